This design comes from an exercise in tuning for small area on the open sky130 flow, not from production work. At most, simulation tests tie the RTL to the original design; equivalence was not proved. The runs stand in the order in which they began. Some may have run side by side, so a run need not build on the results above it, and the first need not be the original design. Some runs may be left out. An edit can pass the tests and still lose a function that they never use. Only the layout flow was run in runs 4 and 5; the RTL was not checked for function there.

==> config.mk <==
export PLATFORM = sky130hd
export DESIGN_NAME = top_module
export DESIGN_NICKNAME = top_module
export VERILOG_FILES = /design/flow/design.v
export SDC_FILE = /design/flow/constraint.sdc
export NUM_CORES = 4
export LEC_CHECK = 0
export ABC_AREA = 1
export CAP_MARGIN = 20
export CORE_MARGIN = 2
export CORE_UTILIZATION = 45
export SLEW_MARGIN = 20
==> constraint.sdc <==
create_clock -name core_clock -period 400.0 [get_ports {clk_100MHz}]
set_input_delay 80.0000 -clock core_clock [delete_from_list [all_inputs] [get_ports {clk_100MHz}]]
set_output_delay 80.0000 -clock core_clock [all_outputs]
set_load 0.01 [all_outputs]
==> design.v <==
module hx711_data_module(   
    input  wire clk_100MHz,      
    input  wire rst,             
    input  wire DOUT,            
    output reg PD_SCK,              
    output wire signed [23:0] RAW_VAL,  
    output wire DATA_VALID       
);
    parameter CLKS_PER_HALF_CYCLE = 5;
    typedef enum logic [1:0] {
        IDLE         = 2'b00,  
        READING_BITS = 2'b01,  
        NEXT_CONV    = 2'b10,  
        CLEANUP      = 2'b11   
    } state_t;
    state_t state;         
    reg [4:0]  bit_index;  
    reg [23:0] read_val;   
    reg [3:0]  counter;    
    always_ff @(posedge clk_100MHz) begin  
        if (rst) begin  
            state     <= IDLE;
            bit_index <= 5'b00000;
            counter   <= 4'b0;
            read_val  <= 24'b0;
            PD_SCK    <= 1'b0;
        end else
        case(state)
            IDLE: begin
                bit_index <= 0;
                counter   <= 0;
                PD_SCK <= 1'b0;  
                if (DOUT == 1'b0) begin  
                    state <= READING_BITS;  
                end
                else begin  
                    state <= IDLE;  
                end
            end
            READING_BITS: begin
                counter <= counter + 4'd1;
                if (PD_SCK == 1'b0) begin
                    if (counter >= CLKS_PER_HALF_CYCLE) begin
                        counter <= 0;      
                        PD_SCK <= 1'b1;    
                    end
                end
                else begin
                    if (counter == 1) begin
                        read_val <= {read_val[22:0], DOUT};   
                    end
                    if (counter >= CLKS_PER_HALF_CYCLE) begin 
                        counter <= 0;
                        PD_SCK <= 1'b0;    
                        bit_index <= bit_index + 5'd1;  
                        if (bit_index == 23) begin
                            state <= NEXT_CONV;   
                        end
                    end
                end
            end
            NEXT_CONV: begin
                counter <= counter + 4'd1;
                if (PD_SCK == 1'b0) begin
                    if (counter >= CLKS_PER_HALF_CYCLE) begin
                        counter <= 0;  
                        PD_SCK <= 1'b1;     
                    end
                end
                else begin
                    if (counter >= CLKS_PER_HALF_CYCLE) begin
                        counter <= 0;
                        PD_SCK <= 1'b0;     
                        state <= CLEANUP;  
                    end
                end
            end
            CLEANUP: begin
                PD_SCK <= 1'b0;  
                counter   <= 0;
                bit_index <= 0;
                state <= IDLE;  
            end
            default: state <= IDLE;  
        endcase
    end
    assign RAW_VAL    = read_val;  
    assign DATA_VALID = (state == CLEANUP);  
endmodule
module get_tare_and_calibration(  
    input  wire        clk_100MHz,      
    input  wire        rst,             
    input  wire        tare_button,     
    input  wire        calib_button,    
    input  wire        DATA_VALID,      
    input  wire signed [23:0] RAW_VAL,  
    output reg  signed [23:0] TARE,           
    output reg  signed [23:0] CALIBRATE_VAL   
);
    reg [2:0] counter;
    reg       slow_clk;
    always @(posedge clk_100MHz) begin
        if (rst) begin
            counter  <= 0;
            slow_clk <= 0;
        end else if (counter >= 3'd7) begin  
            counter  <= 0;   
            slow_clk <= ~slow_clk;    
        end else begin 
            counter <= counter + 3'd1;  
        end
    end
    wire slow_en = (counter >= 3'd7) & ~slow_clk;  
    reg t_dff0, t_dff1, t_dff2;
    always @(posedge clk_100MHz) begin
        if (rst) begin
            t_dff0 <= 0;
            t_dff1 <= 0;
            t_dff2 <= 0;
        end else if (slow_en) begin
            t_dff0 <= tare_button;
            t_dff1 <= t_dff0;
            t_dff2 <= t_dff1;
        end
    end
    wire tare_pulse_slow = t_dff1 & ~t_dff2;  
    reg c_dff0, c_dff1, c_dff2;
    always @(posedge clk_100MHz) begin
        if (rst) begin
            c_dff0 <= 0;
            c_dff1 <= 0;
            c_dff2 <= 0;
        end else if (slow_en) begin
            c_dff0 <= calib_button;
            c_dff1 <= c_dff0;
            c_dff2 <= c_dff1;
        end
    end
    wire calib_pulse_slow = c_dff1 & ~c_dff2;  
    reg t_sync0, t_sync1;  
    reg c_sync0, c_sync1;  
    always @(posedge clk_100MHz) begin  
        if (rst) begin
            t_sync0 <= 0;
            t_sync1 <= 0;
            c_sync0 <= 0;
            c_sync1 <= 0;
        end else begin
            t_sync0 <= tare_pulse_slow;  
            t_sync1 <= t_sync0;  
            c_sync0 <= calib_pulse_slow;  
            c_sync1 <= c_sync0;  
        end
    end
    wire tare_pulse  = t_sync0 & ~t_sync1;  
    wire calib_pulse = c_sync0 & ~c_sync1;  
    reg signed [23:0] last_raw_val;
    always @(posedge clk_100MHz) begin  
        if (rst) begin
            last_raw_val <= 24'sd0;
        end else if (DATA_VALID) begin
            last_raw_val <= RAW_VAL;  
        end
    end
    always @(posedge clk_100MHz) begin
        if (rst) begin
            TARE          <= 24'sd0;  
            CALIBRATE_VAL <= 24'sd100000;  
        end else begin
            if (tare_pulse) begin  
                TARE <= last_raw_val;  
            end
            if (calib_pulse) begin  
                if ((last_raw_val - TARE) != 24'sd0)  
                    CALIBRATE_VAL <= last_raw_val - TARE;  
            end
        end
    end
endmodule
module output_calibrated_weight(input clk, 
                                input rst,
                                input signed [23:0] TARE,
                                input signed [23:0] CALIBRATE_VAL,
                                input signed [23:0] RAW_VAL,
                                output [24:0] CALIBRATED_OUTPUT,
                                output [2:0] DP_LOC
    );
    reg signed [38:0] big_calibrated_output, big_tare, big_calibrate, big_raw;
    parameter signed [38:0]calibration_mass = 5;
    always@(posedge clk) begin
        if (rst) begin
            big_tare <= 0;
            big_calibrate <= 39'sd100000;  
            big_raw <= 0;
            big_calibrated_output <= 0;
        end else begin
            big_tare <= TARE;  
            big_calibrate <= CALIBRATE_VAL;  
            big_raw <= RAW_VAL;  
            big_calibrated_output <= ((big_raw-big_tare)*(calibration_mass*10000))/(big_calibrate);
        end
    end
    assign CALIBRATED_OUTPUT = big_calibrated_output[24]?{1'b1, ~big_calibrated_output[23:0]}:big_calibrated_output[24:0];
    assign DP_LOC = 4;  
endmodule
module signed_bcd_driver(
                        input CLK,
                        input RST,
                        input [24:0] SIGNED_INT_DISPLAY,
                        output reg [7:0]segment,
                        output reg [7:0]anode
    );
    parameter TICKS_PER_DIGIT = 3;
    localparam [2:0] DECIMAL_LOCATION = 3;
    reg [1:0] TICK_COUNT;  
    reg NEGATIVE;  
    reg [2:0] selected_digit;  
    reg [3:0] active_segment;  
    reg [27:0]bcd;  
    integer i, j;  
    always @(posedge CLK) begin  
        if (RST) begin
            TICK_COUNT <= 0;
            selected_digit <= 0;  
            active_segment <= 0;  
            anode <= 8'b11111111;  
        end
        else if(TICK_COUNT < TICKS_PER_DIGIT) begin  
            TICK_COUNT <= TICK_COUNT + 2'd1;
        end
        else begin
            TICK_COUNT <= 0;  
            selected_digit <= (selected_digit > 7) ? 3'd0 : selected_digit + 3'd1;  
            case(selected_digit)  
                3'b000: begin
                    active_segment <= bcd[3:0];
                    anode <= 8'b11111110;
                end
                3'b001: begin
                    active_segment <= bcd[7:4];
                    anode <= 8'b11111101;
                end
                3'b010: begin
                    active_segment <= bcd[11:8];
                    anode <= 8'b11111011;
                end
                3'b011: begin
                    active_segment <= bcd[15:12];
                    anode <= 8'b11110111;
                end
                3'b100: begin
                    active_segment <= bcd[19:16];
                    anode <= 8'b11101111;
                end
                3'b101: begin
                    active_segment <= bcd[23:20];
                    anode <= 8'b11011111;
                end
                3'b110: begin
                    active_segment <= bcd[27:24];
                    anode <= 8'b10111111;
                end
                3'b111: begin
                    active_segment <= NEGATIVE?4'b1010:4'b1011;
                    anode <= 8'b01111111;
                end
            endcase
        end
    end
    always @(posedge CLK) begin
        if (RST) begin
            segment <= 8'b11111111;  
        end else begin
        case(active_segment)
            4'b0000: segment <= 8'b00000011;  
            4'b0001: segment <= 8'b10011111;  
            4'b0010: segment <= 8'b00100101;  
            4'b0011: segment <= 8'b00001101;  
            4'b0100: segment <= 8'b10011001;  
            4'b0101: segment <= 8'b01001001;  
            4'b0110: segment <= 8'b01000001;  
            4'b0111: segment <= 8'b00011111;  
            4'b1000: segment <= 8'b00000001;  
            4'b1001: segment <= 8'b00001001;  
            4'b1010: segment <= 8'b11111101;  
            default: segment <= 8'b11111111;  
       endcase 
        if ((selected_digit == DECIMAL_LOCATION) && (selected_digit != 3'b000)) begin
                if (DECIMAL_LOCATION != 3'b000)
                    segment[0] <= 1'b0;  
                else
                    segment[0] <= 1'b1;  
        end
        end
end
    always @* begin
        NEGATIVE = SIGNED_INT_DISPLAY[24];
        bcd=0;		 	
        for (i=0;i<24;i=i+1) begin					                 
           for (j=0; (j<7) && (i >= 3*j+3+j/3); j=j+1)
               if (bcd[4*j +: 4] >= 4'd5) bcd[4*j +: 4] = bcd[4*j +: 4] + 4'd3;
           bcd = {bcd[26:0],SIGNED_INT_DISPLAY[23-i]};	 
        end
    end 
endmodule
module UARTtx(
    input wire clk_100MHz,      
    input wire rst,             
    input wire signed [24:0] WEIGHTED,   
    output reg tx  
);
    reg baud_tick;  
    typedef enum logic [1:0] {
	   IDLE_BIT	    = 2'b00,  
	   START_BIT    = 2'b01,  
	   DATA_BIT	    = 2'b10,  
	   STOP_BIT	    = 2'b11   
       } bit_state_t;
       bit_state_t state_bit;  
    typedef enum logic [3:0] {
        IDLE_BYTE    = 4'b0000,  
        SEND0        = 4'b0001,  
        WAIT0_DONE   = 4'b0010,  
	    SEND1	     = 4'b0011,  
	    WAIT1_DONE   = 4'b0100,  
	    SEND2        = 4'b0101,  
	    WAIT2_DONE   = 4'b0110,  
	    SEND3        = 4'b0111,  
	    WAIT3_DONE   = 4'b1000   
	    } byte_state_t;
	    byte_state_t state_byte;  
    parameter int DIV = 8;  
    reg [3:0] cnt;	 
    reg [2:0] bit_index;  
    reg [24:0] latched_weight;  
    wire [7:0] byte0 = latched_weight[7:0];  
    wire [7:0] byte1 = latched_weight[15:8];  
    wire [7:0] byte2 = latched_weight[23:16];  
    wire [7:0] byte3 = {7'b0, latched_weight[24]};  
    reg [7:0] load_byte;  
    always_ff @(posedge clk_100MHz) begin  
      if (rst) begin  
        tx <= 1'b1;
        baud_tick <= 1'b0;
        state_bit <= IDLE_BIT;
        state_byte <= IDLE_BYTE;
        cnt <= 4'b0;
        bit_index <= 3'b0;
        latched_weight <= 25'b0;
        load_byte <= 8'b0;
      end else begin
        if (cnt == DIV-1) begin 
            cnt <= 0;  
            baud_tick <= 1;  
        end
        else begin
	        cnt <= cnt + 4'd1;  
	        baud_tick <= 0;  
        end
	    if (baud_tick) begin  
	        case (state_bit)  
	            IDLE_BIT: begin  
	                tx <= 1;  
		        end		
		        START_BIT: begin  
                    tx <= 0;  
		            state_bit <= DATA_BIT;  
		            bit_index <= 0;  
		        end
		        DATA_BIT: begin  
		            tx <= load_byte[bit_index];  
		            if (bit_index == 7)  
			            state_bit <= STOP_BIT;  
		            else
			            bit_index <= bit_index + 3'd1;  
		        end
		        STOP_BIT: begin  
		            tx <= 1;  
		            state_bit <= IDLE_BIT;  
		        end
	        endcase
	        case (state_byte)
		        IDLE_BYTE: begin  
		            if (state_bit == IDLE_BIT)   
			            state_byte <= SEND0;  
		            else
			            state_byte <= IDLE_BYTE;  
			            latched_weight <= WEIGHTED;  
		        end       
		        SEND0: begin  
		            if (state_bit == IDLE_BIT) begin  
		                load_byte <= byte0;  
		                state_bit <= START_BIT;  
		                state_byte <= WAIT0_DONE;  
		            end
		        end
		        WAIT0_DONE: begin  
                    if (state_bit == IDLE_BIT)  
			            state_byte <= SEND1;  
		        end
		        SEND1: begin  
		            if (state_bit == IDLE_BIT) begin  
		                load_byte <= byte1;  
		                state_bit <= START_BIT;  
		                state_byte <= WAIT1_DONE;  
		            end
		        end
		        WAIT1_DONE: begin  
		            if (state_bit == IDLE_BIT)  
			            state_byte <= SEND2;  
		        end
		        SEND2: begin  
		            if (state_bit == IDLE_BIT) begin  
		                load_byte <= byte2;  
		                state_bit <= START_BIT;  
		                state_byte <= WAIT2_DONE;  
		            end
		        end
		        WAIT2_DONE: begin  
		            if (state_bit == IDLE_BIT)  
			            state_byte <= SEND3;  
		            end
	            SEND3: begin  
		            if (state_bit == IDLE_BIT) begin  
		                load_byte <= byte3;  
		                state_bit <= START_BIT;  
		                state_byte <= WAIT3_DONE;  
		            end
		        end
		        WAIT3_DONE: begin  
		            if (state_bit == IDLE_BIT)  
			            state_byte <= IDLE_BYTE;  
		        end
		    endcase
        end
      end
    end
endmodule
module top_module(
    input wire clk_100MHz,
    input wire rst,
    input wire DOUT,
    input wire tare_button,       
    input wire calib_button,      
    output wire PD_SCK,
    output wire [7:0] SEG,
    output wire [7:0] AN,
    output wire TX
);
    wire signed [23:0] RAW_VAL;
    wire DATA_VALID; 
    wire signed [24:0] CALIBRATED_OUTPUT;
    wire [2:0] DP_LOC;
    wire signed [23:0] TARE;
    wire signed [23:0] CALIBRATE_VAL;
    hx711_data_module HX711(
        clk_100MHz, 
        rst,
        DOUT, 
        PD_SCK, 
        RAW_VAL, 
        DATA_VALID
    );
    output_calibrated_weight CALC_WEIGHT(
        clk_100MHz, 
        rst,
        TARE, 
        CALIBRATE_VAL, 
        RAW_VAL, 
        CALIBRATED_OUTPUT, 
        DP_LOC
    );
    signed_bcd_driver DISPLAY(
        clk_100MHz, 
        rst,
        CALIBRATED_OUTPUT, 
        SEG, 
        AN
    );
    get_tare_and_calibration GET_TARE_CAL(
        clk_100MHz, 
        rst,
        tare_button, 
        calib_button, 
        DATA_VALID, 
        RAW_VAL, 
        TARE,
        CALIBRATE_VAL
    );
    UARTtx UART(
        clk_100MHz, 
        rst,
        CALIBRATED_OUTPUT, 
        TX
    );
endmodule
==> run.sh <==
#!/bin/bash
# synth_recipe.tcl (not shown) runs the flow's synth.tcl, then flattens the netlist and writes it again
# the make line also repeats each setting of config.mk as NAME=value (left out here)
make -C /OpenROAD-flow-scripts/flow DESIGN_CONFIG=/design/flow/config.mk WORK_HOME=/design/flow/orfs CLKGATE_MAP_FILE= SYNTH_SCRIPT=/design/flow/synth_recipe.tcl finish
==> parameters.txt, run 1 <==
Parameter                              Value

Critical path
  Setup Crit Path Kind    reg -> reg
  Worst endpoint required time    400.46 ns
  Top Family by Delay on Critical Path    compound AO/OA/AOI/OAI gates
  Slowest stage delay, CP    0.93 ns
  CP Capture Type    flip-flop
  Critical path endpoint    CALC_WEIGHT.big_calibrated_output[24]$_SDFF_PP0_
  Maximum net fanout on the critical path    53
  RR Endpoint    CALC_WEIGHT.big_calibrated_output[24]$_SDFF_PP0_
  Count of buffer and inverter cells on the critical path    195
  Cell type of the slowest stage on the worst timing path    sky130_fd_sc_hd__inv_1
  Reg2reg start    CALC_WEIGHT.big_tare[2]$_SDFF_PP0_
  Cell occurring most often along the worst timing path    sky130_fd_sc_hd__inv_1
  Cell depth of the worst setup path    938
  Register-to-register path setup slack    272.29 ns
  Crit path arrival time    about 130 ns
  Path depth of the worst reg2reg path    ~750
  Element type at the critical path start    flip-flop
  Beginning of the critical path    CALC_WEIGHT.big_tare[2]$_SDFF_PP0_

Logic synthesis
  Top FF cell, synth    sky130_fd_sc_hd__dfxtp_1
  Number of warnings issued by yosys    5
  Synth Area per Inst    5.93 µm²
  FFs w/ async S/R, synth    0%
  Portion of the post-synthesis area used by sequential elements    7.99%
  Number of distinct library cells after synthesis    88
  Gate count of the mapped netlist    12300
  Flip-flop and latch count after synthesis    slightly below 300
  Count of flip-flops with a built-in enable after synthesis    0
  Area of the mapped netlist    approximately 73000 µm²

Finish
  Largest registers    CALC_WEIGHT.big_calibrated_output: 25 flops, UART.latched_weight: 25 flops
  Number of cells in the finished layout apart from fillers    14600
  Share of post-route cells with drive strength above 1    5.17%
  Synthesis-to-layout area growth    5.96%
  Net count reported at finish    13600

Die
  Initial standard-cell utilization of the core    45.4%
  Total Die Area    about 170000 µm²
  I/O pin total    23
  Width of the die    407 µm
  Row count    147
  Height of the die    between 400 and 500 µm
  Floorplan Core Area    161000 µm²

Global route
  Layer with the highest usage after global routing    met2
  Met3 GRT Util    2.76%
  Antenna violations before repair    6
  Met2 capacity usage during global routing    43.7%
  Via count of the first global-routing pass    between 70000 and 80000
  Overflow left after global routing    0
  Largest net degree at the start of global routing    88
  Global routing usage on met1    37.3%
  GRT Resource Usage Total    26.7%
  Wire length of the first global-routing pass    369000 µm

Drt
  Aggregate routed wire length    229000 µm
  Routed via count divided by cell count    5.27
  Number of nets with antenna violations after routing    0
  DR iter-0 viols    5918
  Average routed wire per standard cell    around 16 µm
  Number of remaining DRC errors    0
  Drt first pass iters    6
  Total via count in the routed design    76800

Status
  Outcome    finished clean

Min path
  Hold path startpoint    GET_TARE_CAL.c_dff2$_SDFFE_PP0P_
  Count of cells along the worst hold path    1
  Endpoint of the worst hold-timing path    GET_TARE_CAL.c_sync0$_SDFF_PP0_
  Worst Hold Class    reg -> reg

Clock network
  Post-CTS setup buffer count    0
  Clock latency (worst-skew pair)    ~0.6 ns
  Hold Buf Count CTS    0
  Quantity of gates resized following cts    0
  Clock-pin slew of the registers on the worst-case setup and hold paths    roughly 0.06 ns
  Max Root-Sink Buffers    3
  TritonCTS sink count    292
  Clock H-tree levels    2
  TritonCTS Buffers    37
  Clock tree from TritonCTS    yes
  Clock root buffer    sky130_fd_sc_hd__clkbuf_16

Placement
  Placer Congestion    0.962
  Cell Count Post-Placement    14500
  I/O Buffers    22
  DPL Wire Length    ~180000 µm

STA
  Final hold violation count    0
  Worst clock skew on the final layout    0.0233 ns
  Clock period minus final worst setup slack    roughly 130 ns
  Fmax    roughly 0.008 GHz
  Setup TNS    0 ns
  Worst hold slack after final layout    ~0.41 ns
  Worst Tran Pin Value    1.15 ns
  Relative max-transition margin    22.1%
  Tcrit/Tclk final    approximately a third
  Setup repair after global routing missed its margin    no
  Number of slew-limit violations in the final report    0
  Setup-failing EPs final    0

Flow run
  Max Cap Violations    0
## final cells by class
type	instances	area, µm²
fillers	17100	83600
multi-input cells	9833	59000
inverters	2139	8030
flip-flops and latches	292	5850
well taps	2160	2700
clock buffers	49	1020
repair buffers	88	726
clock inverters	18	228
diodes	1	2.50
## per-stage QoR
step                      utilization (%)  instance area (µm²)  setup WS (ns)
after global routing                 48.1                77500         256.72
after CTS                            48.1                77500         273.77
final                                48.1                77500         272.29
after global placement               47.3                76300         278.01
after detailed placement             47.3                76300         274.11
after floorplan                         -                73600         299.18
## cells in the mapped netlist (12+ instances only)
cell type | number | share of area [%]
sky130_fd_sc_hd__nor4_1 | 42 | 0.36
sky130_fd_sc_hd__nand4_1 | 123 | 1.1
sky130_fd_sc_hd__a211oi_1 | 55 | 0.56
sky130_fd_sc_hd__xnor2_1 | 276 | 3.3
sky130_fd_sc_hd__a21oi_1 | 1003 | 6.9
sky130_fd_sc_hd__nor3_1 | 114 | 0.78
sky130_fd_sc_hd__nor2_2 | 15 | 0.13
sky130_fd_sc_hd__nand3_2 | 53 | 0.72
sky130_fd_sc_hd__nand2_1 | 3292 | 17
sky130_fd_sc_hd__o21bai_1 | 73 | 0.75
sky130_fd_sc_hd__dfxtp_1 | 292 | 8.0
sky130_fd_sc_hd__a31oi_1 | 48 | 0.41
sky130_fd_sc_hd__ha_1 | 1141 | 20
sky130_fd_sc_hd__and2_1 | 21 | 0.18
sky130_fd_sc_hd__inv_1 | 2040 | 10
sky130_fd_sc_hd__nand3b_1 | 45 | 0.46
sky130_fd_sc_hd__o21ai_2 | 39 | 0.47
sky130_fd_sc_hd__xor2_1 | 424 | 5.1
sky130_fd_sc_hd__o21ai_1 | 91 | 0.62
sky130_fd_sc_hd__nor2_1 | 916 | 4.7
sky130_fd_sc_hd__inv_2 | 88 | 0.45
sky130_fd_sc_hd__o21ai_0 | 622 | 4.3
sky130_fd_sc_hd__or2_2 | 129 | 1.1
sky130_fd_sc_hd__fa_1 | 76 | 2.1
sky130_fd_sc_hd__o311ai_0 | 12 | 0.14
sky130_fd_sc_hd__o21a_1 | 30 | 0.31
sky130_fd_sc_hd__nand2_2 | 105 | 0.90
sky130_fd_sc_hd__buf_1 | 21 | 0.11
sky130_fd_sc_hd__clkbuf_1 | 110 | 0.56
sky130_fd_sc_hd__nand3_1 | 656 | 4.5
sky130_fd_sc_hd__o221ai_1 | 14 | 0.17
sky130_fd_sc_hd__o211ai_1 | 42 | 0.43
sky130_fd_sc_hd__o31ai_1 | 40 | 0.41
sky130_fd_sc_hd__a21o_1 | 48 | 0.49
sky130_fd_sc_hd__buf_2 | 59 | 0.40
## kinds of logic (layout without fill, tap and decap cells)
family | count (synthesis) | in the layout | synth area share, %
AND/OR/NAND/NOR | 5572 | 5572 | 32.6
buffers and inverters | 2337 | 2294 | 12.1
AO/OA/AOI/OAI | 2206 | 2206 | 17.0
adder cells (fa/ha/maj) | 1217 | 1217 | 21.6
XOR/XNOR | 707 | 707 | 8.56
flip-flops | 292 | 292 | 7.99
multiplexers | 11 | 11 | 0.150
other | 1 | 121 | 0.00512
## per-layer routing
layer,vias to the layer above,wire length [µm]
met4,8,6140
met5,-,55
li1,39900,-
met3,316,13500
met1,34700,110000
met2,1875,99200
## placed cells by master, fill, tap and decap left out, types with 12 or more instances in the layout
cell                              netlist  layout
sky130_fd_sc_hd__a211oi_1              55      55
sky130_fd_sc_hd__a21o_1                48      48
sky130_fd_sc_hd__a21oi_1             1003    1003
sky130_fd_sc_hd__a31oi_1               48      42
sky130_fd_sc_hd__and2_1                21      21
sky130_fd_sc_hd__buf_4                  5      66
sky130_fd_sc_hd__clkbuf_16              0      37
sky130_fd_sc_hd__clkdlybuf4s50_1        0      21
sky130_fd_sc_hd__conb_1                 1     120
sky130_fd_sc_hd__dfxtp_1              292     291
sky130_fd_sc_hd__fa_1                  76      76
sky130_fd_sc_hd__ha_1                1141    1141
sky130_fd_sc_hd__inv_1               2040    2025
sky130_fd_sc_hd__inv_2                 88     101
sky130_fd_sc_hd__nand2_1             3292    3291
sky130_fd_sc_hd__nand2_2              105     106
sky130_fd_sc_hd__nand3_1              656     656
sky130_fd_sc_hd__nand3_2               53      53
sky130_fd_sc_hd__nand3b_1              45      45
sky130_fd_sc_hd__nand4_1              123     123
sky130_fd_sc_hd__nor2_1               916     915
sky130_fd_sc_hd__nor2_2                15      15
sky130_fd_sc_hd__nor3_1               114     114
sky130_fd_sc_hd__nor4_1                42      42
sky130_fd_sc_hd__o211ai_1              42      42
sky130_fd_sc_hd__o21a_1                30      30
sky130_fd_sc_hd__o21ai_0              622     619
sky130_fd_sc_hd__o21ai_1               91      93
sky130_fd_sc_hd__o21ai_2               39      40
sky130_fd_sc_hd__o21bai_1              73      73
sky130_fd_sc_hd__o221ai_1              14      14
sky130_fd_sc_hd__o311ai_0              12      12
sky130_fd_sc_hd__o31ai_1               40      40
sky130_fd_sc_hd__or2_2                129     129
sky130_fd_sc_hd__xnor2_1              276     275
sky130_fd_sc_hd__xor2_1               424     423
Power of run 1 is not shown: the default activity estimate is doubtful for this run.
==> run 2: changes to the inputs <==
==> design.v (replaced) <==
module hx711_data_module(
    input  wire clk_100MHz,
    input  wire rst,
    input  wire [1:0] phase,
    input  wire DOUT,
    output reg  PD_SCK,
    output wire signed [23:0] RAW_VAL,
    output wire DATA_VALID,
    output reg  RAW_PEND           
);
    parameter CLKS_PER_HALF_CYCLE = 5;
    localparam [1:0] IDLE = 2'b00, READING_BITS = 2'b01, NEXT_CONV = 2'b10, CLEANUP = 2'b11;
    reg [1:0]  state;
    reg [4:0]  bit_index;
    reg [2:0]  counter;
    reg [23:0] read_val;
    reg        pend_bit;
    wire half_done = (counter >= CLKS_PER_HALF_CYCLE);
    wire shift_now = (state == READING_BITS) & PD_SCK & (counter == 3'd1);
    wire apply     = (phase == 2'd0);
    always @(posedge clk_100MHz) begin
        if (rst) begin
            read_val <= 24'b0;
            RAW_PEND <= 1'b0;
        end else if (apply) begin
            RAW_PEND <= 1'b0;
            if (shift_now | RAW_PEND)
                read_val <= {read_val[22:0], shift_now ? DOUT : pend_bit};
        end else if (shift_now) begin
            RAW_PEND <= 1'b1;
        end
        if (shift_now) pend_bit <= DOUT;
    end
    always @(posedge clk_100MHz) begin
        if (rst) begin
            state     <= IDLE;
            bit_index <= 5'd0;
            counter   <= 3'd0;
            PD_SCK    <= 1'b0;
        end else
        case (state)
            IDLE: begin
                bit_index <= 5'd0;
                counter   <= 3'd0;
                PD_SCK    <= 1'b0;
                if (!DOUT) state <= READING_BITS;
            end
            READING_BITS, NEXT_CONV: begin
                counter <= counter + 3'd1;
                if (half_done) begin
                    counter <= 3'd0;
                    PD_SCK  <= ~PD_SCK;
                    if (PD_SCK) begin
                        if (state == NEXT_CONV) state <= CLEANUP;
                        else begin
                            bit_index <= bit_index + 5'd1;
                            if (bit_index == 5'd23) state <= NEXT_CONV;
                        end
                    end
                end
            end
            CLEANUP: begin
                PD_SCK    <= 1'b0;
                counter   <= 3'd0;
                bit_index <= 5'd0;
                state     <= IDLE;
            end
        endcase
    end
    assign RAW_VAL    = read_val;
    assign DATA_VALID = (state == CLEANUP);
endmodule
module get_tare_and_calibration(
    input  wire        clk_100MHz,
    input  wire        rst,
    input  wire [3:0]  T,
    input  wire        tare_button,
    input  wire        calib_button,
    input  wire        DATA_VALID,
    input  wire signed [23:0] RAW_VAL,
    output reg  signed [23:0] TARE,
    output reg  signed [23:0] CALIBRATE_VAL
);
    wire slow_en = (T == 4'd7);
    wire upd     = (T == 4'd12);
    reg t_dff0, t_dff1, t_dff2;
    reg c_dff0, c_dff1, c_dff2;
    always @(posedge clk_100MHz) begin
        if (rst) begin
            {t_dff0, t_dff1, t_dff2} <= 3'b0;
            {c_dff0, c_dff1, c_dff2} <= 3'b0;
        end else if (slow_en) begin
            {t_dff0, t_dff1, t_dff2} <= {tare_button, t_dff0, t_dff1};
            {c_dff0, c_dff1, c_dff2} <= {calib_button, c_dff0, c_dff1};
        end
    end
    wire tare_pulse  = upd & t_dff1 & ~t_dff2;
    wire calib_pulse = upd & c_dff1 & ~c_dff2;
    reg [2:0] dv_d;
    reg signed [23:0] last_raw_val;
    always @(posedge clk_100MHz) begin
        if (rst) begin
            dv_d         <= 3'b0;
            last_raw_val <= 24'sd0;
        end else begin
            dv_d <= {dv_d[1:0], DATA_VALID};
            if (dv_d[2]) last_raw_val <= RAW_VAL;
        end
    end
    reg [23:0] new_cal;
    reg c;
    integer i;
    always @* begin
        c = 1'b1;
        for (i = 0; i < 24; i = i + 1) begin
            new_cal[i] = last_raw_val[i] ^ ~TARE[i] ^ c;
            c = (last_raw_val[i] & ~TARE[i]) | (c & (last_raw_val[i] ^ ~TARE[i]));
        end
    end
    always @(posedge clk_100MHz) begin
        if (rst) begin
            TARE          <= 24'sd0;
            CALIBRATE_VAL <= 24'sd100000;
        end else begin
            if (tare_pulse) TARE <= last_raw_val;
            if (calib_pulse && new_cal != 24'd0) CALIBRATE_VAL <= new_cal;
        end
    end
endmodule
module output_calibrated_weight(
    input  wire clk,
    input  wire clr,                  
    input  wire [1:0] phase,
    input  wire signed [23:0] TARE,
    input  wire signed [23:0] CALIBRATE_VAL,
    input  wire signed [23:0] RAW_VAL,
    output reg  [24:0] CALIBRATED_OUTPUT
);
    function automatic [34:0] add35(input [34:0] a, input [34:0] b, input cin);
        reg c; integer i;
        begin
            c = cin;
            for (i = 0; i < 35; i = i + 1) begin
                add35[i] = a[i] ^ b[i] ^ c;
                c = (a[i] & b[i]) | (c & (a[i] ^ b[i]));
            end
        end
    endfunction
    function automatic [24:0] add25(input [24:0] a, input [24:0] b, input cin);
        reg c; integer i;
        begin
            c = cin;
            for (i = 0; i < 25; i = i + 1) begin
                add25[i] = a[i] ^ b[i] ^ c;
                c = (a[i] & b[i]) | (c & (a[i] ^ b[i]));
            end
        end
    endfunction
    wire [34:0] d  = add35({{11{RAW_VAL[23]}}, RAW_VAL}, ~{{11{TARE[23]}}, TARE}, 1'b1);
    wire [34:0] d3 = add35(d, {d[33:0], 1'b0}, 1'b0);
    wire [34:0] d5 = add35(d, {d[32:0], 2'b0}, 1'b0);
    wire [34:0] e  = add35({d3[24:0], 10'b0}, {d3[30:0], 4'b0}, 1'b0);
    wire [34:0] Np = add35(e, d5, 1'b0);
    wire        sN = Np[34];
    reg [34:0] absN;
    reg        ci;
    integer i;
    always @* begin
        ci = sN;
        for (i = 0; i < 35; i = i + 1) begin
            absN[i] = Np[i] ^ sN ^ ci;
            ci = ci & (Np[i] ^ sN);
        end
    end
    wire [39:0] X = {1'b0, absN, 4'b0};
    wire [9:0] xin = (phase == 2'd1) ? X[39:30] :
                     (phase == 2'd2) ? X[29:20] :
                     (phase == 2'd3) ? X[19:10] : X[9:0];
    wire        sD   = CALIBRATE_VAL[23];
    wire [24:0] Dext = {sD, CALIBRATE_VAL};
    reg  [24:0] rem_q;    
    reg  [13:0] q_hi;     
    reg [24:0] r;
    reg [9:0]  qb;
    reg        sub;
    integer k;
    always @* begin
        r = (phase == 2'd1) ? 25'd0 : rem_q;
        for (k = 9; k >= 0; k = k - 1) begin
            sub   = ~(r[24] ^ sD);
            qb[k] = sub;
            r = add25({r[23:0], xin[k]}, Dext ^ {25{sub}}, sub);
        end
    end
    wire        rneg = r[24];
    wire        inc  = rneg & (sD ^ sN);
    wire [23:0] y    = {q_hi, qb} ^ {24{sN}};
    reg  [23:0] yi;
    reg         cy;
    integer m;
    always @* begin
        cy = inc;
        for (m = 0; m < 24; m = m + 1) begin
            yi[m] = y[m] ^ cy;
            cy = cy & y[m];
        end
    end
    wire [24:0] Q = {yi, ~rneg};
    wire [24:0] W = {Q[24], Q[23:0] ^ {24{Q[24]}}};
    always @(posedge clk) begin
        rem_q <= r;
        q_hi  <= {q_hi[3:0], qb};
        if (clr) CALIBRATED_OUTPUT <= 25'd0;
        else if (phase == 2'd0) CALIBRATED_OUTPUT <= W;
    end
endmodule
module signed_bcd_driver(
    input  wire       CLK,
    input  wire       RST,
    input  wire       RST_D,
    input  wire [4:0] T,
    input  wire [24:0] SIGNED_INT_DISPLAY,
    output reg  [7:0] segment,
    output reg  [7:0] anode
);
    reg started4;   
    reg started5;   
    always @(posedge CLK) begin
        if (RST | RST_D) begin
            started4 <= 1'b0;
            started5 <= 1'b0;
        end else begin
            if (T[1:0] == 2'd3) started4 <= 1'b1;
            if (T[1:0] == 2'd0) started5 <= 1'b1;
        end
    end
    wire [27:0] st [0:24];
    assign st[0] = 28'd0;
    genvar gi, gj;
    generate for (gi = 0; gi < 24; gi = gi + 1) begin : g_step
        wire [27:0] adj;
        for (gj = 0; gj < 7; gj = gj + 1) begin : g_dig
            if (gi >= 3*gj+3+gj/3) begin : g_add
                bcd_add3 u_add3(.a(st[gi][4*gj +: 4]), .o(adj[4*gj +: 4]));
            end else begin : g_keep
                assign adj[4*gj +: 4] = st[gi][4*gj +: 4];
            end
        end
        assign st[gi+1] = {adj[26:0], SIGNED_INT_DISPLAY[23-gi]};
    end endgenerate
    wire [27:0] bcd = st[24];
    wire [4:0]  tm5   = T - 5'd5;
    wire [2:0]  sel   = tm5[4:2];
    wire [31:0] codes = {3'b101, ~SIGNED_INT_DISPLAY[24], bcd};
    wire [3:0]  dig   = started5 ? codes[4*sel +: 4] : 4'd0;
    always @* begin
        case (dig)
            4'b0000: segment = 8'b00000011;
            4'b0001: segment = 8'b10011111;
            4'b0010: segment = 8'b00100101;
            4'b0011: segment = 8'b00001101;
            4'b0100: segment = 8'b10011001;
            4'b0101: segment = 8'b01001001;
            4'b0110: segment = 8'b01000001;
            4'b0111: segment = 8'b00011111;
            4'b1000: segment = 8'b00000001;
            4'b1001: segment = 8'b00001001;
            4'b1010: segment = 8'b11111101;
            default: segment = 8'b11111111;
        endcase
        if (T >= 5'd13 && T <= 5'd16) segment[0] = 1'b0;
        if (RST_D) segment = 8'b11111111;
        anode = started4 ? ~(8'd1 << (T[4:2] - 3'd1)) : 8'b11111111;
    end
endmodule
module bcd_add3(input wire [3:0] a, output wire [3:0] o);
    wire g = a[3] | (a[2] & (a[1] | a[0]));
    assign o[3] = g;
    assign o[2] = (a[2] & ~a[1] & ~a[0]) | (a[3] & a[0]);
    assign o[1] = a[1] ^ (g & ~a[0]);
    assign o[0] = a[0] ^ g;
endmodule
module UARTtx(
    input  wire clk_100MHz,
    input  wire rst,
    input  wire rst_d,
    input  wire [2:0] T,
    input  wire raw_pend,
    input  wire [24:0] WEIGHTED,
    output reg  tx
);
    reg [5:0]  fc;      
    reg [24:0] sr;      
    reg        fix;
    wire tick = (T == 3'd0) & ~rst_d;
    wire [3:0] pos = (fc >= 6'd37) ? fc - 6'd36 : (fc >= 6'd25) ? fc - 6'd24 :
                     (fc >= 6'd13) ? fc - 6'd12 : fc[3:0];    
    wire start_bit = (fc != 6'd0) & (pos == 4'd2);
    wire data_bit  = (fc != 6'd0) & (pos >= 4'd3) & (pos <= 4'd10);
    always @(posedge clk_100MHz) begin
        if (rst) begin
            tx  <= 1'b1;
            fc  <= 6'd0;
            fix <= 1'b0;
        end else begin
            if (T == 3'd6) fix <= raw_pend;
            if (tick) begin
                fc <= (fc == 6'd48) ? 6'd0 : fc + 6'd1;
                tx <= start_bit ? 1'b0 : data_bit ? sr[0] : 1'b1;
            end
        end
        if (fc == 6'd1 && (T == 3'd1 || (T == 3'd5 && fix)))
            sr <= WEIGHTED;
        else if (tick && data_bit)
            sr <= {1'b0, sr[24:1]};
    end
endmodule
module top_module(
    input wire clk_100MHz,
    input wire rst,
    input wire DOUT,
    input wire tare_button,
    input wire calib_button,
    output wire PD_SCK,
    output wire [7:0] SEG,
    output wire [7:0] AN,
    output wire TX
);
    reg [4:0] T;      
    reg       rst_d;  
    always @(posedge clk_100MHz) begin
        rst_d <= rst;
        if (rst) T <= 5'd0;
        else     T <= T + 5'd1;
    end
    wire signed [23:0] RAW_VAL;
    wire        DATA_VALID;
    wire        RAW_PEND;
    wire signed [23:0] TARE;
    wire signed [23:0] CALIBRATE_VAL;
    wire [24:0] CALIBRATED_OUTPUT;
    hx711_data_module HX711(
        .clk_100MHz(clk_100MHz), .rst(rst), .phase(T[1:0]), .DOUT(DOUT),
        .PD_SCK(PD_SCK), .RAW_VAL(RAW_VAL), .DATA_VALID(DATA_VALID), .RAW_PEND(RAW_PEND)
    );
    get_tare_and_calibration GET_TARE_CAL(
        .clk_100MHz(clk_100MHz), .rst(rst), .T(T[3:0]),
        .tare_button(tare_button), .calib_button(calib_button),
        .DATA_VALID(DATA_VALID), .RAW_VAL(RAW_VAL),
        .TARE(TARE), .CALIBRATE_VAL(CALIBRATE_VAL)
    );
    output_calibrated_weight CALC_WEIGHT(
        .clk(clk_100MHz), .clr(rst | rst_d), .phase(T[1:0]),
        .TARE(TARE), .CALIBRATE_VAL(CALIBRATE_VAL), .RAW_VAL(RAW_VAL),
        .CALIBRATED_OUTPUT(CALIBRATED_OUTPUT)
    );
    signed_bcd_driver DISPLAY(
        .CLK(clk_100MHz), .RST(rst), .RST_D(rst_d), .T(T),
        .SIGNED_INT_DISPLAY(CALIBRATED_OUTPUT), .segment(SEG), .anode(AN)
    );
    UARTtx UART(
        .clk_100MHz(clk_100MHz), .rst(rst), .rst_d(rst_d), .T(T[2:0]),
        .raw_pend(RAW_PEND), .WEIGHTED(CALIBRATED_OUTPUT), .tx(TX)
    );
endmodule
==> run 2 against run 1 <==
Clock-buffer cell count decreased by 11; cell count down 74%; sequential cell count fell by 69; die area is 63% lower; final area fell by 63%; via count fell by 75%; register-to-register slack got worse by 0.43 ns; non-clock buffer count is 46 lower; largest cell class unchanged; highest routed layer is now met4.
==> parameters.txt, run 2 <==
Parameter                              Value

Drt
  DR iter-0 viols    912 (-85%)
  Aggregate routed wire length    57600 µm (-75%)
  Routed via count divided by cell count    4.98 (-5.6%)
  Number of remaining DRC errors    0 (unchanged)
  Average routed wire per standard cell    15.1 µm (-3.7%)
  Number of nets with antenna violations after routing    0 (unchanged)
  Drt first pass iters    5 (-1)
  Total via count in the routed design    18900 (-75%)

Logic synthesis
  Proportion of netlist area held by the largest area contributor    29.5% (+9.9 points)
  Top FF cell, synth    sky130_fd_sc_hd__dfxtp_1
  Number of distinct library cells after synthesis    53 (-40%)
  List of most frequent post-synthesis cells    507 x sky130_fd_sc_hd__inv_1, 463 x sky130_fd_sc_hd__nand2_1, 389 x sky130_fd_sc_hd__fa_1
  Portion of the post-synthesis area used by sequential elements    17.8% (+9.8 points)
  Library cell with the highest instance count after synthesis    sky130_fd_sc_hd__inv_1
  Gate count of the mapped netlist    3032 (-75%)
  Number of warnings issued by yosys    6 (+1)
  FFs w/ async S/R, synth    0% (unchanged)
  Count of flip-flops with a built-in enable after synthesis    25 (+25)
  Library cell with the largest summed area after synthesis    sky130_fd_sc_hd__fa_1
  Flip-flop and latch count after synthesis    223 (-24%)
  Area of the mapped netlist    26400 µm² (-64%)
  Leading post-synthesis cells by cell area    sky130_fd_sc_hd__fa_1 29%, sky130_fd_sc_hd__dfxtp_1 15%, sky130_fd_sc_hd__xor2_1 9.7%
  Synth Area per Inst    8.72 µm² (+47%)

Finish
  Number of cells in the finished layout apart from fillers    3807 (-74%)
  Fill cell total of the finished layout    5472 (-68%)
  Ant. Diodes    0 (-1)
  Net count reported at finish    3582 (-74%)
  Share of post-route cells with drive strength above 1    5.33% (+0.16 points)
  Commonest cells after routing, fill and taps aside    506 x sky130_fd_sc_hd__inv_1, 462 x sky130_fd_sc_hd__nand2_1, 389 x sky130_fd_sc_hd__fa_1, 288 x sky130_fd_sc_hd__xor2_1, 198 x sky130_fd_sc_hd__dfxtp_1
  Largest registers    CALC_WEIGHT.CALIBRATED_OUTPUT: 25 flops, CALC_WEIGHT.rem_q: 25 flops, UART.sr: 25 flops
  Leading cell type in the layout, fill and taps excluded    sky130_fd_sc_hd__inv_1
  Synthesis-to-layout area growth    7.67%
  Finished layout cell area    28500 µm² (-63%)

Critical path
  Cell occurring most often along the worst timing path    sky130_fd_sc_hd__fa_1
  Slowest stage delay, CP    0.70 ns (-0.23 ns)
  CP Capture Type    flip-flop
  Cell type of the slowest stage on the worst timing path    sky130_fd_sc_hd__nand2_1
  Setup Crit Path Kind    reg -> reg
  Element type at the critical path start    flip-flop
  Crit path arrival time    128.59 ns (+0.42 ns)
  Maximum net fanout on the critical path    52 (-1.9%)
  Worst endpoint required time    400.44 ns (-0.02 ns)

Global route
  Antenna violations before repair    0 (-6)
  GRT Resource Usage Total    19.8% (-7.0 points)
  Via count of the first global-routing pass    20000 (-72%)
  Overflow left after global routing    0 (unchanged)
  Wire length of the first global-routing pass    97500 µm (-74%)
  Largest net degree at the start of global routing    103 (+17%)

STA
  Final hold violation count    0 (unchanged)
  Tcrit/Tclk final    32.0% (+0.11 points)
  Setup-failing EPs final    0 (unchanged)
  Worst clock skew on the final layout    0.0220 ns (-0.00133 ns)
  Setup TNS    0 ns (unchanged)
  Fmax    0.00780 GHz (-0.34%)
  Setup repair after global routing missed its margin    no
  Clock period minus final worst setup slack    128.14 ns (+0.433 ns)
  Relative max-transition margin    29.7% (+7.6 points)
  Worst hold slack after final layout    0.364 ns (-0.0463 ns)
  Number of slew-limit violations in the final report    0 (unchanged)
  Worst Tran Pin Value    1.05 ns (-0.102 ns)

Clock network
  Post-CTS setup buffer count    0 (unchanged)
  Quantity of gates resized following cts    0 (unchanged)
  TritonCTS sink count    223 (-24%)
  Max Root-Sink Buffers    3 (unchanged)
  Hold Buf Count CTS    0 (unchanged)
  TritonCTS Buffers    28 (-24%)
  Clock latency (worst-skew pair)    0.57 ns (-0.04 ns)
  Clock-pin slew of the registers on the worst-case setup and hold paths    0.06 ns (about the same)
  Clock root buffer    sky130_fd_sc_hd__clkbuf_16
  Clock tree from TritonCTS    yes
  Clock H-tree levels    1 (-1)

Status
  Outcome    finished clean

Placement
  Placer Congestion    0.892 (-7.2%)
  DPL Wire Length    47500 µm (-74%)
  Area after detailed placement    27500 µm² (-64%)
  I/O Buffers    22 (unchanged)
  Cell Count Post-Placement    3755 (-74%)

Min path
  Worst Hold Class    reg -> reg

Flow run
  Max Cap Violations    0 (unchanged)

Die
  Total Die Area    60700 µm² (-63%)
  Height of the die    246 µm (-40%)
  Floorplan Core Area    57900 µm² (-64%)
  Row count    88 (-40%)
  Initial standard-cell utilization of the core    45.7% (+0.23 points)
  I/O pin total    23 (unchanged)
  Width of the die    246 µm (-40%)
[run 2: cell type report]
class                           count  area [µm²]  share of cell area [%]
Multi-Input combinational cell   2200       19500                    68.3
Clock buffer                       38         820                    2.88
Timing Repair Buffer               42         370                    1.30
Inverter                          525        1970                    6.93
Tap cell                          765         957                    3.36
Sequential cell                   223        4710                    16.6
Clock inverter                     14         178                   0.624
[run 2: kinds of logic (layout without fill, tap and decap cells)]
kind of cell	count (synthesis)	after routing	synth area share [%]
AO/OA/AOI/OAI	386	386	7.63
XOR/XNOR	411	411	14.1
adder cells (fa/ha/maj)	557	557	37.4
AND/OR/NAND/NOR	846	846	14.2
buffers and inverters	609	619	8.80
flip-flops	223	223	17.8
[run 2: worst paths after layout]
check | slack (ns) | endpoint | cells after the start | start
max | 271.86 | CALC_WEIGHT.CALIBRATED_OUTPUT[19]$_SDFFE_PP0P_ | 432 | HX711.read_val[0]$_SDFFE_PP0P_
min | 0.36 | CALC_WEIGHT.q_hi[10]$_DFF_P_ | 0 | CALC_WEIGHT.q_hi[0]$_DFF_P_
max reg2reg | 271.86 | CALC_WEIGHT.CALIBRATED_OUTPUT[19]$_SDFFE_PP0P_ | 432 | HX711.read_val[0]$_SDFFE_PP0P_
min reg2reg | 0.36 | CALC_WEIGHT.q_hi[10]$_DFF_P_ | 0 | CALC_WEIGHT.q_hi[0]$_DFF_P_
[run 2: routing by layer]
layer | share of wire [%] | track usage, % | vias up
met5 | 0 | 0 | -
met4 | 2.2 | 4.41 | 0
met3 | 3.4 | 2.08 | 69
met2 | 48 | 34.8 | 261
met1 | 46 | 26.1 | 9229
li1 | - | - | 9383
[run 2: critical path: cells and delay by family, from the launching register on]
kind | cells | cell delay [ns]
xor+xnor | 26 | 6.00
flops | 1 | 0.30
compound gates | 3 | 0.57
buf+inv | 58 | 5.89
fa+ha+maj | 314 | 109.93
simple gates | 31 | 5.10
[run 2: per-stage QoR]
step / setup slack (ns) / utilization (%)
finish: 271.86 / 49.2
global route: 266.87 / 49.2
CTS: 272.16 / 49.2
detailed placement: 272.48 / 47.4
global placement: 273.95 / 47.4
floorplan: 279.75 / -
Power of run 2 is not shown: default switching activity piles up to over one toggle a cycle in this logic, so the estimate is an artifact.
==> run 3: changes to the inputs <==
--- a/config.mk
+++ b/config.mk
@@ -9,4 +9,6 @@
 export CAP_MARGIN = 20
 export CORE_MARGIN = 2
 export CORE_UTILIZATION = 45
+export CTS_BUF_LIST = sky130_fd_sc_hd__clkbuf_4
+export CTS_CLUSTER_SIZE = 30
 export SLEW_MARGIN = 20
==> run 3 against run 2 <==
Still clean; critical path depth stayed put; non-clock buffer count stayed put; synthesized area stayed put; worst hold slack better by 0.020 ns; global-route usage is 0.35 points higher; via count is 1.7% higher; final area is 0.46% lower; worst setup slack better by 0.049 ns; core utilization is 0.23 points lower; sequential share of layout area is 0.077 points higher; synthesized cell count stayed put; clock skew is 0.035 ns higher.
==> parameters.txt, run 3 <==
Parameter                              Value

Logic synthesis
  Synth Area per Inst    8.72 µm² (unchanged)
  Top FF cell, synth    sky130_fd_sc_hd__dfxtp_1
  Number of distinct library cells after synthesis    53 (unchanged)
  Flip-flop and latch count after synthesis    223 (unchanged)
  Xor/xnor share of the synthesized area    14.1% (unchanged)
  Library cell with the largest summed area after synthesis    sky130_fd_sc_hd__fa_1
  Area of the mapped netlist    26400 µm² (unchanged)
  FFs w/ async S/R, synth    0% (unchanged)
  Leading post-synthesis cells by cell area    sky130_fd_sc_hd__fa_1 29%, sky130_fd_sc_hd__dfxtp_1 15%, sky130_fd_sc_hd__xor2_1 9.7%
  Simple-gate share of the synthesized area    14.2% (unchanged)
  Arithmetic-cell share of the synthesized area counting full adders, half adders and majority gates    37.4% (unchanged)
  Combinational family with the most area after synthesis    adder cells
  Proportion of netlist area held by the largest area contributor    29.5% (unchanged)
  Number of warnings issued by yosys    6 (unchanged)
  Portion of the post-synthesis area used by sequential elements    17.8% (unchanged)
  Area fraction in compound gates after synthesis    7.63% (unchanged)
  Count of flip-flops with a built-in enable after synthesis    25 (unchanged)
  Multiplexer share of the synthesized area    0% (unchanged)
  List of most frequent post-synthesis cells    507 x sky130_fd_sc_hd__inv_1, 463 x sky130_fd_sc_hd__nand2_1, 389 x sky130_fd_sc_hd__fa_1
  Library cell with the highest instance count after synthesis    sky130_fd_sc_hd__inv_1
  Gate count of the mapped netlist    3032 (unchanged)

Min path
  Hold path startpoint    CALC_WEIGHT.q_hi[0]$_DFF_P_
  Endpoint of the worst hold-timing path    CALC_WEIGHT.q_hi[10]$_DFF_P_
  Worst Hold Class    reg -> reg
  Count of cells along the worst hold path    0 (unchanged)

Finish
  Net count reported at finish    3623 (+1.1%)
  Fill cell total of the finished layout    5541 (+1.3%)
  Largest registers    CALC_WEIGHT.CALIBRATED_OUTPUT: 25 flops, CALC_WEIGHT.rem_q: 25 flops, UART.sr: 25 flops
  Commonest cells after routing, fill and taps aside    506 x sky130_fd_sc_hd__inv_1, 462 x sky130_fd_sc_hd__nand2_1, 389 x sky130_fd_sc_hd__fa_1, 288 x sky130_fd_sc_hd__xor2_1, 198 x sky130_fd_sc_hd__dfxtp_1
  Share of post-route cells with drive strength above 1    7.27% (+1.9 points)
  Synthesis-to-layout area growth    7.17%
  Leading cell type in the layout, fill and taps excluded    sky130_fd_sc_hd__inv_1
  Final Util    48.9% (-0.23 points)

Critical path
  Cell occurring most often along the worst timing path    sky130_fd_sc_hd__fa_1
  Register-to-register path setup slack    271.91 ns (+0.05 ns)
  Element type at the critical path start    flip-flop
  Setup Crit Path Kind    reg -> reg
  Reg2reg start    HX711.read_val[0]$_SDFFE_PP0P_
  Beginning of the critical path    HX711.read_val[0]$_SDFFE_PP0P_
  Maximum net fanout on the critical path    52 (unchanged)
  Worst endpoint required time    400.63 ns (+0.19 ns)
  RR Endpoint    CALC_WEIGHT.CALIBRATED_OUTPUT[19]$_SDFFE_PP0P_
  Crit path arrival time    128.73 ns (+0.14 ns)
  CP Capture Type    flip-flop
  Cell type of the slowest stage on the worst timing path    sky130_fd_sc_hd__nand2_1
  Path depth of the worst reg2reg path    432 (unchanged)
  Slowest stage delay, CP    0.72 ns (+0.02 ns)

Flow run
  Max Cap Violations    0 (unchanged)

Clock network
  TritonCTS sink count    223 (unchanged)
  Max Root-Sink Buffers    3 (unchanged)
  Clock latency (worst-skew pair)    0.80 ns (+0.23 ns)
  Clock-pin slew of the registers on the worst-case setup and hold paths    0.06 ns (about the same)
  Quantity of gates resized following cts    0 (unchanged)
  Clock H-tree levels    3 (+2)
  Hold Buf Count CTS    0 (unchanged)
  TritonCTS Buffers    69 (+150%)
  Clock tree from TritonCTS    yes
  Clock root buffer    sky130_fd_sc_hd__clkbuf_4
  Post-CTS setup buffer count    0 (unchanged)

Global route
  Antenna violations before repair    2 (+2)
  GRT Resource Usage Total    20.1% (+0.35 points)
  Largest net degree at the start of global routing    103 (unchanged)
  Via count of the first global-routing pass    20300 (+1.7%)
  Wire length of the first global-routing pass    98100 µm (+0.59%)
  Overflow left after global routing    0 (unchanged)

STA
  Setup repair after global routing missed its margin    no
  Tcrit/Tclk final    32.0% (about the same)
  Worst Tran Pin Value    1.04 ns (-0.0134 ns)
  Worst clock skew on the final layout    0.0571 ns (+0.0352 ns)
  Clock period minus final worst setup slack    128.09 ns (-0.0490 ns)
  Final hold violation count    0 (unchanged)
  Fmax    0.00781 GHz (about the same)
  Relative max-transition margin    30.6% (+0.90 points)
  Setup-failing EPs final    0 (unchanged)
  Number of slew-limit violations in the final report    0 (unchanged)
  Setup TNS    0 ns (unchanged)

Drt
  DR iter-0 viols    910 (-0.22%)
  Aggregate routed wire length    57900 µm (+0.55%)
  Total via count in the routed design    19300 (+1.7%)
  Number of remaining DRC errors    0 (unchanged)
  Routed via count divided by cell count    4.97 (-0.12%)
  Number of nets with antenna violations after routing    0 (unchanged)
  Drt first pass iters    6 (+1)
  Average routed wire per standard cell    14.9 µm (-1.2%)

Die
  Width of the die    246 µm (unchanged)
  Height of the die    246 µm (unchanged)
  Row count    88 (unchanged)
  Total Die Area    60700 µm² (unchanged)
  Floorplan Core Area    57900 µm² (unchanged)
  Initial standard-cell utilization of the core    45.7% (unchanged)
  I/O pin total    23 (unchanged)

Placement
  I/O Buffers    22 (unchanged)
  Placer Congestion    0.892 (unchanged)
  DPL Wire Length    47500 µm (unchanged)

Status
  Outcome    finished clean
==> run 3: per-stage QoR <==
stage | area [µm²] | std cells | setup WS, ns | hold slack (ns)
after floorplan | 26400 | 3032 | 279.75 | 0.350
after global placement | 27500 | 3755 | 273.95 | 0.359
after detailed placement | 27500 | 3755 | 272.48 | 0.359
after CTS | 28300 | 3873 | 272.18 | 0.386
after global routing | 28300 | 3876 | 266.90 | 0.377
final | 28300 | 3876 | 271.91 | 0.385
==> run 3: final cells by class <==
class	count	area (µm²)	area share [%]
antenna	3	7.51	0.0265
clock buffer	101	758	2.68
clock inverter	17	100	0.353
inverter	525	1970	6.96
multi-input combinational	2200	19500	68.7
sequential	223	4710	16.6
tap	765	957	3.38
timing repair buffer	42	370	1.31
==> run 3: how the worst max path moves through the flow <==
stage          depth (start not counted)                                              to
3_3_place_gp                         428   CALC_WEIGHT.CALIBRATED_OUTPUT[2]$_SDFFE_PP0P_
4_1_cts                              428  CALC_WEIGHT.CALIBRATED_OUTPUT[19]$_SDFFE_PP0P_
2_1_floorplan                        437  CALC_WEIGHT.CALIBRATED_OUTPUT[10]$_SDFFE_PP0P_
3_5_place_dp                         428  CALC_WEIGHT.CALIBRATED_OUTPUT[19]$_SDFFE_PP0P_
6_report                             432  CALC_WEIGHT.CALIBRATED_OUTPUT[19]$_SDFFE_PP0P_
5_1_grt                              433  CALC_WEIGHT.CALIBRATED_OUTPUT[17]$_SDFFE_PP0P_
==> run 3: layer usage <==
| metal | track usage (%) | part of all wire, % | vias to the layer above |
|---|---|---|---|
| met1 | 25.8 | 45 | 9352 |
| met2 | 34.6 | 48 | 316 |
| met4 | 6.38 | 2.5 | 0 |
| met3 | 3.30 | 3.8 | 87 |
| met5 | 0 | 0 | - |
| li1 | - | - | 9507 |
==> run 3: logic make-up after synthesis <==
kind of cell,count (synthesis)
AOI/OAI and AO/OA,386
adders and majority gates,557
DFF,223
xor gates and xnor gates,411
buffers and inverters,609
and+or+nand+nor,846
==> run 3: critical path, delay by kind of cell (launching register included) <==
kind | cells | cell delay [ns]
flops | 1 | 0.30
compound gates | 3 | 0.58
xor+xnor | 26 | 5.97
fa+ha+maj | 314 | 109.90
simple gates | 31 | 5.11
buf+inv | 58 | 5.89
Power of run 3 is left out for the same reason.
==> run 4: changes to the inputs <==
--- a/design.v
+++ b/design.v
@@ -73,6 +73,7 @@
 module get_tare_and_calibration(
     input  wire        clk_100MHz,
     input  wire        rst,
+    input  wire        rst_d,           
     input  wire [3:0]  T,
     input  wire        tare_button,
     input  wire        calib_button,
@@ -99,13 +100,9 @@
     reg [2:0] dv_d;
     reg signed [23:0] last_raw_val;
     always @(posedge clk_100MHz) begin
-        if (rst) begin
-            dv_d         <= 3'b0;
-            last_raw_val <= 24'sd0;
-        end else begin
-            dv_d <= {dv_d[1:0], DATA_VALID};
-            if (dv_d[2]) last_raw_val <= RAW_VAL;
-        end
+        if (rst) dv_d <= 3'b0;
+        else     dv_d <= {dv_d[1:0], DATA_VALID};
+        if (dv_d[2] | rst_d) last_raw_val <= RAW_VAL;
     end
     reg [23:0] new_cal;
     reg c;
@@ -129,7 +126,6 @@
 endmodule
 module output_calibrated_weight(
     input  wire clk,
-    input  wire clr,                  
     input  wire [1:0] phase,
     input  wire signed [23:0] TARE,
     input  wire signed [23:0] CALIBRATE_VAL,
@@ -157,10 +153,10 @@
         end
     endfunction
     wire [34:0] d  = add35({{11{RAW_VAL[23]}}, RAW_VAL}, ~{{11{TARE[23]}}, TARE}, 1'b1);
-    wire [34:0] d3 = add35(d, {d[33:0], 1'b0}, 1'b0);
-    wire [34:0] d5 = add35(d, {d[32:0], 2'b0}, 1'b0);
-    wire [34:0] e  = add35({d3[24:0], 10'b0}, {d3[30:0], 4'b0}, 1'b0);
-    wire [34:0] Np = add35(e, d5, 1'b0);
+    wire [34:0] d3 = add35({{10{d[24]}}, d[24:0]}, {{9{d[24]}}, d[24:0], 1'b0}, 1'b0);
+    wire [34:0] d5 = add35({{10{d[24]}}, d[24:0]}, {{8{d[24]}}, d[24:0], 2'b0}, 1'b0);
+    wire [34:0] e  = add35({d3[24:0], 10'b0}, {{4{d3[26]}}, d3[26:0], 4'b0}, 1'b0);
+    wire [34:0] Np = add35(e, {{7{d5[27]}}, d5[27:0]}, 1'b0);
     wire        sN = Np[34];
     reg [34:0] absN;
     reg        ci;
@@ -210,8 +206,7 @@
     always @(posedge clk) begin
         rem_q <= r;
         q_hi  <= {q_hi[3:0], qb};
-        if (clr) CALIBRATED_OUTPUT <= 25'd0;
-        else if (phase == 2'd0) CALIBRATED_OUTPUT <= W;
+        if (phase == 2'd0) CALIBRATED_OUTPUT <= W;
     end
 endmodule
 module signed_bcd_driver(
@@ -234,25 +229,162 @@
             if (T[1:0] == 2'd0) started5 <= 1'b1;
         end
     end
-    wire [27:0] st [0:24];
-    assign st[0] = 28'd0;
+    wire [25:0] st [0:24];
+    assign st[0] = 26'd0;
     genvar gi, gj;
     generate for (gi = 0; gi < 24; gi = gi + 1) begin : g_step
-        wire [27:0] adj;
-        for (gj = 0; gj < 7; gj = gj + 1) begin : g_dig
-            if (gi >= 3*gj+3+gj/3) begin : g_add
-                bcd_add3 u_add3(.a(st[gi][4*gj +: 4]), .o(adj[4*gj +: 4]));
+        wire [25:0] adj;
+        for (gj = 0; gj < 3; gj = gj + 1) begin : g_dig
+            if (gi >= (gj == 0 ? 6 : gj == 1 ? 13 : 19)) begin : g_add
+                b100_fix u_fix(.a(st[gi][7*gj +: 7]), .o(adj[7*gj +: 7]));
             end else begin : g_keep
-                assign adj[4*gj +: 4] = st[gi][4*gj +: 4];
+                assign adj[7*gj +: 7] = st[gi][7*gj +: 7];
             end
         end
-        assign st[gi+1] = {adj[26:0], SIGNED_INT_DISPLAY[23-gi]};
+        assign adj[25:21] = st[gi][25:21];
+        assign st[gi+1] = {adj[24:0], SIGNED_INT_DISPLAY[23-gi]};
     end endgenerate
-    wire [27:0] bcd = st[24];
-    wire [4:0]  tm5   = T - 5'd5;
-    wire [2:0]  sel   = tm5[4:2];
-    wire [31:0] codes = {3'b101, ~SIGNED_INT_DISPLAY[24], bcd};
-    wire [3:0]  dig   = started5 ? codes[4*sel +: 4] : 4'd0;
+    wire [4:0] tm5 = T - 5'd5;
+    wire [2:0] sel = tm5[4:2];
+    wire [6:0] b100 = (sel[2:1] == 2'd0) ? st[24][6:0] :
+                      (sel[2:1] == 2'd1) ? st[24][13:7] :
+                      (sel[2:1] == 2'd2) ? st[24][20:14] : {2'b0, st[24][25:21]};
+    reg [7:0] tu;        
+    always @* begin
+        case (b100)
+            7'd0: tu = 8'h00;
+            7'd1: tu = 8'h01;
+            7'd2: tu = 8'h02;
+            7'd3: tu = 8'h03;
+            7'd4: tu = 8'h04;
+            7'd5: tu = 8'h05;
+            7'd6: tu = 8'h06;
+            7'd7: tu = 8'h07;
+            7'd8: tu = 8'h08;
+            7'd9: tu = 8'h09;
+            7'd10: tu = 8'h10;
+            7'd11: tu = 8'h11;
+            7'd12: tu = 8'h12;
+            7'd13: tu = 8'h13;
+            7'd14: tu = 8'h14;
+            7'd15: tu = 8'h15;
+            7'd16: tu = 8'h16;
+            7'd17: tu = 8'h17;
+            7'd18: tu = 8'h18;
+            7'd19: tu = 8'h19;
+            7'd20: tu = 8'h20;
+            7'd21: tu = 8'h21;
+            7'd22: tu = 8'h22;
+            7'd23: tu = 8'h23;
+            7'd24: tu = 8'h24;
+            7'd25: tu = 8'h25;
+            7'd26: tu = 8'h26;
+            7'd27: tu = 8'h27;
+            7'd28: tu = 8'h28;
+            7'd29: tu = 8'h29;
+            7'd30: tu = 8'h30;
+            7'd31: tu = 8'h31;
+            7'd32: tu = 8'h32;
+            7'd33: tu = 8'h33;
+            7'd34: tu = 8'h34;
+            7'd35: tu = 8'h35;
+            7'd36: tu = 8'h36;
+            7'd37: tu = 8'h37;
+            7'd38: tu = 8'h38;
+            7'd39: tu = 8'h39;
+            7'd40: tu = 8'h40;
+            7'd41: tu = 8'h41;
+            7'd42: tu = 8'h42;
+            7'd43: tu = 8'h43;
+            7'd44: tu = 8'h44;
+            7'd45: tu = 8'h45;
+            7'd46: tu = 8'h46;
+            7'd47: tu = 8'h47;
+            7'd48: tu = 8'h48;
+            7'd49: tu = 8'h49;
+            7'd50: tu = 8'h50;
+            7'd51: tu = 8'h51;
+            7'd52: tu = 8'h52;
+            7'd53: tu = 8'h53;
+            7'd54: tu = 8'h54;
+            7'd55: tu = 8'h55;
+            7'd56: tu = 8'h56;
+            7'd57: tu = 8'h57;
+            7'd58: tu = 8'h58;
+            7'd59: tu = 8'h59;
+            7'd60: tu = 8'h60;
+            7'd61: tu = 8'h61;
+            7'd62: tu = 8'h62;
+            7'd63: tu = 8'h63;
+            7'd64: tu = 8'h64;
+            7'd65: tu = 8'h65;
+            7'd66: tu = 8'h66;
+            7'd67: tu = 8'h67;
+            7'd68: tu = 8'h68;
+            7'd69: tu = 8'h69;
+            7'd70: tu = 8'h70;
+            7'd71: tu = 8'h71;
+            7'd72: tu = 8'h72;
+            7'd73: tu = 8'h73;
+            7'd74: tu = 8'h74;
+            7'd75: tu = 8'h75;
+            7'd76: tu = 8'h76;
+            7'd77: tu = 8'h77;
+            7'd78: tu = 8'h78;
+            7'd79: tu = 8'h79;
+            7'd80: tu = 8'h80;
+            7'd81: tu = 8'h81;
+            7'd82: tu = 8'h82;
+            7'd83: tu = 8'h83;
+            7'd84: tu = 8'h84;
+            7'd85: tu = 8'h85;
+            7'd86: tu = 8'h86;
+            7'd87: tu = 8'h87;
+            7'd88: tu = 8'h88;
+            7'd89: tu = 8'h89;
+            7'd90: tu = 8'h90;
+            7'd91: tu = 8'h91;
+            7'd92: tu = 8'h92;
+            7'd93: tu = 8'h93;
+            7'd94: tu = 8'h94;
+            7'd95: tu = 8'h95;
+            7'd96: tu = 8'h96;
+            7'd97: tu = 8'h97;
+            7'd98: tu = 8'h98;
+            7'd99: tu = 8'h99;
+            7'd100: tu = 8'h00;
+            7'd101: tu = 8'h00;
+            7'd102: tu = 8'h00;
+            7'd103: tu = 8'h00;
+            7'd104: tu = 8'h00;
+            7'd105: tu = 8'h00;
+            7'd106: tu = 8'h00;
+            7'd107: tu = 8'h00;
+            7'd108: tu = 8'h00;
+            7'd109: tu = 8'h00;
+            7'd110: tu = 8'h00;
+            7'd111: tu = 8'h00;
+            7'd112: tu = 8'h00;
+            7'd113: tu = 8'h00;
+            7'd114: tu = 8'h00;
+            7'd115: tu = 8'h00;
+            7'd116: tu = 8'h00;
+            7'd117: tu = 8'h00;
+            7'd118: tu = 8'h00;
+            7'd119: tu = 8'h00;
+            7'd120: tu = 8'h00;
+            7'd121: tu = 8'h00;
+            7'd122: tu = 8'h00;
+            7'd123: tu = 8'h00;
+            7'd124: tu = 8'h00;
+            7'd125: tu = 8'h00;
+            7'd126: tu = 8'h00;
+            7'd127: tu = 8'h00;
+        endcase
+    end
+    wire [3:0] dig = ~started5 ? 4'd0 :
+                     (sel == 3'd7) ? {3'b101, ~SIGNED_INT_DISPLAY[24]} :
+                     sel[0] ? tu[7:4] : tu[3:0];
     always @* begin
         case (dig)
             4'b0000: segment = 8'b00000011;
@@ -273,12 +405,14 @@
         anode = started4 ? ~(8'd1 << (T[4:2] - 3'd1)) : 8'b11111111;
     end
 endmodule
-module bcd_add3(input wire [3:0] a, output wire [3:0] o);
-    wire g = a[3] | (a[2] & (a[1] | a[0]));
-    assign o[3] = g;
-    assign o[2] = (a[2] & ~a[1] & ~a[0]) | (a[3] & a[0]);
-    assign o[1] = a[1] ^ (g & ~a[0]);
-    assign o[0] = a[0] ^ g;
+module b100_fix(input wire [6:0] a, output wire [6:0] o);
+    wire g  = a[6] | (a[5] & a[4] & (a[3] | a[2] | a[1]));
+    wire c2 = a[1] & g;
+    wire c3 = (a[2] & g) | (c2 & (a[2] | g));
+    wire c4 = (a[3] & g) | (c3 & (a[3] | g));
+    wire c5 = a[4] & c4;
+    wire c6 = a[5] & c5;
+    assign o = {a[6] ^ c6, a[5] ^ c5, a[4] ^ c4, a[3] ^ g ^ c3, a[2] ^ g ^ c2, a[1] ^ g, a[0]};
 endmodule
 module UARTtx(
     input  wire clk_100MHz,
@@ -289,27 +423,33 @@
     input  wire [24:0] WEIGHTED,
     output reg  tx
 );
-    reg [5:0]  fc;      
+    reg        fs;      
+    reg [3:0]  pc;      
+    reg [1:0]  bc;      
     reg [24:0] sr;      
     reg        fix;
-    wire tick = (T == 3'd0) & ~rst_d;
-    wire [3:0] pos = (fc >= 6'd37) ? fc - 6'd36 : (fc >= 6'd25) ? fc - 6'd24 :
-                     (fc >= 6'd13) ? fc - 6'd12 : fc[3:0];    
-    wire start_bit = (fc != 6'd0) & (pos == 4'd2);
-    wire data_bit  = (fc != 6'd0) & (pos >= 4'd3) & (pos <= 4'd10);
+    wire tick      = (T == 3'd0) & ~rst_d;
+    wire start_bit = ~fs & (pc == 4'd2);
+    wire data_bit  = ~fs & (pc >= 4'd3) & (pc <= 4'd10);
+    wire byte_end  = (pc == 4'd12);
     always @(posedge clk_100MHz) begin
         if (rst) begin
             tx  <= 1'b1;
-            fc  <= 6'd0;
+            fs  <= 1'b1;
             fix <= 1'b0;
         end else begin
             if (T == 3'd6) fix <= raw_pend;
             if (tick) begin
-                fc <= (fc == 6'd48) ? 6'd0 : fc + 6'd1;
                 tx <= start_bit ? 1'b0 : data_bit ? sr[0] : 1'b1;
+                if (fs | byte_end) fs <= ~fs & (bc == 2'd3);
             end
         end
-        if (fc == 6'd1 && (T == 3'd1 || (T == 3'd5 && fix)))
+        if (tick) begin
+            pc <= (fs | byte_end) ? 4'd1 : pc + 4'd1;
+            if (fs) bc <= 2'd0;
+            else if (byte_end) bc <= bc + 2'd1;
+        end
+        if (~fs && pc == 4'd1 && bc == 2'd0 && (T == 3'd1 || (T == 3'd5 && fix)))
             sr <= WEIGHTED;
         else if (tick && data_bit)
             sr <= {1'b0, sr[24:1]};
@@ -344,13 +484,13 @@
         .PD_SCK(PD_SCK), .RAW_VAL(RAW_VAL), .DATA_VALID(DATA_VALID), .RAW_PEND(RAW_PEND)
     );
     get_tare_and_calibration GET_TARE_CAL(
-        .clk_100MHz(clk_100MHz), .rst(rst), .T(T[3:0]),
+        .clk_100MHz(clk_100MHz), .rst(rst), .rst_d(rst_d), .T(T[3:0]),
         .tare_button(tare_button), .calib_button(calib_button),
         .DATA_VALID(DATA_VALID), .RAW_VAL(RAW_VAL),
         .TARE(TARE), .CALIBRATE_VAL(CALIBRATE_VAL)
     );
     output_calibrated_weight CALC_WEIGHT(
-        .clk(clk_100MHz), .clr(rst | rst_d), .phase(T[1:0]),
+        .clk(clk_100MHz), .phase(T[1:0]),
         .TARE(TARE), .CALIBRATE_VAL(CALIBRATE_VAL), .RAW_VAL(RAW_VAL),
         .CALIBRATED_OUTPUT(CALIBRATED_OUTPUT)
     );
--- a/config.mk
+++ b/config.mk
@@ -9,6 +9,7 @@
 export CAP_MARGIN = 20
 export CORE_MARGIN = 2
 export CORE_UTILIZATION = 45
-export CTS_BUF_LIST = sky130_fd_sc_hd__clkbuf_4
-export CTS_CLUSTER_SIZE = 30
+export CTS_BUF_LIST = sky130_fd_sc_hd__clkbuf_8
+export CTS_CLUSTER_DIAMETER = 60
+export CTS_CLUSTER_SIZE = 16
 export SLEW_MARGIN = 20
==> run 4 against run 3 <==
Critical path depth fell by 4; still clean on timing, DRC and antenna; worst setup slack gained 1.7 ns; highest routed layer is now met5; synthesized cell count fell by 14%; non-clock buffer count unchanged; critical endpoint is now CALC_WEIGHT.CALIBRATED_OUTPUT[0]$_DFFE_PP_; clock skew decreased by 0.022 ns; wire length shrank 1.5%; first-iteration DRC count down 15%; register-to-register slack improved by 1.7 ns.
==> parameters.txt, run 4 <==
Parameter                              Value

Logic synthesis
  Area of the mapped netlist    26000 µm² (-1.6%)
  Number of distinct library cells after synthesis    56 (+5.7%)
  Portion of the post-synthesis area used by sequential elements    20.3% (+2.5 points)
  Gate count of the mapped netlist    2617 (-14%)
  Leading post-synthesis cells by cell area    sky130_fd_sc_hd__fa_1 34%, sky130_fd_sc_hd__dfxtp_1 11%, sky130_fd_sc_hd__xor2_1 11%
  Top FF cell, synth    sky130_fd_sc_hd__dfxtp_1
  List of most frequent post-synthesis cells    437 x sky130_fd_sc_hd__fa_1, 433 x sky130_fd_sc_hd__inv_1, 314 x sky130_fd_sc_hd__xor2_1
  Count of flip-flops with a built-in enable after synthesis    80 (+220%)
  Number of warnings issued by yosys    6 (unchanged)
  Library cell with the largest summed area after synthesis    sky130_fd_sc_hd__fa_1
  Flip-flop and latch count after synthesis    224 (+0.45%)
  Synth Area per Inst    9.94 µm² (+14%)
  Library cell with the highest instance count after synthesis    sky130_fd_sc_hd__fa_1
  FFs w/ async S/R, synth    0% (unchanged)
  Proportion of netlist area held by the largest area contributor    33.6% (+4.2 points)

STA
  Setup repair after global routing missed its margin    no
  Clock period minus final worst setup slack    126.35 ns (-1.75 ns)
  Worst clock skew on the final layout    0.0355 ns (-0.0217 ns)
  Fmax    0.00791 GHz (+1.4%)
  Final hold violation count    0 (unchanged)
  Setup TNS    0 ns (unchanged)
  Setup-failing EPs final    0 (unchanged)
  Worst Tran Pin Value    0.834 ns (-0.206 ns)
  Tcrit/Tclk final    31.6% (-0.44 points)
  Number of slew-limit violations in the final report    0 (unchanged)
  Relative max-transition margin    44.4% (+14 points)

Clock network
  Clock tree from TritonCTS    yes
  TritonCTS sink count    224 (+0.45%)
  Clock latency (worst-skew pair)    0.66 ns (-0.14 ns)
  Clock-pin slew of the registers on the worst-case setup and hold paths    0.10 ns (+0.04 ns)
  TritonCTS Buffers    27 (-61%)
  Post-CTS setup buffer count    0 (unchanged)
  Hold Buf Count CTS    0 (unchanged)
  Clock H-tree levels    1 (-2)
  Clock root buffer    sky130_fd_sc_hd__clkbuf_8
  Max Root-Sink Buffers    3 (unchanged)
  Quantity of gates resized following cts    0 (unchanged)

Finish
  Net count reported at finish    3228 (-11%)
  Share of post-route cells with drive strength above 1    5.86% (-1.4 points)
  Commonest cells after routing, fill and taps aside    438 x sky130_fd_sc_hd__inv_1, 437 x sky130_fd_sc_hd__fa_1, 312 x sky130_fd_sc_hd__xor2_1, 267 x sky130_fd_sc_hd__nand2_1, 196 x sky130_fd_sc_hd__ha_1
  Ant. Diodes    0 (-3)
  Largest registers    CALC_WEIGHT.CALIBRATED_OUTPUT: 25 flops, CALC_WEIGHT.rem_q: 25 flops, UART.sr: 25 flops
  Leading cell type in the layout, fill and taps excluded    sky130_fd_sc_hd__inv_1
  Synthesis-to-layout area growth    6.06%

Critical path
  Slowest stage delay, CP    0.62 ns (-0.10 ns)
  Cell occurring most often along the worst timing path    sky130_fd_sc_hd__fa_1
  Setup Crit Path Kind    reg -> reg
  Worst endpoint required time    400.39 ns (-0.24 ns)
  CP Capture Type    flip-flop
  Element type at the critical path start    flip-flop
  Cell type of the slowest stage on the worst timing path    sky130_fd_sc_hd__fa_1
  Maximum net fanout on the critical path    26 (-50%)
  Crit path arrival time    126.74 ns (-1.99 ns)

Global route
  Antenna violations before repair    1 (-1)
  Via count of the first global-routing pass    18500 (-9.0%)
  Largest net degree at the start of global routing    72 (-30%)
  GRT Resource Usage Total    19.9% (-0.18 points)
  Wire length of the first global-routing pass    95300 µm (-2.8%)
  Overflow left after global routing    0 (unchanged)

Die
  Initial standard-cell utilization of the core    45.3% (-0.31 points)
  Height of the die    244 µm (-0.80%)
  Floorplan Core Area    57400 µm² (-0.95%)
  Row count    88 (unchanged)
  Total Die Area    59700 µm² (-1.6%)
  Width of the die    244 µm (-0.80%)
  I/O pin total    23 (unchanged)

Drt
  Number of remaining DRC errors    0 (unchanged)
  Routed metal-1 wirelength    25100 µm (-4.5%)
  Number of nets with antenna violations after routing    0 (unchanged)
  Total via count in the routed design    17100 (-11%)
  Met3 Wirelength    2250 µm (+1.7%)
  Drt first pass iters    5 (-1)
  Met2 wirelength from detailed routing    28000 µm (+0.14%)
  Routed via count divided by cell count    5.05 (+1.7%)
  Aggregate routed wire length    57000 µm (-1.5%)
  Uppermost layer routed    met5
  DR iter-0 viols    772 (-15%)
  Average routed wire per standard cell    16.9 µm (+13%)

Placement
  Placer Congestion    0.903 (+1.2%)
  DPL Wire Length    46400 µm (-2.2%)
  I/O Buffers    22 (unchanged)

Status
  Outcome    finished clean

Flow run
  Max Cap Violations    0 (unchanged)

Min path
  Worst Hold Class    reg -> reg
run 4: kinds of logic after synthesis:
group / after synthesis / share of synthesized area, %
xor gates and xnor gates: 339 / 11.5
AOI/OAI and AO/OA: 280 / 5.94
buffers and inverters: 565 / 8.58
and+or+nand+nor: 556 / 9.76
adders and majority gates: 633 / 43.1
DFF: 224 / 20.3
muxes: 20 / 0.866
run 4: worst max-delay path, delay by kind of cell (launching register included):
family / cells / cell delay (ns)
flops: 1 / 0.35
compound gates: 7 / 1.19
xor+xnor: 18 / 4.28
buf+inv: 59 / 6.32
simple gates: 30 / 5.00
fa+ha+maj: 314 / 108.69
run 4: through the flow:
step                      std cells  area [µm²]  setup slack, ns  hold WS (ns)  utilization (%)
after floorplan                2617       26000           282.34         0.349                -
after global placement         3326       26900           275.35         0.358             47.0
after detailed placement       3326       26900           274.11         0.357             47.0
after CTS                      3376       27600           273.99         0.370             48.1
after global routing           3376       27600           268.59         0.366             48.1
final                          3376       27600           273.65         0.368             48.1
run 4: path summary, 6_finish.rpt:
check	startpoint	to	slack [ns]	cells past startpoint
setup / recovery	HX711.read_val[0]$_SDFFE_PP0P_	CALC_WEIGHT.CALIBRATED_OUTPUT[0]$_DFFE_PP_	273.65	428
hold / removal	CALC_WEIGHT.q_hi[0]$_DFF_P_	CALC_WEIGHT.q_hi[10]$_DFF_P_	0.37	0
setup reg to reg	HX711.read_val[0]$_SDFFE_PP0P_	CALC_WEIGHT.CALIBRATED_OUTPUT[0]$_DFFE_PP_	273.65	428
hold reg to reg	CALC_WEIGHT.q_hi[0]$_DFF_P_	CALC_WEIGHT.q_hi[10]$_DFF_P_	0.37	0
run 4: layout make-up:
class / count / area [µm²]
fill: 5336 / 29800
multi-input combinational: 1828 / 18600
sequential: 224 / 5290
inverter: 467 / 1760
tap: 765 / 957
clock buffer: 27 / 372
timing repair buffer: 42 / 370
clock inverter: 23 / 282
run 4: routing by layer:
layer / vias up / track usage, %
met4: 2 / 5.74
met1: 8593 / 26.1
met2: 289 / 34.7
li1: 8095 / -
met3: 82 / 2.34
met5: - / 0
Power of run 4 is left out for the same reason.
==> run 5: changes to the inputs <==
--- a/config.mk
+++ b/config.mk
@@ -9,7 +9,7 @@
 export CAP_MARGIN = 20
 export CORE_MARGIN = 2
 export CORE_UTILIZATION = 45
-export CTS_BUF_LIST = sky130_fd_sc_hd__clkbuf_8
+export CTS_BUF_LIST = sky130_fd_sc_hd__clkbuf_16
 export CTS_CLUSTER_DIAMETER = 60
-export CTS_CLUSTER_SIZE = 16
+export CTS_CLUSTER_SIZE = 25
 export SLEW_MARGIN = 20
==> run 5 against run 4 <==
Register-to-register slack improved by 0.06 ns; critical path depth did not move; die area did not move; sequential share of layout area fell by 0.23 points; maximum frequency barely moved; clock-buffer cell count rose by 1; wire length fell by 0.14%; sequential cell count did not move; cell count barely moved; clock skew fell by 0.0083 ns.
==> parameters.txt, run 5 <==
Parameter                              Value

Status
  Outcome    finished clean

Critical path
  Path depth of the worst reg2reg path    428 (unchanged)
  Worst endpoint required time    400.31 ns (-0.08 ns)
  Count of buffer and inverter cells on the critical path    59 (unchanged)
  RR Endpoint    CALC_WEIGHT.CALIBRATED_OUTPUT[0]$_DFFE_PP_
  Cell type of the slowest stage on the worst timing path    sky130_fd_sc_hd__fa_1
  Maximum net fanout on the critical path    26 (unchanged)
  Crit path arrival time    126.60 ns (-0.14 ns)
  Top Family by Delay on Critical Path    adder cells
  CP Capture Type    flip-flop
  Element type at the critical path start    flip-flop
  Slowest stage delay, CP    0.62 ns (about the same)
  Setup Crit Path Kind    reg -> reg
  Cell depth of the worst setup path    428 (unchanged)
  Cell occurring most often along the worst timing path    sky130_fd_sc_hd__fa_1
  Register-to-register path setup slack    273.71 ns (+0.06 ns)
  Reg2reg start    HX711.read_val[0]$_SDFFE_PP0P_

Finish
  Finished layout cell area    27900 µm² (+1.2%)
  Ant. Diodes    0 (unchanged)
  Share of post-route cells with drive strength above 1    5.94% (+0.081 points)
  Net count reported at finish    3227 (-0.031%)
  Synthesis-to-layout area growth    7.34%
  Leading cell type in the layout, fill and taps excluded    sky130_fd_sc_hd__fa_1
  Largest registers    CALC_WEIGHT.CALIBRATED_OUTPUT: 25 flops, CALC_WEIGHT.rem_q: 25 flops, UART.sr: 25 flops
  Commonest cells after routing, fill and taps aside    437 x sky130_fd_sc_hd__fa_1, 434 x sky130_fd_sc_hd__inv_1, 312 x sky130_fd_sc_hd__xor2_1, 267 x sky130_fd_sc_hd__nand2_1, 196 x sky130_fd_sc_hd__ha_1
  Final Util    48.7% (+0.58 points)

Logic synthesis
  List of most frequent post-synthesis cells    437 x sky130_fd_sc_hd__fa_1, 433 x sky130_fd_sc_hd__inv_1, 314 x sky130_fd_sc_hd__xor2_1
  Library cell with the highest instance count after synthesis    sky130_fd_sc_hd__fa_1
  Count of flip-flops with a built-in enable after synthesis    80 (unchanged)
  Leading post-synthesis cells by cell area    sky130_fd_sc_hd__fa_1 34%, sky130_fd_sc_hd__dfxtp_1 11%, sky130_fd_sc_hd__xor2_1 11%
  Area of the mapped netlist    26000 µm² (unchanged)
  Synth Area per Inst    9.94 µm² (unchanged)
  Number of distinct library cells after synthesis    56 (unchanged)
  Gate count of the mapped netlist    2617 (unchanged)
  Flip-flop and latch count after synthesis    224 (unchanged)
  Top FF cell, synth    sky130_fd_sc_hd__dfxtp_1
  FFs w/ async S/R, synth    0% (unchanged)
  Proportion of netlist area held by the largest area contributor    33.6% (unchanged)
  Library cell with the largest summed area after synthesis    sky130_fd_sc_hd__fa_1
  Portion of the post-synthesis area used by sequential elements    20.3% (unchanged)
  Number of warnings issued by yosys    6 (unchanged)

Placement
  Placer Congestion    0.903 (unchanged)
  Area after detailed placement    26900 µm² (unchanged)
  DPL Wire Length    46400 µm (unchanged)
  I/O Buffers    22 (unchanged)

Global route
  Via count of the first global-routing pass    18400 (-0.45%)
  Largest net degree at the start of global routing    72 (unchanged)
  GRT Resource Usage Total    19.9% (about the same)
  Overflow left after global routing    0 (unchanged)
  Wire length of the first global-routing pass    95200 µm (about the same)
  Antenna violations before repair    0 (-1)

STA
  Final hold violation count    0 (unchanged)
  Relative max-transition margin    45.8% (+1.5 points)
  Worst clock skew on the final layout    0.0271 ns (-0.00832 ns)
  Worst Tran Pin Value    0.812 ns (-0.0219 ns)
  Setup repair after global routing missed its margin    no
  Fmax    0.00792 GHz (about the same)
  Tcrit/Tclk final    31.6% (about the same)
  Worst hold slack after final layout    0.367 ns (-0.00116 ns)
  Clock period minus final worst setup slack    126.29 ns (-0.0600 ns)
  Number of slew-limit violations in the final report    0 (unchanged)
  Setup TNS    0 ns (unchanged)
  Setup-failing EPs final    0 (unchanged)

Die
  I/O pin total    23 (unchanged)
  Total Die Area    59700 µm² (unchanged)
  Height of the die    244 µm (unchanged)
  Initial standard-cell utilization of the core    45.3% (unchanged)
  Width of the die    244 µm (unchanged)
  Floorplan Core Area    57400 µm² (unchanged)
  Row count    88 (unchanged)

Drt
  DR iter-0 viols    751 (-2.7%)
  Total via count in the routed design    17000 (-0.16%)
  Aggregate routed wire length    57000 µm (-0.14%)
  Drt first pass iters    7 (+2)
  Number of remaining DRC errors    0 (unchanged)
  Number of nets with antenna violations after routing    0 (unchanged)
  Average routed wire per standard cell    16.9 µm (about the same)
  Routed via count divided by cell count    5.05 (about the same)

Clock network
  Max Root-Sink Buffers    3 (unchanged)
  Post-CTS setup buffer count    0 (unchanged)
  Clock latency (worst-skew pair)    0.58 ns (-0.08 ns)
  TritonCTS sink count    224 (unchanged)
  Clock tree from TritonCTS    yes
  Quantity of gates resized following cts    0 (unchanged)
  Clock root buffer    sky130_fd_sc_hd__clkbuf_16
  TritonCTS Buffers    26 (-3.7%)
  Clock-pin slew of the registers on the worst-case setup and hold paths    0.09 ns (about the same)
  Hold Buf Count CTS    0 (unchanged)
  Clock H-tree levels    1 (unchanged)

Min path
  Hold path startpoint    CALC_WEIGHT.q_hi[0]$_DFF_P_
  Endpoint of the worst hold-timing path    CALC_WEIGHT.q_hi[10]$_DFF_P_
  Worst Hold Class    reg -> reg
  Count of cells along the worst hold path    0 (unchanged)

Flow run
  Max Cap Violations    0 (unchanged)
run 5: cell counts after synthesis:
No cell type changed its count.
run 5: metal layers:
| metal | part of all wire (%) | track usage, % | wire length, µm |
|---|---|---|---|
| met5 | 0 | 0 | 0 |
| met1 | 44 | 26.1 | 25100 |
| met2 | 49 | 35.0 | 28200 |
| met4 | 2.6 | 5.22 | 1470 |
| met3 | 3.9 | 2.16 | 2240 |
run 5: cells by family after synthesis:
logic type | after synthesis | share of synthesized area [%]
AOI/OAI and AO/OA | 280 | 5.94
xor gates and xnor gates | 339 | 11.5
adders and majority gates | 633 | 43.1
buffers and inverters | 565 | 8.58
DFF | 224 | 20.3
muxes | 20 | 0.866
and+or+nand+nor | 556 | 9.76
run 5: how the worst max path moves through the flow:
stage,slack (ns),endpoint,start
after floorplan,282.34,CALC_WEIGHT.CALIBRATED_OUTPUT[10]$_DFFE_PP_,HX711.read_val[0]$_SDFFE_PP0P_
after global placement,275.35,CALC_WEIGHT.CALIBRATED_OUTPUT[0]$_DFFE_PP_,HX711.read_val[0]$_SDFFE_PP0P_
after detailed placement,274.11,CALC_WEIGHT.CALIBRATED_OUTPUT[0]$_DFFE_PP_,HX711.read_val[0]$_SDFFE_PP0P_
after CTS,274.01,CALC_WEIGHT.CALIBRATED_OUTPUT[0]$_DFFE_PP_,HX711.read_val[0]$_SDFFE_PP0P_
after global routing,268.64,CALC_WEIGHT.CALIBRATED_OUTPUT[0]$_DFFE_PP_,HX711.read_val[0]$_SDFFE_PP0P_
final,273.71,CALC_WEIGHT.CALIBRATED_OUTPUT[0]$_DFFE_PP_,HX711.read_val[0]$_SDFFE_PP0P_
run 5: per-stage QoR:
stage,setup slack [ns],instances
final,273.71,3374
after floorplan,282.34,2617
after global placement,275.35,3326
after global routing,268.64,3374
after detailed placement,274.11,3326
after CTS,274.01,3374
run 5: layout make-up:
cell class                 count  area (µm²)
fill                        5302       29400
multi-input combinational   1828       18600
sequential                   224        5290
inverter                     467        1760
tap                          765         957
clock buffer                  28         701
timing repair buffer          42         370
clock inverter                20         284
Power of run 5 is left out for the same reason.
==> run 6: changes to the inputs <==
--- a/design.v
+++ b/design.v
@@ -130,7 +130,7 @@
     input  wire signed [23:0] TARE,
     input  wire signed [23:0] CALIBRATE_VAL,
     input  wire signed [23:0] RAW_VAL,
-    output reg  [24:0] CALIBRATED_OUTPUT
+    output wire [24:0] CALIBRATED_OUTPUT
 );
     function automatic [34:0] add35(input [34:0] a, input [34:0] b, input cin);
         reg c; integer i;
@@ -202,11 +202,10 @@
         end
     end
     wire [24:0] Q = {yi, ~rneg};
-    wire [24:0] W = {Q[24], Q[23:0] ^ {24{Q[24]}}};
+    assign CALIBRATED_OUTPUT = {Q[24], Q[23:0] ^ {24{Q[24]}}};
     always @(posedge clk) begin
         rem_q <= r;
         q_hi  <= {q_hi[3:0], qb};
-        if (phase == 2'd0) CALIBRATED_OUTPUT <= W;
     end
 endmodule
 module signed_bcd_driver(
@@ -219,15 +218,9 @@
     output reg  [7:0] anode
 );
     reg started4;   
-    reg started5;   
     always @(posedge CLK) begin
-        if (RST | RST_D) begin
-            started4 <= 1'b0;
-            started5 <= 1'b0;
-        end else begin
-            if (T[1:0] == 2'd3) started4 <= 1'b1;
-            if (T[1:0] == 2'd0) started5 <= 1'b1;
-        end
+        if (RST | RST_D)        started4 <= 1'b0;
+        else if (T[1:0] == 2'd3) started4 <= 1'b1;
     end
     wire [25:0] st [0:24];
     assign st[0] = 26'd0;
@@ -244,8 +237,7 @@
         assign adj[25:21] = st[gi][25:21];
         assign st[gi+1] = {adj[24:0], SIGNED_INT_DISPLAY[23-gi]};
     end endgenerate
-    wire [4:0] tm5 = T - 5'd5;
-    wire [2:0] sel = tm5[4:2];
+    wire [2:0] sel = T[4:2] - 3'd1;
     wire [6:0] b100 = (sel[2:1] == 2'd0) ? st[24][6:0] :
                       (sel[2:1] == 2'd1) ? st[24][13:7] :
                       (sel[2:1] == 2'd2) ? st[24][20:14] : {2'b0, st[24][25:21]};
@@ -382,9 +374,13 @@
             7'd127: tu = 8'h00;
         endcase
     end
-    wire [3:0] dig = ~started5 ? 4'd0 :
-                     (sel == 3'd7) ? {3'b101, ~SIGNED_INT_DISPLAY[24]} :
-                     sel[0] ? tu[7:4] : tu[3:0];
+    wire [3:0] code = (sel == 3'd7) ? {3'b101, ~SIGNED_INT_DISPLAY[24]} :
+                      sel[0] ? tu[7:4] : tu[3:0];
+    reg  [3:0] dig;      
+    always @(posedge CLK) begin
+        if (RST | RST_D)         dig <= 4'd0;
+        else if (T[1:0] == 2'd0) dig <= code;
+    end
     always @* begin
         case (dig)
             4'b0000: segment = 8'b00000011;
@@ -402,7 +398,7 @@
         endcase
         if (T >= 5'd13 && T <= 5'd16) segment[0] = 1'b0;
         if (RST_D) segment = 8'b11111111;
-        anode = started4 ? ~(8'd1 << (T[4:2] - 3'd1)) : 8'b11111111;
+        anode = started4 ? ~(8'd1 << sel) : 8'b11111111;
     end
 endmodule
 module b100_fix(input wire [6:0] a, output wire [6:0] o);
@@ -449,7 +445,7 @@
             if (fs) bc <= 2'd0;
             else if (byte_end) bc <= bc + 2'd1;
         end
-        if (~fs && pc == 4'd1 && bc == 2'd0 && (T == 3'd1 || (T == 3'd5 && fix)))
+        if ((tick && fs) || (~fs && pc == 4'd1 && bc == 2'd0 && T == 3'd4 && fix))
             sr <= WEIGHTED;
         else if (tick && data_bit)
             sr <= {1'b0, sr[24:1]};
--- a/config.mk
+++ b/config.mk
@@ -9,7 +9,7 @@
 export CAP_MARGIN = 20
 export CORE_MARGIN = 2
 export CORE_UTILIZATION = 45
-export CTS_BUF_LIST = sky130_fd_sc_hd__clkbuf_16
+export CTS_BUF_LIST = sky130_fd_sc_hd__clkbuf_8
 export CTS_CLUSTER_DIAMETER = 60
-export CTS_CLUSTER_SIZE = 25
+export CTS_CLUSTER_SIZE = 16
 export SLEW_MARGIN = 20
==> run 6 against run 5 <==
Wire length decreased by 4.5%; register-to-register slack lost 33 ns; synthesized cell count fell by 0.76%; non-clock buffer count shrank 4; final area decreased by 3.4%; via count is 2.7% lower; cell count shrank 0.92%; highest routed layer unchanged.
==> parameters.txt, run 6 <==
Parameter                              Value

Flow run
  Max Cap Violations    0 (unchanged)

Logic synthesis
  Synth Area per Inst    9.80 µm² (-1.4%)
  Xor/xnor share of the synthesized area    12.7% (+1.3 points)
  Portion of the post-synthesis area used by sequential elements    18.6% (-1.7 points)
  Number of distinct library cells after synthesis    53 (-5.4%)
  Area of the mapped netlist    25400 µm² (-2.2%)
  Proportion of netlist area held by the largest area contributor    34.2% (+0.58 points)
  Multiplexer share of the synthesized area    0% (-0.87 points)
  Combinational family with the most area after synthesis    adder cells
  Leading post-synthesis cells by cell area    sky130_fd_sc_hd__fa_1 34%, sky130_fd_sc_hd__dfxtp_1 12%, sky130_fd_sc_hd__xor2_1 11%
  List of most frequent post-synthesis cells    492 x sky130_fd_sc_hd__inv_1, 435 x sky130_fd_sc_hd__fa_1, 324 x sky130_fd_sc_hd__xor2_1
  Flip-flop and latch count after synthesis    209 (-6.7%)
  Library cell with the highest instance count after synthesis    sky130_fd_sc_hd__inv_1
  Top FF cell, synth    sky130_fd_sc_hd__dfxtp_1
  Arithmetic-cell share of the synthesized area counting full adders, half adders and majority gates    44.2% (+1.2 points)
  FFs w/ async S/R, synth    0% (unchanged)
  Number of warnings issued by yosys    6 (unchanged)
  Library cell with the largest summed area after synthesis    sky130_fd_sc_hd__fa_1
  Gate count of the mapped netlist    2597 (-0.76%)
  Area fraction in compound gates after synthesis    7.04% (+1.1 points)
  Simple-gate share of the synthesized area    8.06% (-1.7 points)
  Count of flip-flops with a built-in enable after synthesis    55 (-31%)

Critical path
  Crit path arrival time    159.80 ns (+33.20 ns)
  Top Family by Delay on Critical Path    adder cells
  CP Capture Type    flip-flop
  Setup Crit Path Kind    reg -> reg
  Register-to-register path setup slack    240.73 ns (-32.98 ns)
  Cell type of the slowest stage on the worst timing path    sky130_fd_sc_hd__buf_4
  Cell depth of the worst setup path    594 (+39%)
  Worst endpoint required time    400.54 ns (+0.23 ns)
  Slowest stage delay, CP    0.65 ns (+0.03 ns)
  Element type at the critical path start    flip-flop
  Count of buffer and inverter cells on the critical path    103 (+75%)
  Path depth of the worst reg2reg path    594 (+39%)
  Cell occurring most often along the worst timing path    sky130_fd_sc_hd__fa_1
  Reg2reg start    HX711.read_val[0]$_SDFFE_PP0P_
  Beginning of the critical path    HX711.read_val[0]$_SDFFE_PP0P_
  Maximum net fanout on the critical path    52 (+100%)

STA
  Number of slew-limit violations in the final report    0 (unchanged)
  Fmax    0.00628 GHz (-21%)
  Final hold violation count    0 (unchanged)
  Clock period minus final worst setup slack    159.27 ns (+32.98 ns)
  Worst clock skew on the final layout    0.0393 ns (+0.0121 ns)
  Tcrit/Tclk final    39.8% (+8.2 points)
  Setup TNS    0 ns (unchanged)
  Relative max-transition margin    38.1% (-7.7 points)
  Worst Tran Pin Value    0.922 ns (+0.111 ns)
  Setup repair after global routing missed its margin    no
  Setup-failing EPs final    0 (unchanged)

Finish
  Area occupied by multi-input gates    18400 µm² (-0.90%)
  Leading cell type in the layout, fill and taps excluded    sky130_fd_sc_hd__inv_1
  Largest registers    CALC_WEIGHT.rem_q: 25 flops, UART.sr: 25 flops
  Share of post-route cells with drive strength above 1    4.99% (-0.95 points)
  Synthesis-to-layout area growth    5.95%
  Commonest cells after routing, fill and taps aside    493 x sky130_fd_sc_hd__inv_1, 435 x sky130_fd_sc_hd__fa_1, 323 x sky130_fd_sc_hd__xor2_1, 215 x sky130_fd_sc_hd__nand2_1, 204 x sky130_fd_sc_hd__ha_1
  Fill cell total of the finished layout    5300 (-0.038%)
  Ant. Diodes    0 (unchanged)
  Sequential cell area    4730 µm² (-10%)
  Net count reported at finish    3212 (-0.46%)

Die
  Height of the die    242 µm (-1.1%)
  I/O pin total    23 (unchanged)
  Floorplan Core Area    56200 µm² (-2.1%)
  Initial standard-cell utilization of the core    45.3% (about the same)
  Total Die Area    58500 µm² (-2.1%)
  Width of the die    242 µm (-1.1%)
  Row count    87 (-1.1%)

Clock network
  TritonCTS sink count    209 (-6.7%)
  Clock latency (worst-skew pair)    0.62 ns (+0.04 ns)
  Clock-pin slew of the registers on the worst-case setup and hold paths    0.09 ns (about the same)
  Quantity of gates resized following cts    0 (unchanged)
  TritonCTS Buffers    25 (-3.8%)
  Clock tree from TritonCTS    yes
  Post-CTS setup buffer count    0 (unchanged)
  Max Root-Sink Buffers    3 (unchanged)
  Clock H-tree levels    1 (unchanged)
  Hold Buf Count CTS    0 (unchanged)
  Clock root buffer    sky130_fd_sc_hd__clkbuf_8

Global route
  Overflow left after global routing    0 (unchanged)
  Largest net degree at the start of global routing    60 (-17%)
  Antenna violations before repair    0 (unchanged)
  GRT Resource Usage Total    19.3% (-0.61 points)
  Wire length of the first global-routing pass    91500 µm (-3.9%)
  Via count of the first global-routing pass    17900 (-2.7%)

Drt
  Number of nets with antenna violations after routing    0 (unchanged)
  Total via count in the routed design    16600 (-2.7%)
  Number of remaining DRC errors    0 (unchanged)
  Routed via count divided by cell count    4.96 (-1.8%)
  DR iter-0 viols    788 (+4.9%)
  Aggregate routed wire length    54400 µm (-4.5%)
  Drt first pass iters    6 (-1)
  Average routed wire per standard cell    16.3 µm (-3.6%)

Min path
  Count of cells along the worst hold path    0 (unchanged)
  Hold path startpoint    CALC_WEIGHT.q_hi[3]$_DFF_P_
  Endpoint of the worst hold-timing path    CALC_WEIGHT.q_hi[13]$_DFF_P_
  Worst Hold Class    reg -> reg

Status
  Outcome    finished clean

Placement
  I/O Buffers    22 (unchanged)
  DPL Wire Length    44800 µm (-3.6%)
  Placer Congestion    0.861 (-4.6%)
-- run 6: changes by cell type after synthesis, moves of 11 or more --
cell	before	now
sky130_fd_sc_hd__mux2_2	20	0
sky130_fd_sc_hd__edfxtp_1	80	55
sky130_fd_sc_hd__nand2_1	268	215
sky130_fd_sc_hd__a31oi_1	9	21
sky130_fd_sc_hd__xnor2_1	23	34
sky130_fd_sc_hd__nand3_1	106	60
sky130_fd_sc_hd__inv_1	433	492
sky130_fd_sc_hd__buf_2	37	14
sky130_fd_sc_hd__buf_1	12	23
sky130_fd_sc_hd__nor3_1	35	24
-- run 6: cell type report --
class                   count  share of cell area [%]
clock buffers              27                    1.38
repair buffers             38                    1.26
flip-flops and latches    209                    17.6
multi-input cells        1771                    68.2
well taps                 756                    3.51
inverters                 523                    7.28
clock inverters            19                   0.789
-- run 6: logic make-up (layout without fill, tap and decap cells) --
group,after synthesis,after routing
flip-flops,209,209
AND/OR/NAND/NOR,446,446
XOR/XNOR,363,363
AO/OA/AOI/OAI,323,323
adder cells (fa/ha/maj),639,639
buffers and inverters,617,607
-- run 6: worst max-delay path by stage --
stage,depth (start not counted),end,start
floorplan,598,flip-flop,HX711.read_val[0]$_SDFFE_PP0P_
global placement,592,flip-flop,HX711.read_val[0]$_SDFFE_PP0P_
-- run 6: metal layers --
metal / global-route usage (%) / vias up / wire length, µm
met5: 0 / - / 0
met3: 2.64 / 65 / 2230
li1: - / 7939 / -
met4: 4.07 / 0 / 1220
met2: 33.2 / 249 / 26400
met1: 26.0 / 8321 / 24500
-- run 6: stage by stage --
stage / setup WS [ns] / hold WS, ns / instances / area, µm² / util (%)
3_5_place_dp: 241.22 / 0.363 / 3297 / 26400 / 47.0
6_report: 240.73 / 0.374 / 3343 / 27000 / 48.0
3_3_place_gp: 243.49 / 0.362 / 3297 / 26400 / 47.0
5_1_grt: 232.91 / 0.380 / 3343 / 27000 / 48.0
4_1_cts: 240.86 / 0.377 / 3343 / 27000 / 48.0
2_1_floorplan: 252.29 / 0.349 / 2597 / 25400 / -
Power of run 6 is not shown: the default activity estimate is doubtful for this run.
==> run 7: changes to the inputs <==
--- a/design.v
+++ b/design.v
@@ -219,163 +219,44 @@
 );
     reg started4;   
     always @(posedge CLK) begin
-        if (RST | RST_D)        started4 <= 1'b0;
+        if (RST | RST_D)         started4 <= 1'b0;
         else if (T[1:0] == 2'd3) started4 <= 1'b1;
     end
-    wire [25:0] st [0:24];
-    assign st[0] = 26'd0;
+    wire [24:0] st [0:24];
+    assign st[0] = 25'd0;
     genvar gi, gj;
     generate for (gi = 0; gi < 24; gi = gi + 1) begin : g_step
-        wire [25:0] adj;
-        for (gj = 0; gj < 3; gj = gj + 1) begin : g_dig
-            if (gi >= (gj == 0 ? 6 : gj == 1 ? 13 : 19)) begin : g_add
-                b100_fix u_fix(.a(st[gi][7*gj +: 7]), .o(adj[7*gj +: 7]));
+        wire [24:0] adj;
+        for (gj = 0; gj < 2; gj = gj + 1) begin : g_dig
+            if (gi >= (gj == 0 ? 9 : 19)) begin : g_add
+                b1000_fix u_fix(.a(st[gi][10*gj +: 10]), .o(adj[10*gj +: 10]));
             end else begin : g_keep
-                assign adj[7*gj +: 7] = st[gi][7*gj +: 7];
+                assign adj[10*gj +: 10] = st[gi][10*gj +: 10];
             end
         end
-        assign adj[25:21] = st[gi][25:21];
-        assign st[gi+1] = {adj[24:0], SIGNED_INT_DISPLAY[23-gi]};
+        assign adj[24:20] = st[gi][24:20];
+        assign st[gi+1] = {adj[23:0], SIGNED_INT_DISPLAY[23-gi]};
     end endgenerate
     wire [2:0] sel = T[4:2] - 3'd1;
-    wire [6:0] b100 = (sel[2:1] == 2'd0) ? st[24][6:0] :
-                      (sel[2:1] == 2'd1) ? st[24][13:7] :
-                      (sel[2:1] == 2'd2) ? st[24][20:14] : {2'b0, st[24][25:21]};
-    reg [7:0] tu;        
-    always @* begin
-        case (b100)
-            7'd0: tu = 8'h00;
-            7'd1: tu = 8'h01;
-            7'd2: tu = 8'h02;
-            7'd3: tu = 8'h03;
-            7'd4: tu = 8'h04;
-            7'd5: tu = 8'h05;
-            7'd6: tu = 8'h06;
-            7'd7: tu = 8'h07;
-            7'd8: tu = 8'h08;
-            7'd9: tu = 8'h09;
-            7'd10: tu = 8'h10;
-            7'd11: tu = 8'h11;
-            7'd12: tu = 8'h12;
-            7'd13: tu = 8'h13;
-            7'd14: tu = 8'h14;
-            7'd15: tu = 8'h15;
-            7'd16: tu = 8'h16;
-            7'd17: tu = 8'h17;
-            7'd18: tu = 8'h18;
-            7'd19: tu = 8'h19;
-            7'd20: tu = 8'h20;
-            7'd21: tu = 8'h21;
-            7'd22: tu = 8'h22;
-            7'd23: tu = 8'h23;
-            7'd24: tu = 8'h24;
-            7'd25: tu = 8'h25;
-            7'd26: tu = 8'h26;
-            7'd27: tu = 8'h27;
-            7'd28: tu = 8'h28;
-            7'd29: tu = 8'h29;
-            7'd30: tu = 8'h30;
-            7'd31: tu = 8'h31;
-            7'd32: tu = 8'h32;
-            7'd33: tu = 8'h33;
-            7'd34: tu = 8'h34;
-            7'd35: tu = 8'h35;
-            7'd36: tu = 8'h36;
-            7'd37: tu = 8'h37;
-            7'd38: tu = 8'h38;
-            7'd39: tu = 8'h39;
-            7'd40: tu = 8'h40;
-            7'd41: tu = 8'h41;
-            7'd42: tu = 8'h42;
-            7'd43: tu = 8'h43;
-            7'd44: tu = 8'h44;
-            7'd45: tu = 8'h45;
-            7'd46: tu = 8'h46;
-            7'd47: tu = 8'h47;
-            7'd48: tu = 8'h48;
-            7'd49: tu = 8'h49;
-            7'd50: tu = 8'h50;
-            7'd51: tu = 8'h51;
-            7'd52: tu = 8'h52;
-            7'd53: tu = 8'h53;
-            7'd54: tu = 8'h54;
-            7'd55: tu = 8'h55;
-            7'd56: tu = 8'h56;
-            7'd57: tu = 8'h57;
-            7'd58: tu = 8'h58;
-            7'd59: tu = 8'h59;
-            7'd60: tu = 8'h60;
-            7'd61: tu = 8'h61;
-            7'd62: tu = 8'h62;
-            7'd63: tu = 8'h63;
-            7'd64: tu = 8'h64;
-            7'd65: tu = 8'h65;
-            7'd66: tu = 8'h66;
-            7'd67: tu = 8'h67;
-            7'd68: tu = 8'h68;
-            7'd69: tu = 8'h69;
-            7'd70: tu = 8'h70;
-            7'd71: tu = 8'h71;
-            7'd72: tu = 8'h72;
-            7'd73: tu = 8'h73;
-            7'd74: tu = 8'h74;
-            7'd75: tu = 8'h75;
-            7'd76: tu = 8'h76;
-            7'd77: tu = 8'h77;
-            7'd78: tu = 8'h78;
-            7'd79: tu = 8'h79;
-            7'd80: tu = 8'h80;
-            7'd81: tu = 8'h81;
-            7'd82: tu = 8'h82;
-            7'd83: tu = 8'h83;
-            7'd84: tu = 8'h84;
-            7'd85: tu = 8'h85;
-            7'd86: tu = 8'h86;
-            7'd87: tu = 8'h87;
-            7'd88: tu = 8'h88;
-            7'd89: tu = 8'h89;
-            7'd90: tu = 8'h90;
-            7'd91: tu = 8'h91;
-            7'd92: tu = 8'h92;
-            7'd93: tu = 8'h93;
-            7'd94: tu = 8'h94;
-            7'd95: tu = 8'h95;
-            7'd96: tu = 8'h96;
-            7'd97: tu = 8'h97;
-            7'd98: tu = 8'h98;
-            7'd99: tu = 8'h99;
-            7'd100: tu = 8'h00;
-            7'd101: tu = 8'h00;
-            7'd102: tu = 8'h00;
-            7'd103: tu = 8'h00;
-            7'd104: tu = 8'h00;
-            7'd105: tu = 8'h00;
-            7'd106: tu = 8'h00;
-            7'd107: tu = 8'h00;
-            7'd108: tu = 8'h00;
-            7'd109: tu = 8'h00;
-            7'd110: tu = 8'h00;
-            7'd111: tu = 8'h00;
-            7'd112: tu = 8'h00;
-            7'd113: tu = 8'h00;
-            7'd114: tu = 8'h00;
-            7'd115: tu = 8'h00;
-            7'd116: tu = 8'h00;
-            7'd117: tu = 8'h00;
-            7'd118: tu = 8'h00;
-            7'd119: tu = 8'h00;
-            7'd120: tu = 8'h00;
-            7'd121: tu = 8'h00;
-            7'd122: tu = 8'h00;
-            7'd123: tu = 8'h00;
-            7'd124: tu = 8'h00;
-            7'd125: tu = 8'h00;
-            7'd126: tu = 8'h00;
-            7'd127: tu = 8'h00;
-        endcase
-    end
+    wire [9:0] b  = (sel <= 3'd2) ? st[24][9:0] :
+                    (sel <= 3'd5) ? st[24][19:10] : {5'd0, st[24][24:20]};
+    wire [1:0] p  = (sel == 3'd0 || sel == 3'd3 || sel == 3'd6) ? 2'd0 :
+                    (sel == 3'd1 || sel == 3'd4) ? 2'd1 : 2'd2;
+    wire [11:0] s2 [0:10];
+    assign s2[0] = 12'd0;
+    generate for (gi = 0; gi < 10; gi = gi + 1) begin : g_s2
+        wire [11:0] adj;
+        for (gj = 0; gj < 3; gj = gj + 1) begin : g_d2
+            if (gi >= 3*gj+3+gj/3) begin : g_add
+                bcd_add3 u_add3(.a(s2[gi][4*gj +: 4]), .o(adj[4*gj +: 4]));
+            end else begin : g_keep
+                assign adj[4*gj +: 4] = s2[gi][4*gj +: 4];
+            end
+        end
+        assign s2[gi+1] = {adj[10:0], b[9-gi]};
+    end endgenerate
     wire [3:0] code = (sel == 3'd7) ? {3'b101, ~SIGNED_INT_DISPLAY[24]} :
-                      sel[0] ? tu[7:4] : tu[3:0];
+                      (p == 2'd0) ? s2[10][3:0] : (p == 2'd1) ? s2[10][7:4] : s2[10][11:8];
     reg  [3:0] dig;      
     always @(posedge CLK) begin
         if (RST | RST_D)         dig <= 4'd0;
@@ -401,14 +282,23 @@
         anode = started4 ? ~(8'd1 << sel) : 8'b11111111;
     end
 endmodule
-module b100_fix(input wire [6:0] a, output wire [6:0] o);
-    wire g  = a[6] | (a[5] & a[4] & (a[3] | a[2] | a[1]));
-    wire c2 = a[1] & g;
-    wire c3 = (a[2] & g) | (c2 & (a[2] | g));
+module b1000_fix(input wire [9:0] a, output wire [9:0] o);
+    wire g  = a[9] | (a[8] & a[7] & a[6] & a[5] & a[4] & (a[3] | a[2]));
+    wire c3 = a[2] & g;
     wire c4 = (a[3] & g) | (c3 & (a[3] | g));
     wire c5 = a[4] & c4;
     wire c6 = a[5] & c5;
-    assign o = {a[6] ^ c6, a[5] ^ c5, a[4] ^ c4, a[3] ^ g ^ c3, a[2] ^ g ^ c2, a[1] ^ g, a[0]};
+    wire c7 = a[6] & c6;
+    wire c8 = a[7] & c7;
+    assign o = {g, a[8] ^ c8, a[7] ^ c7, a[6] ^ c6, a[5] ^ c5, a[4] ^ c4,
+                a[3] ^ g ^ c3, a[2] ^ g, a[1:0]};
+endmodule
+module bcd_add3(input wire [3:0] a, output wire [3:0] o);
+    wire g = a[3] | (a[2] & (a[1] | a[0]));
+    assign o[3] = g;
+    assign o[2] = (a[2] & ~a[1] & ~a[0]) | (a[3] & a[0]);
+    assign o[1] = a[1] ^ (g & ~a[0]);
+    assign o[0] = a[0] ^ g;
 endmodule
 module UARTtx(
     input  wire clk_100MHz,
==> run 7 against run 6 <==
Sequential share of layout area grew 0.88 points; sequential cell count unchanged; clock skew down 0.0056 ns.
==> parameters.txt, run 7 <==
Parameter                              Value

Status
  Outcome    finished clean

Critical path
  Maximum net fanout on the critical path    32 (-38%)
  Worst endpoint required time    400.58 ns (+0.04 ns)
  Cell depth of the worst setup path    629 (+5.9%)
  Element type at the critical path start    flip-flop
  Slowest stage delay, CP    0.68 ns (+0.03 ns)
  Path depth of the worst reg2reg path    629 (+5.9%)
  Top Family by Delay on Critical Path    adder cells
  Cell occurring most often along the worst timing path    sky130_fd_sc_hd__fa_1
  Reg2reg start    HX711.read_val[0]$_SDFFE_PP0P_
  Crit path arrival time    159.25 ns (-0.55 ns)
  Setup Crit Path Kind    reg -> reg
  CP Capture Type    flip-flop
  Count of buffer and inverter cells on the critical path    72 (-30%)
  Register-to-register path setup slack    241.33 ns (+0.60 ns)
  Cell type of the slowest stage on the worst timing path    sky130_fd_sc_hd__nand2_2
  Beginning of the critical path    HX711.read_val[0]$_SDFFE_PP0P_

Clock network
  Clock tree from TritonCTS    yes
  Post-CTS setup buffer count    0 (unchanged)
  Hold Buf Count CTS    0 (unchanged)
  TritonCTS Buffers    28 (+12%)
  Clock root buffer    sky130_fd_sc_hd__clkbuf_8
  Clock H-tree levels    1 (unchanged)
  Clock latency (worst-skew pair)    0.64 ns (+0.02 ns)
  Max Root-Sink Buffers    3 (unchanged)
  Quantity of gates resized following cts    0 (unchanged)
  TritonCTS sink count    209 (unchanged)
  Clock-pin slew of the registers on the worst-case setup and hold paths    0.10 ns (about the same)

Placement
  Dpl ws    241.48 ns (+0.255 ns)
  Placer Congestion    0.855 (-0.73%)
  DPL Wire Length    41800 µm (-6.7%)
  I/O Buffers    22 (unchanged)

Logic synthesis
  Number of warnings issued by yosys    6 (unchanged)
  Portion of the post-synthesis area used by sequential elements    19.6% (+1.0 points)
  List of most frequent post-synthesis cells    411 x sky130_fd_sc_hd__inv_1, 390 x sky130_fd_sc_hd__fa_1, 303 x sky130_fd_sc_hd__xor2_1
  Proportion of netlist area held by the largest area contributor    32.3% (-1.9 points)
  FFs w/ async S/R, synth    0% (unchanged)
  Library cell with the largest summed area after synthesis    sky130_fd_sc_hd__fa_1
  Area of the mapped netlist    24100 µm² (-5.1%)
  Number of distinct library cells after synthesis    49 (-7.5%)
  Gate count of the mapped netlist    2489 (-4.2%)
  Synth Area per Inst    9.70 µm² (-1.0%)
  Count of flip-flops with a built-in enable after synthesis    55 (unchanged)
  Leading post-synthesis cells by cell area    sky130_fd_sc_hd__fa_1 32%, sky130_fd_sc_hd__dfxtp_1 13%, sky130_fd_sc_hd__xor2_1 11%
  Library cell with the highest instance count after synthesis    sky130_fd_sc_hd__inv_1
  Flip-flop and latch count after synthesis    209 (unchanged)
  Top FF cell, synth    sky130_fd_sc_hd__dfxtp_1

Min path
  Endpoint of the worst hold-timing path    CALC_WEIGHT.q_hi[11]$_DFF_P_
  Worst Hold Class    reg -> reg
  Count of cells along the worst hold path    0 (unchanged)
  Hold path startpoint    CALC_WEIGHT.q_hi[1]$_DFF_P_

Finish
  Share of post-route cells with drive strength above 1    5.76% (+0.77 points)
  Commonest cells after routing, fill and taps aside    413 x sky130_fd_sc_hd__inv_1, 390 x sky130_fd_sc_hd__fa_1, 302 x sky130_fd_sc_hd__xor2_1, 262 x sky130_fd_sc_hd__nand2_1, 205 x sky130_fd_sc_hd__ha_1
  Final Util    48.7% (+0.66 points)
  Leading cell type in the layout, fill and taps excluded    sky130_fd_sc_hd__inv_1
  Synthesis-to-layout area growth    6.33%
  Fill cell total of the finished layout    4960 (-6.4%)
  Largest registers    CALC_WEIGHT.rem_q: 25 flops, UART.sr: 25 flops
  Net count reported at finish    3080 (-4.1%)
  Ant. Diodes    0 (unchanged)

Global route
  Antenna violations before repair    0 (unchanged)
  Overflow left after global routing    0 (unchanged)
  Via count of the first global-routing pass    17100 (-4.2%)
  Wire length of the first global-routing pass    87200 µm (-4.7%)
  GRT Resource Usage Total    19.3% (-0.037 points)
  Largest net degree at the start of global routing    69 (+15%)

STA
  Setup TNS    0 ns (unchanged)
  Number of slew-limit violations in the final report    0 (unchanged)
  Final worst setup slack    241.33 ns (+0.601 ns)
  Clock period minus final worst setup slack    158.67 ns (-0.601 ns)
  Setup-failing EPs final    0 (unchanged)
  Setup repair after global routing missed its margin    no
  Tcrit/Tclk final    39.7% (-0.15 points)
  Worst clock skew on the final layout    0.0337 ns (-0.00558 ns)
  Worst hold slack after final layout    0.368 ns (-0.00562 ns)
  Fmax    0.00630 GHz (+0.38%)
  Worst Tran Pin Value    1.03 ns (+0.106 ns)
  Final hold violation count    0 (unchanged)
  Relative max-transition margin    31.2% (-6.9 points)

Die
  Height of the die    236 µm (-2.5%)
  I/O pin total    23 (unchanged)
  Initial standard-cell utilization of the core    45.8% (+0.46 points)
  Total Die Area    55500 µm² (-5.0%)
  Floorplan Core Area    52800 µm² (-6.1%)
  Width of the die    236 µm (-2.5%)
  Row count    84 (-3.4%)

Drt
  Aggregate routed wire length    51300 µm (-5.7%)
  DR iter-0 viols    765 (-2.9%)
  Drt first pass iters    7 (+1)
  Number of nets with antenna violations after routing    0 (unchanged)
  Number of remaining DRC errors    0 (unchanged)
  Total via count in the routed design    15900 (-3.8%)
  Average routed wire per standard cell    16.1 µm (-1.2%)
  Routed via count divided by cell count    5.00 (+0.83%)

Flow run
  Max Cap Violations    0 (unchanged)
run 7: cell types whose count changed after synthesis, sizes merged, moves of 10 or more:
cell    before  now
clkinv      21    4
nand2      234  299
nand3       70   98
xnor2       36   46
fa         435  390
inv        502  425
a31oi       21    9
nor2        74  107
o21bai      12    0
buf         44   30
xor2       327  303
run 7: kinds of logic (layout without fill, tap and decap cells):
group / Yosys count / count (layout) / share of synthesized area, %
flip-flops: 209 / 209 / 19.6
adder cells (fa/ha/maj): 595 / 595 / 43.0
XOR/XNOR: 349 / 349 / 12.7
AO/OA/AOI/OAI: 268 / 268 / 5.88
AND/OR/NAND/NOR: 567 / 567 / 10.8
buffers and inverters: 501 / 513 / 8.04
run 7: area by class of cell:
| class | count | area (µm²) | area share (%) |
|---|---|---|---|
| Tap cell | 688 | 861 | 3.35 |
| Sequential cell | 209 | 4730 | 18.4 |
| Clock buffer | 28 | 385 | 1.50 |
| Timing Repair Buffer | 33 | 303 | 1.18 |
| Multi-Input combinational cell | 1779 | 17500 | 68.2 |
| Inverter | 429 | 1610 | 6.27 |
| Clock inverter | 23 | 279 | 1.09 |
run 7: routing by layer:
| metal | wire [µm] | track usage (%) | up-vias |
|---|---|---|---|
| met4 | 692 | 3.42 | 0 |
| met3 | 1380 | 1.92 | 52 |
| met5 | 0 | 0 | - |
| met2 | 25100 | 33.4 | 174 |
| met1 | 24100 | 26.4 | 7990 |
| li1 | - | - | 7726 |
run 7: per-stage QoR:
step,instances,instance area [µm²]
floorplan,2489,24100
global placement,3138,25000
detailed placement,3138,25000
CTS,3189,25700
global route,3189,25700
finish,3189,25700
Power of run 7 is not shown: the default activity estimate is doubtful for this run.
==> run 8: changes to the inputs <==
--- a/config.mk
+++ b/config.mk
@@ -8,8 +8,9 @@
 export ABC_AREA = 1
 export CAP_MARGIN = 20
 export CORE_MARGIN = 2
-export CORE_UTILIZATION = 45
+export CORE_UTILIZATION = 70
 export CTS_BUF_LIST = sky130_fd_sc_hd__clkbuf_8
 export CTS_CLUSTER_DIAMETER = 60
 export CTS_CLUSTER_SIZE = 16
+export PLACE_DENSITY = 0.8
 export SLEW_MARGIN = 20
==> run 8 against run 7 <==
Still clean on timing, DRC and antenna; clock skew grew 0.0090 ns; final area shrank 1.5%; maximum frequency shrank 0.19%; critical path type unchanged; largest cell class unchanged.
==> parameters.txt, run 8 <==
Parameter                              Value

Status
  Outcome    finished clean

Drt
  Number of nets with antenna violations after routing    0 (unchanged)
  Total via count in the routed design    16300 (+2.5%)
  Average routed wire per standard cell    16.8 µm (+4.4%)
  Aggregate routed wire length    49600 µm (-3.3%)
  Routed via count divided by cell count    5.53 (+11%)
  Drt first pass iters    5 (-2)
  DR iter-0 viols    956 (+25%)
  Number of remaining DRC errors    0 (unchanged)

Logic synthesis
  List of most frequent post-synthesis cells    411 x sky130_fd_sc_hd__inv_1, 390 x sky130_fd_sc_hd__fa_1, 303 x sky130_fd_sc_hd__xor2_1
  Count of flip-flops with a built-in enable after synthesis    55 (unchanged)
  Gate count of the mapped netlist    2489 (unchanged)
  Flip-flop and latch count after synthesis    209 (unchanged)
  Top FF cell, synth    sky130_fd_sc_hd__dfxtp_1
  Leading post-synthesis cells by cell area    sky130_fd_sc_hd__fa_1 32%, sky130_fd_sc_hd__dfxtp_1 13%, sky130_fd_sc_hd__xor2_1 11%
  Number of warnings issued by yosys    6 (unchanged)
  Number of distinct library cells after synthesis    49 (unchanged)
  FFs w/ async S/R, synth    0% (unchanged)
  Proportion of netlist area held by the largest area contributor    32.3% (unchanged)
  Portion of the post-synthesis area used by sequential elements    19.6% (unchanged)
  Library cell with the highest instance count after synthesis    sky130_fd_sc_hd__inv_1
  Area of the mapped netlist    24100 µm² (unchanged)
  Library cell with the largest summed area after synthesis    sky130_fd_sc_hd__fa_1
  Synth Area per Inst    9.70 µm² (unchanged)

Clock network
  Clock root buffer    sky130_fd_sc_hd__clkbuf_8
  TritonCTS Buffers    25 (-11%)
  Hold Buf Count CTS    0 (unchanged)
  Post-CTS setup buffer count    0 (unchanged)
  Max Root-Sink Buffers    3 (unchanged)
  Clock tree from TritonCTS    yes
  Clock latency (worst-skew pair)    0.64 ns (about the same)
  TritonCTS sink count    209 (unchanged)
  Clock-pin slew of the registers on the worst-case setup and hold paths    0.11 ns (about the same)
  Quantity of gates resized following cts    0 (unchanged)
  Clock H-tree levels    1 (unchanged)

Critical path
  Beginning of the critical path    HX711.read_val[0]$_SDFFE_PP0P_
  Crit path arrival time    159.56 ns (+0.31 ns)
  Setup Crit Path Kind    reg -> reg
  Cell depth of the worst setup path    623 (-0.95%)
  Worst endpoint required time    400.58 ns (about the same)
  Cell occurring most often along the worst timing path    sky130_fd_sc_hd__fa_1
  Top Family by Delay on Critical Path    adder cells
  Slowest stage delay, CP    0.62 ns (-0.06 ns)
  Path depth of the worst reg2reg path    623 (-0.95%)
  Reg2reg start    HX711.read_val[0]$_SDFFE_PP0P_
  Maximum net fanout on the critical path    34 (+6.3%)
  CP Capture Type    flip-flop
  Cell type of the slowest stage on the worst timing path    sky130_fd_sc_hd__fa_1
  Element type at the critical path start    flip-flop
  Count of buffer and inverter cells on the critical path    68 (-5.6%)
  Register-to-register path setup slack    241.02 ns (-0.31 ns)

Global route
  Largest net degree at the start of global routing    77 (+12%)
  Overflow left after global routing    0 (unchanged)
  Wire length of the first global-routing pass    85700 µm (-1.7%)
  GRT Resource Usage Total    29.8% (+11 points)
  Antenna violations before repair    0 (unchanged)
  Via count of the first global-routing pass    17900 (+4.5%)

STA
  Clock period minus final worst setup slack    158.98 ns (+0.309 ns)
  Tcrit/Tclk final    39.7% (+0.077 points)
  Final hold violation count    0 (unchanged)
  Setup TNS    0 ns (unchanged)
  Setup-failing EPs final    0 (unchanged)
  Number of slew-limit violations in the final report    0 (unchanged)
  Setup repair after global routing missed its margin    no
  Fmax    0.00629 GHz (-0.19%)
  Relative max-transition margin    32.9% (+1.7 points)
  Worst clock skew on the final layout    0.0427 ns (+0.00899 ns)
  Worst Tran Pin Value    1.00 ns (-0.0252 ns)

Flow run
  Max Cap Violations    0 (unchanged)

Placement
  Placer Congestion    0.906 (+5.9%)
  DPL Wire Length    40300 µm (-3.5%)
  I/O Buffers    22 (unchanged)
  Area after detailed placement    24700 µm² (-1.1%)

Die
  Width of the die    190 µm (-19%)
  Row count    68 (-19%)
  I/O pin total    23 (unchanged)
  Height of the die    190 µm (-19%)
  Initial standard-cell utilization of the core    70.4% (+25 points)
  Floorplan Core Area    34300 µm² (-35%)
  Total Die Area    36000 µm² (-35%)

Min path
  Endpoint of the worst hold-timing path    CALC_WEIGHT.q_hi[13]$_DFF_P_
  Count of cells along the worst hold path    0 (unchanged)
  Hold path startpoint    CALC_WEIGHT.q_hi[3]$_DFF_P_
  Worst Hold Class    reg -> reg

Finish
  Leading cell type in the layout, fill and taps excluded    sky130_fd_sc_hd__inv_1
  Area occupied by multi-input gates    17500 µm² (about the same)
  Net count reported at finish    3080 (unchanged)
  Fill cell total of the finished layout    2402 (-52%)
  Sequential cell area    4730 µm² (unchanged)
  Finished layout cell area    25300 µm² (-1.5%)
  Synthesis-to-layout area growth    4.78%
  Final Util    73.8% (+25 points)
  Largest registers    CALC_WEIGHT.rem_q: 25 flops, UART.sr: 25 flops
  Ant. Diodes    0 (unchanged)
  Commonest cells after routing, fill and taps aside    415 x sky130_fd_sc_hd__inv_1, 390 x sky130_fd_sc_hd__fa_1, 302 x sky130_fd_sc_hd__xor2_1, 262 x sky130_fd_sc_hd__nand2_1, 205 x sky130_fd_sc_hd__ha_1
  Share of post-route cells with drive strength above 1    5.60% (-0.16 points)
run 8: metal layers:
metal | vias up | GRT usage [%] | share of wire [%]
met4 | 0 | 6.80 | 2.2
met3 | 83 | 3.86 | 4.4
li1 | 7711 | - | -
met5 | - | 0 | 0
met1 | 8207 | 38.8 | 42
met2 | 339 | 53.4 | 51
run 8: area by class of cell:
type	instances	share of cell area [%]
multi-input cells	1779	69.1
flip-flops and latches	209	18.7
inverters	429	6.36
well taps	455	2.25
clock buffers	25	1.36
repair buffers	36	1.29
clock inverters	21	0.890
run 8: logic make-up (layout without fill, tap and decap cells):
family          count (synthesis)  in the layout  share of synthesized area [%]
buf+inv                       501            511                           8.04
compound gates                268            268                           5.88
fa+ha+maj                     595            595                           43.0
flops                         209            209                           19.6
simple gates                  567            567                           10.8
xor+xnor                      349            349                           12.7
run 8: through the flow:
stage	hold slack (ns)	worst slack, ns	std cells
after floorplan	0.349	253.89	2489
after global placement	0.366	244.97	2908
after detailed placement	0.369	242.21	2908
after CTS	0.376	241.86	2954
after global routing	0.386	233.61	2954
final	0.366	241.02	2954
Power of run 8 is not shown: the default activity estimate is doubtful for this run.
==> run 9: changes to the inputs <==
--- a/config.mk
+++ b/config.mk
@@ -8,9 +8,8 @@
 export ABC_AREA = 1
 export CAP_MARGIN = 20
 export CORE_MARGIN = 2
-export CORE_UTILIZATION = 70
-export CTS_BUF_LIST = sky130_fd_sc_hd__clkbuf_8
-export CTS_CLUSTER_DIAMETER = 60
-export CTS_CLUSTER_SIZE = 16
-export PLACE_DENSITY = 0.8
+export CORE_UTILIZATION = 45
+export CTS_BUF_LIST = sky130_fd_sc_hd__clkbuf_16
+export CTS_CLUSTER_DIAMETER = 100
+export CTS_CLUSTER_SIZE = 30
 export SLEW_MARGIN = 20
==> run 9 against run 8 <==
Sequential share of layout area shrank 0.20 points; worst hold slack gained 0.0061 ns; synthesized cell count unchanged; final area grew 1.1%; clock-buffer cell count decreased by 10; synthesized area unchanged; global-route usage fell by 11 points; first-iteration DRC count shrank 29%; via count shrank 2.6%; critical path depth rose by 6; critical path type unchanged; highest routed layer unchanged.
==> parameters.txt, run 9 <==
Parameter                              Value

Status
  Outcome    finished clean

Critical path
  Setup Crit Path Kind    reg -> reg
  Reg2reg start    HX711.read_val[0]$_SDFFE_PP0P_
  Beginning of the critical path    HX711.read_val[0]$_SDFFE_PP0P_
  Cell type of the slowest stage on the worst timing path    sky130_fd_sc_hd__nand2_2
  Slowest stage delay, CP    0.68 ns (+0.06 ns)
  Path depth of the worst reg2reg path    629 (+0.96%)
  CP Capture Type    flip-flop
  Register-to-register path setup slack    241.09 ns (+0.07 ns)
  Cell occurring most often along the worst timing path    sky130_fd_sc_hd__fa_1
  Top Family by Delay on Critical Path    adder cells
  Worst endpoint required time    400.49 ns (-0.09 ns)
  Element type at the critical path start    flip-flop
  Count of buffer and inverter cells on the critical path    72 (+5.9%)
  Crit path arrival time    159.39 ns (-0.17 ns)
  Maximum net fanout on the critical path    32 (-5.9%)
  Cell depth of the worst setup path    629 (+0.96%)

Drt
  Drt first pass iters    5 (unchanged)
  Met2 wirelength from detailed routing    25200 µm (-0.44%)
  Routed via count divided by cell count    5.03 (-9.0%)
  Total via count in the routed design    15900 (-2.6%)
  Aggregate routed wire length    51300 µm (+3.5%)
  Met3 Wirelength    1340 µm (-38%)
  Number of remaining DRC errors    0 (unchanged)
  DR iter-0 viols    683 (-29%)
  Average routed wire per standard cell    16.2 µm (-3.4%)
  Number of nets with antenna violations after routing    0 (unchanged)
  Uppermost layer routed    met4
  Routed metal-1 wirelength    24100 µm (+15%)

Die
  Row count    84 (+24%)
  Height of the die    236 µm (+24%)
  Width of the die    236 µm (+24%)
  Total Die Area    55500 µm² (+54%)
  Initial standard-cell utilization of the core    45.8% (-25 points)
  I/O pin total    23 (unchanged)
  Floorplan Core Area    52800 µm² (+54%)

Logic synthesis
  Xor/xnor share of the synthesized area    12.7% (unchanged)
  Number of warnings issued by yosys    6 (unchanged)
  Gate count of the mapped netlist    2489 (unchanged)
  Multiplexer share of the synthesized area    0% (unchanged)
  FFs w/ async S/R, synth    0% (unchanged)
  Count of flip-flops with a built-in enable after synthesis    55 (unchanged)
  Synth Area per Inst    9.70 µm² (unchanged)
  Flip-flop and latch count after synthesis    209 (unchanged)
  Arithmetic-cell share of the synthesized area counting full adders, half adders and majority gates    43.0% (unchanged)
  Area fraction in compound gates after synthesis    5.88% (unchanged)
  Simple-gate share of the synthesized area    10.8% (unchanged)
  Top FF cell, synth    sky130_fd_sc_hd__dfxtp_1
  Proportion of netlist area held by the largest area contributor    32.3% (unchanged)
  Library cell with the highest instance count after synthesis    sky130_fd_sc_hd__inv_1
  List of most frequent post-synthesis cells    411 x sky130_fd_sc_hd__inv_1, 390 x sky130_fd_sc_hd__fa_1, 303 x sky130_fd_sc_hd__xor2_1
  Portion of the post-synthesis area used by sequential elements    19.6% (unchanged)
  Library cell with the largest summed area after synthesis    sky130_fd_sc_hd__fa_1
  Leading post-synthesis cells by cell area    sky130_fd_sc_hd__fa_1 32%, sky130_fd_sc_hd__dfxtp_1 13%, sky130_fd_sc_hd__xor2_1 11%
  Combinational family with the most area after synthesis    adder cells
  Number of distinct library cells after synthesis    49 (unchanged)
  Area of the mapped netlist    24100 µm² (unchanged)

Clock network
  Clock root buffer    sky130_fd_sc_hd__clkbuf_16
  Hold Buf Count CTS    0 (unchanged)
  Post-CTS setup buffer count    0 (unchanged)
  TritonCTS Buffers    15 (-40%)
  Clock-pin slew of the registers on the worst-case setup and hold paths    0.11 ns (about the same)
  Clock tree from TritonCTS    yes
  Max Root-Sink Buffers    3 (unchanged)
  Quantity of gates resized following cts    0 (unchanged)
  Clock H-tree levels    1 (unchanged)
  Clock latency (worst-skew pair)    0.54 ns (-0.10 ns)
  TritonCTS sink count    209 (unchanged)

Placement
  Placer Congestion    0.855 (-5.6%)
  I/O Buffers    22 (unchanged)
  DPL Wire Length    41800 µm (+3.7%)

Global route
  Antenna violations before repair    0 (unchanged)
  GRT Resource Usage Total    19.2% (-11 points)
  Wire length of the first global-routing pass    86900 µm (+1.4%)
  Via count of the first global-routing pass    17000 (-5.0%)
  Overflow left after global routing    0 (unchanged)
  Largest net degree at the start of global routing    69 (-10%)

STA
  Setup TNS    0 ns (unchanged)
  Worst clock skew on the final layout    0.0416 ns (-0.00112 ns)
  Clock period minus final worst setup slack    158.91 ns (-0.0710 ns)
  Final hold violation count    0 (unchanged)
  Setup-failing EPs final    0 (unchanged)
  Tcrit/Tclk final    39.7% (about the same)
  Relative max-transition margin    30.7% (-2.3 points)
  Fmax    0.00629 GHz (about the same)
  Number of slew-limit violations in the final report    0 (unchanged)
  Setup repair after global routing missed its margin    no
  Worst Tran Pin Value    1.04 ns (+0.0339 ns)

Finish
  Ant. Diodes    0 (unchanged)
  Commonest cells after routing, fill and taps aside    411 x sky130_fd_sc_hd__inv_1, 390 x sky130_fd_sc_hd__fa_1, 302 x sky130_fd_sc_hd__xor2_1, 262 x sky130_fd_sc_hd__nand2_1, 205 x sky130_fd_sc_hd__ha_1
  Largest registers    CALC_WEIGHT.rem_q: 25 flops, UART.sr: 25 flops
  Leading cell type in the layout, fill and taps excluded    sky130_fd_sc_hd__inv_1
  Net count reported at finish    3067 (-0.42%)
  Share of post-route cells with drive strength above 1    4.93% (-0.67 points)
  Synthesis-to-layout area growth    5.89%

Min path
  Hold path startpoint    CALC_WEIGHT.q_hi[1]$_DFF_P_
  Count of cells along the worst hold path    0 (unchanged)
  Endpoint of the worst hold-timing path    CALC_WEIGHT.q_hi[11]$_DFF_P_
  Worst Hold Class    reg -> reg

Flow run
  Max Cap Violations    0 (unchanged)
==> run 9: cell counts after synthesis <==
No cell type changed its count.
==> run 9: metal layers <==
layer	GRT usage (%)	vias to the layer above
met5	0	-
met4	2.99	0
met3	1.95	47
met2	33.5	175
met1	26.4	8006
li1	-	7691
==> run 9: area by class of cell <==
type,instances,area [µm²]
Sequential cell,209,4730
Tap cell,688,861
Fill cell,4958,27200
Clock inverter,11,181
Inverter,429,1610
Clock buffer,15,375
Multi-Input combinational cell,1779,17500
Timing Repair Buffer,33,303
==> run 9: metrics by stage <==
stage | utilization, % | instance area, µm² | cells | hold WS (ns) | worst slack (ns)
floorplan | - | 24100 | 2489 | 0.349 | 253.89
global placement | 47.4 | 25000 | 3138 | 0.361 | 243.32
detailed placement | 47.4 | 25000 | 3138 | 0.359 | 241.48
CTS | 48.5 | 25600 | 3164 | 0.375 | 241.15
global route | 48.5 | 25600 | 3164 | 0.381 | 233.31
finish | 48.5 | 25600 | 3164 | 0.372 | 241.09
==> run 9: kinds of logic (layout without fill, tap and decap cells) <==
kind of cell    count (synthesis)  after routing
compound gates                268            268
fa+ha+maj                     595            595
flops                         209            209
buf+inv                       501            488
simple gates                  567            567
xor+xnor                      349            349
Power of run 9 is not shown: the default activity estimate is doubtful for this run.
==> run 10: changes to the inputs <==
==> flow/run.sh (new file) <==
#!/bin/bash
# Layout flow: the standard synthesis, unchanged; then the combinational
# cells of its netlist are mapped again by ABC with an area-oriented mapper
# (flip-flops, full and half adders and tie cells are kept as they are, with
# their names); then the standard flow from floorplan to finish.
set -euo pipefail
R=$PWD/orfs/results/$FLOW_PLATFORM/top_module/base
L=$PWD/orfs/logs/$FLOW_PLATFORM/top_module/base
LIB=$FLOW_HOME/platforms/$FLOW_PLATFORM/lib/sky130_fd_sc_hd__tt_025C_1v80.lib
YOSYS=$FLOW_HOME/../tools/install/yosys/bin/yosys
[ -x "$YOSYS" ] || YOSYS=yosys

# 1. standard synthesis (writes 1_2_yosys.v)
bash standard.sh "$R/1_2_yosys.v" > std_synth.log 2>&1
cp "$R/1_2_yosys.v" "$R/1_2_yosys_std.v"

# 2. re-map the combinational logic
KEEP=$(grep -o 'sky130_fd_sc_hd__[a-z0-9_]*' "$R/1_2_yosys_std.v" | sort -u |
       grep -E '__(df|edf|sdf|dl|fa_|ha_|conb)' | tr '\n' ' ')
DU=$(grep -o -- '-dont_use [A-Za-z0-9_]*' "$L/1_2_yosys.log" | sort -u | tr '\n' ' ')
sed -e "s#@LIB@#$LIB#g" -e "s#@KEEP@#$KEEP#g" -e "s#@DU@#$DU#g" \
    -e "s#@IN@#$R/1_2_yosys_std.v#g" -e "s#@OUT@#$R/1_2_yosys.v#g" \
    -e "s#@ABC@#$PWD/flow/area.abc#g" flow/remap.ys > remap_run.ys
"$YOSYS" -l remap.log remap_run.ys > /dev/null 2>&1
sed -e "s#@LIB@#$LIB#g" -e "s#@OUT@#$R/1_2_yosys.v#g" flow/stat.ys > stat_run.ys
"$YOSYS" -l remap_stat.log stat_run.ys > /dev/null 2>&1

# 3. standard flow on the re-mapped netlist
bash standard.sh > std_finish.log 2>&1
==> flow/area.abc (new file) <==
strash
dch -f
amap
topo
==> flow/remap.ys (new file) <==
# cells as their functions, except the ones kept as they are
read_liberty -ignore_miss_func @LIB@
read_verilog @IN@
hierarchy -top top_module
setattr -mod -set keep_hierarchy 1 @KEEP@
flatten top_module
opt_clean top_module
abc -script @ABC@ -liberty @LIB@ @DU@ top_module
opt_clean -purge top_module
hilomap -singleton -hicell sky130_fd_sc_hd__conb_1 HI -locell sky130_fd_sc_hd__conb_1 LO top_module
insbuf -buf sky130_fd_sc_hd__buf_4 A X top_module
opt_clean -purge top_module
select top_module
write_verilog -noattr -nohex -nodec -selected @OUT@
==> flow/stat.ys (new file) <==
read_liberty -lib @LIB@
read_verilog @OUT@
hierarchy -top top_module
check -assert
stat -liberty @LIB@
==> standard.sh (new file) <==
#!/bin/bash
# synth_recipe.tcl (not shown) runs the flow's synth.tcl, then flattens the netlist and writes it again
# the make line also repeats each setting of config.mk as NAME=value (left out here)
make -C /OpenROAD-flow-scripts/flow DESIGN_CONFIG=/design/flow/config.mk WORK_HOME=/design/flow/orfs CLKGATE_MAP_FILE= SYNTH_SCRIPT=/design/flow/synth_recipe.tcl "${@:-finish}"
removed: run.sh
==> run 10 against run 9 <==
Sequential share of layout area rose by 1.1 points; synthesized area shrank 7.4%; global-route usage rose by 3.0 points; critical path type unchanged.
==> parameters.txt, run 10 <==
Parameter                              Value

Critical path
  Top Family by Delay on Critical Path    adder cells
  Beginning of the critical path    HX711.read_val[0]$_SDFFE_PP0P_
  Cell occurring most often along the worst timing path    sky130_fd_sc_hd__fa_1
  Reg2reg start    HX711.read_val[0]$_SDFFE_PP0P_
  Maximum net fanout on the critical path    85 (+170%)
  Setup Crit Path Kind    reg -> reg
  Worst endpoint required time    400.36 ns (-0.13 ns)
  Cell type of the slowest stage on the worst timing path    sky130_fd_sc_hd__o31ai_1
  Count of buffer and inverter cells on the critical path    80 (+11%)
  Path depth of the worst reg2reg path    596 (-5.2%)
  Register-to-register path setup slack    235.88 ns (-5.22 ns)
  Crit path arrival time    164.49 ns (+5.10 ns)
  Slowest stage delay, CP    0.66 ns (-0.02 ns)
  CP Capture Type    flip-flop
  Element type at the critical path start    flip-flop
  Cell depth of the worst setup path    596 (-5.2%)

Finish
  Synthesis-to-layout area growth    7.88%
  Ant. Diodes    0 (unchanged)
  Largest registers    CALC_WEIGHT.rem_q: 25 flops, UART.sr: 25 flops
  Share of post-route cells with drive strength above 1    2.94% (-2.0 points)
  Leading cell type in the layout, fill and taps excluded    sky130_fd_sc_hd__clkinv_1
  Net count reported at finish    2868 (-6.5%)
  Commonest cells after routing, fill and taps aside    401 x sky130_fd_sc_hd__clkinv_1, 390 x sky130_fd_sc_hd__fa_1, 256 x sky130_fd_sc_hd__o22ai_1, 205 x sky130_fd_sc_hd__ha_1, 190 x sky130_fd_sc_hd__nor2_1
  Fill cell total of the finished layout    4475 (-9.7%)
  Final Util    49.3% (+0.82 points)

Logic synthesis
  Area of the mapped netlist    22400 µm² (-7.4%)
  Synth Area per Inst    10.1 µm² (+3.9%)
  Gate count of the mapped netlist    2218 (-11%)
  Number of warnings issued by yosys    6 (unchanged)

Drt
  Average routed wire per standard cell    18.6 µm (+15%)
  Number of remaining DRC errors    0 (unchanged)
  Number of nets with antenna violations after routing    0 (unchanged)
  DR iter-0 viols    1088 (+59%)
  Routed via count divided by cell count    5.70 (+13%)
  Aggregate routed wire length    54700 µm (+6.6%)
  Total via count in the routed design    16800 (+5.3%)
  Drt first pass iters    5 (unchanged)

Min path
  Worst Hold Class    reg -> reg
  Count of cells along the worst hold path    0 (unchanged)
  Endpoint of the worst hold-timing path    CALC_WEIGHT.q_hi[12]$_DFF_P_
  Hold path startpoint    CALC_WEIGHT.q_hi[2]$_DFF_P_

STA
  Setup repair after global routing missed its margin    no
  Worst Tran Pin Value    1.00 ns (-0.0320 ns)
  Setup TNS    0 ns (unchanged)
  Worst clock skew on the final layout    0.0253 ns (-0.0162 ns)
  Final hold violation count    0 (unchanged)
  Tcrit/Tclk final    41.0% (+1.3 points)
  Number of slew-limit violations in the final report    0 (unchanged)
  Relative max-transition margin    33.0% (+2.4 points)
  Setup-failing EPs final    0 (unchanged)
  Clock period minus final worst setup slack    164.12 ns (+5.22 ns)
  Fmax    0.00609 GHz (-3.2%)

Clock network
  TritonCTS sink count    209 (unchanged)
  Quantity of gates resized following cts    0 (unchanged)
  Post-CTS setup buffer count    0 (unchanged)
  Clock root buffer    sky130_fd_sc_hd__clkbuf_16
  Clock tree from TritonCTS    yes
  Hold Buf Count CTS    0 (unchanged)
  Clock-pin slew of the registers on the worst-case setup and hold paths    0.11 ns (about the same)
  TritonCTS Buffers    14 (-1)
  Max Root-Sink Buffers    3 (unchanged)
  Clock H-tree levels    1 (unchanged)
  Clock latency (worst-skew pair)    0.52 ns (-0.02 ns)

Die
  Total Die Area    51500 µm² (-7.3%)
  Initial standard-cell utilization of the core    45.7% (-0.080 points)
  Height of the die    227 µm (-3.7%)
  Floorplan Core Area    49000 µm² (-7.2%)
  Width of the die    227 µm (-3.7%)
  I/O pin total    23 (unchanged)
  Row count    81 (-3.6%)

Global route
  Wire length of the first global-routing pass    90700 µm (+4.4%)
  Overflow left after global routing    0 (unchanged)
  GRT Resource Usage Total    22.2% (+3.0 points)
  Antenna violations before repair    0 (unchanged)
  Via count of the first global-routing pass    17700 (+4.0%)
  Largest net degree at the start of global routing    86 (+25%)

Placement
  I/O Buffers    22 (unchanged)
  Placer Congestion    0.852 (-0.30%)
  DPL Wire Length    43000 µm (+3.0%)

Status
  Outcome    finished clean

Flow run
  Max Cap Violations    0 (unchanged)
==> run 10: cell types whose count changed in the layout (fill, tap and decap cells not counted), moves of 21 or more <==
cell,before,now
sky130_fd_sc_hd__xnor2_1,44,0
sky130_fd_sc_hd__o22ai_1,0,256
sky130_fd_sc_hd__inv_1,411,0
sky130_fd_sc_hd__nand2_2,30,0
sky130_fd_sc_hd__clkinv_1,4,401
sky130_fd_sc_hd__o21ai_0,129,74
sky130_fd_sc_hd__a22oi_1,1,37
sky130_fd_sc_hd__nand2_1,262,79
sky130_fd_sc_hd__a21oi_1,105,126
sky130_fd_sc_hd__nand3_1,88,18
sky130_fd_sc_hd__a221oi_1,0,40
sky130_fd_sc_hd__o221ai_1,0,25
sky130_fd_sc_hd__nor2_1,106,190
sky130_fd_sc_hd__xor2_1,302,0
==> run 10: layout make-up <==
| type | instances | area (µm²) | share of cell area [%] |
|---|---|---|---|
| clock buffer | 15 | 375 | 1.56 |
| clock inverter | 9 | 161 | 0.669 |
| inverter | 400 | 1500 | 6.22 |
| multi-input combinational | 1592 | 16100 | 66.7 |
| sequential | 209 | 4730 | 19.6 |
| tap | 664 | 831 | 3.44 |
| timing repair buffer | 51 | 433 | 1.79 |
==> run 10: metrics by stage <==
| step | instances | worst slack [ns] | hold WS [ns] | cell area (µm²) |
|---|---|---|---|---|
| floorplan | 2218 | 241.26 | 0.352 | 22400 |
| global placement | 2916 | 238.88 | 0.362 | 23600 |
| detailed placement | 2916 | 236.37 | 0.365 | 23600 |
| global route | 2940 | 227.49 | 0.389 | 24100 |
| CTS | 2940 | 236.20 | 0.382 | 24100 |
| finish | 2940 | 235.88 | 0.380 | 24100 |
==> run 10: worst min path at each step <==
stage | from | end | depth (start not counted)
2_1_floorplan | CALC_WEIGHT.q_hi[0]$_DFF_P_ | CALC_WEIGHT.q_hi[10]$_DFF_P_ | 0
3_3_place_gp | CALC_WEIGHT.q_hi[2]$_DFF_P_ | CALC_WEIGHT.q_hi[12]$_DFF_P_ | 0
==> run 10: metal layers <==
| layer | share of wire, % | GRT usage [%] | vias to the layer above |
|---|---|---|---|
| li1 | - | - | 7928 |
| met1 | 44 | 29.8 | 8362 |
| met2 | 49 | 38.7 | 398 |
| met3 | 5.3 | 2.70 | 77 |
| met4 | 2.1 | 5.10 | 0 |
| met5 | 0 | 0 | - |
Power of run 10 is not shown: the default activity estimate is doubtful for this run.
==> run 11: changes to the inputs <==
--- a/flow/run.sh
+++ b/flow/run.sh
@@ -1,7 +1,7 @@
 #!/bin/bash
 # Layout flow: the standard synthesis, unchanged; then the combinational
 # cells of its netlist are mapped again by ABC with an area-oriented mapper
-# (flip-flops, full and half adders and tie cells are kept as they are, with
+# (flip-flops, full adders and tie cells are kept as they are, with
 # their names); then the standard flow from floorplan to finish.
 set -euo pipefail
 R=$PWD/orfs/results/$FLOW_PLATFORM/top_module/base
@@ -16,7 +16,7 @@
 
 # 2. re-map the combinational logic
 KEEP=$(grep -o 'sky130_fd_sc_hd__[a-z0-9_]*' "$R/1_2_yosys_std.v" | sort -u |
-       grep -E '__(df|edf|sdf|dl|fa_|ha_|conb)' | tr '\n' ' ')
+       grep -E '__(df|edf|sdf|dl|fa_|conb)' | tr '\n' ' ')
 DU=$(grep -o -- '-dont_use [A-Za-z0-9_]*' "$L/1_2_yosys.log" | sort -u | tr '\n' ' ')
 sed -e "s#@LIB@#$LIB#g" -e "s#@KEEP@#$KEEP#g" -e "s#@DU@#$DU#g" \
     -e "s#@IN@#$R/1_2_yosys_std.v#g" -e "s#@OUT@#$R/1_2_yosys.v#g" \
==> run 11 against run 10 <==
Clock skew increased by 0.015 ns; global-route usage increased by 1.2 points; synthesized area decreased by 3.6%; still clean on timing, DRC and antenna.
==> parameters.txt, run 11 <==
Parameter                              Value

Clock network
  TritonCTS sink count    209 (unchanged)
  Clock root buffer    sky130_fd_sc_hd__clkbuf_16
  Max Root-Sink Buffers    3 (unchanged)
  Post-CTS setup buffer count    0 (unchanged)
  Clock-pin slew of the registers on the worst-case setup and hold paths    0.11 ns (about the same)
  Clock latency (worst-skew pair)    0.56 ns (+0.04 ns)
  TritonCTS Buffers    16 (+2)
  Hold Buf Count CTS    0 (unchanged)
  Quantity of gates resized following cts    0 (unchanged)
  Clock tree from TritonCTS    yes
  Clock H-tree levels    1 (unchanged)

STA
  Final hold violation count    0 (unchanged)
  Relative max-transition margin    32.5% (-0.52 points)
  Number of slew-limit violations in the final report    0 (unchanged)
  Setup-failing EPs final    0 (unchanged)
  Worst Tran Pin Value    1.00 ns (+0.00000647 ns)
  Tcrit/Tclk final    40.2% (-0.83 points)
  Fmax    0.00622 GHz (+2.1%)
  Setup repair after global routing missed its margin    no
  Setup TNS    0 ns (unchanged)
  Worst hold slack after final layout    0.375 ns (-0.00514 ns)
  Worst clock skew on the final layout    0.0399 ns (+0.0145 ns)
  Clock period minus final worst setup slack    160.79 ns (-3.33 ns)

Critical path
  Element type at the critical path start    flip-flop
  Cell occurring most often along the worst timing path    sky130_fd_sc_hd__fa_1
  Top Family by Delay on Critical Path    adder cells
  CP Capture Type    flip-flop
  Path depth of the worst reg2reg path    604 (+1.3%)
  Worst endpoint required time    400.48 ns (+0.12 ns)
  Beginning of the critical path    HX711.read_val[0]$_SDFFE_PP0P_
  Count of buffer and inverter cells on the critical path    116 (+45%)
  Cell type of the slowest stage on the worst timing path    sky130_fd_sc_hd__o41ai_1
  Cell depth of the worst setup path    604 (+1.3%)
  Maximum net fanout on the critical path    28 (-67%)
  Reg2reg start    HX711.read_val[0]$_SDFFE_PP0P_
  Slowest stage delay, CP    0.86 ns (+0.20 ns)
  Register-to-register path setup slack    239.21 ns (+3.33 ns)
  Setup Crit Path Kind    reg -> reg
  Crit path arrival time    161.27 ns (-3.22 ns)

Drt
  Total via count in the routed design    17900 (+6.7%)
  DR iter-0 viols    1279 (+18%)
  Drt first pass iters    7 (+2)
  Number of nets with antenna violations after routing    0 (unchanged)
  Aggregate routed wire length    57100 µm (+4.4%)
  Average routed wire per standard cell    18.4 µm (-1.1%)
  Number of remaining DRC errors    0 (unchanged)
  Routed via count divided by cell count    5.76 (+1.0%)

Min path
  Endpoint of the worst hold-timing path    CALC_WEIGHT.q_hi[12]$_DFF_P_
  Worst Hold Class    reg -> reg
  Hold path startpoint    CALC_WEIGHT.q_hi[2]$_DFF_P_
  Count of cells along the worst hold path    0 (unchanged)

Global route
  Overflow left after global routing    0 (unchanged)
  Wire length of the first global-routing pass    93900 µm (+3.5%)
  Global routing usage on met1    32.6% (+2.7 points)
  Met2 capacity usage during global routing    40.5% (+1.8 points)
  GRT Resource Usage Total    23.4% (+1.2 points)
  Layer with the highest usage after global routing    met2
  Met3 GRT Util    2.34% (-0.35 points)
  Antenna violations before repair    0 (unchanged)
  Via count of the first global-routing pass    17900 (+1.0%)
  Largest net degree at the start of global routing    74 (-14%)

Die
  Total Die Area    49700 µm² (-3.6%)
  Initial standard-cell utilization of the core    45.3% (-0.36 points)
  Row count    80 (-1.2%)
  Height of the die    223 µm (-1.8%)
  Width of the die    223 µm (-1.8%)
  I/O pin total    23 (unchanged)
  Floorplan Core Area    47500 µm² (-2.9%)

Finish
  Largest registers    CALC_WEIGHT.rem_q: 25 flops, UART.sr: 25 flops
  Finished layout cell area    23300 µm² (-3.4%)
  Synthesis-to-layout area growth    8.19%
  Number of cells in the finished layout apart from fillers    3104 (+5.6%)
  Share of post-route cells with drive strength above 1    2.89% (-0.051 points)
  Net count reported at finish    2874 (+0.21%)
  Commonest cells after routing, fill and taps aside    425 x sky130_fd_sc_hd__clkinv_1, 390 x sky130_fd_sc_hd__fa_1, 284 x sky130_fd_sc_hd__nor2_1, 254 x sky130_fd_sc_hd__o22ai_1, 185 x sky130_fd_sc_hd__nand2_1
  Ant. Diodes    0 (unchanged)
  Leading cell type in the layout, fill and taps excluded    sky130_fd_sc_hd__clkinv_1

Status
  Outcome    finished clean

Placement
  I/O Buffers    22 (unchanged)
  Cell Count Post-Placement    3076 (+5.5%)
  Placer Congestion    0.905 (+6.2%)
  Area after detailed placement    22700 µm² (-3.6%)
  DPL Wire Length    44500 µm (+3.5%)

Flow run
  Max Cap Violations    0 (unchanged)

Logic synthesis
  Gate count of the mapped netlist    2424 (+9.3%)
  Number of warnings issued by yosys    6 (unchanged)
  Area of the mapped netlist    21600 µm² (-3.6%)
  Synth Area per Inst    8.89 µm² (-12%)
-- run 11: changes by cell type in the layout (fill, tap and decap cells not counted), moves of 6 or more --
| cell | delta |
|---|---|
| sky130_fd_sc_hd__o21ai_0 | +94 |
| sky130_fd_sc_hd__o22a_1 | -16 |
| sky130_fd_sc_hd__ha_1 | -205 |
| sky130_fd_sc_hd__nor2_1 | +94 |
| sky130_fd_sc_hd__nand2_1 | +106 |
| sky130_fd_sc_hd__a31oi_1 | +13 |
| sky130_fd_sc_hd__nor4_1 | +6 |
| sky130_fd_sc_hd__a21oi_1 | +53 |
| sky130_fd_sc_hd__o221ai_1 | -8 |
| sky130_fd_sc_hd__nor3_1 | +25 |
| sky130_fd_sc_hd__or2_0 | +8 |
| sky130_fd_sc_hd__o2111ai_1 | -6 |
| sky130_fd_sc_hd__and2_0 | +8 |
| sky130_fd_sc_hd__clkinv_1 | +24 |
-- run 11: stage by stage --
step | util [%] | setup WS (ns)
floorplan | - | 248.67
global placement | 47.8 | 242.53
detailed placement | 47.8 | 240.70
CTS | 49.0 | 240.22
global route | 49.0 | 228.63
finish | 49.0 | 239.21
-- run 11: layout make-up --
type / count / area, µm²
Clock inverter: 12 / 184
Timing Repair Buffer: 52 / 440
Inverter: 426 / 1600
Tap cell: 615 / 769
Fill cell: 4505 / 24200
Multi-Input combinational cell: 1774 / 15200
Sequential cell: 209 / 4730
Clock buffer: 16 / 400
-- run 11: metal layers --
layer | up-vias | routed length (µm)
li1 | 8569 | -
met1 | 8765 | 25500
met2 | 458 | 27900
met3 | 92 | 2590
met4 | 0 | 1120
met5 | - | 0
Power of run 11 is not shown: the default activity estimate is doubtful for this run.
==> run 12: changes to the inputs <==
--- a/design.v
+++ b/design.v
@@ -34,8 +34,6 @@
     always @(posedge clk_100MHz) begin
         if (rst) begin
             state     <= IDLE;
-            bit_index <= 5'd0;
-            counter   <= 3'd0;
             PD_SCK    <= 1'b0;
         end else
         case (state)
@@ -100,8 +98,7 @@
     reg [2:0] dv_d;
     reg signed [23:0] last_raw_val;
     always @(posedge clk_100MHz) begin
-        if (rst) dv_d <= 3'b0;
-        else     dv_d <= {dv_d[1:0], DATA_VALID};
+        dv_d <= {dv_d[1:0], DATA_VALID};
         if (dv_d[2] | rst_d) last_raw_val <= RAW_VAL;
     end
     reg [23:0] new_cal;
@@ -319,12 +316,11 @@
     wire data_bit  = ~fs & (pc >= 4'd3) & (pc <= 4'd10);
     wire byte_end  = (pc == 4'd12);
     always @(posedge clk_100MHz) begin
+        if (T == 3'd6) fix <= raw_pend;    
         if (rst) begin
             tx  <= 1'b1;
             fs  <= 1'b1;
-            fix <= 1'b0;
         end else begin
-            if (T == 3'd6) fix <= raw_pend;
             if (tick) begin
                 tx <= start_bit ? 1'b0 : data_bit ? sr[0] : 1'b1;
                 if (fs | byte_end) fs <= ~fs & (bc == 2'd3);
==> run 12 against run 11 <==
Still clean; core utilization decreased by 0.073 points; synthesized area decreased by 0.23%; synthesized cell count decreased by 1.9%; highest routed layer unchanged.
==> parameters.txt, run 12 <==
Parameter                              Value

STA
  Setup TNS    0 ns (unchanged)
  Fmax    0.00624 GHz (+0.33%)
  Worst Tran Pin Value    1.06 ns (+0.0520 ns)
  Number of slew-limit violations in the final report    0 (unchanged)
  Tcrit/Tclk final    40.1% (-0.13 points)
  Setup repair after global routing missed its margin    no
  Setup-failing EPs final    0 (unchanged)
  Worst clock skew on the final layout    0.0393 ns (-0.000588 ns)
  Final hold violation count    0 (unchanged)
  Relative max-transition margin    29.5% (-3.0 points)
  Worst hold slack after final layout    0.338 ns (-0.0364 ns)
  Clock period minus final worst setup slack    160.26 ns (-0.529 ns)

Logic synthesis
  Gate count of the mapped netlist    2379 (-1.9%)
  Area of the mapped netlist    21500 µm² (-0.23%)
  Synth Area per Inst    9.04 µm² (+1.7%)
  Number of warnings issued by yosys    6 (unchanged)

Global route
  Overflow left after global routing    0 (unchanged)
  GRT Resource Usage Total    23.8% (+0.33 points)
  Via count of the first global-routing pass    18000 (+0.55%)
  Antenna violations before repair    3 (+3)
  Wire length of the first global-routing pass    94600 µm (+0.72%)
  Largest net degree at the start of global routing    76 (+2.7%)

Finish
  Leading cell type in the layout, fill and taps excluded    sky130_fd_sc_hd__fa_1
  Final Util    49.0% (-0.073 points)
  Number of cells in the finished layout apart from fillers    3063 (-1.3%)
  Fill cell total of the finished layout    4577 (+1.6%)
  Ant. Diodes    0 (unchanged)
  Net count reported at finish    2835 (-1.4%)
  Commonest cells after routing, fill and taps aside    390 x sky130_fd_sc_hd__fa_1, 380 x sky130_fd_sc_hd__clkinv_1, 307 x sky130_fd_sc_hd__nor2_1, 232 x sky130_fd_sc_hd__o22ai_1, 198 x sky130_fd_sc_hd__nand2_1
  Share of post-route cells with drive strength above 1    2.86% (-0.033 points)
  Synthesis-to-layout area growth    8.05%
  Largest registers    CALC_WEIGHT.rem_q: 25 flops, UART.sr: 25 flops

Clock network
  Hold Buf Count CTS    0 (unchanged)
  Clock latency (worst-skew pair)    0.52 ns (-0.04 ns)
  Quantity of gates resized following cts    0 (unchanged)
  Clock-pin slew of the registers on the worst-case setup and hold paths    0.11 ns (about the same)
  TritonCTS Buffers    14 (-2)
  Clock root buffer    sky130_fd_sc_hd__clkbuf_16
  Post-CTS setup buffer count    0 (unchanged)
  Clock tree from TritonCTS    yes
  Max Root-Sink Buffers    3 (unchanged)
  Clock H-tree levels    1 (unchanged)
  TritonCTS sink count    209 (unchanged)

Min path
  Count of cells along the worst hold path    0 (unchanged)
  Endpoint of the worst hold-timing path    GET_TARE_CAL.dv_d[2]$_DFF_P_
  Worst Hold Class    reg -> reg
  Hold path startpoint    GET_TARE_CAL.dv_d[1]$_DFF_P_

Critical path
  Cell depth of the worst setup path    596 (-1.3%)
  Worst endpoint required time    400.39 ns (-0.09 ns)
  Crit path arrival time    160.66 ns (-0.61 ns)
  Register-to-register path setup slack    239.74 ns (+0.53 ns)
  Beginning of the critical path    HX711.read_val[0]$_SDFFE_PP0P_
  Cell type of the slowest stage on the worst timing path    sky130_fd_sc_hd__o41ai_1
  Top Family by Delay on Critical Path    adder cells
  Maximum net fanout on the critical path    25 (-11%)
  CP Capture Type    flip-flop
  Setup Crit Path Kind    reg -> reg
  Path depth of the worst reg2reg path    596 (-1.3%)
  Cell occurring most often along the worst timing path    sky130_fd_sc_hd__fa_1
  Reg2reg start    HX711.read_val[0]$_SDFFE_PP0P_
  Element type at the critical path start    flip-flop
  Count of buffer and inverter cells on the critical path    96 (-17%)
  Slowest stage delay, CP    0.73 ns (-0.13 ns)

Drt
  Drt first pass iters    5 (-2)
  Number of nets with antenna violations after routing    0 (unchanged)
  Total via count in the routed design    17500 (-2.3%)
  DR iter-0 viols    1203 (-5.9%)
  Number of remaining DRC errors    0 (unchanged)
  Average routed wire per standard cell    18.7 µm (+1.5%)
  Aggregate routed wire length    57200 µm (+0.13%)
  Routed via count divided by cell count    5.70 (-1.0%)

Placement
  Cell Count Post-Placement    3039 (-1.2%)
  DPL Wire Length    44300 µm (-0.64%)
  Placer Congestion    0.872 (-3.6%)
  I/O Buffers    22 (unchanged)

Status
  Outcome    finished clean

Die
  Width of the die    223 µm (-0.11%)
  I/O pin total    23 (unchanged)
  Height of the die    223 µm (-0.11%)
  Total Die Area    49600 µm² (-0.22%)
  Row count    80 (unchanged)
  Initial standard-cell utilization of the core    45.3% (about the same)
  Floorplan Core Area    47400 µm² (-0.21%)

Flow run
  Max Cap Violations    0 (unchanged)
## run 12: worst max-delay path by stage
| stage | cells after the start | slack [ns] | endpoint |
|---|---|---|---|
| 2_1_floorplan | 583 | 248.38 | flip-flop |
| 3_3_place_gp | 596 | 243.19 | flip-flop |
## run 12: routing by layer
layer | track usage [%] | vias up | share of wire, %
li1 | - | 8436 | -
met1 | 31.8 | 8501 | 43
met2 | 40.9 | 444 | 49
met3 | 3.95 | 83 | 5.8
met4 | 4.63 | 0 | 2.1
met5 | 0 | - | 0
## run 12: final cells by class
class | count | area [µm²] | area share (%)
sequential | 209 | 4820 | 20.8
inverter | 381 | 1430 | 6.16
multi-input combinational | 1781 | 15300 | 65.8
tap | 615 | 769 | 3.31
clock buffer | 15 | 375 | 1.62
clock inverter | 9 | 110 | 0.474
timing repair buffer | 53 | 448 | 1.93
## run 12: stage by stage
stage / cell area, µm² / setup slack (ns)
global placement: 22700 / 243.19
finish: 23200 / 239.74
detailed placement: 22700 / 240.93
CTS: 23200 / 240.63
global route: 23200 / 229.61
floorplan: 21500 / 248.38
Power of run 12 is not shown: the default activity estimate is doubtful for this run.
==> run 13: changes to the inputs <==
--- a/config.mk
+++ b/config.mk
@@ -12,4 +12,5 @@
 export CTS_BUF_LIST = sky130_fd_sc_hd__clkbuf_16
 export CTS_CLUSTER_DIAMETER = 100
 export CTS_CLUSTER_SIZE = 30
+export GPL_TIMING_DRIVEN = 0
 export SLEW_MARGIN = 20
==> run 13 against run 12 <==
Synthesized area unchanged; cell count barely moved; via count up 1.1%; wire length decreased by 3.4%; maximum frequency decreased by 1.6%; clock skew decreased by 0.0090 ns; sequential cell count unchanged; global-route usage decreased by 0.73 points; largest cell class unchanged; highest routed layer unchanged.
==> parameters.txt, run 13 <==
Parameter                              Value

Status
  Outcome    finished clean

STA
  Setup-failing EPs final    0 (unchanged)
  Worst Tran Pin Value    1.07 ns (+0.0107 ns)
  Number of slew-limit violations in the final report    0 (unchanged)
  Setup TNS    0 ns (unchanged)
  Worst clock skew on the final layout    0.0303 ns (-0.00898 ns)
  Clock period minus final worst setup slack    162.83 ns (+2.57 ns)
  Tcrit/Tclk final    40.7% (+0.64 points)
  Fmax    0.00614 GHz (-1.6%)
  Worst hold slack after final layout    0.335 ns (-0.00288 ns)
  Setup repair after global routing missed its margin    no
  Relative max-transition margin    28.1% (-1.5 points)
  Final hold violation count    0 (unchanged)

Critical path
  Maximum net fanout on the critical path    24 (-4.0%)
  Element type at the critical path start    flip-flop
  Cell type of the slowest stage on the worst timing path    sky130_fd_sc_hd__o41ai_1
  Path depth of the worst reg2reg path    594 (-0.34%)
  Register-to-register path setup slack    237.17 ns (-2.57 ns)
  CP Capture Type    flip-flop
  Worst endpoint required time    400.45 ns (+0.06 ns)
  Count of buffer and inverter cells on the critical path    93 (-3.1%)
  Cell occurring most often along the worst timing path    sky130_fd_sc_hd__fa_1
  Cell depth of the worst setup path    594 (-0.34%)
  Reg2reg start    HX711.read_val[0]$_SDFFE_PP0P_
  Beginning of the critical path    HX711.read_val[0]$_SDFFE_PP0P_
  Crit path arrival time    163.28 ns (+2.62 ns)
  Slowest stage delay, CP    0.74 ns (about the same)
  Setup Crit Path Kind    reg -> reg
  Top Family by Delay on Critical Path    adder cells

Die
  I/O pin total    23 (unchanged)
  Initial standard-cell utilization of the core    45.3% (unchanged)
  Width of the die    223 µm (unchanged)
  Total Die Area    49600 µm² (unchanged)
  Floorplan Core Area    47400 µm² (unchanged)
  Row count    80 (unchanged)
  Height of the die    223 µm (unchanged)

Logic synthesis
  Number of warnings issued by yosys    6 (unchanged)
  Synth Area per Inst    9.04 µm² (unchanged)
  Area of the mapped netlist    21500 µm² (unchanged)
  Gate count of the mapped netlist    2379 (unchanged)

Clock network
  Max Root-Sink Buffers    3 (unchanged)
  Clock root buffer    sky130_fd_sc_hd__clkbuf_16
  Clock tree from TritonCTS    yes
  Clock latency (worst-skew pair)    0.53 ns (about the same)
  Post-CTS setup buffer count    0 (unchanged)
  Clock-pin slew of the registers on the worst-case setup and hold paths    0.11 ns (about the same)
  TritonCTS sink count    209 (unchanged)
  Quantity of gates resized following cts    0 (unchanged)
  Hold Buf Count CTS    0 (unchanged)
  TritonCTS Buffers    15 (+1)
  Clock H-tree levels    1 (unchanged)

Global route
  Via count of the first global-routing pass    18300 (+2.0%)
  GRT Resource Usage Total    23.0% (-0.73 points)
  Overflow left after global routing    0 (unchanged)
  Antenna violations before repair    0 (-3)
  Largest net degree at the start of global routing    57 (-25%)
  Wire length of the first global-routing pass    92600 µm (-2.1%)

Drt
  Average routed wire per standard cell    18.0 µm (-3.4%)
  Drt first pass iters    7 (+2)
  Number of nets with antenna violations after routing    0 (unchanged)
  Routed via count divided by cell count    5.76 (+1.1%)
  Total via count in the routed design    17700 (+1.1%)
  DR iter-0 viols    1111 (-7.6%)
  Aggregate routed wire length    55200 µm (-3.4%)
  Number of remaining DRC errors    0 (unchanged)

Placement
  I/O Buffers    22 (unchanged)
  Placer Congestion    0.857 (-1.7%)
  DPL Wire Length    43400 µm (-1.8%)
  Cell Count Post-Placement    3037 (-0.066%)

Flow run
  Max Cap Violations    0 (unchanged)

Finish
  Share of post-route cells with drive strength above 1    3.02% (+0.16 points)
  Area occupied by multi-input gates    15400 µm² (+0.57%)
  Ant. Diodes    0 (unchanged)
  Commonest cells after routing, fill and taps aside    390 x sky130_fd_sc_hd__fa_1, 379 x sky130_fd_sc_hd__clkinv_1, 305 x sky130_fd_sc_hd__nor2_1, 232 x sky130_fd_sc_hd__o22ai_1, 198 x sky130_fd_sc_hd__nand2_1
  Synthesis-to-layout area growth    9.72%
  Sequential cell area    4820 µm² (unchanged)
  Fill cell total of the finished layout    4505 (-1.6%)
  Leading cell type in the layout, fill and taps excluded    sky130_fd_sc_hd__fa_1
  Largest registers    CALC_WEIGHT.rem_q: 25 flops, UART.sr: 25 flops
  Net count reported at finish    2834 (-0.035%)
  Number of cells in the finished layout apart from fillers    3062 (-0.033%)

Min path
  Hold path startpoint    GET_TARE_CAL.dv_d[0]$_DFF_P_
  Worst Hold Class    reg -> reg
  Count of cells along the worst hold path    0 (unchanged)
  Endpoint of the worst hold-timing path    GET_TARE_CAL.dv_d[1]$_DFF_P_
## run 13: cell type report
class	instances	area share, %
Tap cell	615	3.26
Timing Repair Buffer	43	2.48
Buffer	8	0.255
Sequential cell	209	20.4
Clock inverter	10	0.774
Multi-Input combinational cell	1781	65.1
Inverter	381	6.07
Clock buffer	15	1.59
## run 13: worst max-delay path by stage
stage                                            start        end  slack [ns]  depth (start not counted)
after floorplan         HX711.read_val[0]$_SDFFE_PP0P_  flip-flop      248.38                        583
after global placement  HX711.read_val[0]$_SDFFE_PP0P_  flip-flop      225.99                        580
## run 13: per-stage QoR
stage / worst slack [ns] / utilization [%] / cell area (µm²)
after global placement: 225.99 / 47.4 / 22500
final: 237.17 / 49.7 / 23600
after global routing: 226.72 / 49.7 / 23600
after detailed placement: 238.60 / 48.6 / 23000
after floorplan: 248.38 / - / 21500
after CTS: 238.27 / 49.7 / 23600
## run 13: routing by layer
metal | global-route usage, % | share of wire (%) | wire [µm] | up-vias
met3 | 2.33 | 4.4 | 2410 | 93
li1 | - | - | - | 8481
met1 | 30.8 | 44 | 24500 | 8658
met2 | 40.1 | 49 | 27000 | 418
met4 | 5.93 | 2.3 | 1260 | 0
met5 | 0 | 0 | 0 | -
Power of run 13 is not shown: the default activity estimate is doubtful for this run.
==> run 14: changes to the inputs <==
--- a/config.mk
+++ b/config.mk
@@ -6,11 +6,10 @@
 export NUM_CORES = 4
 export LEC_CHECK = 0
 export ABC_AREA = 1
-export CAP_MARGIN = 20
+export CAP_MARGIN = 0
 export CORE_MARGIN = 2
 export CORE_UTILIZATION = 45
 export CTS_BUF_LIST = sky130_fd_sc_hd__clkbuf_16
 export CTS_CLUSTER_DIAMETER = 100
 export CTS_CLUSTER_SIZE = 30
-export GPL_TIMING_DRIVEN = 0
-export SLEW_MARGIN = 20
+export SLEW_MARGIN = 0
==> run 14 against run 13 <==
Still clean on timing, DRC and antenna; critical path depth increased by 2; worst hold slack improved by 0.0029 ns; sequential cell count unchanged; maximum frequency increased by 1.6%; first-iteration DRC count increased by 4.8%; non-clock buffer count increased by 2; synthesized cell count unchanged; cell count about the same; critical path type unchanged.
==> parameters.txt, run 14 <==
Parameter                              Value

Critical path
  Slowest stage delay, CP    0.73 ns (about the same)
  Element type at the critical path start    flip-flop
  Reg2reg start    HX711.read_val[0]$_SDFFE_PP0P_
  Cell type of the slowest stage on the worst timing path    sky130_fd_sc_hd__o41ai_1
  Cell occurring most often along the worst timing path    sky130_fd_sc_hd__fa_1
  Maximum net fanout on the critical path    25 (+4.2%)
  Path depth of the worst reg2reg path    596 (+0.34%)
  Worst endpoint required time    400.39 ns (-0.06 ns)
  Setup Crit Path Kind    reg -> reg
  Beginning of the critical path    HX711.read_val[0]$_SDFFE_PP0P_
  Top Family by Delay on Critical Path    adder cells
  Cell depth of the worst setup path    596 (+0.34%)
  CP Capture Type    flip-flop
  Count of buffer and inverter cells on the critical path    96 (+3.2%)
  Crit path arrival time    160.64 ns (-2.64 ns)
  Register-to-register path setup slack    239.75 ns (+2.58 ns)

Clock network
  Max Root-Sink Buffers    3 (unchanged)
  TritonCTS Buffers    14 (-1)
  Clock root buffer    sky130_fd_sc_hd__clkbuf_16
  Post-CTS setup buffer count    0 (unchanged)
  Hold Buf Count CTS    0 (unchanged)
  Clock H-tree levels    1 (unchanged)
  TritonCTS sink count    209 (unchanged)
  Quantity of gates resized following cts    0 (unchanged)
  Clock-pin slew of the registers on the worst-case setup and hold paths    0.11 ns (about the same)
  Clock latency (worst-skew pair)    0.53 ns (about the same)
  Clock tree from TritonCTS    yes

Placement
  DPL Wire Length    44300 µm (+1.9%)
  I/O Buffers    22 (unchanged)
  Placer Congestion    0.872 (+1.8%)
  Cell Count Post-Placement    3039 (+0.066%)

Die
  Total Die Area    49600 µm² (unchanged)
  I/O pin total    23 (unchanged)
  Initial standard-cell utilization of the core    45.3% (unchanged)
  Height of the die    223 µm (unchanged)
  Floorplan Core Area    47400 µm² (unchanged)
  Row count    80 (unchanged)
  Width of the die    223 µm (unchanged)

Drt
  Number of remaining DRC errors    0 (unchanged)
  Average routed wire per standard cell    18.7 µm (+3.5%)
  Drt first pass iters    5 (-2)
  Number of nets with antenna violations after routing    0 (unchanged)
  Routed via count divided by cell count    5.69 (-1.3%)
  Aggregate routed wire length    57200 µm (+3.6%)
  Total via count in the routed design    17400 (-1.3%)
  DR iter-0 viols    1164 (+4.8%)

Finish
  Commonest cells after routing, fill and taps aside    390 x sky130_fd_sc_hd__fa_1, 380 x sky130_fd_sc_hd__clkinv_1, 307 x sky130_fd_sc_hd__nor2_1, 232 x sky130_fd_sc_hd__o22ai_1, 198 x sky130_fd_sc_hd__nand2_1
  Synthesis-to-layout area growth    8.01%
  Number of cells in the finished layout apart from fillers    3063 (+0.033%)
  Ant. Diodes    0 (unchanged)
  Fill cell total of the finished layout    4576 (+1.6%)
  Leading cell type in the layout, fill and taps excluded    sky130_fd_sc_hd__fa_1
  Largest registers    CALC_WEIGHT.rem_q: 25 flops, UART.sr: 25 flops
  Share of post-route cells with drive strength above 1    2.86% (-0.16 points)
  Net count reported at finish    2835 (+0.035%)

Min path
  Endpoint of the worst hold-timing path    GET_TARE_CAL.dv_d[2]$_DFF_P_
  Count of cells along the worst hold path    0 (unchanged)
  Worst Hold Class    reg -> reg
  Hold path startpoint    GET_TARE_CAL.dv_d[1]$_DFF_P_

STA
  Fmax    0.00624 GHz (+1.6%)
  Clock period minus final worst setup slack    160.25 ns (-2.58 ns)
  Tcrit/Tclk final    40.1% (-0.64 points)
  Setup repair after global routing missed its margin    no
  Setup-failing EPs final    0 (unchanged)
  Number of slew-limit violations in the final report    0 (unchanged)
  Worst clock skew on the final layout    0.0413 ns (+0.0109 ns)
  Setup TNS    0 ns (unchanged)
  Worst Tran Pin Value    1.23 ns (+0.167 ns)
  Final hold violation count    0 (unchanged)
  Relative max-transition margin    17.7% (-10 points)

Status
  Outcome    finished clean

Logic synthesis
  Number of warnings issued by yosys    6 (unchanged)
  Gate count of the mapped netlist    2379 (unchanged)
  Synth Area per Inst    9.04 µm² (unchanged)
  Area of the mapped netlist    21500 µm² (unchanged)

Global route
  Largest net degree at the start of global routing    76 (+33%)
  Overflow left after global routing    0 (unchanged)
  Wire length of the first global-routing pass    94600 µm (+2.1%)
  GRT Resource Usage Total    23.8% (+0.73 points)
  Antenna violations before repair    3 (+3)
  Via count of the first global-routing pass    18000 (-1.9%)

Flow run
  Max Cap Violations    0 (unchanged)
==> run 14: per-layer routing <==
metal  GRT usage (%)  part of all wire [%]  vias to the layer above
met3            3.95                   5.7                       80
met4            4.63                   2.1                        0
li1                -                     -                     8442
met5               0                     0                        -
met1            31.8                    44                     8466
met2            40.9                    49                      435
==> run 14: worst max path at each step <==
stage	from	to	slack (ns)	cells past startpoint
2_1_floorplan	HX711.read_val[0]$_SDFFE_PP0P_	flip-flop	248.38	583
3_3_place_gp	HX711.read_val[0]$_SDFFE_PP0P_	flip-flop	243.19	596
==> run 14: cell type report <==
class / count / area, µm² / area share (%)
clock inverters: 9 / 110 / 0.474
flip-flops and latches: 209 / 4820 / 20.8
repair buffers: 53 / 448 / 1.93
well taps: 615 / 769 / 3.31
clock buffers: 15 / 375 / 1.62
inverters: 381 / 1430 / 6.16
multi-input cells: 1781 / 15300 / 65.7
==> run 14: metrics by stage <==
step | hold WS (ns) | util (%) | area (µm²) | setup slack [ns]
global route | 0.342 | 49.0 | 23200 | 229.61
detailed placement | 0.312 | 47.9 | 22700 | 240.93
global placement | 0.312 | 47.9 | 22700 | 243.19
floorplan | 0.310 | - | 21500 | 248.38
finish | 0.338 | 49.0 | 23200 | 239.75
CTS | 0.339 | 49.0 | 23200 | 240.63
Power of run 14 is not shown: the default activity estimate is doubtful for this run.
==> run 15: changes to the inputs <==
==> flow/area.abc (replaced) <==
strash
dch
amap
topo
--- a/config.mk
+++ b/config.mk
@@ -6,10 +6,10 @@
 export NUM_CORES = 4
 export LEC_CHECK = 0
 export ABC_AREA = 1
-export CAP_MARGIN = 0
+export CAP_MARGIN = 20
 export CORE_MARGIN = 2
 export CORE_UTILIZATION = 45
 export CTS_BUF_LIST = sky130_fd_sc_hd__clkbuf_16
 export CTS_CLUSTER_DIAMETER = 100
 export CTS_CLUSTER_SIZE = 30
-export SLEW_MARGIN = 0
+export SLEW_MARGIN = 20
==> run 15 against run 14 <==
Global-route usage is 0.56 points lower; worst hold slack worse by 0.0079 ns; still clean; worst setup slack worse by 4.2 ns; die area is 0.48% lower; cell count is 1.2% lower; largest cell class unchanged; non-clock buffer count is 6 lower; synthesized cell count is 0.97% lower; core utilization is 0.50 points higher; sequential share of layout area is 0.093 points higher.
==> parameters.txt, run 15 <==
Parameter                              Value

Status
  Outcome    finished clean

Die
  Height of the die    222 µm (-0.24%)
  Floorplan Core Area    46800 µm² (-1.5%)
  Total Die Area    49300 µm² (-0.48%)
  I/O pin total    23 (unchanged)
  Initial standard-cell utilization of the core    45.8% (+0.45 points)
  Row count    79 (-1.3%)
  Width of the die    222 µm (-0.24%)

Critical path
  Cell occurring most often along the worst timing path    sky130_fd_sc_hd__fa_1
  Cell depth of the worst setup path    611 (+2.5%)
  Slowest stage delay, CP    0.90 ns (+0.17 ns)
  Worst endpoint required time    400.40 ns (about the same)
  Path depth of the worst reg2reg path    611 (+2.5%)
  Beginning of the critical path    HX711.read_val[0]$_SDFFE_PP0P_
  Element type at the critical path start    flip-flop
  Top Family by Delay on Critical Path    adder cells
  Cell type of the slowest stage on the worst timing path    sky130_fd_sc_hd__o41ai_1
  Setup Crit Path Kind    reg -> reg
  Crit path arrival time    164.80 ns (+4.16 ns)
  CP Capture Type    flip-flop
  Register-to-register path setup slack    235.60 ns (-4.15 ns)
  Maximum net fanout on the critical path    87 (+250%)
  Reg2reg start    HX711.read_val[0]$_SDFFE_PP0P_
  Count of buffer and inverter cells on the critical path    111 (+16%)

Placement
  Cell Count Post-Placement    3001 (-1.3%)
  I/O Buffers    22 (unchanged)
  DPL Wire Length    43400 µm (-1.9%)
  Placer Congestion    0.896 (+2.7%)

Clock network
  TritonCTS sink count    209 (unchanged)
  Max Root-Sink Buffers    3 (unchanged)
  Quantity of gates resized following cts    0 (unchanged)
  Clock H-tree levels    1 (unchanged)
  Clock latency (worst-skew pair)    0.54 ns (about the same)
  Clock tree from TritonCTS    yes
  TritonCTS Buffers    14 (unchanged)
  Clock root buffer    sky130_fd_sc_hd__clkbuf_16
  Clock-pin slew of the registers on the worst-case setup and hold paths    0.11 ns (about the same)
  Hold Buf Count CTS    0 (unchanged)
  Post-CTS setup buffer count    0 (unchanged)

Min path
  Hold path startpoint    GET_TARE_CAL.dv_d[0]$_DFF_P_
  Endpoint of the worst hold-timing path    GET_TARE_CAL.dv_d[1]$_DFF_P_
  Count of cells along the worst hold path    0 (unchanged)
  Worst Hold Class    reg -> reg

Flow run
  Max Cap Violations    0 (unchanged)

STA
  Number of slew-limit violations in the final report    0 (unchanged)
  Fmax    0.00608 GHz (-2.5%)
  Setup-failing EPs final    0 (unchanged)
  Worst clock skew on the final layout    0.0529 ns (+0.0116 ns)
  Tcrit/Tclk final    41.1% (+1.0 points)
  Final hold violation count    0 (unchanged)
  Setup TNS    0 ns (unchanged)
  Clock period minus final worst setup slack    164.41 ns (+4.15 ns)
  Setup repair after global routing missed its margin    no
  Worst Tran Pin Value    1.04 ns (-0.195 ns)
  Relative max-transition margin    30.0% (+12 points)

Finish
  Leading cell type in the layout, fill and taps excluded    sky130_fd_sc_hd__clkinv_1
  Area occupied by multi-input gates    15100 µm² (-1.1%)
  Largest registers    CALC_WEIGHT.rem_q: 25 flops, UART.sr: 25 flops
  Share of post-route cells with drive strength above 1    2.65% (-0.21 points)
  Commonest cells after routing, fill and taps aside    407 x sky130_fd_sc_hd__clkinv_1, 390 x sky130_fd_sc_hd__fa_1, 294 x sky130_fd_sc_hd__nor2_1, 238 x sky130_fd_sc_hd__o22ai_1, 215 x sky130_fd_sc_hd__a21oi_1
  Synthesis-to-layout area growth    8.06% (about the same)
  Net count reported at finish    2805 (-1.1%)
  Fill cell total of the finished layout    4374 (-4.4%)
  Final Util    49.5% (+0.50 points)
  Sequential cell area    4820 µm² (unchanged)
  Number of cells in the finished layout apart from fillers    3026 (-1.2%)

Global route
  Via count of the first global-routing pass    17700 (-1.7%)
  GRT Resource Usage Total    23.2% (-0.56 points)
  Antenna violations before repair    0 (-3)
  Wire length of the first global-routing pass    92600 µm (-2.1%)
  Overflow left after global routing    0 (unchanged)
  Largest net degree at the start of global routing    88 (+16%)

Drt
  Routed via count divided by cell count    5.76 (+1.2%)
  Aggregate routed wire length    56200 µm (-1.6%)
  Average routed wire per standard cell    18.6 µm (-0.39%)
  Number of remaining DRC errors    0 (unchanged)
  Number of nets with antenna violations after routing    0 (unchanged)
  Drt first pass iters    5 (unchanged)
  DR iter-0 viols    985 (-15%)
  Total via count in the routed design    17400 (+0.023%)

Logic synthesis
  Number of warnings issued by yosys    6 (unchanged)
  Gate count of the mapped netlist    2356 (-0.97%)
  Area of the mapped netlist    21400 µm² (-0.49%)
  Synth Area per Inst    9.08 µm² (+0.48%)
==> run 15: cell types whose count changed in the layout (fill, tap and decap cells not counted), sizes merged, moves of 6 or more <==
cell | before | now
a21oi | 164 | 215
nand2 | 198 | 159
a22oi | 66 | 37
clkinv | 384 | 410
and3 | 17 | 0
nor2 | 307 | 294
o21ai | 151 | 140
o221a | 1 | 12
or3 | 10 | 1
a211oi | 12 | 19
o22ai | 240 | 247
buf | 32 | 26
nor3 | 23 | 29
==> run 15: through the flow <==
stage / worst slack (ns) / cell area, µm² / hold WS [ns]
after detailed placement: 236.90 / 22600 / 0.315
after global routing: 224.84 / 23100 / 0.357
after CTS: 236.45 / 23100 / 0.342
after global placement: 239.09 / 22600 / 0.313
final: 235.60 / 23100 / 0.331
after floorplan: 243.05 / 21400 / 0.310
==> run 15: area by class of cell <==
| type | instances | area share, % |
|---|---|---|
| Antenna cell | 1 | 0.0108 |
| Clock buffer | 14 | 1.52 |
| Clock inverter | 10 | 0.703 |
| Inverter | 406 | 6.59 |
| Multi-Input combinational cell | 1732 | 65.3 |
| Sequential cell | 209 | 20.9 |
| Tap cell | 607 | 3.28 |
| Timing Repair Buffer | 47 | 1.74 |
==> run 15: routing by layer <==
layer | part of all wire (%) | vias up | track usage [%]
li1 | - | 8383 | -
met1 | 43 | 8591 | 31.0
met2 | 49 | 392 | 40.0
met3 | 5.5 | 61 | 3.67
met4 | 1.8 | 0 | 4.69
met5 | 0 | - | 0
Power of run 15 is not shown: the default activity estimate is doubtful for this run.
==> run 16: changes to the inputs <==
--- a/design.v
+++ b/design.v
@@ -77,6 +77,8 @@
     input  wire        calib_button,
     input  wire        DATA_VALID,
     input  wire signed [23:0] RAW_VAL,
+    input  wire [23:0] new_cal,         
+    output reg  signed [23:0] last_raw_val,
     output reg  signed [23:0] TARE,
     output reg  signed [23:0] CALIBRATE_VAL
 );
@@ -96,21 +98,10 @@
     wire tare_pulse  = upd & t_dff1 & ~t_dff2;
     wire calib_pulse = upd & c_dff1 & ~c_dff2;
     reg [2:0] dv_d;
-    reg signed [23:0] last_raw_val;
     always @(posedge clk_100MHz) begin
         dv_d <= {dv_d[1:0], DATA_VALID};
         if (dv_d[2] | rst_d) last_raw_val <= RAW_VAL;
     end
-    reg [23:0] new_cal;
-    reg c;
-    integer i;
-    always @* begin
-        c = 1'b1;
-        for (i = 0; i < 24; i = i + 1) begin
-            new_cal[i] = last_raw_val[i] ^ ~TARE[i] ^ c;
-            c = (last_raw_val[i] & ~TARE[i]) | (c & (last_raw_val[i] ^ ~TARE[i]));
-        end
-    end
     always @(posedge clk_100MHz) begin
         if (rst) begin
             TARE          <= 24'sd0;
@@ -127,6 +118,8 @@
     input  wire signed [23:0] TARE,
     input  wire signed [23:0] CALIBRATE_VAL,
     input  wire signed [23:0] RAW_VAL,
+    input  wire signed [23:0] LAST,
+    output wire [23:0] NEW_CAL,
     output wire [24:0] CALIBRATED_OUTPUT
 );
     function automatic [34:0] add35(input [34:0] a, input [34:0] b, input cin);
@@ -149,7 +142,9 @@
             end
         end
     endfunction
-    wire [34:0] d  = add35({{11{RAW_VAL[23]}}, RAW_VAL}, ~{{11{TARE[23]}}, TARE}, 1'b1);
+    wire [23:0] minuend = (phase == 2'd0) ? LAST : RAW_VAL;
+    wire [34:0] d  = add35({{11{minuend[23]}}, minuend}, ~{{11{TARE[23]}}, TARE}, 1'b1);
+    assign NEW_CAL = d[23:0];
     wire [34:0] d3 = add35({{10{d[24]}}, d[24:0]}, {{9{d[24]}}, d[24:0], 1'b0}, 1'b0);
     wire [34:0] d5 = add35({{10{d[24]}}, d[24:0]}, {{8{d[24]}}, d[24:0], 2'b0}, 1'b0);
     wire [34:0] e  = add35({d3[24:0], 10'b0}, {{4{d3[26]}}, d3[26:0], 4'b0}, 1'b0);
@@ -165,10 +160,16 @@
             ci = ci & (Np[i] ^ sN);
         end
     end
+    reg        sN_q;
+    reg  [5:0] absN_lo;
+    always @(posedge clk) begin
+        sN_q    <= sN;
+        absN_lo <= absN[5:0];
+    end
     wire [39:0] X = {1'b0, absN, 4'b0};
     wire [9:0] xin = (phase == 2'd1) ? X[39:30] :
                      (phase == 2'd2) ? X[29:20] :
-                     (phase == 2'd3) ? X[19:10] : X[9:0];
+                     (phase == 2'd3) ? X[19:10] : {absN_lo, 4'b0};
     wire        sD   = CALIBRATE_VAL[23];
     wire [24:0] Dext = {sD, CALIBRATE_VAL};
     reg  [24:0] rem_q;    
@@ -186,8 +187,8 @@
         end
     end
     wire        rneg = r[24];
-    wire        inc  = rneg & (sD ^ sN);
-    wire [23:0] y    = {q_hi, qb} ^ {24{sN}};
+    wire        inc  = rneg & (sD ^ sN_q);
+    wire [23:0] y    = {q_hi, qb} ^ {24{sN_q}};
     reg  [23:0] yi;
     reg         cy;
     integer m;
@@ -361,6 +362,8 @@
     wire signed [23:0] TARE;
     wire signed [23:0] CALIBRATE_VAL;
     wire [24:0] CALIBRATED_OUTPUT;
+    wire signed [23:0] LAST;
+    wire [23:0] NEW_CAL;
     hx711_data_module HX711(
         .clk_100MHz(clk_100MHz), .rst(rst), .phase(T[1:0]), .DOUT(DOUT),
         .PD_SCK(PD_SCK), .RAW_VAL(RAW_VAL), .DATA_VALID(DATA_VALID), .RAW_PEND(RAW_PEND)
@@ -368,13 +371,13 @@
     get_tare_and_calibration GET_TARE_CAL(
         .clk_100MHz(clk_100MHz), .rst(rst), .rst_d(rst_d), .T(T[3:0]),
         .tare_button(tare_button), .calib_button(calib_button),
-        .DATA_VALID(DATA_VALID), .RAW_VAL(RAW_VAL),
-        .TARE(TARE), .CALIBRATE_VAL(CALIBRATE_VAL)
+        .DATA_VALID(DATA_VALID), .RAW_VAL(RAW_VAL), .new_cal(NEW_CAL),
+        .last_raw_val(LAST), .TARE(TARE), .CALIBRATE_VAL(CALIBRATE_VAL)
     );
     output_calibrated_weight CALC_WEIGHT(
         .clk(clk_100MHz), .phase(T[1:0]),
         .TARE(TARE), .CALIBRATE_VAL(CALIBRATE_VAL), .RAW_VAL(RAW_VAL),
-        .CALIBRATED_OUTPUT(CALIBRATED_OUTPUT)
+        .LAST(LAST), .NEW_CAL(NEW_CAL), .CALIBRATED_OUTPUT(CALIBRATED_OUTPUT)
     );
     signed_bcd_driver DISPLAY(
         .CLK(clk_100MHz), .RST(rst), .RST_D(rst_d), .T(T),
==> run 16 against run 15 <==
Still clean on timing, DRC and antenna; worst hold slack gained 0.0092 ns; final area shrank 0.41%; cell count grew 0.66%; synthesized cell count grew 0.59%; synthesized area shrank 0.40%; worst setup slack gained 3.4 ns; sequential share of layout area grew 0.69 points; sequential cell count grew 7; critical path depth shrank 3; die area shrank 0.40%.
==> parameters.txt, run 16 <==
Parameter                              Value

Die
  Floorplan Core Area    46700 µm² (-0.21%)
  Height of the die    222 µm (-0.20%)
  Total Die Area    49100 µm² (-0.40%)
  Initial standard-cell utilization of the core    45.7% (-0.088 points)
  Row count    79 (unchanged)
  I/O pin total    23 (unchanged)
  Width of the die    222 µm (-0.20%)

Critical path
  Path depth of the worst reg2reg path    608 (-0.49%)
  Worst endpoint required time    400.45 ns (+0.05 ns)
  CP Capture Type    flip-flop
  Setup Crit Path Kind    reg -> reg
  Maximum net fanout on the critical path    57 (-34%)
  Cell occurring most often along the worst timing path    sky130_fd_sc_hd__fa_1
  Cell depth of the worst setup path    608 (-0.49%)
  Top Family by Delay on Critical Path    adder cells
  Slowest stage delay, CP    0.78 ns (-0.12 ns)
  Count of buffer and inverter cells on the critical path    104 (-6.3%)
  Beginning of the critical path    T[1]$_SDFF_PP0_
  Register-to-register path setup slack    239.01 ns (+3.42 ns)
  Crit path arrival time    161.44 ns (-3.36 ns)
  Element type at the critical path start    flip-flop
  Cell type of the slowest stage on the worst timing path    sky130_fd_sc_hd__o41ai_1
  Reg2reg start    T[1]$_SDFF_PP0_

Global route
  Via count of the first global-routing pass    18000 (+1.9%)
  Antenna violations before repair    0 (unchanged)
  Wire length of the first global-routing pass    97200 µm (+5.0%)
  Largest net degree at the start of global routing    58 (-34%)
  Overflow left after global routing    0 (unchanged)
  GRT Resource Usage Total    24.4% (+1.2 points)

STA
  Number of slew-limit violations in the final report    0 (unchanged)
  Fmax    0.00621 GHz (+2.1%)
  Relative max-transition margin    28.8% (-1.2 points)
  Setup-failing EPs final    0 (unchanged)
  Worst clock skew on the final layout    0.0411 ns (-0.0118 ns)
  Setup TNS    0 ns (unchanged)
  Setup repair after global routing missed its margin    no
  Tcrit/Tclk final    40.2% (-0.85 points)
  Worst Tran Pin Value    1.07 ns (+0.0289 ns)
  Clock period minus final worst setup slack    160.99 ns (-3.42 ns)
  Final hold violation count    0 (unchanged)

Drt
  Average routed wire per standard cell    19.2 µm (+3.0%)
  Aggregate routed wire length    58300 µm (+3.7%)
  DR iter-0 viols    1282 (+30%)
  Number of remaining DRC errors    0 (unchanged)
  Total via count in the routed design    17900 (+2.5%)
  Routed via count divided by cell count    5.86 (+1.8%)
  Drt first pass iters    7 (+2)
  Number of nets with antenna violations after routing    0 (unchanged)

Clock network
  Clock latency (worst-skew pair)    0.53 ns (about the same)
  Post-CTS setup buffer count    0 (unchanged)
  Quantity of gates resized following cts    0 (unchanged)
  Max Root-Sink Buffers    3 (unchanged)
  Clock-pin slew of the registers on the worst-case setup and hold paths    0.12 ns (about the same)
  Clock tree from TritonCTS    yes
  Hold Buf Count CTS    0 (unchanged)
  TritonCTS Buffers    14 (unchanged)
  TritonCTS sink count    216 (+3.3%)
  Clock root buffer    sky130_fd_sc_hd__clkbuf_16
  Clock H-tree levels    1 (unchanged)

Placement
  Placer Congestion    0.922 (+2.9%)
  DPL Wire Length    44700 µm (+2.9%)
  I/O Buffers    22 (unchanged)

Min path
  Worst Hold Class    reg -> reg
  Count of cells along the worst hold path    0 (unchanged)
  Hold path startpoint    GET_TARE_CAL.dv_d[1]$_DFF_P_
  Endpoint of the worst hold-timing path    GET_TARE_CAL.dv_d[2]$_DFF_P_

Logic synthesis
  Number of warnings issued by yosys    6 (unchanged)
  Synth Area per Inst    8.99 µm² (-0.99%)
  Gate count of the mapped netlist    2370 (+0.59%)
  Area of the mapped netlist    21300 µm² (-0.40%)

Finish
  Net count reported at finish    2804 (-0.036%)
  Share of post-route cells with drive strength above 1    2.95% (+0.31 points)
  Ant. Diodes    0 (-1)
  Synthesis-to-layout area growth    8.05% (about the same)
  Leading cell type in the layout, fill and taps excluded    sky130_fd_sc_hd__clkinv_1
  Largest registers    CALC_WEIGHT.rem_q: 25 flops, UART.sr: 25 flops
  Commonest cells after routing, fill and taps aside    410 x sky130_fd_sc_hd__clkinv_1, 368 x sky130_fd_sc_hd__fa_1, 294 x sky130_fd_sc_hd__nor2_1, 283 x sky130_fd_sc_hd__o22ai_1, 188 x sky130_fd_sc_hd__nand2_1

Flow run
  Max Cap Violations    0 (unchanged)

Status
  Outcome    finished clean
## run 16: changes by cell type in the layout (fill, tap and decap cells not counted), moves of 11 or more
cell / previous run / this run
sky130_fd_sc_hd__a21oi_1: 215 / 157
sky130_fd_sc_hd__a22oi_1: 37 / 9
sky130_fd_sc_hd__and3_1: 0 / 11
sky130_fd_sc_hd__fa_1: 390 / 368
sky130_fd_sc_hd__nand2_1: 159 / 188
sky130_fd_sc_hd__o221a_1: 12 / 28
sky130_fd_sc_hd__o22ai_1: 238 / 283
## run 16: area by class of cell
class	instances	area, µm²
fill	4466	23600
multi-input combinational	1735	14800
sequential	216	4960
inverter	410	1540
tap	607	759
timing repair buffer	54	455
clock buffer	15	375
clock inverter	9	96.3
## run 16: per-stage QoR
step | util [%] | std cells | cell area, µm² | hold WS (ns) | worst slack (ns)
6_report | 49.4 | 3046 | 23000 | 0.340 | 239.01
5_1_grt | 49.4 | 3046 | 23000 | 0.358 | 228.54
4_1_cts | 49.3 | 3046 | 23000 | 0.342 | 239.55
3_5_place_dp | 48.3 | 3022 | 22500 | 0.313 | 240.00
3_3_place_gp | 48.3 | 3022 | 22500 | 0.313 | 242.39
2_1_floorplan | - | 2370 | 21300 | 0.310 | 247.49
## run 16: per-layer routing
layer | wire, µm | global-route usage, % | vias up | part of all wire [%]
li1 | - | - | 8496 | -
met1 | 25700 | 34.4 | 8746 | 44
met2 | 27500 | 39.9 | 542 | 47
met3 | 3880 | 3.67 | 71 | 6.6
met4 | 1270 | 5.30 | 0 | 2.2
met5 | 0 | 0 | - | 0
Power of run 16 is not shown: the default activity estimate is doubtful for this run.
==> run 17: changes to the inputs <==
--- a/flow/run.sh
+++ b/flow/run.sh
@@ -25,5 +25,5 @@
 sed -e "s#@LIB@#$LIB#g" -e "s#@OUT@#$R/1_2_yosys.v#g" flow/stat.ys > stat_run.ys
 "$YOSYS" -l remap_stat.log stat_run.ys > /dev/null 2>&1
 
-# 3. standard flow on the re-mapped netlist
+export CTS_ARGS="-sink_clustering_enable -repair_clock_nets -sink_clustering_size 30 -sink_clustering_max_diameter 100 -buf_list sky130_fd_sc_hd__clkbuf_16 -dont_use_dummy_load"
 bash standard.sh > std_finish.log 2>&1
==> run 17 against run 16 <==
Clock skew rose by 0.031 ns; register-to-register slack improved by 0.03 ns; cell count fell by 0.33%; maximum frequency barely moved; first-iteration DRC count fell by 5.9%; die area did not move; core utilization fell by 0.26 points; synthesized cell count did not move; worst setup slack improved by 0.032 ns; critical path type unchanged.
==> parameters.txt, run 17 <==
Parameter                              Value

Global route
  Via count of the first global-routing pass    18000 (-0.14%)
  GRT Resource Usage Total    24.4% (about the same)
  Largest net degree at the start of global routing    58 (unchanged)
  Antenna violations before repair    0 (unchanged)
  Wire length of the first global-routing pass    97200 µm (about the same)
  Overflow left after global routing    0 (unchanged)

Logic synthesis
  Synth Area per Inst    8.99 µm² (unchanged)
  Number of warnings issued by yosys    6 (unchanged)
  Gate count of the mapped netlist    2370 (unchanged)
  Area of the mapped netlist    21300 µm² (unchanged)

Placement
  Placer Congestion    0.922 (unchanged)
  I/O Buffers    22 (unchanged)
  Cell Count Post-Placement    3022 (unchanged)
  DPL Wire Length    44700 µm (unchanged)

Clock network
  Clock-pin slew of the registers on the worst-case setup and hold paths    0.11 ns (about the same)
  Max Root-Sink Buffers    3 (unchanged)
  Clock tree from TritonCTS    yes
  Clock root buffer    sky130_fd_sc_hd__clkbuf_16
  TritonCTS sink count    216 (unchanged)
  Quantity of gates resized following cts    0 (unchanged)
  Clock latency (worst-skew pair)    0.53 ns (about the same)
  Post-CTS setup buffer count    0 (unchanged)
  TritonCTS Buffers    14 (unchanged)
  Hold Buf Count CTS    0 (unchanged)
  Clock H-tree levels    1 (unchanged)

Critical path
  Maximum net fanout on the critical path    57 (unchanged)
  Cell occurring most often along the worst timing path    sky130_fd_sc_hd__fa_1
  Top Family by Delay on Critical Path    adder cells
  CP Capture Type    flip-flop
  Worst endpoint required time    400.45 ns (about the same)
  Cell type of the slowest stage on the worst timing path    sky130_fd_sc_hd__o41ai_1
  Count of buffer and inverter cells on the critical path    104 (unchanged)
  Register-to-register path setup slack    239.04 ns (+0.03 ns)
  Cell depth of the worst setup path    608 (unchanged)
  Slowest stage delay, CP    0.78 ns (about the same)
  Element type at the critical path start    flip-flop
  Crit path arrival time    161.40 ns (-0.04 ns)
  Setup Crit Path Kind    reg -> reg
  Path depth of the worst reg2reg path    608 (unchanged)
  Reg2reg start    T[1]$_SDFF_PP0_
  Beginning of the critical path    T[1]$_SDFF_PP0_

Finish
  Final Util    49.1% (-0.26 points)
  Number of cells in the finished layout apart from fillers    3036 (-0.33%)
  Synthesis-to-layout area growth    7.48%
  Ant. Diodes    0 (unchanged)
  Share of post-route cells with drive strength above 1    2.68% (-0.28 points)
  Commonest cells after routing, fill and taps aside    409 x sky130_fd_sc_hd__clkinv_1, 368 x sky130_fd_sc_hd__fa_1, 294 x sky130_fd_sc_hd__nor2_1, 283 x sky130_fd_sc_hd__o22ai_1, 188 x sky130_fd_sc_hd__nand2_1
  Net count reported at finish    2804 (unchanged)
  Leading cell type in the layout, fill and taps excluded    sky130_fd_sc_hd__clkinv_1
  Largest registers    CALC_WEIGHT.rem_q: 25 flops, UART.sr: 25 flops

STA
  Setup-failing EPs final    0 (unchanged)
  Setup repair after global routing missed its margin    no
  Relative max-transition margin    30.4% (+1.6 points)
  Worst clock skew on the final layout    0.0723 ns (+0.0312 ns)
  Number of slew-limit violations in the final report    0 (unchanged)
  Fmax    0.00621 GHz (about the same)
  Tcrit/Tclk final    40.2% (about the same)
  Worst Tran Pin Value    1.04 ns (-0.0238 ns)
  Clock period minus final worst setup slack    160.96 ns (-0.0320 ns)
  Final hold violation count    0 (unchanged)
  Setup TNS    0 ns (unchanged)

Flow run
  Max Cap Violations    0 (unchanged)

Die
  Initial standard-cell utilization of the core    45.7% (unchanged)
  Width of the die    222 µm (unchanged)
  Total Die Area    49100 µm² (unchanged)
  Floorplan Core Area    46700 µm² (unchanged)
  Row count    79 (unchanged)
  Height of the die    222 µm (unchanged)
  I/O pin total    23 (unchanged)

Drt
  Average routed wire per standard cell    19.2 µm (+0.45%)
  DR iter-0 viols    1207 (-5.9%)
  Number of remaining DRC errors    0 (unchanged)
  Drt first pass iters    5 (-2)
  Total via count in the routed design    17800 (-0.45%)
  Routed via count divided by cell count    5.85 (-0.13%)
  Aggregate routed wire length    58400 µm (+0.12%)
  Number of nets with antenna violations after routing    0 (unchanged)

Status
  Outcome    finished clean

Min path
  Count of cells along the worst hold path    0 (unchanged)
  Hold path startpoint    GET_TARE_CAL.dv_d[0]$_DFF_P_
  Endpoint of the worst hold-timing path    GET_TARE_CAL.dv_d[1]$_DFF_P_
  Worst Hold Class    reg -> reg
## run 17: layer usage
layer | track usage (%) | vias to the layer above | part of all wire (%)
met5 | 0 | - | 0
met3 | 3.88 | 74 | 6.2
li1 | - | 8477 | -
met2 | 40.2 | 498 | 47
met4 | 4.86 | 0 | 2.1
met1 | 34.3 | 8725 | 44
## run 17: cell type report
cell class              count  area [µm²]
fillers                  4470       23700
multi-input cells        1735       14800
well taps                 607         759
repair buffers             54         455
flip-flops and latches    216        4960
clock buffers              14         350
inverters                 410        1540
## run 17: stage by stage
step / cell area [µm²] / worst slack (ns) / hold slack, ns
6_report: 22900 / 239.04 / 0.339
5_1_grt: 22900 / 228.59 / 0.358
4_1_cts: 22900 / 239.58 / 0.341
3_5_place_dp: 22500 / 240.00 / 0.313
3_3_place_gp: 22500 / 242.39 / 0.313
2_1_floorplan: 21300 / 247.49 / 0.310
Power of run 17 is not shown: the default activity estimate is doubtful for this run.
==> run 18: changes to the inputs <==
==> flow/area.abc (replaced) <==
strash
dch -f
amap
topo
==> run 18 against run 17 <==
Non-clock buffer count is the same; global-route usage shrank 0.55 points; sequential cell count is the same; critical path depth shrank 3; final area shrank 0.17%; die area shrank 0.28%; via count is essentially flat; clock-buffer cell count grew 1; core utilization is essentially flat; sequential share of layout area is essentially flat; maximum frequency shrank 0.61%; wire length shrank 1.9%; critical path type unchanged; largest cell class unchanged.
==> parameters.txt, run 18 <==
Parameter                              Value

Status
  Outcome    finished clean

Global route
  Via count of the first global-routing pass    17900 (-0.36%)
  Overflow left after global routing    0 (unchanged)
  Wire length of the first global-routing pass    95300 µm (-2.0%)
  Antenna violations before repair    0 (unchanged)
  Largest net degree at the start of global routing    52 (-10%)
  GRT Resource Usage Total    23.9% (-0.55 points)

Clock network
  Hold Buf Count CTS    0 (unchanged)
  TritonCTS sink count    216 (unchanged)
  Clock latency (worst-skew pair)    0.54 ns (about the same)
  Post-CTS setup buffer count    0 (unchanged)
  Clock H-tree levels    1 (unchanged)
  Quantity of gates resized following cts    0 (unchanged)
  Clock tree from TritonCTS    yes
  Max Root-Sink Buffers    3 (unchanged)
  TritonCTS Buffers    15 (+1)
  Clock-pin slew of the registers on the worst-case setup and hold paths    0.11 ns (about the same)
  Clock root buffer    sky130_fd_sc_hd__clkbuf_16

Finish
  Net count reported at finish    2812 (+0.29%)
  Leading cell type in the layout, fill and taps excluded    sky130_fd_sc_hd__fa_1
  Largest registers    CALC_WEIGHT.rem_q: 25 flops, UART.sr: 25 flops
  Fill cell total of the finished layout    4412 (-1.3%)
  Commonest cells after routing, fill and taps aside    368 x sky130_fd_sc_hd__fa_1, 365 x sky130_fd_sc_hd__clkinv_1, 327 x sky130_fd_sc_hd__nor2_1, 263 x sky130_fd_sc_hd__o22ai_1, 176 x sky130_fd_sc_hd__nand2_1
  Share of post-route cells with drive strength above 1    2.67% (-0.0088 points)
  Ant. Diodes    0 (unchanged)
  Synthesis-to-layout area growth    7.60%

Critical path
  Beginning of the critical path    T[1]$_SDFF_PP0_
  Worst endpoint required time    400.43 ns (-0.02 ns)
  Setup Crit Path Kind    reg -> reg
  Crit path arrival time    162.38 ns (+0.98 ns)
  Cell type of the slowest stage on the worst timing path    sky130_fd_sc_hd__o41ai_1
  CP Capture Type    flip-flop
  Slowest stage delay, CP    0.85 ns (+0.07 ns)
  Element type at the critical path start    flip-flop
  Count of buffer and inverter cells on the critical path    106 (+1.9%)
  Reg2reg start    T[1]$_SDFF_PP0_
  Path depth of the worst reg2reg path    605 (-0.49%)
  Top Family by Delay on Critical Path    adder cells
  Cell depth of the worst setup path    605 (-0.49%)
  Register-to-register path setup slack    238.05 ns (-0.99 ns)
  Maximum net fanout on the critical path    51 (-11%)
  Cell occurring most often along the worst timing path    sky130_fd_sc_hd__fa_1

Drt
  DR iter-0 viols    1238 (+2.6%)
  Drt first pass iters    7 (+2)
  Number of nets with antenna violations after routing    0 (unchanged)
  Average routed wire per standard cell    18.8 µm (-2.1%)
  Aggregate routed wire length    57300 µm (-1.9%)
  Routed via count divided by cell count    5.84 (-0.24%)
  Number of remaining DRC errors    0 (unchanged)
  Total via count in the routed design    17800 (+0.023%)

Die
  Width of the die    221 µm (-0.14%)
  Initial standard-cell utilization of the core    45.7% (about the same)
  Total Die Area    49000 µm² (-0.28%)
  Row count    79 (unchanged)
  Floorplan Core Area    46600 µm² (-0.21%)
  I/O pin total    23 (unchanged)
  Height of the die    221 µm (-0.14%)

STA
  Setup repair after global routing missed its margin    no
  Setup TNS    0 ns (unchanged)
  Clock period minus final worst setup slack    161.95 ns (+0.994 ns)
  Worst hold slack after final layout    0.340 ns (+0.00116 ns)
  Number of slew-limit violations in the final report    0 (unchanged)
  Fmax    0.00617 GHz (-0.61%)
  Final hold violation count    0 (unchanged)
  Relative max-transition margin    35.2% (+4.8 points)
  Setup-failing EPs final    0 (unchanged)
  Worst Tran Pin Value    0.960 ns (-0.0852 ns)
  Tcrit/Tclk final    40.5% (+0.25 points)
  Worst clock skew on the final layout    0.0867 ns (+0.0144 ns)

Min path
  Worst Hold Class    reg -> reg
  Hold path startpoint    GET_TARE_CAL.dv_d[1]$_DFF_P_
  Endpoint of the worst hold-timing path    GET_TARE_CAL.dv_d[2]$_DFF_P_
  Count of cells along the worst hold path    0 (unchanged)

Logic synthesis
  Number of warnings issued by yosys    6 (unchanged)
  Gate count of the mapped netlist    2377 (+0.30%)
  Synth Area per Inst    8.94 µm² (-0.58%)
  Area of the mapped netlist    21300 µm² (-0.28%)

Placement
  DPL Wire Length    43900 µm (-1.9%)
  I/O Buffers    22 (unchanged)
  Placer Congestion    0.905 (-1.9%)

Flow run
  Max Cap Violations    0 (unchanged)
## run 18: layout make-up
cell class	count	area (µm²)	share of cell area, %
Sequential cell	216	4970	21.7
Tap cell	607	759	3.32
Inverter	366	1370	6.01
Clock buffer	15	375	1.64
Multi-Input combinational cell	1786	14900	65.3
Timing Repair Buffer	54	455	1.99
## run 18: per-layer routing
metal,track usage [%],vias to the layer above,part of all wire [%]
li1,-,8488,-
met1,33.1,8679,44
met2,38.7,520,46
met3,3.90,91,6.4
met4,6.82,0,3.1
met5,0,-,0
## run 18: per-stage QoR
step / cells / cell area (µm²) / worst slack [ns] / util (%)
after floorplan: 2377 / 21300 / 246.45 / -
after global placement: 3029 / 22500 / 241.43 / 48.3
after detailed placement: 3029 / 22500 / 239.44 / 48.3
after CTS: 3044 / 22900 / 239.00 / 49.1
after global routing: 3044 / 22900 / 227.03 / 49.1
final: 3044 / 22900 / 238.05 / 49.1
Power of run 18 is not shown: the default activity estimate is doubtful for this run.

==> re-timing with driven ports <==
How much do the figures lean on ideal ports? The routed layouts below were timed once more, with nothing changed but the port constraints.
Step 1, drivers: a clkbuf_16 drives clk_100MHz and a buf_2 each remaining input, both assumed.
Step 2 adds t to the input delays and takes it off the output delays; t is the mean of the earliest and latest rising clock arrival at the registers after step 1. Input paths then give back, and output paths get back, about the clock's delay inside the block.
Three values: ideal ports, drivers, drivers and shift; two values: the first two.
run	t, ns	slack for setup (ns)	clock arrival spread, ns
run 1	0.673	272.290 / 272.290 / 272.290	0.028 / 0.028
run 2	0.615	271.857 / 271.857 / 271.857	0.023 / 0.023
run 3	0.824	271.906 / 271.906 / 271.906	0.057 / 0.057
run 4	0.695	273.654 / 273.654 / 273.654	0.036 / 0.036
run 5	0.619	273.714 / 273.714 / 273.714	0.027 / 0.027
run 6	0.649	240.731 / 240.731 / 240.731	0.039 / 0.039
run 7	0.672	241.332 / 241.332 / 241.332	0.034 / 0.033
run 8	0.671	241.023 / 241.023 / 241.023	0.043 / 0.043
run 9	0.576	241.094 / 241.094 / 241.094	0.041 / 0.041
run 10	0.564	235.879 / 235.879 / 235.879	0.025 / 0.025
run 11	0.586	239.208 / 239.208 / 239.208	0.039 / 0.040
run 12	0.559	239.737 / 239.737 / 239.737	0.040 / 0.039
run 13	0.565	237.169 / 237.169 / 237.169	0.030 / 0.030
run 14	0.559	239.749 / 239.749 / 239.749	0.041 / 0.042
run 15	0.571	235.595 / 235.595 / 235.595	0.053 / 0.053
run 16	0.565	239.011 / 239.011 / 239.011	0.041 / 0.041
run 17	0.546	239.043 / 239.043 / 239.043	0.072 / 0.072
run 18	0.546	238.049 / 238.049 / 238.049	0.086 / 0.087
After both steps every run listed still meets setup and hold.
